This is an optimization exercise on Yosys and OpenROAD, whose aim is small area and a short achievable clock period, not a production implementation.
The RTL was checked by simulation tests, not by an equivalence proof against the original design.
Runs are listed by start time; runs that overlapped did not see each other's results, and the first one shown may already differ from the original design.
Some runs may be left out. An edit can pass the tests and still lose a function that they never use.

==> design.v <==
`timescale 1ns / 1ps
module md5_pipeline(
	input         clk,
	input         reset,       
	input         valid_in,
	input  [ 5:0] offset_in,
	input  [ 7:0] msbyte_in,
	output reg [31:0] c_out,
	output reg [31:0] d_out,
	output reg        valid_out
);
	reg [5:0] off_0; reg [7:0] byt_0; reg vld_0;
	always @(posedge clk) begin off_0 <= offset_in; byt_0 <= msbyte_in; vld_0 <= reset ? 1'b0 : valid_in; end
	reg [5:0] off_1; reg [7:0] byt_1;
	always @(posedge clk) begin off_1 <= off_0; byt_1 <= byt_0; end
	reg [5:0] off_2; reg [7:0] byt_2;
	always @(posedge clk) begin off_2 <= off_1; byt_2 <= byt_1; end
	reg [5:0] off_3; reg [7:0] byt_3;
	always @(posedge clk) begin off_3 <= off_2; byt_3 <= byt_2; end
	reg [5:0] off_4; reg [7:0] byt_4;
	always @(posedge clk) begin off_4 <= off_3; byt_4 <= byt_3; end
	reg [5:0] off_5; reg [7:0] byt_5;
	always @(posedge clk) begin off_5 <= off_4; byt_5 <= byt_4; end
	reg [5:0] off_6; reg [7:0] byt_6;
	always @(posedge clk) begin off_6 <= off_5; byt_6 <= byt_5; end
	reg [5:0] off_7; reg [7:0] byt_7;
	always @(posedge clk) begin off_7 <= off_6; byt_7 <= byt_6; end
	reg [5:0] off_8; reg [7:0] byt_8;
	always @(posedge clk) begin off_8 <= off_7; byt_8 <= byt_7; end
	reg [5:0] off_9; reg [7:0] byt_9;
	always @(posedge clk) begin off_9 <= off_8; byt_9 <= byt_8; end
	reg [5:0] off_10; reg [7:0] byt_10;
	always @(posedge clk) begin off_10 <= off_9; byt_10 <= byt_9; end
	reg [5:0] off_11; reg [7:0] byt_11;
	always @(posedge clk) begin off_11 <= off_10; byt_11 <= byt_10; end
	reg [5:0] off_12; reg [7:0] byt_12;
	always @(posedge clk) begin off_12 <= off_11; byt_12 <= byt_11; end
	reg [5:0] off_13; reg [7:0] byt_13;
	always @(posedge clk) begin off_13 <= off_12; byt_13 <= byt_12; end
	reg [5:0] off_14; reg [7:0] byt_14;
	always @(posedge clk) begin off_14 <= off_13; byt_14 <= byt_13; end
	reg [5:0] off_15; reg [7:0] byt_15;
	always @(posedge clk) begin off_15 <= off_14; byt_15 <= byt_14; end
	reg [5:0] off_16; reg [7:0] byt_16;
	always @(posedge clk) begin off_16 <= off_15; byt_16 <= byt_15; end
	reg [5:0] off_17; reg [7:0] byt_17;
	always @(posedge clk) begin off_17 <= off_16; byt_17 <= byt_16; end
	reg [5:0] off_18; reg [7:0] byt_18;
	always @(posedge clk) begin off_18 <= off_17; byt_18 <= byt_17; end
	reg [5:0] off_19; reg [7:0] byt_19;
	always @(posedge clk) begin off_19 <= off_18; byt_19 <= byt_18; end
	reg [5:0] off_20; reg [7:0] byt_20;
	always @(posedge clk) begin off_20 <= off_19; byt_20 <= byt_19; end
	reg [5:0] off_21; reg [7:0] byt_21;
	always @(posedge clk) begin off_21 <= off_20; byt_21 <= byt_20; end
	reg [5:0] off_22; reg [7:0] byt_22;
	always @(posedge clk) begin off_22 <= off_21; byt_22 <= byt_21; end
	reg [5:0] off_23; reg [7:0] byt_23;
	always @(posedge clk) begin off_23 <= off_22; byt_23 <= byt_22; end
	reg [5:0] off_24; reg [7:0] byt_24;
	always @(posedge clk) begin off_24 <= off_23; byt_24 <= byt_23; end
	reg [5:0] off_25; reg [7:0] byt_25;
	always @(posedge clk) begin off_25 <= off_24; byt_25 <= byt_24; end
	reg [5:0] off_26; reg [7:0] byt_26;
	always @(posedge clk) begin off_26 <= off_25; byt_26 <= byt_25; end
	reg [5:0] off_27; reg [7:0] byt_27;
	always @(posedge clk) begin off_27 <= off_26; byt_27 <= byt_26; end
	reg [5:0] off_28; reg [7:0] byt_28;
	always @(posedge clk) begin off_28 <= off_27; byt_28 <= byt_27; end
	reg [5:0] off_29; reg [7:0] byt_29;
	always @(posedge clk) begin off_29 <= off_28; byt_29 <= byt_28; end
	reg [5:0] off_30; reg [7:0] byt_30;
	always @(posedge clk) begin off_30 <= off_29; byt_30 <= byt_29; end
	reg [5:0] off_31; reg [7:0] byt_31;
	always @(posedge clk) begin off_31 <= off_30; byt_31 <= byt_30; end
	reg [5:0] off_32; reg [7:0] byt_32;
	always @(posedge clk) begin off_32 <= off_31; byt_32 <= byt_31; end
	reg [5:0] off_33; reg [7:0] byt_33;
	always @(posedge clk) begin off_33 <= off_32; byt_33 <= byt_32; end
	reg [5:0] off_34; reg [7:0] byt_34;
	always @(posedge clk) begin off_34 <= off_33; byt_34 <= byt_33; end
	reg [5:0] off_35; reg [7:0] byt_35;
	always @(posedge clk) begin off_35 <= off_34; byt_35 <= byt_34; end
	reg [5:0] off_36; reg [7:0] byt_36;
	always @(posedge clk) begin off_36 <= off_35; byt_36 <= byt_35; end
	reg [5:0] off_37; reg [7:0] byt_37;
	always @(posedge clk) begin off_37 <= off_36; byt_37 <= byt_36; end
	reg [5:0] off_38; reg [7:0] byt_38;
	always @(posedge clk) begin off_38 <= off_37; byt_38 <= byt_37; end
	reg [5:0] off_39; reg [7:0] byt_39;
	always @(posedge clk) begin off_39 <= off_38; byt_39 <= byt_38; end
	reg [5:0] off_40; reg [7:0] byt_40;
	always @(posedge clk) begin off_40 <= off_39; byt_40 <= byt_39; end
	reg [5:0] off_41; reg [7:0] byt_41;
	always @(posedge clk) begin off_41 <= off_40; byt_41 <= byt_40; end
	reg [5:0] off_42; reg [7:0] byt_42;
	always @(posedge clk) begin off_42 <= off_41; byt_42 <= byt_41; end
	reg [5:0] off_43; reg [7:0] byt_43;
	always @(posedge clk) begin off_43 <= off_42; byt_43 <= byt_42; end
	reg [5:0] off_44; reg [7:0] byt_44;
	always @(posedge clk) begin off_44 <= off_43; byt_44 <= byt_43; end
	reg [5:0] off_45; reg [7:0] byt_45;
	always @(posedge clk) begin off_45 <= off_44; byt_45 <= byt_44; end
	reg [5:0] off_46; reg [7:0] byt_46;
	always @(posedge clk) begin off_46 <= off_45; byt_46 <= byt_45; end
	reg [5:0] off_47; reg [7:0] byt_47;
	always @(posedge clk) begin off_47 <= off_46; byt_47 <= byt_46; end
	reg [5:0] off_48; reg [7:0] byt_48;
	always @(posedge clk) begin off_48 <= off_47; byt_48 <= byt_47; end
	reg [5:0] off_49; reg [7:0] byt_49;
	always @(posedge clk) begin off_49 <= off_48; byt_49 <= byt_48; end
	reg [5:0] off_50; reg [7:0] byt_50;
	always @(posedge clk) begin off_50 <= off_49; byt_50 <= byt_49; end
	reg [5:0] off_51; reg [7:0] byt_51;
	always @(posedge clk) begin off_51 <= off_50; byt_51 <= byt_50; end
	reg [5:0] off_52; reg [7:0] byt_52;
	always @(posedge clk) begin off_52 <= off_51; byt_52 <= byt_51; end
	reg [5:0] off_53; reg [7:0] byt_53;
	always @(posedge clk) begin off_53 <= off_52; byt_53 <= byt_52; end
	reg [5:0] off_54; reg [7:0] byt_54;
	always @(posedge clk) begin off_54 <= off_53; byt_54 <= byt_53; end
	reg [5:0] off_55; reg [7:0] byt_55;
	always @(posedge clk) begin off_55 <= off_54; byt_55 <= byt_54; end
	reg [5:0] off_56; reg [7:0] byt_56;
	always @(posedge clk) begin off_56 <= off_55; byt_56 <= byt_55; end
	reg [5:0] off_57; reg [7:0] byt_57;
	always @(posedge clk) begin off_57 <= off_56; byt_57 <= byt_56; end
	reg [5:0] off_58; reg [7:0] byt_58;
	always @(posedge clk) begin off_58 <= off_57; byt_58 <= byt_57; end
	reg [5:0] off_59; reg [7:0] byt_59;
	always @(posedge clk) begin off_59 <= off_58; byt_59 <= byt_58; end
	reg [5:0] off_60; reg [7:0] byt_60;
	always @(posedge clk) begin off_60 <= off_59; byt_60 <= byt_59; end
	reg [5:0] off_61; reg [7:0] byt_61;
	always @(posedge clk) begin off_61 <= off_60; byt_61 <= byt_60; end
	reg [5:0] off_62; reg [7:0] byt_62;
	always @(posedge clk) begin off_62 <= off_61; byt_62 <= byt_61; end
	reg vld_1;
	always @(posedge clk) vld_1 <= reset ? 1'b0 : vld_0;
	reg vld_2;
	always @(posedge clk) vld_2 <= reset ? 1'b0 : vld_1;
	reg vld_3;
	always @(posedge clk) vld_3 <= reset ? 1'b0 : vld_2;
	reg vld_4;
	always @(posedge clk) vld_4 <= reset ? 1'b0 : vld_3;
	reg vld_5;
	always @(posedge clk) vld_5 <= reset ? 1'b0 : vld_4;
	reg vld_6;
	always @(posedge clk) vld_6 <= reset ? 1'b0 : vld_5;
	reg vld_7;
	always @(posedge clk) vld_7 <= reset ? 1'b0 : vld_6;
	reg vld_8;
	always @(posedge clk) vld_8 <= reset ? 1'b0 : vld_7;
	reg vld_9;
	always @(posedge clk) vld_9 <= reset ? 1'b0 : vld_8;
	reg vld_10;
	always @(posedge clk) vld_10 <= reset ? 1'b0 : vld_9;
	reg vld_11;
	always @(posedge clk) vld_11 <= reset ? 1'b0 : vld_10;
	reg vld_12;
	always @(posedge clk) vld_12 <= reset ? 1'b0 : vld_11;
	reg vld_13;
	always @(posedge clk) vld_13 <= reset ? 1'b0 : vld_12;
	reg vld_14;
	always @(posedge clk) vld_14 <= reset ? 1'b0 : vld_13;
	reg vld_15;
	always @(posedge clk) vld_15 <= reset ? 1'b0 : vld_14;
	reg vld_16;
	always @(posedge clk) vld_16 <= reset ? 1'b0 : vld_15;
	reg vld_17;
	always @(posedge clk) vld_17 <= reset ? 1'b0 : vld_16;
	reg vld_18;
	always @(posedge clk) vld_18 <= reset ? 1'b0 : vld_17;
	reg vld_19;
	always @(posedge clk) vld_19 <= reset ? 1'b0 : vld_18;
	reg vld_20;
	always @(posedge clk) vld_20 <= reset ? 1'b0 : vld_19;
	reg vld_21;
	always @(posedge clk) vld_21 <= reset ? 1'b0 : vld_20;
	reg vld_22;
	always @(posedge clk) vld_22 <= reset ? 1'b0 : vld_21;
	reg vld_23;
	always @(posedge clk) vld_23 <= reset ? 1'b0 : vld_22;
	reg vld_24;
	always @(posedge clk) vld_24 <= reset ? 1'b0 : vld_23;
	reg vld_25;
	always @(posedge clk) vld_25 <= reset ? 1'b0 : vld_24;
	reg vld_26;
	always @(posedge clk) vld_26 <= reset ? 1'b0 : vld_25;
	reg vld_27;
	always @(posedge clk) vld_27 <= reset ? 1'b0 : vld_26;
	reg vld_28;
	always @(posedge clk) vld_28 <= reset ? 1'b0 : vld_27;
	reg vld_29;
	always @(posedge clk) vld_29 <= reset ? 1'b0 : vld_28;
	reg vld_30;
	always @(posedge clk) vld_30 <= reset ? 1'b0 : vld_29;
	reg vld_31;
	always @(posedge clk) vld_31 <= reset ? 1'b0 : vld_30;
	reg vld_32;
	always @(posedge clk) vld_32 <= reset ? 1'b0 : vld_31;
	reg vld_33;
	always @(posedge clk) vld_33 <= reset ? 1'b0 : vld_32;
	reg vld_34;
	always @(posedge clk) vld_34 <= reset ? 1'b0 : vld_33;
	reg vld_35;
	always @(posedge clk) vld_35 <= reset ? 1'b0 : vld_34;
	reg vld_36;
	always @(posedge clk) vld_36 <= reset ? 1'b0 : vld_35;
	reg vld_37;
	always @(posedge clk) vld_37 <= reset ? 1'b0 : vld_36;
	reg vld_38;
	always @(posedge clk) vld_38 <= reset ? 1'b0 : vld_37;
	reg vld_39;
	always @(posedge clk) vld_39 <= reset ? 1'b0 : vld_38;
	reg vld_40;
	always @(posedge clk) vld_40 <= reset ? 1'b0 : vld_39;
	reg vld_41;
	always @(posedge clk) vld_41 <= reset ? 1'b0 : vld_40;
	reg vld_42;
	always @(posedge clk) vld_42 <= reset ? 1'b0 : vld_41;
	reg vld_43;
	always @(posedge clk) vld_43 <= reset ? 1'b0 : vld_42;
	reg vld_44;
	always @(posedge clk) vld_44 <= reset ? 1'b0 : vld_43;
	reg vld_45;
	always @(posedge clk) vld_45 <= reset ? 1'b0 : vld_44;
	reg vld_46;
	always @(posedge clk) vld_46 <= reset ? 1'b0 : vld_45;
	reg vld_47;
	always @(posedge clk) vld_47 <= reset ? 1'b0 : vld_46;
	reg vld_48;
	always @(posedge clk) vld_48 <= reset ? 1'b0 : vld_47;
	reg vld_49;
	always @(posedge clk) vld_49 <= reset ? 1'b0 : vld_48;
	reg vld_50;
	always @(posedge clk) vld_50 <= reset ? 1'b0 : vld_49;
	reg vld_51;
	always @(posedge clk) vld_51 <= reset ? 1'b0 : vld_50;
	reg vld_52;
	always @(posedge clk) vld_52 <= reset ? 1'b0 : vld_51;
	reg vld_53;
	always @(posedge clk) vld_53 <= reset ? 1'b0 : vld_52;
	reg vld_54;
	always @(posedge clk) vld_54 <= reset ? 1'b0 : vld_53;
	reg vld_55;
	always @(posedge clk) vld_55 <= reset ? 1'b0 : vld_54;
	reg vld_56;
	always @(posedge clk) vld_56 <= reset ? 1'b0 : vld_55;
	reg vld_57;
	always @(posedge clk) vld_57 <= reset ? 1'b0 : vld_56;
	reg vld_58;
	always @(posedge clk) vld_58 <= reset ? 1'b0 : vld_57;
	reg vld_59;
	always @(posedge clk) vld_59 <= reset ? 1'b0 : vld_58;
	reg vld_60;
	always @(posedge clk) vld_60 <= reset ? 1'b0 : vld_59;
	reg vld_61;
	always @(posedge clk) vld_61 <= reset ? 1'b0 : vld_60;
	reg vld_62;
	always @(posedge clk) vld_62 <= reset ? 1'b0 : vld_61;
	reg vld_63;
	always @(posedge clk) vld_63 <= reset ? 1'b0 : vld_62;
	reg vld_64;
	always @(posedge clk) vld_64 <= reset ? 1'b0 : vld_63;
	always @(*) valid_out = vld_64;
	reg [31:0] b_2, c_2, d_2;
	reg [31:0] b_3, c_3, d_3;
	reg [31:0] b_4, c_4, d_4;
	reg [31:0] b_5, c_5, d_5;
	reg [31:0] b_6, c_6, d_6;
	reg [31:0] b_7, c_7, d_7;
	reg [31:0] b_8, c_8, d_8;
	reg [31:0] b_9, c_9, d_9;
	reg [31:0] b_10, c_10, d_10;
	reg [31:0] b_11, c_11, d_11;
	reg [31:0] b_12, c_12, d_12;
	reg [31:0] b_13, c_13, d_13;
	reg [31:0] b_14, c_14, d_14;
	reg [31:0] b_15, c_15, d_15;
	reg [31:0] b_16, c_16, d_16;
	reg [31:0] b_17, c_17, d_17;
	reg [31:0] b_18, c_18, d_18;
	reg [31:0] b_19, c_19, d_19;
	reg [31:0] b_20, c_20, d_20;
	reg [31:0] b_21, c_21, d_21;
	reg [31:0] b_22, c_22, d_22;
	reg [31:0] b_23, c_23, d_23;
	reg [31:0] b_24, c_24, d_24;
	reg [31:0] b_25, c_25, d_25;
	reg [31:0] b_26, c_26, d_26;
	reg [31:0] b_27, c_27, d_27;
	reg [31:0] b_28, c_28, d_28;
	reg [31:0] b_29, c_29, d_29;
	reg [31:0] b_30, c_30, d_30;
	reg [31:0] b_31, c_31, d_31;
	reg [31:0] b_32, c_32, d_32;
	reg [31:0] b_33, c_33, d_33;
	reg [31:0] b_34, c_34, d_34;
	reg [31:0] b_35, c_35, d_35;
	reg [31:0] b_36, c_36, d_36;
	reg [31:0] b_37, c_37, d_37;
	reg [31:0] b_38, c_38, d_38;
	reg [31:0] b_39, c_39, d_39;
	reg [31:0] b_40, c_40, d_40;
	reg [31:0] b_41, c_41, d_41;
	reg [31:0] b_42, c_42, d_42;
	reg [31:0] b_43, c_43, d_43;
	reg [31:0] b_44, c_44, d_44;
	reg [31:0] b_45, c_45, d_45;
	reg [31:0] b_46, c_46, d_46;
	reg [31:0] b_47, c_47, d_47;
	reg [31:0] b_48, c_48, d_48;
	reg [31:0] b_49, c_49, d_49;
	reg [31:0] b_50, c_50, d_50;
	reg [31:0] b_51, c_51, d_51;
	reg [31:0] b_52, c_52, d_52;
	reg [31:0] b_53, c_53, d_53;
	reg [31:0] b_54, c_54, d_54;
	reg [31:0] b_55, c_55, d_55;
	reg [31:0] b_56, c_56, d_56;
	reg [31:0] b_57, c_57, d_57;
	reg [31:0] b_58, c_58, d_58;
	reg [31:0] b_59, c_59, d_59;
	reg [31:0] b_60, c_60, d_60;
	reg [31:0] b_61, c_61, d_61;
	reg [31:0] b_62, c_62, d_62;
	reg [31:0] b_63, c_63, d_63;
	reg [31:0] p_1;
	reg [31:0] p_2;
	reg [31:0] p_3;
	reg [31:0] p_4;
	reg [31:0] p_5;
	reg [31:0] p_6;
	reg [31:0] p_7;
	reg [31:0] p_8;
	reg [31:0] p_9;
	reg [31:0] p_10;
	reg [31:0] p_11;
	reg [31:0] p_12;
	reg [31:0] p_13;
	reg [31:0] p_14;
	reg [31:0] p_15;
	reg [31:0] p_16;
	reg [31:0] p_17;
	reg [31:0] p_18;
	reg [31:0] p_19;
	reg [31:0] p_20;
	reg [31:0] p_21;
	reg [31:0] p_22;
	reg [31:0] p_23;
	reg [31:0] p_24;
	reg [31:0] p_25;
	reg [31:0] p_26;
	reg [31:0] p_27;
	reg [31:0] p_28;
	reg [31:0] p_29;
	reg [31:0] p_30;
	reg [31:0] p_31;
	reg [31:0] p_32;
	reg [31:0] p_33;
	reg [31:0] p_34;
	reg [31:0] p_35;
	reg [31:0] p_36;
	reg [31:0] p_37;
	reg [31:0] p_38;
	reg [31:0] p_39;
	reg [31:0] p_40;
	reg [31:0] p_41;
	reg [31:0] p_42;
	reg [31:0] p_43;
	reg [31:0] p_44;
	reg [31:0] p_45;
	reg [31:0] p_46;
	reg [31:0] p_47;
	reg [31:0] p_48;
	reg [31:0] p_49;
	reg [31:0] p_50;
	reg [31:0] p_51;
	reg [31:0] p_52;
	reg [31:0] p_53;
	reg [31:0] p_54;
	reg [31:0] p_55;
	reg [31:0] p_56;
	reg [31:0] p_57;
	reg [31:0] p_58;
	reg [31:0] p_59;
	reg [31:0] p_60;
	reg [31:0] p_61;
	reg [31:0] p_62;
	reg [31:0] p_63;
	reg [31:0] m_0;
	wire [31:0] mm_0;
	reg [3:0] wb_0;
	always @(posedge clk) wb_0[0] <= reset ? 1'b0 : (valid_in && offset_in == 6'd0);
	always @(posedge clk) wb_0[1] <= reset ? 1'b0 : (valid_in && offset_in == 6'd1);
	always @(posedge clk) wb_0[2] <= reset ? 1'b0 : (valid_in && offset_in == 6'd2);
	always @(posedge clk) wb_0[3] <= reset ? 1'b0 : (valid_in && offset_in == 6'd3);
	assign mm_0[7:0] = wb_0[0] ? byt_0 : m_0[7:0];
	assign mm_0[15:8] = wb_0[1] ? byt_0 : m_0[15:8];
	assign mm_0[23:16] = wb_0[2] ? byt_0 : m_0[23:16];
	assign mm_0[31:24] = wb_0[3] ? byt_0 : m_0[31:24];
	wire [31:0] mn_0 = mm_0;
	always @(posedge clk) m_0 <= mn_0;
	wire [31:0] ps_0 = 32'h67452301 ^ mn_0 ^ 32'hd76aa478;
	wire [31:0] pc_0 = ((32'h67452301 & mn_0) | (32'h67452301 & 32'hd76aa478) | (mn_0 & 32'hd76aa478)) << 1;
	wire [31:0] sum1;
	md5_add32_bk u_sum1(.a(ps_0), .b(pc_0), .s(sum1));
	always @(posedge clk) p_1 <= sum1;
	reg [31:0] m_1;
	wire [31:0] mm_1;
	reg [3:0] wb_1;
	always @(posedge clk) wb_1[0] <= reset ? 1'b0 : (vld_0 && off_0 == 6'd4);
	always @(posedge clk) wb_1[1] <= reset ? 1'b0 : (vld_0 && off_0 == 6'd5);
	always @(posedge clk) wb_1[2] <= reset ? 1'b0 : (vld_0 && off_0 == 6'd6);
	always @(posedge clk) wb_1[3] <= reset ? 1'b0 : (vld_0 && off_0 == 6'd7);
	assign mm_1[7:0] = wb_1[0] ? byt_1 : m_1[7:0];
	assign mm_1[15:8] = wb_1[1] ? byt_1 : m_1[15:8];
	assign mm_1[23:16] = wb_1[2] ? byt_1 : m_1[23:16];
	assign mm_1[31:24] = wb_1[3] ? byt_1 : m_1[31:24];
	wire [31:0] mn_1 = mm_1;
	always @(posedge clk) m_1 <= mn_1;
	wire [31:0] ps_1 = 32'h10325476 ^ mn_1 ^ 32'he8c7b756;
	wire [31:0] pc_1 = ((32'h10325476 & mn_1) | (32'h10325476 & 32'he8c7b756) | (mn_1 & 32'he8c7b756)) << 1;
	wire [31:0] sum2;
	md5_add32_bk u_sum2(.a(ps_1), .b(pc_1), .s(sum2));
	always @(posedge clk) p_2 <= sum2;
	reg [31:0] m_2;
	wire [31:0] mm_2;
	reg [3:0] wb_2;
	always @(posedge clk) wb_2[0] <= reset ? 1'b0 : (vld_1 && off_1 == 6'd8);
	always @(posedge clk) wb_2[1] <= reset ? 1'b0 : (vld_1 && off_1 == 6'd9);
	always @(posedge clk) wb_2[2] <= reset ? 1'b0 : (vld_1 && off_1 == 6'd10);
	always @(posedge clk) wb_2[3] <= reset ? 1'b0 : (vld_1 && off_1 == 6'd11);
	assign mm_2[7:0] = wb_2[0] ? byt_2 : m_2[7:0];
	assign mm_2[15:8] = wb_2[1] ? byt_2 : m_2[15:8];
	assign mm_2[23:16] = wb_2[2] ? byt_2 : m_2[23:16];
	assign mm_2[31:24] = wb_2[3] ? byt_2 : m_2[31:24];
	wire [31:0] mn_2 = mm_2;
	always @(posedge clk) m_2 <= mn_2;
	wire [31:0] ps_2 = d_2 ^ mn_2 ^ 32'h242070db;
	wire [31:0] pc_2 = ((d_2 & mn_2) | (d_2 & 32'h242070db) | (mn_2 & 32'h242070db)) << 1;
	wire [31:0] sum3;
	md5_add32_bk u_sum3(.a(ps_2), .b(pc_2), .s(sum3));
	always @(posedge clk) p_3 <= sum3;
	reg [31:0] m_3;
	wire [31:0] mm_3;
	reg [3:0] wb_3;
	always @(posedge clk) wb_3[0] <= reset ? 1'b0 : (vld_2 && off_2 == 6'd12);
	always @(posedge clk) wb_3[1] <= reset ? 1'b0 : (vld_2 && off_2 == 6'd13);
	always @(posedge clk) wb_3[2] <= reset ? 1'b0 : (vld_2 && off_2 == 6'd14);
	always @(posedge clk) wb_3[3] <= reset ? 1'b0 : (vld_2 && off_2 == 6'd15);
	assign mm_3[7:0] = wb_3[0] ? byt_3 : m_3[7:0];
	assign mm_3[15:8] = wb_3[1] ? byt_3 : m_3[15:8];
	assign mm_3[23:16] = wb_3[2] ? byt_3 : m_3[23:16];
	assign mm_3[31:24] = wb_3[3] ? byt_3 : m_3[31:24];
	wire [31:0] mn_3 = mm_3;
	always @(posedge clk) m_3 <= mn_3;
	wire [31:0] ps_3 = d_3 ^ mn_3 ^ 32'hc1bdceee;
	wire [31:0] pc_3 = ((d_3 & mn_3) | (d_3 & 32'hc1bdceee) | (mn_3 & 32'hc1bdceee)) << 1;
	wire [31:0] sum4;
	md5_add32_bk u_sum4(.a(ps_3), .b(pc_3), .s(sum4));
	always @(posedge clk) p_4 <= sum4;
	reg [31:0] m_4;
	wire [31:0] mm_4;
	reg [3:0] wb_4;
	always @(posedge clk) wb_4[0] <= reset ? 1'b0 : (vld_3 && off_3 == 6'd16);
	always @(posedge clk) wb_4[1] <= reset ? 1'b0 : (vld_3 && off_3 == 6'd17);
	always @(posedge clk) wb_4[2] <= reset ? 1'b0 : (vld_3 && off_3 == 6'd18);
	always @(posedge clk) wb_4[3] <= reset ? 1'b0 : (vld_3 && off_3 == 6'd19);
	assign mm_4[7:0] = wb_4[0] ? byt_4 : m_4[7:0];
	assign mm_4[15:8] = wb_4[1] ? byt_4 : m_4[15:8];
	assign mm_4[23:16] = wb_4[2] ? byt_4 : m_4[23:16];
	assign mm_4[31:24] = wb_4[3] ? byt_4 : m_4[31:24];
	wire [31:0] mn_4 = mm_4;
	always @(posedge clk) m_4 <= mn_4;
	wire [31:0] ps_4 = d_4 ^ mn_4 ^ 32'hf57c0faf;
	wire [31:0] pc_4 = ((d_4 & mn_4) | (d_4 & 32'hf57c0faf) | (mn_4 & 32'hf57c0faf)) << 1;
	wire [31:0] sum5;
	md5_add32_bk u_sum5(.a(ps_4), .b(pc_4), .s(sum5));
	always @(posedge clk) p_5 <= sum5;
	reg [31:0] m_5;
	wire [31:0] mm_5;
	reg [3:0] wb_5;
	always @(posedge clk) wb_5[0] <= reset ? 1'b0 : (vld_4 && off_4 == 6'd20);
	always @(posedge clk) wb_5[1] <= reset ? 1'b0 : (vld_4 && off_4 == 6'd21);
	always @(posedge clk) wb_5[2] <= reset ? 1'b0 : (vld_4 && off_4 == 6'd22);
	always @(posedge clk) wb_5[3] <= reset ? 1'b0 : (vld_4 && off_4 == 6'd23);
	assign mm_5[7:0] = wb_5[0] ? byt_5 : m_5[7:0];
	assign mm_5[15:8] = wb_5[1] ? byt_5 : m_5[15:8];
	assign mm_5[23:16] = wb_5[2] ? byt_5 : m_5[23:16];
	assign mm_5[31:24] = wb_5[3] ? byt_5 : m_5[31:24];
	wire [31:0] mn_5 = mm_5;
	always @(posedge clk) m_5 <= mn_5;
	wire [31:0] ps_5 = d_5 ^ mn_5 ^ 32'h4787c62a;
	wire [31:0] pc_5 = ((d_5 & mn_5) | (d_5 & 32'h4787c62a) | (mn_5 & 32'h4787c62a)) << 1;
	wire [31:0] sum6;
	md5_add32_bk u_sum6(.a(ps_5), .b(pc_5), .s(sum6));
	always @(posedge clk) p_6 <= sum6;
	reg [31:0] m_6;
	wire [31:0] mm_6;
	reg [3:0] wb_6;
	always @(posedge clk) wb_6[0] <= reset ? 1'b0 : (vld_5 && off_5 == 6'd24);
	always @(posedge clk) wb_6[1] <= reset ? 1'b0 : (vld_5 && off_5 == 6'd25);
	always @(posedge clk) wb_6[2] <= reset ? 1'b0 : (vld_5 && off_5 == 6'd26);
	always @(posedge clk) wb_6[3] <= reset ? 1'b0 : (vld_5 && off_5 == 6'd27);
	assign mm_6[7:0] = wb_6[0] ? byt_6 : m_6[7:0];
	assign mm_6[15:8] = wb_6[1] ? byt_6 : m_6[15:8];
	assign mm_6[23:16] = wb_6[2] ? byt_6 : m_6[23:16];
	assign mm_6[31:24] = wb_6[3] ? byt_6 : m_6[31:24];
	wire [31:0] mn_6 = mm_6;
	always @(posedge clk) m_6 <= mn_6;
	wire [31:0] ps_6 = d_6 ^ mn_6 ^ 32'ha8304613;
	wire [31:0] pc_6 = ((d_6 & mn_6) | (d_6 & 32'ha8304613) | (mn_6 & 32'ha8304613)) << 1;
	wire [31:0] sum7;
	md5_add32_bk u_sum7(.a(ps_6), .b(pc_6), .s(sum7));
	always @(posedge clk) p_7 <= sum7;
	reg [31:0] m_7;
	wire [31:0] mm_7;
	reg [3:0] wb_7;
	always @(posedge clk) wb_7[0] <= reset ? 1'b0 : (vld_6 && off_6 == 6'd28);
	always @(posedge clk) wb_7[1] <= reset ? 1'b0 : (vld_6 && off_6 == 6'd29);
	always @(posedge clk) wb_7[2] <= reset ? 1'b0 : (vld_6 && off_6 == 6'd30);
	always @(posedge clk) wb_7[3] <= reset ? 1'b0 : (vld_6 && off_6 == 6'd31);
	assign mm_7[7:0] = wb_7[0] ? byt_7 : m_7[7:0];
	assign mm_7[15:8] = wb_7[1] ? byt_7 : m_7[15:8];
	assign mm_7[23:16] = wb_7[2] ? byt_7 : m_7[23:16];
	assign mm_7[31:24] = wb_7[3] ? byt_7 : m_7[31:24];
	wire [31:0] mn_7 = mm_7;
	always @(posedge clk) m_7 <= mn_7;
	wire [31:0] ps_7 = d_7 ^ mn_7 ^ 32'hfd469501;
	wire [31:0] pc_7 = ((d_7 & mn_7) | (d_7 & 32'hfd469501) | (mn_7 & 32'hfd469501)) << 1;
	wire [31:0] sum8;
	md5_add32_bk u_sum8(.a(ps_7), .b(pc_7), .s(sum8));
	always @(posedge clk) p_8 <= sum8;
	reg [31:0] m_8;
	wire [31:0] mm_8;
	reg [3:0] wb_8;
	always @(posedge clk) wb_8[0] <= reset ? 1'b0 : (vld_7 && off_7 == 6'd32);
	always @(posedge clk) wb_8[1] <= reset ? 1'b0 : (vld_7 && off_7 == 6'd33);
	always @(posedge clk) wb_8[2] <= reset ? 1'b0 : (vld_7 && off_7 == 6'd34);
	always @(posedge clk) wb_8[3] <= reset ? 1'b0 : (vld_7 && off_7 == 6'd35);
	assign mm_8[7:0] = wb_8[0] ? byt_8 : m_8[7:0];
	assign mm_8[15:8] = wb_8[1] ? byt_8 : m_8[15:8];
	assign mm_8[23:16] = wb_8[2] ? byt_8 : m_8[23:16];
	assign mm_8[31:24] = wb_8[3] ? byt_8 : m_8[31:24];
	wire [31:0] mn_8 = mm_8;
	always @(posedge clk) m_8 <= mn_8;
	wire [31:0] ps_8 = d_8 ^ mn_8 ^ 32'h698098d8;
	wire [31:0] pc_8 = ((d_8 & mn_8) | (d_8 & 32'h698098d8) | (mn_8 & 32'h698098d8)) << 1;
	wire [31:0] sum9;
	md5_add32_bk u_sum9(.a(ps_8), .b(pc_8), .s(sum9));
	always @(posedge clk) p_9 <= sum9;
	reg [31:0] m_9;
	wire [31:0] mm_9;
	reg [3:0] wb_9;
	always @(posedge clk) wb_9[0] <= reset ? 1'b0 : (vld_8 && off_8 == 6'd36);
	always @(posedge clk) wb_9[1] <= reset ? 1'b0 : (vld_8 && off_8 == 6'd37);
	always @(posedge clk) wb_9[2] <= reset ? 1'b0 : (vld_8 && off_8 == 6'd38);
	always @(posedge clk) wb_9[3] <= reset ? 1'b0 : (vld_8 && off_8 == 6'd39);
	assign mm_9[7:0] = wb_9[0] ? byt_9 : m_9[7:0];
	assign mm_9[15:8] = wb_9[1] ? byt_9 : m_9[15:8];
	assign mm_9[23:16] = wb_9[2] ? byt_9 : m_9[23:16];
	assign mm_9[31:24] = wb_9[3] ? byt_9 : m_9[31:24];
	wire [31:0] mn_9 = mm_9;
	always @(posedge clk) m_9 <= mn_9;
	wire [31:0] ps_9 = d_9 ^ mn_9 ^ 32'h8b44f7af;
	wire [31:0] pc_9 = ((d_9 & mn_9) | (d_9 & 32'h8b44f7af) | (mn_9 & 32'h8b44f7af)) << 1;
	wire [31:0] sum10;
	md5_add32_bk u_sum10(.a(ps_9), .b(pc_9), .s(sum10));
	always @(posedge clk) p_10 <= sum10;
	reg [31:0] m_10;
	wire [31:0] mm_10;
	reg [3:0] wb_10;
	always @(posedge clk) wb_10[0] <= reset ? 1'b0 : (vld_9 && off_9 == 6'd40);
	always @(posedge clk) wb_10[1] <= reset ? 1'b0 : (vld_9 && off_9 == 6'd41);
	always @(posedge clk) wb_10[2] <= reset ? 1'b0 : (vld_9 && off_9 == 6'd42);
	always @(posedge clk) wb_10[3] <= reset ? 1'b0 : (vld_9 && off_9 == 6'd43);
	assign mm_10[7:0] = wb_10[0] ? byt_10 : m_10[7:0];
	assign mm_10[15:8] = wb_10[1] ? byt_10 : m_10[15:8];
	assign mm_10[23:16] = wb_10[2] ? byt_10 : m_10[23:16];
	assign mm_10[31:24] = wb_10[3] ? byt_10 : m_10[31:24];
	wire [31:0] mn_10 = mm_10;
	always @(posedge clk) m_10 <= mn_10;
	wire [31:0] ps_10 = d_10 ^ mn_10 ^ 32'hffff5bb1;
	wire [31:0] pc_10 = ((d_10 & mn_10) | (d_10 & 32'hffff5bb1) | (mn_10 & 32'hffff5bb1)) << 1;
	wire [31:0] sum11;
	md5_add32_bk u_sum11(.a(ps_10), .b(pc_10), .s(sum11));
	always @(posedge clk) p_11 <= sum11;
	reg [31:0] m_11;
	wire [31:0] mm_11;
	reg [3:0] wb_11;
	always @(posedge clk) wb_11[0] <= reset ? 1'b0 : (vld_10 && off_10 == 6'd44);
	always @(posedge clk) wb_11[1] <= reset ? 1'b0 : (vld_10 && off_10 == 6'd45);
	always @(posedge clk) wb_11[2] <= reset ? 1'b0 : (vld_10 && off_10 == 6'd46);
	always @(posedge clk) wb_11[3] <= reset ? 1'b0 : (vld_10 && off_10 == 6'd47);
	assign mm_11[7:0] = wb_11[0] ? byt_11 : m_11[7:0];
	assign mm_11[15:8] = wb_11[1] ? byt_11 : m_11[15:8];
	assign mm_11[23:16] = wb_11[2] ? byt_11 : m_11[23:16];
	assign mm_11[31:24] = wb_11[3] ? byt_11 : m_11[31:24];
	wire [31:0] mn_11 = mm_11;
	always @(posedge clk) m_11 <= mn_11;
	wire [31:0] ps_11 = d_11 ^ mn_11 ^ 32'h895cd7be;
	wire [31:0] pc_11 = ((d_11 & mn_11) | (d_11 & 32'h895cd7be) | (mn_11 & 32'h895cd7be)) << 1;
	wire [31:0] sum12;
	md5_add32_bk u_sum12(.a(ps_11), .b(pc_11), .s(sum12));
	always @(posedge clk) p_12 <= sum12;
	reg [31:0] m_12;
	wire [31:0] mm_12;
	reg [3:0] wb_12;
	always @(posedge clk) wb_12[0] <= reset ? 1'b0 : (vld_11 && off_11 == 6'd48);
	always @(posedge clk) wb_12[1] <= reset ? 1'b0 : (vld_11 && off_11 == 6'd49);
	always @(posedge clk) wb_12[2] <= reset ? 1'b0 : (vld_11 && off_11 == 6'd50);
	always @(posedge clk) wb_12[3] <= reset ? 1'b0 : (vld_11 && off_11 == 6'd51);
	assign mm_12[7:0] = wb_12[0] ? byt_12 : m_12[7:0];
	assign mm_12[15:8] = wb_12[1] ? byt_12 : m_12[15:8];
	assign mm_12[23:16] = wb_12[2] ? byt_12 : m_12[23:16];
	assign mm_12[31:24] = wb_12[3] ? byt_12 : m_12[31:24];
	wire [31:0] mn_12 = mm_12;
	always @(posedge clk) m_12 <= mn_12;
	wire [31:0] ps_12 = d_12 ^ mn_12 ^ 32'h6b901122;
	wire [31:0] pc_12 = ((d_12 & mn_12) | (d_12 & 32'h6b901122) | (mn_12 & 32'h6b901122)) << 1;
	wire [31:0] sum13;
	md5_add32_bk u_sum13(.a(ps_12), .b(pc_12), .s(sum13));
	always @(posedge clk) p_13 <= sum13;
	reg [31:0] m_13;
	wire [31:0] mm_13;
	reg [3:0] wb_13;
	always @(posedge clk) wb_13[0] <= reset ? 1'b0 : (vld_12 && off_12 == 6'd52);
	always @(posedge clk) wb_13[1] <= reset ? 1'b0 : (vld_12 && off_12 == 6'd53);
	always @(posedge clk) wb_13[2] <= reset ? 1'b0 : (vld_12 && off_12 == 6'd54);
	always @(posedge clk) wb_13[3] <= reset ? 1'b0 : (vld_12 && off_12 == 6'd55);
	assign mm_13[7:0] = wb_13[0] ? byt_13 : m_13[7:0];
	assign mm_13[15:8] = wb_13[1] ? byt_13 : m_13[15:8];
	assign mm_13[23:16] = wb_13[2] ? byt_13 : m_13[23:16];
	assign mm_13[31:24] = wb_13[3] ? byt_13 : m_13[31:24];
	wire [31:0] mn_13 = {mm_13[31:7], 7'h0};
	always @(posedge clk) m_13 <= mn_13;
	wire [31:0] ps_13 = d_13 ^ mn_13 ^ 32'hfd987193;
	wire [31:0] pc_13 = ((d_13 & mn_13) | (d_13 & 32'hfd987193) | (mn_13 & 32'hfd987193)) << 1;
	wire [31:0] sum14;
	md5_add32_bk u_sum14(.a(ps_13), .b(pc_13), .s(sum14));
	always @(posedge clk) p_14 <= sum14;
	reg [31:0] m_14;
	wire [31:0] mm_14;
	reg [3:0] wb_14;
	always @(posedge clk) wb_14[0] <= reset ? 1'b0 : (vld_13 && off_13 == 6'd56);
	always @(posedge clk) wb_14[1] <= reset ? 1'b0 : (vld_13 && off_13 == 6'd57);
	always @(posedge clk) wb_14[2] <= reset ? 1'b0 : (vld_13 && off_13 == 6'd58);
	always @(posedge clk) wb_14[3] <= reset ? 1'b0 : (vld_13 && off_13 == 6'd59);
	assign mm_14[7:0] = wb_14[0] ? byt_14 : m_14[7:0];
	assign mm_14[15:8] = wb_14[1] ? byt_14 : m_14[15:8];
	assign mm_14[23:16] = wb_14[2] ? byt_14 : m_14[23:16];
	assign mm_14[31:24] = wb_14[3] ? byt_14 : m_14[31:24];
	wire [31:0] mn_14 = {23'h0, mm_14[8:3], 3'h0};
	always @(posedge clk) m_14 <= mn_14;
	wire [31:0] ps_14 = d_14 ^ mn_14 ^ 32'ha679438e;
	wire [31:0] pc_14 = ((d_14 & mn_14) | (d_14 & 32'ha679438e) | (mn_14 & 32'ha679438e)) << 1;
	wire [31:0] sum15;
	md5_add32_bk u_sum15(.a(ps_14), .b(pc_14), .s(sum15));
	always @(posedge clk) p_15 <= sum15;
	wire [31:0] mn_15 = 32'h0;
	wire [31:0] ps_15 = d_15 ^ mn_15 ^ 32'h49b40821;
	wire [31:0] pc_15 = ((d_15 & mn_15) | (d_15 & 32'h49b40821) | (mn_15 & 32'h49b40821)) << 1;
	wire [31:0] sum16;
	md5_add32_bk u_sum16(.a(ps_15), .b(pc_15), .s(sum16));
	always @(posedge clk) p_16 <= sum16;
	reg [31:0] m_16;
	wire [31:0] mm_16;
	reg [3:0] wb_16;
	always @(posedge clk) wb_16[0] <= reset ? 1'b0 : (vld_15 && off_15 == 6'd4);
	always @(posedge clk) wb_16[1] <= reset ? 1'b0 : (vld_15 && off_15 == 6'd5);
	always @(posedge clk) wb_16[2] <= reset ? 1'b0 : (vld_15 && off_15 == 6'd6);
	always @(posedge clk) wb_16[3] <= reset ? 1'b0 : (vld_15 && off_15 == 6'd7);
	assign mm_16[7:0] = wb_16[0] ? byt_16 : m_16[7:0];
	assign mm_16[15:8] = wb_16[1] ? byt_16 : m_16[15:8];
	assign mm_16[23:16] = wb_16[2] ? byt_16 : m_16[23:16];
	assign mm_16[31:24] = wb_16[3] ? byt_16 : m_16[31:24];
	wire [31:0] mn_16 = mm_16;
	always @(posedge clk) m_16 <= mn_16;
	wire [31:0] ps_16 = d_16 ^ mn_16 ^ 32'hf61e2562;
	wire [31:0] pc_16 = ((d_16 & mn_16) | (d_16 & 32'hf61e2562) | (mn_16 & 32'hf61e2562)) << 1;
	wire [31:0] sum17;
	md5_add32_bk u_sum17(.a(ps_16), .b(pc_16), .s(sum17));
	always @(posedge clk) p_17 <= sum17;
	reg [31:0] m_17;
	wire [31:0] mm_17;
	reg [3:0] wb_17;
	always @(posedge clk) wb_17[0] <= reset ? 1'b0 : (vld_16 && off_16 == 6'd24);
	always @(posedge clk) wb_17[1] <= reset ? 1'b0 : (vld_16 && off_16 == 6'd25);
	always @(posedge clk) wb_17[2] <= reset ? 1'b0 : (vld_16 && off_16 == 6'd26);
	always @(posedge clk) wb_17[3] <= reset ? 1'b0 : (vld_16 && off_16 == 6'd27);
	assign mm_17[7:0] = wb_17[0] ? byt_17 : m_17[7:0];
	assign mm_17[15:8] = wb_17[1] ? byt_17 : m_17[15:8];
	assign mm_17[23:16] = wb_17[2] ? byt_17 : m_17[23:16];
	assign mm_17[31:24] = wb_17[3] ? byt_17 : m_17[31:24];
	wire [31:0] mn_17 = mm_17;
	always @(posedge clk) m_17 <= mn_17;
	wire [31:0] ps_17 = d_17 ^ mn_17 ^ 32'hc040b340;
	wire [31:0] pc_17 = ((d_17 & mn_17) | (d_17 & 32'hc040b340) | (mn_17 & 32'hc040b340)) << 1;
	wire [31:0] sum18;
	md5_add32_bk u_sum18(.a(ps_17), .b(pc_17), .s(sum18));
	always @(posedge clk) p_18 <= sum18;
	reg [31:0] m_18;
	wire [31:0] mm_18;
	reg [3:0] wb_18;
	always @(posedge clk) wb_18[0] <= reset ? 1'b0 : (vld_17 && off_17 == 6'd44);
	always @(posedge clk) wb_18[1] <= reset ? 1'b0 : (vld_17 && off_17 == 6'd45);
	always @(posedge clk) wb_18[2] <= reset ? 1'b0 : (vld_17 && off_17 == 6'd46);
	always @(posedge clk) wb_18[3] <= reset ? 1'b0 : (vld_17 && off_17 == 6'd47);
	assign mm_18[7:0] = wb_18[0] ? byt_18 : m_18[7:0];
	assign mm_18[15:8] = wb_18[1] ? byt_18 : m_18[15:8];
	assign mm_18[23:16] = wb_18[2] ? byt_18 : m_18[23:16];
	assign mm_18[31:24] = wb_18[3] ? byt_18 : m_18[31:24];
	wire [31:0] mn_18 = mm_18;
	always @(posedge clk) m_18 <= mn_18;
	wire [31:0] ps_18 = d_18 ^ mn_18 ^ 32'h265e5a51;
	wire [31:0] pc_18 = ((d_18 & mn_18) | (d_18 & 32'h265e5a51) | (mn_18 & 32'h265e5a51)) << 1;
	wire [31:0] sum19;
	md5_add32_bk u_sum19(.a(ps_18), .b(pc_18), .s(sum19));
	always @(posedge clk) p_19 <= sum19;
	reg [31:0] m_19;
	wire [31:0] mm_19;
	reg [3:0] wb_19;
	always @(posedge clk) wb_19[0] <= reset ? 1'b0 : (vld_18 && off_18 == 6'd0);
	always @(posedge clk) wb_19[1] <= reset ? 1'b0 : (vld_18 && off_18 == 6'd1);
	always @(posedge clk) wb_19[2] <= reset ? 1'b0 : (vld_18 && off_18 == 6'd2);
	always @(posedge clk) wb_19[3] <= reset ? 1'b0 : (vld_18 && off_18 == 6'd3);
	assign mm_19[7:0] = wb_19[0] ? byt_19 : m_19[7:0];
	assign mm_19[15:8] = wb_19[1] ? byt_19 : m_19[15:8];
	assign mm_19[23:16] = wb_19[2] ? byt_19 : m_19[23:16];
	assign mm_19[31:24] = wb_19[3] ? byt_19 : m_19[31:24];
	wire [31:0] mn_19 = mm_19;
	always @(posedge clk) m_19 <= mn_19;
	wire [31:0] ps_19 = d_19 ^ mn_19 ^ 32'he9b6c7aa;
	wire [31:0] pc_19 = ((d_19 & mn_19) | (d_19 & 32'he9b6c7aa) | (mn_19 & 32'he9b6c7aa)) << 1;
	wire [31:0] sum20;
	md5_add32_bk u_sum20(.a(ps_19), .b(pc_19), .s(sum20));
	always @(posedge clk) p_20 <= sum20;
	reg [31:0] m_20;
	wire [31:0] mm_20;
	reg [3:0] wb_20;
	always @(posedge clk) wb_20[0] <= reset ? 1'b0 : (vld_19 && off_19 == 6'd20);
	always @(posedge clk) wb_20[1] <= reset ? 1'b0 : (vld_19 && off_19 == 6'd21);
	always @(posedge clk) wb_20[2] <= reset ? 1'b0 : (vld_19 && off_19 == 6'd22);
	always @(posedge clk) wb_20[3] <= reset ? 1'b0 : (vld_19 && off_19 == 6'd23);
	assign mm_20[7:0] = wb_20[0] ? byt_20 : m_20[7:0];
	assign mm_20[15:8] = wb_20[1] ? byt_20 : m_20[15:8];
	assign mm_20[23:16] = wb_20[2] ? byt_20 : m_20[23:16];
	assign mm_20[31:24] = wb_20[3] ? byt_20 : m_20[31:24];
	wire [31:0] mn_20 = mm_20;
	always @(posedge clk) m_20 <= mn_20;
	wire [31:0] ps_20 = d_20 ^ mn_20 ^ 32'hd62f105d;
	wire [31:0] pc_20 = ((d_20 & mn_20) | (d_20 & 32'hd62f105d) | (mn_20 & 32'hd62f105d)) << 1;
	wire [31:0] sum21;
	md5_add32_bk u_sum21(.a(ps_20), .b(pc_20), .s(sum21));
	always @(posedge clk) p_21 <= sum21;
	reg [31:0] m_21;
	wire [31:0] mm_21;
	reg [3:0] wb_21;
	always @(posedge clk) wb_21[0] <= reset ? 1'b0 : (vld_20 && off_20 == 6'd40);
	always @(posedge clk) wb_21[1] <= reset ? 1'b0 : (vld_20 && off_20 == 6'd41);
	always @(posedge clk) wb_21[2] <= reset ? 1'b0 : (vld_20 && off_20 == 6'd42);
	always @(posedge clk) wb_21[3] <= reset ? 1'b0 : (vld_20 && off_20 == 6'd43);
	assign mm_21[7:0] = wb_21[0] ? byt_21 : m_21[7:0];
	assign mm_21[15:8] = wb_21[1] ? byt_21 : m_21[15:8];
	assign mm_21[23:16] = wb_21[2] ? byt_21 : m_21[23:16];
	assign mm_21[31:24] = wb_21[3] ? byt_21 : m_21[31:24];
	wire [31:0] mn_21 = mm_21;
	always @(posedge clk) m_21 <= mn_21;
	wire [31:0] ps_21 = d_21 ^ mn_21 ^ 32'h02441453;
	wire [31:0] pc_21 = ((d_21 & mn_21) | (d_21 & 32'h02441453) | (mn_21 & 32'h02441453)) << 1;
	wire [31:0] sum22;
	md5_add32_bk u_sum22(.a(ps_21), .b(pc_21), .s(sum22));
	always @(posedge clk) p_22 <= sum22;
	wire [31:0] mn_22 = 32'h0;
	wire [31:0] ps_22 = d_22 ^ mn_22 ^ 32'hd8a1e681;
	wire [31:0] pc_22 = ((d_22 & mn_22) | (d_22 & 32'hd8a1e681) | (mn_22 & 32'hd8a1e681)) << 1;
	wire [31:0] sum23;
	md5_add32_bk u_sum23(.a(ps_22), .b(pc_22), .s(sum23));
	always @(posedge clk) p_23 <= sum23;
	reg [31:0] m_23;
	wire [31:0] mm_23;
	reg [3:0] wb_23;
	always @(posedge clk) wb_23[0] <= reset ? 1'b0 : (vld_22 && off_22 == 6'd16);
	always @(posedge clk) wb_23[1] <= reset ? 1'b0 : (vld_22 && off_22 == 6'd17);
	always @(posedge clk) wb_23[2] <= reset ? 1'b0 : (vld_22 && off_22 == 6'd18);
	always @(posedge clk) wb_23[3] <= reset ? 1'b0 : (vld_22 && off_22 == 6'd19);
	assign mm_23[7:0] = wb_23[0] ? byt_23 : m_23[7:0];
	assign mm_23[15:8] = wb_23[1] ? byt_23 : m_23[15:8];
	assign mm_23[23:16] = wb_23[2] ? byt_23 : m_23[23:16];
	assign mm_23[31:24] = wb_23[3] ? byt_23 : m_23[31:24];
	wire [31:0] mn_23 = mm_23;
	always @(posedge clk) m_23 <= mn_23;
	wire [31:0] ps_23 = d_23 ^ mn_23 ^ 32'he7d3fbc8;
	wire [31:0] pc_23 = ((d_23 & mn_23) | (d_23 & 32'he7d3fbc8) | (mn_23 & 32'he7d3fbc8)) << 1;
	wire [31:0] sum24;
	md5_add32_bk u_sum24(.a(ps_23), .b(pc_23), .s(sum24));
	always @(posedge clk) p_24 <= sum24;
	reg [31:0] m_24;
	wire [31:0] mm_24;
	reg [3:0] wb_24;
	always @(posedge clk) wb_24[0] <= reset ? 1'b0 : (vld_23 && off_23 == 6'd36);
	always @(posedge clk) wb_24[1] <= reset ? 1'b0 : (vld_23 && off_23 == 6'd37);
	always @(posedge clk) wb_24[2] <= reset ? 1'b0 : (vld_23 && off_23 == 6'd38);
	always @(posedge clk) wb_24[3] <= reset ? 1'b0 : (vld_23 && off_23 == 6'd39);
	assign mm_24[7:0] = wb_24[0] ? byt_24 : m_24[7:0];
	assign mm_24[15:8] = wb_24[1] ? byt_24 : m_24[15:8];
	assign mm_24[23:16] = wb_24[2] ? byt_24 : m_24[23:16];
	assign mm_24[31:24] = wb_24[3] ? byt_24 : m_24[31:24];
	wire [31:0] mn_24 = mm_24;
	always @(posedge clk) m_24 <= mn_24;
	wire [31:0] ps_24 = d_24 ^ mn_24 ^ 32'h21e1cde6;
	wire [31:0] pc_24 = ((d_24 & mn_24) | (d_24 & 32'h21e1cde6) | (mn_24 & 32'h21e1cde6)) << 1;
	wire [31:0] sum25;
	md5_add32_bk u_sum25(.a(ps_24), .b(pc_24), .s(sum25));
	always @(posedge clk) p_25 <= sum25;
	reg [31:0] m_25;
	wire [31:0] mm_25;
	reg [3:0] wb_25;
	always @(posedge clk) wb_25[0] <= reset ? 1'b0 : (vld_24 && off_24 == 6'd56);
	always @(posedge clk) wb_25[1] <= reset ? 1'b0 : (vld_24 && off_24 == 6'd57);
	always @(posedge clk) wb_25[2] <= reset ? 1'b0 : (vld_24 && off_24 == 6'd58);
	always @(posedge clk) wb_25[3] <= reset ? 1'b0 : (vld_24 && off_24 == 6'd59);
	assign mm_25[7:0] = wb_25[0] ? byt_25 : m_25[7:0];
	assign mm_25[15:8] = wb_25[1] ? byt_25 : m_25[15:8];
	assign mm_25[23:16] = wb_25[2] ? byt_25 : m_25[23:16];
	assign mm_25[31:24] = wb_25[3] ? byt_25 : m_25[31:24];
	wire [31:0] mn_25 = {23'h0, mm_25[8:3], 3'h0};
	always @(posedge clk) m_25 <= mn_25;
	wire [31:0] ps_25 = d_25 ^ mn_25 ^ 32'hc33707d6;
	wire [31:0] pc_25 = ((d_25 & mn_25) | (d_25 & 32'hc33707d6) | (mn_25 & 32'hc33707d6)) << 1;
	wire [31:0] sum26;
	md5_add32_bk u_sum26(.a(ps_25), .b(pc_25), .s(sum26));
	always @(posedge clk) p_26 <= sum26;
	reg [31:0] m_26;
	wire [31:0] mm_26;
	reg [3:0] wb_26;
	always @(posedge clk) wb_26[0] <= reset ? 1'b0 : (vld_25 && off_25 == 6'd12);
	always @(posedge clk) wb_26[1] <= reset ? 1'b0 : (vld_25 && off_25 == 6'd13);
	always @(posedge clk) wb_26[2] <= reset ? 1'b0 : (vld_25 && off_25 == 6'd14);
	always @(posedge clk) wb_26[3] <= reset ? 1'b0 : (vld_25 && off_25 == 6'd15);
	assign mm_26[7:0] = wb_26[0] ? byt_26 : m_26[7:0];
	assign mm_26[15:8] = wb_26[1] ? byt_26 : m_26[15:8];
	assign mm_26[23:16] = wb_26[2] ? byt_26 : m_26[23:16];
	assign mm_26[31:24] = wb_26[3] ? byt_26 : m_26[31:24];
	wire [31:0] mn_26 = mm_26;
	always @(posedge clk) m_26 <= mn_26;
	wire [31:0] ps_26 = d_26 ^ mn_26 ^ 32'hf4d50d87;
	wire [31:0] pc_26 = ((d_26 & mn_26) | (d_26 & 32'hf4d50d87) | (mn_26 & 32'hf4d50d87)) << 1;
	wire [31:0] sum27;
	md5_add32_bk u_sum27(.a(ps_26), .b(pc_26), .s(sum27));
	always @(posedge clk) p_27 <= sum27;
	reg [31:0] m_27;
	wire [31:0] mm_27;
	reg [3:0] wb_27;
	always @(posedge clk) wb_27[0] <= reset ? 1'b0 : (vld_26 && off_26 == 6'd32);
	always @(posedge clk) wb_27[1] <= reset ? 1'b0 : (vld_26 && off_26 == 6'd33);
	always @(posedge clk) wb_27[2] <= reset ? 1'b0 : (vld_26 && off_26 == 6'd34);
	always @(posedge clk) wb_27[3] <= reset ? 1'b0 : (vld_26 && off_26 == 6'd35);
	assign mm_27[7:0] = wb_27[0] ? byt_27 : m_27[7:0];
	assign mm_27[15:8] = wb_27[1] ? byt_27 : m_27[15:8];
	assign mm_27[23:16] = wb_27[2] ? byt_27 : m_27[23:16];
	assign mm_27[31:24] = wb_27[3] ? byt_27 : m_27[31:24];
	wire [31:0] mn_27 = mm_27;
	always @(posedge clk) m_27 <= mn_27;
	wire [31:0] ps_27 = d_27 ^ mn_27 ^ 32'h455a14ed;
	wire [31:0] pc_27 = ((d_27 & mn_27) | (d_27 & 32'h455a14ed) | (mn_27 & 32'h455a14ed)) << 1;
	wire [31:0] sum28;
	md5_add32_bk u_sum28(.a(ps_27), .b(pc_27), .s(sum28));
	always @(posedge clk) p_28 <= sum28;
	reg [31:0] m_28;
	wire [31:0] mm_28;
	reg [3:0] wb_28;
	always @(posedge clk) wb_28[0] <= reset ? 1'b0 : (vld_27 && off_27 == 6'd52);
	always @(posedge clk) wb_28[1] <= reset ? 1'b0 : (vld_27 && off_27 == 6'd53);
	always @(posedge clk) wb_28[2] <= reset ? 1'b0 : (vld_27 && off_27 == 6'd54);
	always @(posedge clk) wb_28[3] <= reset ? 1'b0 : (vld_27 && off_27 == 6'd55);
	assign mm_28[7:0] = wb_28[0] ? byt_28 : m_28[7:0];
	assign mm_28[15:8] = wb_28[1] ? byt_28 : m_28[15:8];
	assign mm_28[23:16] = wb_28[2] ? byt_28 : m_28[23:16];
	assign mm_28[31:24] = wb_28[3] ? byt_28 : m_28[31:24];
	wire [31:0] mn_28 = {mm_28[31:7], 7'h0};
	always @(posedge clk) m_28 <= mn_28;
	wire [31:0] ps_28 = d_28 ^ mn_28 ^ 32'ha9e3e905;
	wire [31:0] pc_28 = ((d_28 & mn_28) | (d_28 & 32'ha9e3e905) | (mn_28 & 32'ha9e3e905)) << 1;
	wire [31:0] sum29;
	md5_add32_bk u_sum29(.a(ps_28), .b(pc_28), .s(sum29));
	always @(posedge clk) p_29 <= sum29;
	reg [31:0] m_29;
	wire [31:0] mm_29;
	reg [3:0] wb_29;
	always @(posedge clk) wb_29[0] <= reset ? 1'b0 : (vld_28 && off_28 == 6'd8);
	always @(posedge clk) wb_29[1] <= reset ? 1'b0 : (vld_28 && off_28 == 6'd9);
	always @(posedge clk) wb_29[2] <= reset ? 1'b0 : (vld_28 && off_28 == 6'd10);
	always @(posedge clk) wb_29[3] <= reset ? 1'b0 : (vld_28 && off_28 == 6'd11);
	assign mm_29[7:0] = wb_29[0] ? byt_29 : m_29[7:0];
	assign mm_29[15:8] = wb_29[1] ? byt_29 : m_29[15:8];
	assign mm_29[23:16] = wb_29[2] ? byt_29 : m_29[23:16];
	assign mm_29[31:24] = wb_29[3] ? byt_29 : m_29[31:24];
	wire [31:0] mn_29 = mm_29;
	always @(posedge clk) m_29 <= mn_29;
	wire [31:0] ps_29 = d_29 ^ mn_29 ^ 32'hfcefa3f8;
	wire [31:0] pc_29 = ((d_29 & mn_29) | (d_29 & 32'hfcefa3f8) | (mn_29 & 32'hfcefa3f8)) << 1;
	wire [31:0] sum30;
	md5_add32_bk u_sum30(.a(ps_29), .b(pc_29), .s(sum30));
	always @(posedge clk) p_30 <= sum30;
	reg [31:0] m_30;
	wire [31:0] mm_30;
	reg [3:0] wb_30;
	always @(posedge clk) wb_30[0] <= reset ? 1'b0 : (vld_29 && off_29 == 6'd28);
	always @(posedge clk) wb_30[1] <= reset ? 1'b0 : (vld_29 && off_29 == 6'd29);
	always @(posedge clk) wb_30[2] <= reset ? 1'b0 : (vld_29 && off_29 == 6'd30);
	always @(posedge clk) wb_30[3] <= reset ? 1'b0 : (vld_29 && off_29 == 6'd31);
	assign mm_30[7:0] = wb_30[0] ? byt_30 : m_30[7:0];
	assign mm_30[15:8] = wb_30[1] ? byt_30 : m_30[15:8];
	assign mm_30[23:16] = wb_30[2] ? byt_30 : m_30[23:16];
	assign mm_30[31:24] = wb_30[3] ? byt_30 : m_30[31:24];
	wire [31:0] mn_30 = mm_30;
	always @(posedge clk) m_30 <= mn_30;
	wire [31:0] ps_30 = d_30 ^ mn_30 ^ 32'h676f02d9;
	wire [31:0] pc_30 = ((d_30 & mn_30) | (d_30 & 32'h676f02d9) | (mn_30 & 32'h676f02d9)) << 1;
	wire [31:0] sum31;
	md5_add32_bk u_sum31(.a(ps_30), .b(pc_30), .s(sum31));
	always @(posedge clk) p_31 <= sum31;
	reg [31:0] m_31;
	wire [31:0] mm_31;
	reg [3:0] wb_31;
	always @(posedge clk) wb_31[0] <= reset ? 1'b0 : (vld_30 && off_30 == 6'd48);
	always @(posedge clk) wb_31[1] <= reset ? 1'b0 : (vld_30 && off_30 == 6'd49);
	always @(posedge clk) wb_31[2] <= reset ? 1'b0 : (vld_30 && off_30 == 6'd50);
	always @(posedge clk) wb_31[3] <= reset ? 1'b0 : (vld_30 && off_30 == 6'd51);
	assign mm_31[7:0] = wb_31[0] ? byt_31 : m_31[7:0];
	assign mm_31[15:8] = wb_31[1] ? byt_31 : m_31[15:8];
	assign mm_31[23:16] = wb_31[2] ? byt_31 : m_31[23:16];
	assign mm_31[31:24] = wb_31[3] ? byt_31 : m_31[31:24];
	wire [31:0] mn_31 = mm_31;
	always @(posedge clk) m_31 <= mn_31;
	wire [31:0] ps_31 = d_31 ^ mn_31 ^ 32'h8d2a4c8a;
	wire [31:0] pc_31 = ((d_31 & mn_31) | (d_31 & 32'h8d2a4c8a) | (mn_31 & 32'h8d2a4c8a)) << 1;
	wire [31:0] sum32;
	md5_add32_bk u_sum32(.a(ps_31), .b(pc_31), .s(sum32));
	always @(posedge clk) p_32 <= sum32;
	reg [31:0] m_32;
	wire [31:0] mm_32;
	reg [3:0] wb_32;
	always @(posedge clk) wb_32[0] <= reset ? 1'b0 : (vld_31 && off_31 == 6'd20);
	always @(posedge clk) wb_32[1] <= reset ? 1'b0 : (vld_31 && off_31 == 6'd21);
	always @(posedge clk) wb_32[2] <= reset ? 1'b0 : (vld_31 && off_31 == 6'd22);
	always @(posedge clk) wb_32[3] <= reset ? 1'b0 : (vld_31 && off_31 == 6'd23);
	assign mm_32[7:0] = wb_32[0] ? byt_32 : m_32[7:0];
	assign mm_32[15:8] = wb_32[1] ? byt_32 : m_32[15:8];
	assign mm_32[23:16] = wb_32[2] ? byt_32 : m_32[23:16];
	assign mm_32[31:24] = wb_32[3] ? byt_32 : m_32[31:24];
	wire [31:0] mn_32 = mm_32;
	always @(posedge clk) m_32 <= mn_32;
	wire [31:0] ps_32 = d_32 ^ mn_32 ^ 32'hfffa3942;
	wire [31:0] pc_32 = ((d_32 & mn_32) | (d_32 & 32'hfffa3942) | (mn_32 & 32'hfffa3942)) << 1;
	wire [31:0] sum33;
	md5_add32_bk u_sum33(.a(ps_32), .b(pc_32), .s(sum33));
	always @(posedge clk) p_33 <= sum33;
	reg [31:0] m_33;
	wire [31:0] mm_33;
	reg [3:0] wb_33;
	always @(posedge clk) wb_33[0] <= reset ? 1'b0 : (vld_32 && off_32 == 6'd32);
	always @(posedge clk) wb_33[1] <= reset ? 1'b0 : (vld_32 && off_32 == 6'd33);
	always @(posedge clk) wb_33[2] <= reset ? 1'b0 : (vld_32 && off_32 == 6'd34);
	always @(posedge clk) wb_33[3] <= reset ? 1'b0 : (vld_32 && off_32 == 6'd35);
	assign mm_33[7:0] = wb_33[0] ? byt_33 : m_33[7:0];
	assign mm_33[15:8] = wb_33[1] ? byt_33 : m_33[15:8];
	assign mm_33[23:16] = wb_33[2] ? byt_33 : m_33[23:16];
	assign mm_33[31:24] = wb_33[3] ? byt_33 : m_33[31:24];
	wire [31:0] mn_33 = mm_33;
	always @(posedge clk) m_33 <= mn_33;
	wire [31:0] ps_33 = d_33 ^ mn_33 ^ 32'h8771f681;
	wire [31:0] pc_33 = ((d_33 & mn_33) | (d_33 & 32'h8771f681) | (mn_33 & 32'h8771f681)) << 1;
	wire [31:0] sum34;
	md5_add32_bk u_sum34(.a(ps_33), .b(pc_33), .s(sum34));
	always @(posedge clk) p_34 <= sum34;
	reg [31:0] m_34;
	wire [31:0] mm_34;
	reg [3:0] wb_34;
	always @(posedge clk) wb_34[0] <= reset ? 1'b0 : (vld_33 && off_33 == 6'd44);
	always @(posedge clk) wb_34[1] <= reset ? 1'b0 : (vld_33 && off_33 == 6'd45);
	always @(posedge clk) wb_34[2] <= reset ? 1'b0 : (vld_33 && off_33 == 6'd46);
	always @(posedge clk) wb_34[3] <= reset ? 1'b0 : (vld_33 && off_33 == 6'd47);
	assign mm_34[7:0] = wb_34[0] ? byt_34 : m_34[7:0];
	assign mm_34[15:8] = wb_34[1] ? byt_34 : m_34[15:8];
	assign mm_34[23:16] = wb_34[2] ? byt_34 : m_34[23:16];
	assign mm_34[31:24] = wb_34[3] ? byt_34 : m_34[31:24];
	wire [31:0] mn_34 = mm_34;
	always @(posedge clk) m_34 <= mn_34;
	wire [31:0] ps_34 = d_34 ^ mn_34 ^ 32'h6d9d6122;
	wire [31:0] pc_34 = ((d_34 & mn_34) | (d_34 & 32'h6d9d6122) | (mn_34 & 32'h6d9d6122)) << 1;
	wire [31:0] sum35;
	md5_add32_bk u_sum35(.a(ps_34), .b(pc_34), .s(sum35));
	always @(posedge clk) p_35 <= sum35;
	reg [31:0] m_35;
	wire [31:0] mm_35;
	reg [3:0] wb_35;
	always @(posedge clk) wb_35[0] <= reset ? 1'b0 : (vld_34 && off_34 == 6'd56);
	always @(posedge clk) wb_35[1] <= reset ? 1'b0 : (vld_34 && off_34 == 6'd57);
	always @(posedge clk) wb_35[2] <= reset ? 1'b0 : (vld_34 && off_34 == 6'd58);
	always @(posedge clk) wb_35[3] <= reset ? 1'b0 : (vld_34 && off_34 == 6'd59);
	assign mm_35[7:0] = wb_35[0] ? byt_35 : m_35[7:0];
	assign mm_35[15:8] = wb_35[1] ? byt_35 : m_35[15:8];
	assign mm_35[23:16] = wb_35[2] ? byt_35 : m_35[23:16];
	assign mm_35[31:24] = wb_35[3] ? byt_35 : m_35[31:24];
	wire [31:0] mn_35 = {23'h0, mm_35[8:3], 3'h0};
	always @(posedge clk) m_35 <= mn_35;
	wire [31:0] ps_35 = d_35 ^ mn_35 ^ 32'hfde5380c;
	wire [31:0] pc_35 = ((d_35 & mn_35) | (d_35 & 32'hfde5380c) | (mn_35 & 32'hfde5380c)) << 1;
	wire [31:0] sum36;
	md5_add32_bk u_sum36(.a(ps_35), .b(pc_35), .s(sum36));
	always @(posedge clk) p_36 <= sum36;
	reg [31:0] m_36;
	wire [31:0] mm_36;
	reg [3:0] wb_36;
	always @(posedge clk) wb_36[0] <= reset ? 1'b0 : (vld_35 && off_35 == 6'd4);
	always @(posedge clk) wb_36[1] <= reset ? 1'b0 : (vld_35 && off_35 == 6'd5);
	always @(posedge clk) wb_36[2] <= reset ? 1'b0 : (vld_35 && off_35 == 6'd6);
	always @(posedge clk) wb_36[3] <= reset ? 1'b0 : (vld_35 && off_35 == 6'd7);
	assign mm_36[7:0] = wb_36[0] ? byt_36 : m_36[7:0];
	assign mm_36[15:8] = wb_36[1] ? byt_36 : m_36[15:8];
	assign mm_36[23:16] = wb_36[2] ? byt_36 : m_36[23:16];
	assign mm_36[31:24] = wb_36[3] ? byt_36 : m_36[31:24];
	wire [31:0] mn_36 = mm_36;
	always @(posedge clk) m_36 <= mn_36;
	wire [31:0] ps_36 = d_36 ^ mn_36 ^ 32'ha4beea44;
	wire [31:0] pc_36 = ((d_36 & mn_36) | (d_36 & 32'ha4beea44) | (mn_36 & 32'ha4beea44)) << 1;
	wire [31:0] sum37;
	md5_add32_bk u_sum37(.a(ps_36), .b(pc_36), .s(sum37));
	always @(posedge clk) p_37 <= sum37;
	reg [31:0] m_37;
	wire [31:0] mm_37;
	reg [3:0] wb_37;
	always @(posedge clk) wb_37[0] <= reset ? 1'b0 : (vld_36 && off_36 == 6'd16);
	always @(posedge clk) wb_37[1] <= reset ? 1'b0 : (vld_36 && off_36 == 6'd17);
	always @(posedge clk) wb_37[2] <= reset ? 1'b0 : (vld_36 && off_36 == 6'd18);
	always @(posedge clk) wb_37[3] <= reset ? 1'b0 : (vld_36 && off_36 == 6'd19);
	assign mm_37[7:0] = wb_37[0] ? byt_37 : m_37[7:0];
	assign mm_37[15:8] = wb_37[1] ? byt_37 : m_37[15:8];
	assign mm_37[23:16] = wb_37[2] ? byt_37 : m_37[23:16];
	assign mm_37[31:24] = wb_37[3] ? byt_37 : m_37[31:24];
	wire [31:0] mn_37 = mm_37;
	always @(posedge clk) m_37 <= mn_37;
	wire [31:0] ps_37 = d_37 ^ mn_37 ^ 32'h4bdecfa9;
	wire [31:0] pc_37 = ((d_37 & mn_37) | (d_37 & 32'h4bdecfa9) | (mn_37 & 32'h4bdecfa9)) << 1;
	wire [31:0] sum38;
	md5_add32_bk u_sum38(.a(ps_37), .b(pc_37), .s(sum38));
	always @(posedge clk) p_38 <= sum38;
	reg [31:0] m_38;
	wire [31:0] mm_38;
	reg [3:0] wb_38;
	always @(posedge clk) wb_38[0] <= reset ? 1'b0 : (vld_37 && off_37 == 6'd28);
	always @(posedge clk) wb_38[1] <= reset ? 1'b0 : (vld_37 && off_37 == 6'd29);
	always @(posedge clk) wb_38[2] <= reset ? 1'b0 : (vld_37 && off_37 == 6'd30);
	always @(posedge clk) wb_38[3] <= reset ? 1'b0 : (vld_37 && off_37 == 6'd31);
	assign mm_38[7:0] = wb_38[0] ? byt_38 : m_38[7:0];
	assign mm_38[15:8] = wb_38[1] ? byt_38 : m_38[15:8];
	assign mm_38[23:16] = wb_38[2] ? byt_38 : m_38[23:16];
	assign mm_38[31:24] = wb_38[3] ? byt_38 : m_38[31:24];
	wire [31:0] mn_38 = mm_38;
	always @(posedge clk) m_38 <= mn_38;
	wire [31:0] ps_38 = d_38 ^ mn_38 ^ 32'hf6bb4b60;
	wire [31:0] pc_38 = ((d_38 & mn_38) | (d_38 & 32'hf6bb4b60) | (mn_38 & 32'hf6bb4b60)) << 1;
	wire [31:0] sum39;
	md5_add32_bk u_sum39(.a(ps_38), .b(pc_38), .s(sum39));
	always @(posedge clk) p_39 <= sum39;
	reg [31:0] m_39;
	wire [31:0] mm_39;
	reg [3:0] wb_39;
	always @(posedge clk) wb_39[0] <= reset ? 1'b0 : (vld_38 && off_38 == 6'd40);
	always @(posedge clk) wb_39[1] <= reset ? 1'b0 : (vld_38 && off_38 == 6'd41);
	always @(posedge clk) wb_39[2] <= reset ? 1'b0 : (vld_38 && off_38 == 6'd42);
	always @(posedge clk) wb_39[3] <= reset ? 1'b0 : (vld_38 && off_38 == 6'd43);
	assign mm_39[7:0] = wb_39[0] ? byt_39 : m_39[7:0];
	assign mm_39[15:8] = wb_39[1] ? byt_39 : m_39[15:8];
	assign mm_39[23:16] = wb_39[2] ? byt_39 : m_39[23:16];
	assign mm_39[31:24] = wb_39[3] ? byt_39 : m_39[31:24];
	wire [31:0] mn_39 = mm_39;
	always @(posedge clk) m_39 <= mn_39;
	wire [31:0] ps_39 = d_39 ^ mn_39 ^ 32'hbebfbc70;
	wire [31:0] pc_39 = ((d_39 & mn_39) | (d_39 & 32'hbebfbc70) | (mn_39 & 32'hbebfbc70)) << 1;
	wire [31:0] sum40;
	md5_add32_bk u_sum40(.a(ps_39), .b(pc_39), .s(sum40));
	always @(posedge clk) p_40 <= sum40;
	reg [31:0] m_40;
	wire [31:0] mm_40;
	reg [3:0] wb_40;
	always @(posedge clk) wb_40[0] <= reset ? 1'b0 : (vld_39 && off_39 == 6'd52);
	always @(posedge clk) wb_40[1] <= reset ? 1'b0 : (vld_39 && off_39 == 6'd53);
	always @(posedge clk) wb_40[2] <= reset ? 1'b0 : (vld_39 && off_39 == 6'd54);
	always @(posedge clk) wb_40[3] <= reset ? 1'b0 : (vld_39 && off_39 == 6'd55);
	assign mm_40[7:0] = wb_40[0] ? byt_40 : m_40[7:0];
	assign mm_40[15:8] = wb_40[1] ? byt_40 : m_40[15:8];
	assign mm_40[23:16] = wb_40[2] ? byt_40 : m_40[23:16];
	assign mm_40[31:24] = wb_40[3] ? byt_40 : m_40[31:24];
	wire [31:0] mn_40 = {mm_40[31:7], 7'h0};
	always @(posedge clk) m_40 <= mn_40;
	wire [31:0] ps_40 = d_40 ^ mn_40 ^ 32'h289b7ec6;
	wire [31:0] pc_40 = ((d_40 & mn_40) | (d_40 & 32'h289b7ec6) | (mn_40 & 32'h289b7ec6)) << 1;
	wire [31:0] sum41;
	md5_add32_bk u_sum41(.a(ps_40), .b(pc_40), .s(sum41));
	always @(posedge clk) p_41 <= sum41;
	reg [31:0] m_41;
	wire [31:0] mm_41;
	reg [3:0] wb_41;
	always @(posedge clk) wb_41[0] <= reset ? 1'b0 : (vld_40 && off_40 == 6'd0);
	always @(posedge clk) wb_41[1] <= reset ? 1'b0 : (vld_40 && off_40 == 6'd1);
	always @(posedge clk) wb_41[2] <= reset ? 1'b0 : (vld_40 && off_40 == 6'd2);
	always @(posedge clk) wb_41[3] <= reset ? 1'b0 : (vld_40 && off_40 == 6'd3);
	assign mm_41[7:0] = wb_41[0] ? byt_41 : m_41[7:0];
	assign mm_41[15:8] = wb_41[1] ? byt_41 : m_41[15:8];
	assign mm_41[23:16] = wb_41[2] ? byt_41 : m_41[23:16];
	assign mm_41[31:24] = wb_41[3] ? byt_41 : m_41[31:24];
	wire [31:0] mn_41 = mm_41;
	always @(posedge clk) m_41 <= mn_41;
	wire [31:0] ps_41 = d_41 ^ mn_41 ^ 32'heaa127fa;
	wire [31:0] pc_41 = ((d_41 & mn_41) | (d_41 & 32'heaa127fa) | (mn_41 & 32'heaa127fa)) << 1;
	wire [31:0] sum42;
	md5_add32_bk u_sum42(.a(ps_41), .b(pc_41), .s(sum42));
	always @(posedge clk) p_42 <= sum42;
	reg [31:0] m_42;
	wire [31:0] mm_42;
	reg [3:0] wb_42;
	always @(posedge clk) wb_42[0] <= reset ? 1'b0 : (vld_41 && off_41 == 6'd12);
	always @(posedge clk) wb_42[1] <= reset ? 1'b0 : (vld_41 && off_41 == 6'd13);
	always @(posedge clk) wb_42[2] <= reset ? 1'b0 : (vld_41 && off_41 == 6'd14);
	always @(posedge clk) wb_42[3] <= reset ? 1'b0 : (vld_41 && off_41 == 6'd15);
	assign mm_42[7:0] = wb_42[0] ? byt_42 : m_42[7:0];
	assign mm_42[15:8] = wb_42[1] ? byt_42 : m_42[15:8];
	assign mm_42[23:16] = wb_42[2] ? byt_42 : m_42[23:16];
	assign mm_42[31:24] = wb_42[3] ? byt_42 : m_42[31:24];
	wire [31:0] mn_42 = mm_42;
	always @(posedge clk) m_42 <= mn_42;
	wire [31:0] ps_42 = d_42 ^ mn_42 ^ 32'hd4ef3085;
	wire [31:0] pc_42 = ((d_42 & mn_42) | (d_42 & 32'hd4ef3085) | (mn_42 & 32'hd4ef3085)) << 1;
	wire [31:0] sum43;
	md5_add32_bk u_sum43(.a(ps_42), .b(pc_42), .s(sum43));
	always @(posedge clk) p_43 <= sum43;
	reg [31:0] m_43;
	wire [31:0] mm_43;
	reg [3:0] wb_43;
	always @(posedge clk) wb_43[0] <= reset ? 1'b0 : (vld_42 && off_42 == 6'd24);
	always @(posedge clk) wb_43[1] <= reset ? 1'b0 : (vld_42 && off_42 == 6'd25);
	always @(posedge clk) wb_43[2] <= reset ? 1'b0 : (vld_42 && off_42 == 6'd26);
	always @(posedge clk) wb_43[3] <= reset ? 1'b0 : (vld_42 && off_42 == 6'd27);
	assign mm_43[7:0] = wb_43[0] ? byt_43 : m_43[7:0];
	assign mm_43[15:8] = wb_43[1] ? byt_43 : m_43[15:8];
	assign mm_43[23:16] = wb_43[2] ? byt_43 : m_43[23:16];
	assign mm_43[31:24] = wb_43[3] ? byt_43 : m_43[31:24];
	wire [31:0] mn_43 = mm_43;
	always @(posedge clk) m_43 <= mn_43;
	wire [31:0] ps_43 = d_43 ^ mn_43 ^ 32'h04881d05;
	wire [31:0] pc_43 = ((d_43 & mn_43) | (d_43 & 32'h04881d05) | (mn_43 & 32'h04881d05)) << 1;
	wire [31:0] sum44;
	md5_add32_bk u_sum44(.a(ps_43), .b(pc_43), .s(sum44));
	always @(posedge clk) p_44 <= sum44;
	reg [31:0] m_44;
	wire [31:0] mm_44;
	reg [3:0] wb_44;
	always @(posedge clk) wb_44[0] <= reset ? 1'b0 : (vld_43 && off_43 == 6'd36);
	always @(posedge clk) wb_44[1] <= reset ? 1'b0 : (vld_43 && off_43 == 6'd37);
	always @(posedge clk) wb_44[2] <= reset ? 1'b0 : (vld_43 && off_43 == 6'd38);
	always @(posedge clk) wb_44[3] <= reset ? 1'b0 : (vld_43 && off_43 == 6'd39);
	assign mm_44[7:0] = wb_44[0] ? byt_44 : m_44[7:0];
	assign mm_44[15:8] = wb_44[1] ? byt_44 : m_44[15:8];
	assign mm_44[23:16] = wb_44[2] ? byt_44 : m_44[23:16];
	assign mm_44[31:24] = wb_44[3] ? byt_44 : m_44[31:24];
	wire [31:0] mn_44 = mm_44;
	always @(posedge clk) m_44 <= mn_44;
	wire [31:0] ps_44 = d_44 ^ mn_44 ^ 32'hd9d4d039;
	wire [31:0] pc_44 = ((d_44 & mn_44) | (d_44 & 32'hd9d4d039) | (mn_44 & 32'hd9d4d039)) << 1;
	wire [31:0] sum45;
	md5_add32_bk u_sum45(.a(ps_44), .b(pc_44), .s(sum45));
	always @(posedge clk) p_45 <= sum45;
	reg [31:0] m_45;
	wire [31:0] mm_45;
	reg [3:0] wb_45;
	always @(posedge clk) wb_45[0] <= reset ? 1'b0 : (vld_44 && off_44 == 6'd48);
	always @(posedge clk) wb_45[1] <= reset ? 1'b0 : (vld_44 && off_44 == 6'd49);
	always @(posedge clk) wb_45[2] <= reset ? 1'b0 : (vld_44 && off_44 == 6'd50);
	always @(posedge clk) wb_45[3] <= reset ? 1'b0 : (vld_44 && off_44 == 6'd51);
	assign mm_45[7:0] = wb_45[0] ? byt_45 : m_45[7:0];
	assign mm_45[15:8] = wb_45[1] ? byt_45 : m_45[15:8];
	assign mm_45[23:16] = wb_45[2] ? byt_45 : m_45[23:16];
	assign mm_45[31:24] = wb_45[3] ? byt_45 : m_45[31:24];
	wire [31:0] mn_45 = mm_45;
	always @(posedge clk) m_45 <= mn_45;
	wire [31:0] ps_45 = d_45 ^ mn_45 ^ 32'he6db99e5;
	wire [31:0] pc_45 = ((d_45 & mn_45) | (d_45 & 32'he6db99e5) | (mn_45 & 32'he6db99e5)) << 1;
	wire [31:0] sum46;
	md5_add32_bk u_sum46(.a(ps_45), .b(pc_45), .s(sum46));
	always @(posedge clk) p_46 <= sum46;
	wire [31:0] mn_46 = 32'h0;
	wire [31:0] ps_46 = d_46 ^ mn_46 ^ 32'h1fa27cf8;
	wire [31:0] pc_46 = ((d_46 & mn_46) | (d_46 & 32'h1fa27cf8) | (mn_46 & 32'h1fa27cf8)) << 1;
	wire [31:0] sum47;
	md5_add32_bk u_sum47(.a(ps_46), .b(pc_46), .s(sum47));
	always @(posedge clk) p_47 <= sum47;
	reg [31:0] m_47;
	wire [31:0] mm_47;
	reg [3:0] wb_47;
	always @(posedge clk) wb_47[0] <= reset ? 1'b0 : (vld_46 && off_46 == 6'd8);
	always @(posedge clk) wb_47[1] <= reset ? 1'b0 : (vld_46 && off_46 == 6'd9);
	always @(posedge clk) wb_47[2] <= reset ? 1'b0 : (vld_46 && off_46 == 6'd10);
	always @(posedge clk) wb_47[3] <= reset ? 1'b0 : (vld_46 && off_46 == 6'd11);
	assign mm_47[7:0] = wb_47[0] ? byt_47 : m_47[7:0];
	assign mm_47[15:8] = wb_47[1] ? byt_47 : m_47[15:8];
	assign mm_47[23:16] = wb_47[2] ? byt_47 : m_47[23:16];
	assign mm_47[31:24] = wb_47[3] ? byt_47 : m_47[31:24];
	wire [31:0] mn_47 = mm_47;
	always @(posedge clk) m_47 <= mn_47;
	wire [31:0] ps_47 = d_47 ^ mn_47 ^ 32'hc4ac5665;
	wire [31:0] pc_47 = ((d_47 & mn_47) | (d_47 & 32'hc4ac5665) | (mn_47 & 32'hc4ac5665)) << 1;
	wire [31:0] sum48;
	md5_add32_bk u_sum48(.a(ps_47), .b(pc_47), .s(sum48));
	always @(posedge clk) p_48 <= sum48;
	reg [31:0] m_48;
	wire [31:0] mm_48;
	reg [3:0] wb_48;
	always @(posedge clk) wb_48[0] <= reset ? 1'b0 : (vld_47 && off_47 == 6'd0);
	always @(posedge clk) wb_48[1] <= reset ? 1'b0 : (vld_47 && off_47 == 6'd1);
	always @(posedge clk) wb_48[2] <= reset ? 1'b0 : (vld_47 && off_47 == 6'd2);
	always @(posedge clk) wb_48[3] <= reset ? 1'b0 : (vld_47 && off_47 == 6'd3);
	assign mm_48[7:0] = wb_48[0] ? byt_48 : m_48[7:0];
	assign mm_48[15:8] = wb_48[1] ? byt_48 : m_48[15:8];
	assign mm_48[23:16] = wb_48[2] ? byt_48 : m_48[23:16];
	assign mm_48[31:24] = wb_48[3] ? byt_48 : m_48[31:24];
	wire [31:0] mn_48 = mm_48;
	always @(posedge clk) m_48 <= mn_48;
	wire [31:0] ps_48 = d_48 ^ mn_48 ^ 32'hf4292244;
	wire [31:0] pc_48 = ((d_48 & mn_48) | (d_48 & 32'hf4292244) | (mn_48 & 32'hf4292244)) << 1;
	wire [31:0] sum49;
	md5_add32_bk u_sum49(.a(ps_48), .b(pc_48), .s(sum49));
	always @(posedge clk) p_49 <= sum49;
	reg [31:0] m_49;
	wire [31:0] mm_49;
	reg [3:0] wb_49;
	always @(posedge clk) wb_49[0] <= reset ? 1'b0 : (vld_48 && off_48 == 6'd28);
	always @(posedge clk) wb_49[1] <= reset ? 1'b0 : (vld_48 && off_48 == 6'd29);
	always @(posedge clk) wb_49[2] <= reset ? 1'b0 : (vld_48 && off_48 == 6'd30);
	always @(posedge clk) wb_49[3] <= reset ? 1'b0 : (vld_48 && off_48 == 6'd31);
	assign mm_49[7:0] = wb_49[0] ? byt_49 : m_49[7:0];
	assign mm_49[15:8] = wb_49[1] ? byt_49 : m_49[15:8];
	assign mm_49[23:16] = wb_49[2] ? byt_49 : m_49[23:16];
	assign mm_49[31:24] = wb_49[3] ? byt_49 : m_49[31:24];
	wire [31:0] mn_49 = mm_49;
	always @(posedge clk) m_49 <= mn_49;
	wire [31:0] ps_49 = d_49 ^ mn_49 ^ 32'h432aff97;
	wire [31:0] pc_49 = ((d_49 & mn_49) | (d_49 & 32'h432aff97) | (mn_49 & 32'h432aff97)) << 1;
	wire [31:0] sum50;
	md5_add32_bk u_sum50(.a(ps_49), .b(pc_49), .s(sum50));
	always @(posedge clk) p_50 <= sum50;
	reg [31:0] m_50;
	wire [31:0] mm_50;
	reg [3:0] wb_50;
	always @(posedge clk) wb_50[0] <= reset ? 1'b0 : (vld_49 && off_49 == 6'd56);
	always @(posedge clk) wb_50[1] <= reset ? 1'b0 : (vld_49 && off_49 == 6'd57);
	always @(posedge clk) wb_50[2] <= reset ? 1'b0 : (vld_49 && off_49 == 6'd58);
	always @(posedge clk) wb_50[3] <= reset ? 1'b0 : (vld_49 && off_49 == 6'd59);
	assign mm_50[7:0] = wb_50[0] ? byt_50 : m_50[7:0];
	assign mm_50[15:8] = wb_50[1] ? byt_50 : m_50[15:8];
	assign mm_50[23:16] = wb_50[2] ? byt_50 : m_50[23:16];
	assign mm_50[31:24] = wb_50[3] ? byt_50 : m_50[31:24];
	wire [31:0] mn_50 = {23'h0, mm_50[8:3], 3'h0};
	always @(posedge clk) m_50 <= mn_50;
	wire [31:0] ps_50 = d_50 ^ mn_50 ^ 32'hab9423a7;
	wire [31:0] pc_50 = ((d_50 & mn_50) | (d_50 & 32'hab9423a7) | (mn_50 & 32'hab9423a7)) << 1;
	wire [31:0] sum51;
	md5_add32_bk u_sum51(.a(ps_50), .b(pc_50), .s(sum51));
	always @(posedge clk) p_51 <= sum51;
	reg [31:0] m_51;
	wire [31:0] mm_51;
	reg [3:0] wb_51;
	always @(posedge clk) wb_51[0] <= reset ? 1'b0 : (vld_50 && off_50 == 6'd20);
	always @(posedge clk) wb_51[1] <= reset ? 1'b0 : (vld_50 && off_50 == 6'd21);
	always @(posedge clk) wb_51[2] <= reset ? 1'b0 : (vld_50 && off_50 == 6'd22);
	always @(posedge clk) wb_51[3] <= reset ? 1'b0 : (vld_50 && off_50 == 6'd23);
	assign mm_51[7:0] = wb_51[0] ? byt_51 : m_51[7:0];
	assign mm_51[15:8] = wb_51[1] ? byt_51 : m_51[15:8];
	assign mm_51[23:16] = wb_51[2] ? byt_51 : m_51[23:16];
	assign mm_51[31:24] = wb_51[3] ? byt_51 : m_51[31:24];
	wire [31:0] mn_51 = mm_51;
	always @(posedge clk) m_51 <= mn_51;
	wire [31:0] ps_51 = d_51 ^ mn_51 ^ 32'hfc93a039;
	wire [31:0] pc_51 = ((d_51 & mn_51) | (d_51 & 32'hfc93a039) | (mn_51 & 32'hfc93a039)) << 1;
	wire [31:0] sum52;
	md5_add32_bk u_sum52(.a(ps_51), .b(pc_51), .s(sum52));
	always @(posedge clk) p_52 <= sum52;
	reg [31:0] m_52;
	wire [31:0] mm_52;
	reg [3:0] wb_52;
	always @(posedge clk) wb_52[0] <= reset ? 1'b0 : (vld_51 && off_51 == 6'd48);
	always @(posedge clk) wb_52[1] <= reset ? 1'b0 : (vld_51 && off_51 == 6'd49);
	always @(posedge clk) wb_52[2] <= reset ? 1'b0 : (vld_51 && off_51 == 6'd50);
	always @(posedge clk) wb_52[3] <= reset ? 1'b0 : (vld_51 && off_51 == 6'd51);
	assign mm_52[7:0] = wb_52[0] ? byt_52 : m_52[7:0];
	assign mm_52[15:8] = wb_52[1] ? byt_52 : m_52[15:8];
	assign mm_52[23:16] = wb_52[2] ? byt_52 : m_52[23:16];
	assign mm_52[31:24] = wb_52[3] ? byt_52 : m_52[31:24];
	wire [31:0] mn_52 = mm_52;
	always @(posedge clk) m_52 <= mn_52;
	wire [31:0] ps_52 = d_52 ^ mn_52 ^ 32'h655b59c3;
	wire [31:0] pc_52 = ((d_52 & mn_52) | (d_52 & 32'h655b59c3) | (mn_52 & 32'h655b59c3)) << 1;
	wire [31:0] sum53;
	md5_add32_bk u_sum53(.a(ps_52), .b(pc_52), .s(sum53));
	always @(posedge clk) p_53 <= sum53;
	reg [31:0] m_53;
	wire [31:0] mm_53;
	reg [3:0] wb_53;
	always @(posedge clk) wb_53[0] <= reset ? 1'b0 : (vld_52 && off_52 == 6'd12);
	always @(posedge clk) wb_53[1] <= reset ? 1'b0 : (vld_52 && off_52 == 6'd13);
	always @(posedge clk) wb_53[2] <= reset ? 1'b0 : (vld_52 && off_52 == 6'd14);
	always @(posedge clk) wb_53[3] <= reset ? 1'b0 : (vld_52 && off_52 == 6'd15);
	assign mm_53[7:0] = wb_53[0] ? byt_53 : m_53[7:0];
	assign mm_53[15:8] = wb_53[1] ? byt_53 : m_53[15:8];
	assign mm_53[23:16] = wb_53[2] ? byt_53 : m_53[23:16];
	assign mm_53[31:24] = wb_53[3] ? byt_53 : m_53[31:24];
	wire [31:0] mn_53 = mm_53;
	always @(posedge clk) m_53 <= mn_53;
	wire [31:0] ps_53 = d_53 ^ mn_53 ^ 32'h8f0ccc92;
	wire [31:0] pc_53 = ((d_53 & mn_53) | (d_53 & 32'h8f0ccc92) | (mn_53 & 32'h8f0ccc92)) << 1;
	wire [31:0] sum54;
	md5_add32_bk u_sum54(.a(ps_53), .b(pc_53), .s(sum54));
	always @(posedge clk) p_54 <= sum54;
	reg [31:0] m_54;
	wire [31:0] mm_54;
	reg [3:0] wb_54;
	always @(posedge clk) wb_54[0] <= reset ? 1'b0 : (vld_53 && off_53 == 6'd40);
	always @(posedge clk) wb_54[1] <= reset ? 1'b0 : (vld_53 && off_53 == 6'd41);
	always @(posedge clk) wb_54[2] <= reset ? 1'b0 : (vld_53 && off_53 == 6'd42);
	always @(posedge clk) wb_54[3] <= reset ? 1'b0 : (vld_53 && off_53 == 6'd43);
	assign mm_54[7:0] = wb_54[0] ? byt_54 : m_54[7:0];
	assign mm_54[15:8] = wb_54[1] ? byt_54 : m_54[15:8];
	assign mm_54[23:16] = wb_54[2] ? byt_54 : m_54[23:16];
	assign mm_54[31:24] = wb_54[3] ? byt_54 : m_54[31:24];
	wire [31:0] mn_54 = mm_54;
	always @(posedge clk) m_54 <= mn_54;
	wire [31:0] ps_54 = d_54 ^ mn_54 ^ 32'hffeff47d;
	wire [31:0] pc_54 = ((d_54 & mn_54) | (d_54 & 32'hffeff47d) | (mn_54 & 32'hffeff47d)) << 1;
	wire [31:0] sum55;
	md5_add32_bk u_sum55(.a(ps_54), .b(pc_54), .s(sum55));
	always @(posedge clk) p_55 <= sum55;
	reg [31:0] m_55;
	wire [31:0] mm_55;
	reg [3:0] wb_55;
	always @(posedge clk) wb_55[0] <= reset ? 1'b0 : (vld_54 && off_54 == 6'd4);
	always @(posedge clk) wb_55[1] <= reset ? 1'b0 : (vld_54 && off_54 == 6'd5);
	always @(posedge clk) wb_55[2] <= reset ? 1'b0 : (vld_54 && off_54 == 6'd6);
	always @(posedge clk) wb_55[3] <= reset ? 1'b0 : (vld_54 && off_54 == 6'd7);
	assign mm_55[7:0] = wb_55[0] ? byt_55 : m_55[7:0];
	assign mm_55[15:8] = wb_55[1] ? byt_55 : m_55[15:8];
	assign mm_55[23:16] = wb_55[2] ? byt_55 : m_55[23:16];
	assign mm_55[31:24] = wb_55[3] ? byt_55 : m_55[31:24];
	wire [31:0] mn_55 = mm_55;
	always @(posedge clk) m_55 <= mn_55;
	wire [31:0] ps_55 = d_55 ^ mn_55 ^ 32'h85845dd1;
	wire [31:0] pc_55 = ((d_55 & mn_55) | (d_55 & 32'h85845dd1) | (mn_55 & 32'h85845dd1)) << 1;
	wire [31:0] sum56;
	md5_add32_bk u_sum56(.a(ps_55), .b(pc_55), .s(sum56));
	always @(posedge clk) p_56 <= sum56;
	reg [31:0] m_56;
	wire [31:0] mm_56;
	reg [3:0] wb_56;
	always @(posedge clk) wb_56[0] <= reset ? 1'b0 : (vld_55 && off_55 == 6'd32);
	always @(posedge clk) wb_56[1] <= reset ? 1'b0 : (vld_55 && off_55 == 6'd33);
	always @(posedge clk) wb_56[2] <= reset ? 1'b0 : (vld_55 && off_55 == 6'd34);
	always @(posedge clk) wb_56[3] <= reset ? 1'b0 : (vld_55 && off_55 == 6'd35);
	assign mm_56[7:0] = wb_56[0] ? byt_56 : m_56[7:0];
	assign mm_56[15:8] = wb_56[1] ? byt_56 : m_56[15:8];
	assign mm_56[23:16] = wb_56[2] ? byt_56 : m_56[23:16];
	assign mm_56[31:24] = wb_56[3] ? byt_56 : m_56[31:24];
	wire [31:0] mn_56 = mm_56;
	always @(posedge clk) m_56 <= mn_56;
	wire [31:0] ps_56 = d_56 ^ mn_56 ^ 32'h6fa87e4f;
	wire [31:0] pc_56 = ((d_56 & mn_56) | (d_56 & 32'h6fa87e4f) | (mn_56 & 32'h6fa87e4f)) << 1;
	wire [31:0] sum57;
	md5_add32_bk u_sum57(.a(ps_56), .b(pc_56), .s(sum57));
	always @(posedge clk) p_57 <= sum57;
	wire [31:0] mn_57 = 32'h0;
	wire [31:0] ps_57 = d_57 ^ mn_57 ^ 32'hfe2ce6e0;
	wire [31:0] pc_57 = ((d_57 & mn_57) | (d_57 & 32'hfe2ce6e0) | (mn_57 & 32'hfe2ce6e0)) << 1;
	wire [31:0] sum58;
	md5_add32_bk u_sum58(.a(ps_57), .b(pc_57), .s(sum58));
	always @(posedge clk) p_58 <= sum58;
	reg [31:0] m_58;
	wire [31:0] mm_58;
	reg [3:0] wb_58;
	always @(posedge clk) wb_58[0] <= reset ? 1'b0 : (vld_57 && off_57 == 6'd24);
	always @(posedge clk) wb_58[1] <= reset ? 1'b0 : (vld_57 && off_57 == 6'd25);
	always @(posedge clk) wb_58[2] <= reset ? 1'b0 : (vld_57 && off_57 == 6'd26);
	always @(posedge clk) wb_58[3] <= reset ? 1'b0 : (vld_57 && off_57 == 6'd27);
	assign mm_58[7:0] = wb_58[0] ? byt_58 : m_58[7:0];
	assign mm_58[15:8] = wb_58[1] ? byt_58 : m_58[15:8];
	assign mm_58[23:16] = wb_58[2] ? byt_58 : m_58[23:16];
	assign mm_58[31:24] = wb_58[3] ? byt_58 : m_58[31:24];
	wire [31:0] mn_58 = mm_58;
	always @(posedge clk) m_58 <= mn_58;
	wire [31:0] ps_58 = d_58 ^ mn_58 ^ 32'ha3014314;
	wire [31:0] pc_58 = ((d_58 & mn_58) | (d_58 & 32'ha3014314) | (mn_58 & 32'ha3014314)) << 1;
	wire [31:0] sum59;
	md5_add32_bk u_sum59(.a(ps_58), .b(pc_58), .s(sum59));
	always @(posedge clk) p_59 <= sum59;
	reg [31:0] m_59;
	wire [31:0] mm_59;
	reg [3:0] wb_59;
	always @(posedge clk) wb_59[0] <= reset ? 1'b0 : (vld_58 && off_58 == 6'd52);
	always @(posedge clk) wb_59[1] <= reset ? 1'b0 : (vld_58 && off_58 == 6'd53);
	always @(posedge clk) wb_59[2] <= reset ? 1'b0 : (vld_58 && off_58 == 6'd54);
	always @(posedge clk) wb_59[3] <= reset ? 1'b0 : (vld_58 && off_58 == 6'd55);
	assign mm_59[7:0] = wb_59[0] ? byt_59 : m_59[7:0];
	assign mm_59[15:8] = wb_59[1] ? byt_59 : m_59[15:8];
	assign mm_59[23:16] = wb_59[2] ? byt_59 : m_59[23:16];
	assign mm_59[31:24] = wb_59[3] ? byt_59 : m_59[31:24];
	wire [31:0] mn_59 = {mm_59[31:7], 7'h0};
	always @(posedge clk) m_59 <= mn_59;
	wire [31:0] ps_59 = d_59 ^ mn_59 ^ 32'h4e0811a1;
	wire [31:0] pc_59 = ((d_59 & mn_59) | (d_59 & 32'h4e0811a1) | (mn_59 & 32'h4e0811a1)) << 1;
	wire [31:0] sum60;
	md5_add32_bk u_sum60(.a(ps_59), .b(pc_59), .s(sum60));
	always @(posedge clk) p_60 <= sum60;
	reg [31:0] m_60;
	wire [31:0] mm_60;
	reg [3:0] wb_60;
	always @(posedge clk) wb_60[0] <= reset ? 1'b0 : (vld_59 && off_59 == 6'd16);
	always @(posedge clk) wb_60[1] <= reset ? 1'b0 : (vld_59 && off_59 == 6'd17);
	always @(posedge clk) wb_60[2] <= reset ? 1'b0 : (vld_59 && off_59 == 6'd18);
	always @(posedge clk) wb_60[3] <= reset ? 1'b0 : (vld_59 && off_59 == 6'd19);
	assign mm_60[7:0] = wb_60[0] ? byt_60 : m_60[7:0];
	assign mm_60[15:8] = wb_60[1] ? byt_60 : m_60[15:8];
	assign mm_60[23:16] = wb_60[2] ? byt_60 : m_60[23:16];
	assign mm_60[31:24] = wb_60[3] ? byt_60 : m_60[31:24];
	wire [31:0] mn_60 = mm_60;
	always @(posedge clk) m_60 <= mn_60;
	wire [31:0] ps_60 = d_60 ^ mn_60 ^ 32'hf7537e82;
	wire [31:0] pc_60 = ((d_60 & mn_60) | (d_60 & 32'hf7537e82) | (mn_60 & 32'hf7537e82)) << 1;
	wire [31:0] sum61;
	md5_add32_bk u_sum61(.a(ps_60), .b(pc_60), .s(sum61));
	always @(posedge clk) p_61 <= sum61;
	reg [31:0] m_61;
	wire [31:0] mm_61;
	reg [3:0] wb_61;
	always @(posedge clk) wb_61[0] <= reset ? 1'b0 : (vld_60 && off_60 == 6'd44);
	always @(posedge clk) wb_61[1] <= reset ? 1'b0 : (vld_60 && off_60 == 6'd45);
	always @(posedge clk) wb_61[2] <= reset ? 1'b0 : (vld_60 && off_60 == 6'd46);
	always @(posedge clk) wb_61[3] <= reset ? 1'b0 : (vld_60 && off_60 == 6'd47);
	assign mm_61[7:0] = wb_61[0] ? byt_61 : m_61[7:0];
	assign mm_61[15:8] = wb_61[1] ? byt_61 : m_61[15:8];
	assign mm_61[23:16] = wb_61[2] ? byt_61 : m_61[23:16];
	assign mm_61[31:24] = wb_61[3] ? byt_61 : m_61[31:24];
	wire [31:0] mn_61 = mm_61;
	always @(posedge clk) m_61 <= mn_61;
	wire [31:0] ps_61 = d_61 ^ mn_61 ^ 32'hbd3af235;
	wire [31:0] pc_61 = ((d_61 & mn_61) | (d_61 & 32'hbd3af235) | (mn_61 & 32'hbd3af235)) << 1;
	wire [31:0] sum62;
	md5_add32_bk u_sum62(.a(ps_61), .b(pc_61), .s(sum62));
	always @(posedge clk) p_62 <= sum62;
	reg [31:0] m_62;
	wire [31:0] mm_62;
	reg [3:0] wb_62;
	always @(posedge clk) wb_62[0] <= reset ? 1'b0 : (vld_61 && off_61 == 6'd8);
	always @(posedge clk) wb_62[1] <= reset ? 1'b0 : (vld_61 && off_61 == 6'd9);
	always @(posedge clk) wb_62[2] <= reset ? 1'b0 : (vld_61 && off_61 == 6'd10);
	always @(posedge clk) wb_62[3] <= reset ? 1'b0 : (vld_61 && off_61 == 6'd11);
	assign mm_62[7:0] = wb_62[0] ? byt_62 : m_62[7:0];
	assign mm_62[15:8] = wb_62[1] ? byt_62 : m_62[15:8];
	assign mm_62[23:16] = wb_62[2] ? byt_62 : m_62[23:16];
	assign mm_62[31:24] = wb_62[3] ? byt_62 : m_62[31:24];
	wire [31:0] mn_62 = mm_62;
	always @(posedge clk) m_62 <= mn_62;
	wire [31:0] ps_62 = d_62 ^ mn_62 ^ 32'h2ad7d2bb;
	wire [31:0] pc_62 = ((d_62 & mn_62) | (d_62 & 32'h2ad7d2bb) | (mn_62 & 32'h2ad7d2bb)) << 1;
	wire [31:0] sum63;
	md5_add32_bk u_sum63(.a(ps_62), .b(pc_62), .s(sum63));
	always @(posedge clk) p_63 <= sum63;
	wire [31:0] f_0 = ((32'hefcdab89) & (32'h98badcfe)) | (~(32'hefcdab89) & (32'h10325476));
	wire [31:0] sum64;
	md5_add32_bk u_sum64(.a(f_0), .b(p_1), .s(sum64));
	wire [31:0] x_0 = sum64;
	wire [31:0] r_0 = {x_0[24:0], x_0[31:25]};
	wire [31:0] sum65;
	md5_add32_bk u_sum65(.a(32'hefcdab89), .b(r_0), .s(sum65));
	always @(posedge clk) begin b_2 <= sum65; c_2 <= 32'hefcdab89; d_2 <= 32'h98badcfe; end
	wire [31:0] f_1 = ((b_2) & (c_2)) | (~(b_2) & (d_2));
	wire [31:0] sum66;
	md5_add32_bk u_sum66(.a(f_1), .b(p_2), .s(sum66));
	wire [31:0] x_1 = sum66;
	wire [31:0] r_1 = {x_1[19:0], x_1[31:20]};
	wire [31:0] sum67;
	md5_add32_bk u_sum67(.a(b_2), .b(r_1), .s(sum67));
	always @(posedge clk) begin b_3 <= sum67; c_3 <= b_2; d_3 <= c_2; end
	wire [31:0] f_2 = ((b_3) & (c_3)) | (~(b_3) & (d_3));
	wire [31:0] sum68;
	md5_add32_bk u_sum68(.a(f_2), .b(p_3), .s(sum68));
	wire [31:0] x_2 = sum68;
	wire [31:0] r_2 = {x_2[14:0], x_2[31:15]};
	wire [31:0] sum69;
	md5_add32_bk u_sum69(.a(b_3), .b(r_2), .s(sum69));
	always @(posedge clk) begin b_4 <= sum69; c_4 <= b_3; d_4 <= c_3; end
	wire [31:0] f_3 = ((b_4) & (c_4)) | (~(b_4) & (d_4));
	wire [31:0] sum70;
	md5_add32_bk u_sum70(.a(f_3), .b(p_4), .s(sum70));
	wire [31:0] x_3 = sum70;
	wire [31:0] r_3 = {x_3[9:0], x_3[31:10]};
	wire [31:0] sum71;
	md5_add32_bk u_sum71(.a(b_4), .b(r_3), .s(sum71));
	always @(posedge clk) begin b_5 <= sum71; c_5 <= b_4; d_5 <= c_4; end
	wire [31:0] f_4 = ((b_5) & (c_5)) | (~(b_5) & (d_5));
	wire [31:0] sum72;
	md5_add32_bk u_sum72(.a(f_4), .b(p_5), .s(sum72));
	wire [31:0] x_4 = sum72;
	wire [31:0] r_4 = {x_4[24:0], x_4[31:25]};
	wire [31:0] sum73;
	md5_add32_bk u_sum73(.a(b_5), .b(r_4), .s(sum73));
	always @(posedge clk) begin b_6 <= sum73; c_6 <= b_5; d_6 <= c_5; end
	wire [31:0] f_5 = ((b_6) & (c_6)) | (~(b_6) & (d_6));
	wire [31:0] sum74;
	md5_add32_bk u_sum74(.a(f_5), .b(p_6), .s(sum74));
	wire [31:0] x_5 = sum74;
	wire [31:0] r_5 = {x_5[19:0], x_5[31:20]};
	wire [31:0] sum75;
	md5_add32_bk u_sum75(.a(b_6), .b(r_5), .s(sum75));
	always @(posedge clk) begin b_7 <= sum75; c_7 <= b_6; d_7 <= c_6; end
	wire [31:0] f_6 = ((b_7) & (c_7)) | (~(b_7) & (d_7));
	wire [31:0] sum76;
	md5_add32_bk u_sum76(.a(f_6), .b(p_7), .s(sum76));
	wire [31:0] x_6 = sum76;
	wire [31:0] r_6 = {x_6[14:0], x_6[31:15]};
	wire [31:0] sum77;
	md5_add32_bk u_sum77(.a(b_7), .b(r_6), .s(sum77));
	always @(posedge clk) begin b_8 <= sum77; c_8 <= b_7; d_8 <= c_7; end
	wire [31:0] f_7 = ((b_8) & (c_8)) | (~(b_8) & (d_8));
	wire [31:0] sum78;
	md5_add32_bk u_sum78(.a(f_7), .b(p_8), .s(sum78));
	wire [31:0] x_7 = sum78;
	wire [31:0] r_7 = {x_7[9:0], x_7[31:10]};
	wire [31:0] sum79;
	md5_add32_bk u_sum79(.a(b_8), .b(r_7), .s(sum79));
	always @(posedge clk) begin b_9 <= sum79; c_9 <= b_8; d_9 <= c_8; end
	wire [31:0] f_8 = ((b_9) & (c_9)) | (~(b_9) & (d_9));
	wire [31:0] sum80;
	md5_add32_bk u_sum80(.a(f_8), .b(p_9), .s(sum80));
	wire [31:0] x_8 = sum80;
	wire [31:0] r_8 = {x_8[24:0], x_8[31:25]};
	wire [31:0] sum81;
	md5_add32_bk u_sum81(.a(b_9), .b(r_8), .s(sum81));
	always @(posedge clk) begin b_10 <= sum81; c_10 <= b_9; d_10 <= c_9; end
	wire [31:0] f_9 = ((b_10) & (c_10)) | (~(b_10) & (d_10));
	wire [31:0] sum82;
	md5_add32_bk u_sum82(.a(f_9), .b(p_10), .s(sum82));
	wire [31:0] x_9 = sum82;
	wire [31:0] r_9 = {x_9[19:0], x_9[31:20]};
	wire [31:0] sum83;
	md5_add32_bk u_sum83(.a(b_10), .b(r_9), .s(sum83));
	always @(posedge clk) begin b_11 <= sum83; c_11 <= b_10; d_11 <= c_10; end
	wire [31:0] f_10 = ((b_11) & (c_11)) | (~(b_11) & (d_11));
	wire [31:0] sum84;
	md5_add32_bk u_sum84(.a(f_10), .b(p_11), .s(sum84));
	wire [31:0] x_10 = sum84;
	wire [31:0] r_10 = {x_10[14:0], x_10[31:15]};
	wire [31:0] sum85;
	md5_add32_bk u_sum85(.a(b_11), .b(r_10), .s(sum85));
	always @(posedge clk) begin b_12 <= sum85; c_12 <= b_11; d_12 <= c_11; end
	wire [31:0] f_11 = ((b_12) & (c_12)) | (~(b_12) & (d_12));
	wire [31:0] sum86;
	md5_add32_bk u_sum86(.a(f_11), .b(p_12), .s(sum86));
	wire [31:0] x_11 = sum86;
	wire [31:0] r_11 = {x_11[9:0], x_11[31:10]};
	wire [31:0] sum87;
	md5_add32_bk u_sum87(.a(b_12), .b(r_11), .s(sum87));
	always @(posedge clk) begin b_13 <= sum87; c_13 <= b_12; d_13 <= c_12; end
	wire [31:0] f_12 = ((b_13) & (c_13)) | (~(b_13) & (d_13));
	wire [31:0] sum88;
	md5_add32_bk u_sum88(.a(f_12), .b(p_13), .s(sum88));
	wire [31:0] x_12 = sum88;
	wire [31:0] r_12 = {x_12[24:0], x_12[31:25]};
	wire [31:0] sum89;
	md5_add32_bk u_sum89(.a(b_13), .b(r_12), .s(sum89));
	always @(posedge clk) begin b_14 <= sum89; c_14 <= b_13; d_14 <= c_13; end
	wire [31:0] f_13 = ((b_14) & (c_14)) | (~(b_14) & (d_14));
	wire [31:0] sum90;
	md5_add32_bk u_sum90(.a(f_13), .b(p_14), .s(sum90));
	wire [31:0] x_13 = sum90;
	wire [31:0] r_13 = {x_13[19:0], x_13[31:20]};
	wire [31:0] sum91;
	md5_add32_bk u_sum91(.a(b_14), .b(r_13), .s(sum91));
	always @(posedge clk) begin b_15 <= sum91; c_15 <= b_14; d_15 <= c_14; end
	wire [31:0] f_14 = ((b_15) & (c_15)) | (~(b_15) & (d_15));
	wire [31:0] sum92;
	md5_add32_bk u_sum92(.a(f_14), .b(p_15), .s(sum92));
	wire [31:0] x_14 = sum92;
	wire [31:0] r_14 = {x_14[14:0], x_14[31:15]};
	wire [31:0] sum93;
	md5_add32_bk u_sum93(.a(b_15), .b(r_14), .s(sum93));
	always @(posedge clk) begin b_16 <= sum93; c_16 <= b_15; d_16 <= c_15; end
	wire [31:0] f_15 = ((b_16) & (c_16)) | (~(b_16) & (d_16));
	wire [31:0] sum94;
	md5_add32_bk u_sum94(.a(f_15), .b(p_16), .s(sum94));
	wire [31:0] x_15 = sum94;
	wire [31:0] r_15 = {x_15[9:0], x_15[31:10]};
	wire [31:0] sum95;
	md5_add32_bk u_sum95(.a(b_16), .b(r_15), .s(sum95));
	always @(posedge clk) begin b_17 <= sum95; c_17 <= b_16; d_17 <= c_16; end
	wire [31:0] f_16 = ((d_17) & (b_17)) | (~(d_17) & (c_17));
	wire [31:0] sum96;
	md5_add32_bk u_sum96(.a(f_16), .b(p_17), .s(sum96));
	wire [31:0] x_16 = sum96;
	wire [31:0] r_16 = {x_16[26:0], x_16[31:27]};
	wire [31:0] sum97;
	md5_add32_bk u_sum97(.a(b_17), .b(r_16), .s(sum97));
	always @(posedge clk) begin b_18 <= sum97; c_18 <= b_17; d_18 <= c_17; end
	wire [31:0] f_17 = ((d_18) & (b_18)) | (~(d_18) & (c_18));
	wire [31:0] sum98;
	md5_add32_bk u_sum98(.a(f_17), .b(p_18), .s(sum98));
	wire [31:0] x_17 = sum98;
	wire [31:0] r_17 = {x_17[22:0], x_17[31:23]};
	wire [31:0] sum99;
	md5_add32_bk u_sum99(.a(b_18), .b(r_17), .s(sum99));
	always @(posedge clk) begin b_19 <= sum99; c_19 <= b_18; d_19 <= c_18; end
	wire [31:0] f_18 = ((d_19) & (b_19)) | (~(d_19) & (c_19));
	wire [31:0] sum100;
	md5_add32_bk u_sum100(.a(f_18), .b(p_19), .s(sum100));
	wire [31:0] x_18 = sum100;
	wire [31:0] r_18 = {x_18[17:0], x_18[31:18]};
	wire [31:0] sum101;
	md5_add32_bk u_sum101(.a(b_19), .b(r_18), .s(sum101));
	always @(posedge clk) begin b_20 <= sum101; c_20 <= b_19; d_20 <= c_19; end
	wire [31:0] f_19 = ((d_20) & (b_20)) | (~(d_20) & (c_20));
	wire [31:0] sum102;
	md5_add32_bk u_sum102(.a(f_19), .b(p_20), .s(sum102));
	wire [31:0] x_19 = sum102;
	wire [31:0] r_19 = {x_19[11:0], x_19[31:12]};
	wire [31:0] sum103;
	md5_add32_bk u_sum103(.a(b_20), .b(r_19), .s(sum103));
	always @(posedge clk) begin b_21 <= sum103; c_21 <= b_20; d_21 <= c_20; end
	wire [31:0] f_20 = ((d_21) & (b_21)) | (~(d_21) & (c_21));
	wire [31:0] sum104;
	md5_add32_bk u_sum104(.a(f_20), .b(p_21), .s(sum104));
	wire [31:0] x_20 = sum104;
	wire [31:0] r_20 = {x_20[26:0], x_20[31:27]};
	wire [31:0] sum105;
	md5_add32_bk u_sum105(.a(b_21), .b(r_20), .s(sum105));
	always @(posedge clk) begin b_22 <= sum105; c_22 <= b_21; d_22 <= c_21; end
	wire [31:0] f_21 = ((d_22) & (b_22)) | (~(d_22) & (c_22));
	wire [31:0] sum106;
	md5_add32_bk u_sum106(.a(f_21), .b(p_22), .s(sum106));
	wire [31:0] x_21 = sum106;
	wire [31:0] r_21 = {x_21[22:0], x_21[31:23]};
	wire [31:0] sum107;
	md5_add32_bk u_sum107(.a(b_22), .b(r_21), .s(sum107));
	always @(posedge clk) begin b_23 <= sum107; c_23 <= b_22; d_23 <= c_22; end
	wire [31:0] f_22 = ((d_23) & (b_23)) | (~(d_23) & (c_23));
	wire [31:0] sum108;
	md5_add32_bk u_sum108(.a(f_22), .b(p_23), .s(sum108));
	wire [31:0] x_22 = sum108;
	wire [31:0] r_22 = {x_22[17:0], x_22[31:18]};
	wire [31:0] sum109;
	md5_add32_bk u_sum109(.a(b_23), .b(r_22), .s(sum109));
	always @(posedge clk) begin b_24 <= sum109; c_24 <= b_23; d_24 <= c_23; end
	wire [31:0] f_23 = ((d_24) & (b_24)) | (~(d_24) & (c_24));
	wire [31:0] sum110;
	md5_add32_bk u_sum110(.a(f_23), .b(p_24), .s(sum110));
	wire [31:0] x_23 = sum110;
	wire [31:0] r_23 = {x_23[11:0], x_23[31:12]};
	wire [31:0] sum111;
	md5_add32_bk u_sum111(.a(b_24), .b(r_23), .s(sum111));
	always @(posedge clk) begin b_25 <= sum111; c_25 <= b_24; d_25 <= c_24; end
	wire [31:0] f_24 = ((d_25) & (b_25)) | (~(d_25) & (c_25));
	wire [31:0] sum112;
	md5_add32_bk u_sum112(.a(f_24), .b(p_25), .s(sum112));
	wire [31:0] x_24 = sum112;
	wire [31:0] r_24 = {x_24[26:0], x_24[31:27]};
	wire [31:0] sum113;
	md5_add32_bk u_sum113(.a(b_25), .b(r_24), .s(sum113));
	always @(posedge clk) begin b_26 <= sum113; c_26 <= b_25; d_26 <= c_25; end
	wire [31:0] f_25 = ((d_26) & (b_26)) | (~(d_26) & (c_26));
	wire [31:0] sum114;
	md5_add32_bk u_sum114(.a(f_25), .b(p_26), .s(sum114));
	wire [31:0] x_25 = sum114;
	wire [31:0] r_25 = {x_25[22:0], x_25[31:23]};
	wire [31:0] sum115;
	md5_add32_bk u_sum115(.a(b_26), .b(r_25), .s(sum115));
	always @(posedge clk) begin b_27 <= sum115; c_27 <= b_26; d_27 <= c_26; end
	wire [31:0] f_26 = ((d_27) & (b_27)) | (~(d_27) & (c_27));
	wire [31:0] sum116;
	md5_add32_bk u_sum116(.a(f_26), .b(p_27), .s(sum116));
	wire [31:0] x_26 = sum116;
	wire [31:0] r_26 = {x_26[17:0], x_26[31:18]};
	wire [31:0] sum117;
	md5_add32_bk u_sum117(.a(b_27), .b(r_26), .s(sum117));
	always @(posedge clk) begin b_28 <= sum117; c_28 <= b_27; d_28 <= c_27; end
	wire [31:0] f_27 = ((d_28) & (b_28)) | (~(d_28) & (c_28));
	wire [31:0] sum118;
	md5_add32_bk u_sum118(.a(f_27), .b(p_28), .s(sum118));
	wire [31:0] x_27 = sum118;
	wire [31:0] r_27 = {x_27[11:0], x_27[31:12]};
	wire [31:0] sum119;
	md5_add32_bk u_sum119(.a(b_28), .b(r_27), .s(sum119));
	always @(posedge clk) begin b_29 <= sum119; c_29 <= b_28; d_29 <= c_28; end
	wire [31:0] f_28 = ((d_29) & (b_29)) | (~(d_29) & (c_29));
	wire [31:0] sum120;
	md5_add32_bk u_sum120(.a(f_28), .b(p_29), .s(sum120));
	wire [31:0] x_28 = sum120;
	wire [31:0] r_28 = {x_28[26:0], x_28[31:27]};
	wire [31:0] sum121;
	md5_add32_bk u_sum121(.a(b_29), .b(r_28), .s(sum121));
	always @(posedge clk) begin b_30 <= sum121; c_30 <= b_29; d_30 <= c_29; end
	wire [31:0] f_29 = ((d_30) & (b_30)) | (~(d_30) & (c_30));
	wire [31:0] sum122;
	md5_add32_bk u_sum122(.a(f_29), .b(p_30), .s(sum122));
	wire [31:0] x_29 = sum122;
	wire [31:0] r_29 = {x_29[22:0], x_29[31:23]};
	wire [31:0] sum123;
	md5_add32_bk u_sum123(.a(b_30), .b(r_29), .s(sum123));
	always @(posedge clk) begin b_31 <= sum123; c_31 <= b_30; d_31 <= c_30; end
	wire [31:0] f_30 = ((d_31) & (b_31)) | (~(d_31) & (c_31));
	wire [31:0] sum124;
	md5_add32_bk u_sum124(.a(f_30), .b(p_31), .s(sum124));
	wire [31:0] x_30 = sum124;
	wire [31:0] r_30 = {x_30[17:0], x_30[31:18]};
	wire [31:0] sum125;
	md5_add32_bk u_sum125(.a(b_31), .b(r_30), .s(sum125));
	always @(posedge clk) begin b_32 <= sum125; c_32 <= b_31; d_32 <= c_31; end
	wire [31:0] f_31 = ((d_32) & (b_32)) | (~(d_32) & (c_32));
	wire [31:0] sum126;
	md5_add32_bk u_sum126(.a(f_31), .b(p_32), .s(sum126));
	wire [31:0] x_31 = sum126;
	wire [31:0] r_31 = {x_31[11:0], x_31[31:12]};
	wire [31:0] sum127;
	md5_add32_bk u_sum127(.a(b_32), .b(r_31), .s(sum127));
	always @(posedge clk) begin b_33 <= sum127; c_33 <= b_32; d_33 <= c_32; end
	wire [31:0] f_32 = (b_33) ^ (c_33) ^ (d_33);
	wire [31:0] sum128;
	md5_add32_bk u_sum128(.a(f_32), .b(p_33), .s(sum128));
	wire [31:0] x_32 = sum128;
	wire [31:0] r_32 = {x_32[27:0], x_32[31:28]};
	wire [31:0] sum129;
	md5_add32_bk u_sum129(.a(b_33), .b(r_32), .s(sum129));
	always @(posedge clk) begin b_34 <= sum129; c_34 <= b_33; d_34 <= c_33; end
	wire [31:0] f_33 = (b_34) ^ (c_34) ^ (d_34);
	wire [31:0] sum130;
	md5_add32_bk u_sum130(.a(f_33), .b(p_34), .s(sum130));
	wire [31:0] x_33 = sum130;
	wire [31:0] r_33 = {x_33[20:0], x_33[31:21]};
	wire [31:0] sum131;
	md5_add32_bk u_sum131(.a(b_34), .b(r_33), .s(sum131));
	always @(posedge clk) begin b_35 <= sum131; c_35 <= b_34; d_35 <= c_34; end
	wire [31:0] f_34 = (b_35) ^ (c_35) ^ (d_35);
	wire [31:0] sum132;
	md5_add32_bk u_sum132(.a(f_34), .b(p_35), .s(sum132));
	wire [31:0] x_34 = sum132;
	wire [31:0] r_34 = {x_34[15:0], x_34[31:16]};
	wire [31:0] sum133;
	md5_add32_bk u_sum133(.a(b_35), .b(r_34), .s(sum133));
	always @(posedge clk) begin b_36 <= sum133; c_36 <= b_35; d_36 <= c_35; end
	wire [31:0] f_35 = (b_36) ^ (c_36) ^ (d_36);
	wire [31:0] sum134;
	md5_add32_bk u_sum134(.a(f_35), .b(p_36), .s(sum134));
	wire [31:0] x_35 = sum134;
	wire [31:0] r_35 = {x_35[8:0], x_35[31:9]};
	wire [31:0] sum135;
	md5_add32_bk u_sum135(.a(b_36), .b(r_35), .s(sum135));
	always @(posedge clk) begin b_37 <= sum135; c_37 <= b_36; d_37 <= c_36; end
	wire [31:0] f_36 = (b_37) ^ (c_37) ^ (d_37);
	wire [31:0] sum136;
	md5_add32_bk u_sum136(.a(f_36), .b(p_37), .s(sum136));
	wire [31:0] x_36 = sum136;
	wire [31:0] r_36 = {x_36[27:0], x_36[31:28]};
	wire [31:0] sum137;
	md5_add32_bk u_sum137(.a(b_37), .b(r_36), .s(sum137));
	always @(posedge clk) begin b_38 <= sum137; c_38 <= b_37; d_38 <= c_37; end
	wire [31:0] f_37 = (b_38) ^ (c_38) ^ (d_38);
	wire [31:0] sum138;
	md5_add32_bk u_sum138(.a(f_37), .b(p_38), .s(sum138));
	wire [31:0] x_37 = sum138;
	wire [31:0] r_37 = {x_37[20:0], x_37[31:21]};
	wire [31:0] sum139;
	md5_add32_bk u_sum139(.a(b_38), .b(r_37), .s(sum139));
	always @(posedge clk) begin b_39 <= sum139; c_39 <= b_38; d_39 <= c_38; end
	wire [31:0] f_38 = (b_39) ^ (c_39) ^ (d_39);
	wire [31:0] sum140;
	md5_add32_bk u_sum140(.a(f_38), .b(p_39), .s(sum140));
	wire [31:0] x_38 = sum140;
	wire [31:0] r_38 = {x_38[15:0], x_38[31:16]};
	wire [31:0] sum141;
	md5_add32_bk u_sum141(.a(b_39), .b(r_38), .s(sum141));
	always @(posedge clk) begin b_40 <= sum141; c_40 <= b_39; d_40 <= c_39; end
	wire [31:0] f_39 = (b_40) ^ (c_40) ^ (d_40);
	wire [31:0] sum142;
	md5_add32_bk u_sum142(.a(f_39), .b(p_40), .s(sum142));
	wire [31:0] x_39 = sum142;
	wire [31:0] r_39 = {x_39[8:0], x_39[31:9]};
	wire [31:0] sum143;
	md5_add32_bk u_sum143(.a(b_40), .b(r_39), .s(sum143));
	always @(posedge clk) begin b_41 <= sum143; c_41 <= b_40; d_41 <= c_40; end
	wire [31:0] f_40 = (b_41) ^ (c_41) ^ (d_41);
	wire [31:0] sum144;
	md5_add32_bk u_sum144(.a(f_40), .b(p_41), .s(sum144));
	wire [31:0] x_40 = sum144;
	wire [31:0] r_40 = {x_40[27:0], x_40[31:28]};
	wire [31:0] sum145;
	md5_add32_bk u_sum145(.a(b_41), .b(r_40), .s(sum145));
	always @(posedge clk) begin b_42 <= sum145; c_42 <= b_41; d_42 <= c_41; end
	wire [31:0] f_41 = (b_42) ^ (c_42) ^ (d_42);
	wire [31:0] sum146;
	md5_add32_bk u_sum146(.a(f_41), .b(p_42), .s(sum146));
	wire [31:0] x_41 = sum146;
	wire [31:0] r_41 = {x_41[20:0], x_41[31:21]};
	wire [31:0] sum147;
	md5_add32_bk u_sum147(.a(b_42), .b(r_41), .s(sum147));
	always @(posedge clk) begin b_43 <= sum147; c_43 <= b_42; d_43 <= c_42; end
	wire [31:0] f_42 = (b_43) ^ (c_43) ^ (d_43);
	wire [31:0] sum148;
	md5_add32_bk u_sum148(.a(f_42), .b(p_43), .s(sum148));
	wire [31:0] x_42 = sum148;
	wire [31:0] r_42 = {x_42[15:0], x_42[31:16]};
	wire [31:0] sum149;
	md5_add32_bk u_sum149(.a(b_43), .b(r_42), .s(sum149));
	always @(posedge clk) begin b_44 <= sum149; c_44 <= b_43; d_44 <= c_43; end
	wire [31:0] f_43 = (b_44) ^ (c_44) ^ (d_44);
	wire [31:0] sum150;
	md5_add32_bk u_sum150(.a(f_43), .b(p_44), .s(sum150));
	wire [31:0] x_43 = sum150;
	wire [31:0] r_43 = {x_43[8:0], x_43[31:9]};
	wire [31:0] sum151;
	md5_add32_bk u_sum151(.a(b_44), .b(r_43), .s(sum151));
	always @(posedge clk) begin b_45 <= sum151; c_45 <= b_44; d_45 <= c_44; end
	wire [31:0] f_44 = (b_45) ^ (c_45) ^ (d_45);
	wire [31:0] sum152;
	md5_add32_bk u_sum152(.a(f_44), .b(p_45), .s(sum152));
	wire [31:0] x_44 = sum152;
	wire [31:0] r_44 = {x_44[27:0], x_44[31:28]};
	wire [31:0] sum153;
	md5_add32_bk u_sum153(.a(b_45), .b(r_44), .s(sum153));
	always @(posedge clk) begin b_46 <= sum153; c_46 <= b_45; d_46 <= c_45; end
	wire [31:0] f_45 = (b_46) ^ (c_46) ^ (d_46);
	wire [31:0] sum154;
	md5_add32_bk u_sum154(.a(f_45), .b(p_46), .s(sum154));
	wire [31:0] x_45 = sum154;
	wire [31:0] r_45 = {x_45[20:0], x_45[31:21]};
	wire [31:0] sum155;
	md5_add32_bk u_sum155(.a(b_46), .b(r_45), .s(sum155));
	always @(posedge clk) begin b_47 <= sum155; c_47 <= b_46; d_47 <= c_46; end
	wire [31:0] f_46 = (b_47) ^ (c_47) ^ (d_47);
	wire [31:0] sum156;
	md5_add32_bk u_sum156(.a(f_46), .b(p_47), .s(sum156));
	wire [31:0] x_46 = sum156;
	wire [31:0] r_46 = {x_46[15:0], x_46[31:16]};
	wire [31:0] sum157;
	md5_add32_bk u_sum157(.a(b_47), .b(r_46), .s(sum157));
	always @(posedge clk) begin b_48 <= sum157; c_48 <= b_47; d_48 <= c_47; end
	wire [31:0] f_47 = (b_48) ^ (c_48) ^ (d_48);
	wire [31:0] sum158;
	md5_add32_bk u_sum158(.a(f_47), .b(p_48), .s(sum158));
	wire [31:0] x_47 = sum158;
	wire [31:0] r_47 = {x_47[8:0], x_47[31:9]};
	wire [31:0] sum159;
	md5_add32_bk u_sum159(.a(b_48), .b(r_47), .s(sum159));
	always @(posedge clk) begin b_49 <= sum159; c_49 <= b_48; d_49 <= c_48; end
	wire [31:0] f_48 = (c_49) ^ ((b_49) | ~(d_49));
	wire [31:0] sum160;
	md5_add32_bk u_sum160(.a(f_48), .b(p_49), .s(sum160));
	wire [31:0] x_48 = sum160;
	wire [31:0] r_48 = {x_48[25:0], x_48[31:26]};
	wire [31:0] sum161;
	md5_add32_bk u_sum161(.a(b_49), .b(r_48), .s(sum161));
	always @(posedge clk) begin b_50 <= sum161; c_50 <= b_49; d_50 <= c_49; end
	wire [31:0] f_49 = (c_50) ^ ((b_50) | ~(d_50));
	wire [31:0] sum162;
	md5_add32_bk u_sum162(.a(f_49), .b(p_50), .s(sum162));
	wire [31:0] x_49 = sum162;
	wire [31:0] r_49 = {x_49[21:0], x_49[31:22]};
	wire [31:0] sum163;
	md5_add32_bk u_sum163(.a(b_50), .b(r_49), .s(sum163));
	always @(posedge clk) begin b_51 <= sum163; c_51 <= b_50; d_51 <= c_50; end
	wire [31:0] f_50 = (c_51) ^ ((b_51) | ~(d_51));
	wire [31:0] sum164;
	md5_add32_bk u_sum164(.a(f_50), .b(p_51), .s(sum164));
	wire [31:0] x_50 = sum164;
	wire [31:0] r_50 = {x_50[16:0], x_50[31:17]};
	wire [31:0] sum165;
	md5_add32_bk u_sum165(.a(b_51), .b(r_50), .s(sum165));
	always @(posedge clk) begin b_52 <= sum165; c_52 <= b_51; d_52 <= c_51; end
	wire [31:0] f_51 = (c_52) ^ ((b_52) | ~(d_52));
	wire [31:0] sum166;
	md5_add32_bk u_sum166(.a(f_51), .b(p_52), .s(sum166));
	wire [31:0] x_51 = sum166;
	wire [31:0] r_51 = {x_51[10:0], x_51[31:11]};
	wire [31:0] sum167;
	md5_add32_bk u_sum167(.a(b_52), .b(r_51), .s(sum167));
	always @(posedge clk) begin b_53 <= sum167; c_53 <= b_52; d_53 <= c_52; end
	wire [31:0] f_52 = (c_53) ^ ((b_53) | ~(d_53));
	wire [31:0] sum168;
	md5_add32_bk u_sum168(.a(f_52), .b(p_53), .s(sum168));
	wire [31:0] x_52 = sum168;
	wire [31:0] r_52 = {x_52[25:0], x_52[31:26]};
	wire [31:0] sum169;
	md5_add32_bk u_sum169(.a(b_53), .b(r_52), .s(sum169));
	always @(posedge clk) begin b_54 <= sum169; c_54 <= b_53; d_54 <= c_53; end
	wire [31:0] f_53 = (c_54) ^ ((b_54) | ~(d_54));
	wire [31:0] sum170;
	md5_add32_bk u_sum170(.a(f_53), .b(p_54), .s(sum170));
	wire [31:0] x_53 = sum170;
	wire [31:0] r_53 = {x_53[21:0], x_53[31:22]};
	wire [31:0] sum171;
	md5_add32_bk u_sum171(.a(b_54), .b(r_53), .s(sum171));
	always @(posedge clk) begin b_55 <= sum171; c_55 <= b_54; d_55 <= c_54; end
	wire [31:0] f_54 = (c_55) ^ ((b_55) | ~(d_55));
	wire [31:0] sum172;
	md5_add32_bk u_sum172(.a(f_54), .b(p_55), .s(sum172));
	wire [31:0] x_54 = sum172;
	wire [31:0] r_54 = {x_54[16:0], x_54[31:17]};
	wire [31:0] sum173;
	md5_add32_bk u_sum173(.a(b_55), .b(r_54), .s(sum173));
	always @(posedge clk) begin b_56 <= sum173; c_56 <= b_55; d_56 <= c_55; end
	wire [31:0] f_55 = (c_56) ^ ((b_56) | ~(d_56));
	wire [31:0] sum174;
	md5_add32_bk u_sum174(.a(f_55), .b(p_56), .s(sum174));
	wire [31:0] x_55 = sum174;
	wire [31:0] r_55 = {x_55[10:0], x_55[31:11]};
	wire [31:0] sum175;
	md5_add32_bk u_sum175(.a(b_56), .b(r_55), .s(sum175));
	always @(posedge clk) begin b_57 <= sum175; c_57 <= b_56; d_57 <= c_56; end
	wire [31:0] f_56 = (c_57) ^ ((b_57) | ~(d_57));
	wire [31:0] sum176;
	md5_add32_bk u_sum176(.a(f_56), .b(p_57), .s(sum176));
	wire [31:0] x_56 = sum176;
	wire [31:0] r_56 = {x_56[25:0], x_56[31:26]};
	wire [31:0] sum177;
	md5_add32_bk u_sum177(.a(b_57), .b(r_56), .s(sum177));
	always @(posedge clk) begin b_58 <= sum177; c_58 <= b_57; d_58 <= c_57; end
	wire [31:0] f_57 = (c_58) ^ ((b_58) | ~(d_58));
	wire [31:0] sum178;
	md5_add32_bk u_sum178(.a(f_57), .b(p_58), .s(sum178));
	wire [31:0] x_57 = sum178;
	wire [31:0] r_57 = {x_57[21:0], x_57[31:22]};
	wire [31:0] sum179;
	md5_add32_bk u_sum179(.a(b_58), .b(r_57), .s(sum179));
	always @(posedge clk) begin b_59 <= sum179; c_59 <= b_58; d_59 <= c_58; end
	wire [31:0] f_58 = (c_59) ^ ((b_59) | ~(d_59));
	wire [31:0] sum180;
	md5_add32_bk u_sum180(.a(f_58), .b(p_59), .s(sum180));
	wire [31:0] x_58 = sum180;
	wire [31:0] r_58 = {x_58[16:0], x_58[31:17]};
	wire [31:0] sum181;
	md5_add32_bk u_sum181(.a(b_59), .b(r_58), .s(sum181));
	always @(posedge clk) begin b_60 <= sum181; c_60 <= b_59; d_60 <= c_59; end
	wire [31:0] f_59 = (c_60) ^ ((b_60) | ~(d_60));
	wire [31:0] sum182;
	md5_add32_bk u_sum182(.a(f_59), .b(p_60), .s(sum182));
	wire [31:0] x_59 = sum182;
	wire [31:0] r_59 = {x_59[10:0], x_59[31:11]};
	wire [31:0] sum183;
	md5_add32_bk u_sum183(.a(b_60), .b(r_59), .s(sum183));
	always @(posedge clk) begin b_61 <= sum183; c_61 <= b_60; d_61 <= c_60; end
	wire [31:0] f_60 = (c_61) ^ ((b_61) | ~(d_61));
	wire [31:0] sum184;
	md5_add32_bk u_sum184(.a(f_60), .b(p_61), .s(sum184));
	wire [31:0] x_60 = sum184;
	wire [31:0] r_60 = {x_60[25:0], x_60[31:26]};
	wire [31:0] sum185;
	md5_add32_bk u_sum185(.a(b_61), .b(r_60), .s(sum185));
	always @(posedge clk) begin b_62 <= sum185; c_62 <= b_61; d_62 <= c_61; end
	wire [31:0] f_61 = (c_62) ^ ((b_62) | ~(d_62));
	wire [31:0] sum186;
	md5_add32_bk u_sum186(.a(f_61), .b(p_62), .s(sum186));
	wire [31:0] x_61 = sum186;
	wire [31:0] r_61 = {x_61[21:0], x_61[31:22]};
	wire [31:0] sum187;
	md5_add32_bk u_sum187(.a(b_62), .b(r_61), .s(sum187));
	always @(posedge clk) begin b_63 <= sum187; c_63 <= b_62; d_63 <= c_62; end
	wire [31:0] f_62 = (c_63) ^ ((b_63) | ~(d_63));
	wire [31:0] sum188;
	md5_add32_bk u_sum188(.a(f_62), .b(p_63), .s(sum188));
	wire [31:0] x_62 = sum188;
	wire [31:0] r_62 = {x_62[16:0], x_62[31:17]};
	wire [31:0] sum189;
	md5_add32_bk u_sum189(.a(b_63), .b(32'h98badcfe), .s(sum189));
	wire [31:0] sum190;
	md5_add32_bk u_sum190(.a(sum189), .b(r_62), .s(sum190));
	wire [31:0] sum191;
	md5_add32_bk u_sum191(.a(b_63), .b(32'h10325476), .s(sum191));
	always @(posedge clk) begin c_out <= sum190; d_out <= sum191; end
endmodule
module md5_add32_bk(input [31:0] a, input [31:0] b, output [31:0] s);
	wire [31:0] g0 = a & b;
	wire [31:0] p0 = a ^ b;
	wire g1_1 = g0[1] | (p0[1] & g0[0]);
	wire p1_1 = p0[1] & p0[0];
	wire g1_3 = g0[3] | (p0[3] & g0[2]);
	wire p1_3 = p0[3] & p0[2];
	wire g1_5 = g0[5] | (p0[5] & g0[4]);
	wire p1_5 = p0[5] & p0[4];
	wire g1_7 = g0[7] | (p0[7] & g0[6]);
	wire p1_7 = p0[7] & p0[6];
	wire g1_9 = g0[9] | (p0[9] & g0[8]);
	wire p1_9 = p0[9] & p0[8];
	wire g1_11 = g0[11] | (p0[11] & g0[10]);
	wire p1_11 = p0[11] & p0[10];
	wire g1_13 = g0[13] | (p0[13] & g0[12]);
	wire p1_13 = p0[13] & p0[12];
	wire g1_15 = g0[15] | (p0[15] & g0[14]);
	wire p1_15 = p0[15] & p0[14];
	wire g1_17 = g0[17] | (p0[17] & g0[16]);
	wire p1_17 = p0[17] & p0[16];
	wire g1_19 = g0[19] | (p0[19] & g0[18]);
	wire p1_19 = p0[19] & p0[18];
	wire g1_21 = g0[21] | (p0[21] & g0[20]);
	wire p1_21 = p0[21] & p0[20];
	wire g1_23 = g0[23] | (p0[23] & g0[22]);
	wire p1_23 = p0[23] & p0[22];
	wire g1_25 = g0[25] | (p0[25] & g0[24]);
	wire p1_25 = p0[25] & p0[24];
	wire g1_27 = g0[27] | (p0[27] & g0[26]);
	wire p1_27 = p0[27] & p0[26];
	wire g1_29 = g0[29] | (p0[29] & g0[28]);
	wire p1_29 = p0[29] & p0[28];
	wire g1_31 = g0[31] | (p0[31] & g0[30]);
	wire p1_31 = p0[31] & p0[30];
	wire g2_3 = g1_3 | (p1_3 & g1_1);
	wire p2_3 = p1_3 & p1_1;
	wire g2_7 = g1_7 | (p1_7 & g1_5);
	wire p2_7 = p1_7 & p1_5;
	wire g2_11 = g1_11 | (p1_11 & g1_9);
	wire p2_11 = p1_11 & p1_9;
	wire g2_15 = g1_15 | (p1_15 & g1_13);
	wire p2_15 = p1_15 & p1_13;
	wire g2_19 = g1_19 | (p1_19 & g1_17);
	wire p2_19 = p1_19 & p1_17;
	wire g2_23 = g1_23 | (p1_23 & g1_21);
	wire p2_23 = p1_23 & p1_21;
	wire g2_27 = g1_27 | (p1_27 & g1_25);
	wire p2_27 = p1_27 & p1_25;
	wire g2_31 = g1_31 | (p1_31 & g1_29);
	wire p2_31 = p1_31 & p1_29;
	wire g3_7 = g2_7 | (p2_7 & g2_3);
	wire p3_7 = p2_7 & p2_3;
	wire g3_15 = g2_15 | (p2_15 & g2_11);
	wire p3_15 = p2_15 & p2_11;
	wire g3_23 = g2_23 | (p2_23 & g2_19);
	wire p3_23 = p2_23 & p2_19;
	wire g3_31 = g2_31 | (p2_31 & g2_27);
	wire p3_31 = p2_31 & p2_27;
	wire g4_15 = g3_15 | (p3_15 & g3_7);
	wire p4_15 = p3_15 & p3_7;
	wire g4_31 = g3_31 | (p3_31 & g3_23);
	wire p4_31 = p3_31 & p3_23;
	wire g5_31 = g4_31 | (p4_31 & g4_15);
	wire p5_31 = p4_31 & p4_15;
	wire g6_23 = g3_23 | (p3_23 & g4_15);
	wire p6_23 = p3_23 & p4_15;
	wire g7_11 = g2_11 | (p2_11 & g3_7);
	wire p7_11 = p2_11 & p3_7;
	wire g7_19 = g2_19 | (p2_19 & g4_15);
	wire p7_19 = p2_19 & p4_15;
	wire g7_27 = g2_27 | (p2_27 & g6_23);
	wire p7_27 = p2_27 & p6_23;
	wire g8_5 = g1_5 | (p1_5 & g2_3);
	wire p8_5 = p1_5 & p2_3;
	wire g8_9 = g1_9 | (p1_9 & g3_7);
	wire p8_9 = p1_9 & p3_7;
	wire g8_13 = g1_13 | (p1_13 & g7_11);
	wire p8_13 = p1_13 & p7_11;
	wire g8_17 = g1_17 | (p1_17 & g4_15);
	wire p8_17 = p1_17 & p4_15;
	wire g8_21 = g1_21 | (p1_21 & g7_19);
	wire p8_21 = p1_21 & p7_19;
	wire g8_25 = g1_25 | (p1_25 & g6_23);
	wire p8_25 = p1_25 & p6_23;
	wire g8_29 = g1_29 | (p1_29 & g7_27);
	wire p8_29 = p1_29 & p7_27;
	wire g9_2 = g0[2] | (p0[2] & g1_1);
	wire p9_2 = p0[2] & p1_1;
	wire g9_4 = g0[4] | (p0[4] & g2_3);
	wire p9_4 = p0[4] & p2_3;
	wire g9_6 = g0[6] | (p0[6] & g8_5);
	wire p9_6 = p0[6] & p8_5;
	wire g9_8 = g0[8] | (p0[8] & g3_7);
	wire p9_8 = p0[8] & p3_7;
	wire g9_10 = g0[10] | (p0[10] & g8_9);
	wire p9_10 = p0[10] & p8_9;
	wire g9_12 = g0[12] | (p0[12] & g7_11);
	wire p9_12 = p0[12] & p7_11;
	wire g9_14 = g0[14] | (p0[14] & g8_13);
	wire p9_14 = p0[14] & p8_13;
	wire g9_16 = g0[16] | (p0[16] & g4_15);
	wire p9_16 = p0[16] & p4_15;
	wire g9_18 = g0[18] | (p0[18] & g8_17);
	wire p9_18 = p0[18] & p8_17;
	wire g9_20 = g0[20] | (p0[20] & g7_19);
	wire p9_20 = p0[20] & p7_19;
	wire g9_22 = g0[22] | (p0[22] & g8_21);
	wire p9_22 = p0[22] & p8_21;
	wire g9_24 = g0[24] | (p0[24] & g6_23);
	wire p9_24 = p0[24] & p6_23;
	wire g9_26 = g0[26] | (p0[26] & g8_25);
	wire p9_26 = p0[26] & p8_25;
	wire g9_28 = g0[28] | (p0[28] & g7_27);
	wire p9_28 = p0[28] & p7_27;
	wire g9_30 = g0[30] | (p0[30] & g8_29);
	wire p9_30 = p0[30] & p8_29;
	assign s[0] = p0[0];
	assign s[1] = p0[1] ^ g0[0];
	assign s[2] = p0[2] ^ g1_1;
	assign s[3] = p0[3] ^ g9_2;
	assign s[4] = p0[4] ^ g2_3;
	assign s[5] = p0[5] ^ g9_4;
	assign s[6] = p0[6] ^ g8_5;
	assign s[7] = p0[7] ^ g9_6;
	assign s[8] = p0[8] ^ g3_7;
	assign s[9] = p0[9] ^ g9_8;
	assign s[10] = p0[10] ^ g8_9;
	assign s[11] = p0[11] ^ g9_10;
	assign s[12] = p0[12] ^ g7_11;
	assign s[13] = p0[13] ^ g9_12;
	assign s[14] = p0[14] ^ g8_13;
	assign s[15] = p0[15] ^ g9_14;
	assign s[16] = p0[16] ^ g4_15;
	assign s[17] = p0[17] ^ g9_16;
	assign s[18] = p0[18] ^ g8_17;
	assign s[19] = p0[19] ^ g9_18;
	assign s[20] = p0[20] ^ g7_19;
	assign s[21] = p0[21] ^ g9_20;
	assign s[22] = p0[22] ^ g8_21;
	assign s[23] = p0[23] ^ g9_22;
	assign s[24] = p0[24] ^ g6_23;
	assign s[25] = p0[25] ^ g9_24;
	assign s[26] = p0[26] ^ g8_25;
	assign s[27] = p0[27] ^ g9_26;
	assign s[28] = p0[28] ^ g7_27;
	assign s[29] = p0[29] ^ g9_28;
	assign s[30] = p0[30] ^ g8_29;
	assign s[31] = p0[31] ^ g9_30;
endmodule
==> flow/run.sh <==
#!/bin/bash
# The standard layout (standard.sh), with one synthesis change: no full/half-adder cell
# extraction (ADDER_MAP_FILE empty), so ABC maps the adders from plain gates.
# Registers and their names are unchanged. The make output goes to flow_make.log here;
# each ORFS step keeps its own log under orfs/logs/.
set -euo pipefail
bash standard.sh ADDER_MAP_FILE= finish > flow_make.log 2>&1
==> standard.sh <==
#!/bin/bash
# synth_recipe.tcl (not shown) runs the flow's synth.tcl, then flattens the netlist and writes it again
# the make line also repeats each setting of config.mk as NAME=value (left out here)
make -C /OpenROAD-flow-scripts/flow DESIGN_CONFIG=/design/flow/config.mk WORK_HOME=/design/flow/orfs CLKGATE_MAP_FILE= SYNTH_SCRIPT=/design/flow/synth_recipe.tcl "${@:-finish}"
==> config.mk <==
export PLATFORM = sky130hd
export DESIGN_NAME = md5_pipeline
export DESIGN_NICKNAME = md5_pipeline
export VERILOG_FILES = /design/flow/design.v
export SDC_FILE = /design/flow/constraint.sdc
export NUM_CORES = 4
export LEC_CHECK = 0
export ABC_AREA = 1
export CAP_MARGIN = 20
export CORE_MARGIN = 2
export CORE_UTILIZATION = 40
export SETUP_SLACK_MARGIN = 4.3
export SLEW_MARGIN = 20
export TNS_END_PERCENT = 5
==> constraint.sdc <==
create_clock -name core_clock -period 8.0 [get_ports {clk}]
set_input_delay 1.6000 -clock core_clock [delete_from_list [all_inputs] [get_ports {clk}]]
set_output_delay 1.6000 -clock core_clock [all_outputs]
set_load 0.01 [all_outputs]
==> results.txt, run 1 <==
* Status: timing/DRC/antenna clean
* Critical Path AT at about 5 ns
* CTS Buffer Depth at 6
* Post-route cell area at 650000 um2
* Synth Register Bits at between 10000 and 15000
* Async set-reset flop share out of synthesis at 0
* Global-route usage over all layers at 0.288
* H-tree levels at 7
* Placed wire-length estimate at approximately 1700000 um
* Cts hold-fix bufs at 0
* Filler cell count at 130000
* Slew HR at 0.186
* Met3 usage at 0.0310
* Sink Count at roughly 11000
* Synth Area in XOR/XNOR at 0.108
* WL/cell at 20.3 um
* Register area share after synthesis at 0.414
* Cts bufs inserted at about 1300
* First-pass GRT wire length at ~2800000 um
* RSZ-0062 raised after global routing: true
* Routability cong. at between 0.9 and 1
* Overflow after GRT at 0
* Hold path cells at 0
* Mux contribution to synthesized area at 0.00294
* Final ANT Viol Nets at 0
* # port buffers at 81
* Core area at 1310000 um2
* Met1 Use GR at 0.351
* Placement Cell Area at between 500000 and 600000 um2
* DIE AREA at between 1000000 and 1500000 um2
* Largest net degree at the start of global routing at 23
* Adder-Cell Fraction of Synth Area at 0.000117
* Mapped Cells at 77000
* Critical R2R Launch: d_52[10]
* Vias at 476000
* Worst-margin pin slew at approximately 1.2 ns
* Largest family of logic cells by synthesized area: simple AND/OR/NAND/NOR gates
* Critical Path Sink: b_53[14]
* CTS tree: done
* WS Path Type: flop to flop
* Crit start category: flop
* DRT Wirelength at between 2000000 and 2500000 um
* TNS Setup at 0 ns
* Top cell by count, worst path: nand2_1
* Layout area overhead at 23.5%
* DIE WIDTH at about 1200 um
* Beginning of the critical path: d_52[10]
* Worst Setup End Kind: flop
* Worst Path Required at slightly above 9 ns
* Grt met2 use at 0.509
* Slowest CP cell: xor2_1
* R2R depth at 24
* Simple-Gate Fraction of Synth Area at 0.318
* Avg Inst Size Synth at about 7 um2
* Die H at 1150 um
* Peak Freq at ~250 MHz
* Initial antenna violation count at ~140
* Synth cell types at 88
* Pins Over Slew Limit at 0
* Vias in the first global route at 434000
* Gr busiest metal: met2
* Syn nets at between 70000 and 80000
* Synth Flop Type: dfxtp_1
* Routed vias/inst at 4.80
* Fin nets at roughly 81000
* Number of synthesized flops with an enable pin at 2
* Drt drc at 0
* R2R Setup Slk at between 4 and 5 ns
* Setup violations, final at 0
* Multi-input gate area at 296000 um2
* Layout cells sized above 1 at 0.201
* Register area at approximately 220000 um2
* Initial DRC Count at approximately 33000
* Clock Skew at between 0.09 and 0.1 ns
* Largest fanout on the critical path at 4
* Period utilization at 0.499
* R2r endpoint: b_53[14]
* Crit path largest cell delay at around 0.48 ns
* Min cycle time layout at 3.99 ns
* Num rows at between 400 and 500
* Clock Latency Late Sink at 1.32 ns
* Final core occ at 0.495
* Starting density of the core at 0.401
* Hold Violations, Final at 0
* Cell area after synthesis at approximately 530000 um2
* Root Driver: clkbuf_16
* Crit path cell chain: nand2_1, xnor2_1, or2_2, nand2_1, nor2_1, nand2_1, o211ai_1, inv_2, nor2_1, nor2_2, nand2_2, nand2_2, nand2_1, nand2_2, nand2_1, nand2_1, nand2_1, nand2_1, nand4_1, nor3_2, buf_4, a21oi_2, o21ai_0, xor2_1
* Clk slew on worst S/H paths at around 0.060 ns
* Synth warn at 1
* Synth Area in Compound Gates at 0.0683
* TritonRoute pass-1 iters at 9
* I/O pins at just over 80
* Hold_ws at about 0.32 ns
* Worst min-delay path category: flop to flop
* Max-Cap Viols at 0
## kinds of logic after synthesis
logic type                 count (synthesis)
DFF                                    10900
and+or+nand+nor                        40700
buffers and inverters                  12500
xor gates and xnor gates                6471
adders and majority gates                  6
AOI/OAI and AO/OA                       6316
muxes                                    150
## area by class of cell
class	count	share of cell area
multi-input combinational	53600	0.455
sequential	10900	0.342
inverter	12300	0.0718
clock buffer	1651	0.0553
tap	17600	0.0338
timing repair buffer	2545	0.0302
clock inverter	573	0.0111
antenna	88	0.000339
timing repair inverter	2	0.0000173
## per-layer routing
layer | up-vias | routed length [um]
li1 | 242000 | -
met1 | 218000 | 824000
met2 | 12400 | 966000
met3 | 3970 | 101000
met4 | 38 | 118000
met5 | - | 250
## worst min path at each step
stage / endpoint / startpoint
after global placement: byt_47[3] / byt_46[3]
after global routing: off_57[5] / off_56[5]
final: byt_36[2] / byt_35[2]
after detailed placement: byt_47[1] / byt_46[1]
after CTS: off_57[5] / off_56[5]
after floorplan: byt_15[1] / byt_14[1]
## placed cells by master (no fill, tap or decap), types with 2181 or more instances in the layout
cell and n:
buf_4 2408, dfxtp_1 8581, inv_1 11400, nand2_1 22800, nand2_2 2551, nand3_1 3518, nor2_1 6077, o21ai_0 2317
xnor2_1 2181, xor2_1 3670
## synth_stat cells (24+ instances only)
master,number,area [um2]
nor3_1,352,1760
o211ai_1,97,728
mux2i_1,114,1140
a31o_2,45,394
nor4_1,157,982
nand3_1,4331,21700
a211oi_1,34,255
o21ai_1,575,2880
xnor2_1,2522,22100
a21boi_1,75,563
and2_1,81,507
o21a_1,53,398
nand4_1,238,1490
and3_1,39,244
buf_4,33,248
a21o_1,395,2970
o21bai_1,110,826
clkbuf_1,144,541
or2_2,1188,7430
nand3b_1,240,1800
or2_1,465,2910
mux2_2,36,405
inv_1,12000,44900
o21bai_2,31,349
o221a_2,58,653
xor2_1,3940,34500
nor2_2,139,870
a31oi_1,133,832
a22o_1,24,210
a21oi_1,1548,7750
clkinv_1,32,120
o21ai_0,2707,13500
o21ai_2,84,736
nor2_1,7006,26300
a21boi_0,148,1110
o221ai_1,52,455
nand2_1,25900,97100
dfxtp_1,10900,217000
a21oi_2,33,289
inv_2,286,1070
nand2_2,445,2780
o31ai_1,43,323
## critical path: cells and delay by family (launching register included)
kind / cells / cell delay [ns]
AOI/OAI and AO/OA: 3 / 0.45
xor gates and xnor gates: 2 / 0.62
buffers and inverters: 2 / 0.25
DFF: 1 / 0.47
and+or+nand+nor: 17 / 2.01
## through the flow
stage                     std cells  setup WS [ns]
after detailed placement      94500           2.97
after floorplan               77000           4.59
final                         99200           4.01
after global routing          99100           3.70
after CTS                     97800           4.04
after global placement        94500           2.86
## timing repair
| action | CTS | global route |
|---|---|---|
| resized for setup | 5377 | 7284 |
| setup buffers | 1131 | 1286 |
| pin swaps | 1206 | 2369 |
| setup endpoints to repair | 2356 | 2308 |
| cloned | 0 | 2 |
Power of run 1 is left out: the tool's default activity adds up to more than one toggle a clock period on the data nets, which glitch-free logic cannot reach.
==> run 2, diff against run 1 <==
--- a/config.mk
+++ b/config.mk
@@ -10,5 +10,6 @@
 export CORE_MARGIN = 2
 export CORE_UTILIZATION = 40
-export SETUP_SLACK_MARGIN = 4.3
+export PLACE_DENSITY = 0.45
+export SETUP_SLACK_MARGIN = 4.0
 export SLEW_MARGIN = 20
 export TNS_END_PERCENT = 5
==> results.txt, run 2 <==
* Worst Setup End Kind: flop
* Layout cells sized above 1 at 0.173 (-0.0277)
* Avg Inst Size Synth at 6.83 um2 (unchanged)
* Vias in the first global route at 427000 (-1.6%)
* Cell area after synthesis at 526000 um2 (unchanged)
* Sink Count at 10900 (unchanged)
* Synth top area share at 0.413 (unchanged)
* Synth cell types at 88 (unchanged)
* Slowest CP cell: dfxtp_4
* Crit start category: flop
* Status: timing/DRC/antenna clean
* Period utilization at 0.512 (+0.0129)
* Synth Register Bits at 10900 (unchanged)
* Filler cell count at 134000 (+2.8%)
* Largest fanout on the critical path at 4 (unchanged)
* Crit path largest cell delay at 0.40 ns (-0.08 ns)
* CTS Buffer Depth at 6 (unchanged)
* Cts bufs inserted at 1325 (+3.0%)
* Routed vias/inst at 4.79 (-0.17%)
* # port buffers at 81 (unchanged)
* H-tree levels at 7 (unchanged)
* I/O pins at 82 (unchanged)
* Critical Path AT at 5.29 ns (+0.19 ns)
* Commonest non-fill, non-tap cell in the layout: nand2_1
* Core area at 1310000 um2 (unchanged)
* Peak Freq at 244 MHz (-2.5%)
* Worst Path Required at 9.19 ns (+0.09 ns)
* Overflow after GRT at 0 (unchanged)
* Setup violations, final at 0 (unchanged)
* Fin nets at 79900 (-0.93%)
* Final ANT Viol Nets at 0 (unchanged)
* Largest cells by area after synthesis: dfxtp_1 (41%), nand2_1 (18%), inv_1 (8.5%)
* Drt drc at 0 (unchanged)
* Clock Latency Late Sink at 1.31 ns (about the same)
* Num rows at 421 (unchanged)
* Max-Cap Viols at 0 (unchanged)
* Placed wire-length estimate at 1900000 um (+15%)
* Layout area overhead at 21.2%
* DIE AREA at 1320000 um2 (unchanged)
* Syn nets at 77000 (unchanged)
* Synth warn at 1 (unchanged)
* WL/cell at 22.8 um (+13%)
* TritonRoute pass-1 iters at 9 (unchanged)
* Synth Flop Type: dfxtp_1
* Initial antenna violation count at 296 (+120%)
* Global-route usage over all layers at 0.324 (+0.0362)
* Pins Over Slew Limit at 0 (unchanged)
* Min cycle time layout at 4.10 ns (+0.103 ns)
* Number of synthesized flops with an enable pin at 2 (unchanged)
* Hold_ws at 0.295 ns (-0.0243 ns)
* Hold Violations, Final at 0 (unchanged)
* RSZ-0062 raised after global routing: true
* Vias at 472000 (-0.85%)
* Mapped Cells at 77000 (unchanged)
* DRT Wirelength at 2250000 um (+12%)
* Most frequent cells in the layout: nand2_1 (23800), inv_1 (11500), dfxtp_1 (8663)
* Routability cong. at 0.972 (-2.5%)
* Top cell by count, worst path: nor2_4
* TNS Setup at 0 ns (unchanged)
* Initial DRC Count at 36700 (+11%)
* Most instantiated cells after synthesis: nand2_1 (25900), inv_1 (12000), dfxtp_1 (10900)
* Count leader, synth: nand2_1
* First-pass GRT wire length at 3080000 um (+9.3%)
* Worst min-delay path category: flop to flop
* Slew HR at 0.0992 (-0.0869)
* WS Path Type: flop to flop
* Clk slew on worst S/H paths at 0.06 ns (about the same)
* Register area share after synthesis at 0.414 (unchanged)
* Cell type with the largest total area after synthesis: dfxtp_1
* DIE WIDTH at 1150 um (unchanged)
* Clock Skew at 0.0705 ns (-0.0283 ns)
* Root Driver: clkbuf_16
* Starting density of the core at 0.401 (unchanged)
* Async set-reset flop share out of synthesis at 0 (unchanged)
* Largest net degree at the start of global routing at 43 (+87%)
* CTS tree: done
* Worst-margin pin slew at 1.34 ns (+0.126 ns)
* Die H at 1150 um (unchanged)
[run 2: final cells by class]
type                            instances  area [um2]  share of cell area
Multi-Input combinational cell      53600      288000               0.451
Sequential cell                     10900      222000               0.348
Inverter                            12300       46700              0.0733
Clock buffer                         1723       37200              0.0584
Tap cell                            17600       22000              0.0345
Timing Repair Buffer                 1759       13600              0.0214
Clock inverter                        574        7830              0.0123
Antenna cell                          123         308            0.000483
[run 2: final timing paths]
path,startpoint,endpoint,slack [ns],cells past startpoint
worst max-delay path,b_63[2],d_out[31],3.90,32
worst min-delay path,c_17[5],d_18[5],0.30,0
worst max register to register,b_63[2],d_out[31],3.90,32
worst min register to register,c_17[5],d_18[5],0.30,0
[run 2: per-layer routing]
layer | GRT usage | wire, um | share of wire
met3 | 0.0367 | 124000 | 0.055
met2 | 0.531 | 1010000 | 0.45
met5 | 0.000179 | 84 | 0.000037
met4 | 0.124 | 105000 | 0.047
met1 | 0.439 | 1010000 | 0.45
[run 2: kinds of logic after synthesis]
kind of cell | Yosys count | synth area share
flip-flops | 10900 | 0.414
AO/OA/AOI/OAI | 6316 | 0.0683
AND/OR/NAND/NOR | 40700 | 0.318
buffers and inverters | 12500 | 0.0896
multiplexers | 150 | 0.00294
adder cells (fa/ha/maj) | 6 | 0.000117
XOR/XNOR | 6471 | 0.108
[run 2: metrics by stage]
| step | instances | area [um2] | setup slack [ns] | util |
|---|---|---|---|---|
| detailed placement | 94500 | 549000 | 2.86 | 0.418 |
| finish | 98500 | 637000 | 3.90 | 0.486 |
| global route | 98400 | 637000 | 3.66 | 0.486 |
| floorplan | 77000 | 526000 | 4.59 | - |
| global placement | 94500 | 549000 | 2.86 | 0.418 |
| CTS | 97100 | 603000 | 3.75 | 0.460 |
[run 2: critical path: cells and delay by family, from the launching register on]
family	cells	cell delay [ns]
flip-flops	1	0.40
buffers and inverters	6	0.44
XOR/XNOR	1	0.15
AND/OR/NAND/NOR	25	2.96
[run 2: timing repair]
| item | 4_1_cts | 5_1_grt |
|---|---|---|
| endpoints found under the setup margin | 1928 | 2002 |
| pin swaps | 278 | 1913 |
| gates resized for setup | 2573 | 7617 |
| hold buffers | 0 | 0 |
| setup buffers | 286 | 1272 |
| cloned | 0 | 0 |
Power of run 2 is left out for the same reason.

re-timing with driven ports:
Ports are ideal in the flow. The routed layouts listed here were re-timed in OpenROAD. Step 1 assumes that a clkbuf_16 drives the clock port and a buf_2 every other input. Step 2 adds t to the input delays and takes it off the output delays; t is the mean of the earliest and latest rising clock arrival at the registers after step 1. Input paths then give back, and output paths get back, about the clock's delay inside the block. Three values: ideal, step 1, step 2; two values: the first two.
| run | shift t [ns] | setup slack, ns | clock arrival spread, ns |
|---|---|---|---|
| run 1 | 1.446 | 4.006 / 3.936 / 3.896 | 0.135 / 0.135 |
| run 2 | 1.473 | 3.902 / 3.725 / 3.459 | 0.091 / 0.091 |
After both steps every run listed still meets setup and hold. The setup slack of run 2, which loses most, moves by -0.177 ns with the drivers and by -0.443 ns with both steps.
